Source: an optimization exercise on an open RTL-to-GDS flow (aim: small area). Production flows keep margins and buffers that such runs may drop.
Only simulation tests tie the RTL to the original design; equivalence was not proved.
Runs are listed by start time; runs that overlapped did not see each other's results, and the first one shown may already differ from the original design.
Not every run is shown, and edits may drop behaviour that the tests do not exercise.
Power figures rest on the tool's default switching activity, not on a simulated workload.

### flow/config.mk
export PLATFORM = sky130hd
export DESIGN_NAME = spacekey
export DESIGN_NICKNAME = spacekey
export VERILOG_FILES = /design/flow/design.v
export SDC_FILE = /design/flow/constraint.sdc
export NUM_CORES = 4
export LEC_CHECK = 0
export ABC_AREA = 1
export CAP_MARGIN = 20
export CORE_MARGIN = 2
export CORE_UTILIZATION = 40
export PLACE_DENSITY = 0.6
export SLEW_MARGIN = 20
### flow/constraint.sdc
create_clock -name core_clock -period 12.0 [get_ports {clk}]
set_input_delay 2.4000 -clock core_clock [delete_from_list [all_inputs] [get_ports {clk}]]
set_output_delay 2.4000 -clock core_clock [all_outputs]
set_load 0.01 [all_outputs]
### flow/design.v
module spacekey
   (
    output logic [3:0]  VGA_RED,
    output logic [3:0]  VGA_BLUE,
    output logic [3:0]  VGA_GREEN,
    output logic [6:0]  hex0,
    input  logic [11:0] pix_x,
    input  logic [11:0] pix_y,
    input  logic        pix_v,
    input  logic        imgReturn,
    input  logic        jump, restart,
    input  logic        clk,
    input  logic        rst
    );
   logic [9:0] x;
   logic [8:0] y;
   assign x = pix_x[9:0];
   assign y = pix_y[8:0];
   logic press;
   assign press = !jump;
   logic [6:0] j1, j2;
   logic       t1, t2, jp1, jp2;
   always_ff @(posedge clk) begin
      if (!rst) begin
         j1 <= '0; t1 <= 1'b0; jp1 <= 1'b0;
         j2 <= '0; t2 <= 1'b0; jp2 <= 1'b0;
      end else begin
         if (press || j1 == 7'd0) jp1 <= press;
         if (j1 == 7'd69) t1 <= 1'b1; else if (j1 == 7'd0) t1 <= 1'b0;
         if (jp1 && imgReturn) j1 <= t1 ? ((j1 == 7'd0) ? 7'd0 : j1 - 7'd1) : j1 + 7'd1;
         if (press || j2 == 7'd0) jp2 <= press;
         if (j2 == 7'd79) t2 <= 1'b1; else if (j2 == 7'd0) t2 <= 1'b0;
         if (jp2 && imgReturn) j2 <= t2 ? ((j2 == 7'd0) ? 7'd0 : j2 - 7'd1) : j2 + 7'd1;
      end
   end
   logic [1:0] lvl, sub;
   logic [9:0] px;
   logic       onStart;
   logic       done, incS, hit, resetX;
   assign done = (sub == 2'd3);
   assign incS = sub[0] ? (px == 10'd1) : (px == 10'd620);
   always_ff @(posedge clk) begin
      if (!rst) begin
         lvl <= 2'd0; sub <= 2'd0;
      end else if (incS) begin
         if (sub == 2'd2) begin
            if (lvl == 2'd2) begin lvl <= 2'd0; sub <= 2'd3; end
            else begin lvl <= lvl + 2'd1; sub <= 2'd0; end
         end else
            sub <= sub + 2'd1;
      end
   end
   assign resetX = !rst || !restart || hit || done || (incS && sub == 2'd2);
   always_ff @(posedge clk) begin
      if (resetX) begin
         px <= '0; onStart <= 1'b0;
      end else begin
         onStart <= 1'b1;
         if (imgReturn) begin
            if (!sub[0]) px <= (px == 10'd639) ? 10'd0 : px + 10'd1;
            else         px <= (px == 10'd0) ? 10'd639 : px - 10'd1;
         end else if (!onStart && sub[0])
            px <= 10'd620;
      end
   end
   logic [10:0] dx;
   logic [9:0]  ty;
   logic        inX, inY, inP;
   assign dx  = {1'b0, x} - {1'b0, px};
   assign inX = (dx <= 11'd20);
   assign ty  = {1'b0, y} + {3'b0, (lvl == 2'd0) ? j1 : j2};
   always_comb begin
      case (sub)
         2'd0:    inY = (ty >= 10'd139) && (ty <= 10'd159);
         2'd1:    inY = (ty >= 10'd300) && (ty <= 10'd320);
         default: inY = (ty >= 10'd459) && (ty <= 10'd479);
      endcase
   end
   assign inP = pix_v && !done && inX && inY;
   function automatic logic r(input logic [9:0] xx, input logic [8:0] yy,
                              input logic [9:0] x0, input logic [9:0] x1,
                              input logic [8:0] y0, input logic [8:0] y1);
      r = (xx >= x0) && (xx <= x1) && (yy >= y0) && (yy <= y1);
   endfunction
   logic o1tb, o1m, o2tb, o2q, o2m, o3tb, o3m;
   assign o1tb = r(x,y,420,450,129,159) || r(x,y,120,140,321,361) || r(x,y,120,140,440,479)
              || r(x,y,300,320,321,381) || r(x,y,300,320,460,479);
   assign o1m  = r(x,y,400,425,295,320) || r(x,y,200,230,290,320);
   assign o2tb = r(x,y,100,170,139,159) || r(x,y,300,320,109,159) || r(x,y,100,125,321,361)
              || r(x,y,100,125,470,479);
   assign o2q  = r(x,y,300,325,321,361) || r(x,y,300,325,430,479);
   assign o2m  = r(x,y,500,525,295,320) || r(x,y,300,325,280,320) || r(x,y,100,125,270,320);
   assign o3tb = r(x,y,100,175,154,159) || r(x,y,400,475,154,159) || r(x,y,100,130,321,451)
              || r(x,y,300,330,450,479);
   assign o3m  = r(x,y,500,525,295,320) || r(x,y,350,375,295,320) || r(x,y,200,225,295,320);
   logic mid;
   assign mid = (y >= 9'd160) && (y <= 9'd320);
   logic [11:0] bg, pc;    
   logic        obst;
   always_comb begin
      case (lvl)
         2'd1: begin
            obst = o2tb || o2q || o2m;
            if (mid) bg = o2m ? 12'hF23 : 12'h69F;
            else     bg = o2tb ? 12'h69F : o2q ? 12'h699 : 12'h033;
            pc = sub[0] ? 12'h2F5 : 12'h66C;
         end
         2'd2: begin
            obst = o3tb || o3m;
            if (mid) bg = o3m ? 12'hEEE : 12'hF60;
            else     bg = o3tb ? 12'hE50 : 12'hEEE;
            pc = sub[0] ? 12'h02E : 12'h072;
         end
         default: begin
            obst = o1tb || o1m;
            if (mid) bg = o1m ? 12'h19F : 12'hDDD;
            else     bg = o1tb ? 12'hDDD : 12'h07C;
            pc = sub[0] ? 12'h4C2 : 12'hD61;
         end
      endcase
   end
   assign hit = inP && obst;
   logic [11:0] pa;
   assign pa = inP ? pc : 12'h000;
   assign VGA_RED   = pix_v ? bg[11:8] + pa[11:8] : 4'h0;
   assign VGA_GREEN = pix_v ? bg[7:4]  + pa[7:4]  : 4'h0;
   assign VGA_BLUE  = pix_v ? bg[3:0]  + pa[3:0]  : 4'h0;
   always_comb begin
      case (sub)
         2'd0: hex0 = 7'b1000000;
         2'd1: hex0 = 7'b1111001;
         2'd2: hex0 = 7'b0100100;
         2'd3: hex0 = 7'b0110000;
      endcase
   end
endmodule
### flow/run.sh
#!/bin/bash
# synth_recipe.tcl (not shown) runs the flow's synth.tcl, then flattens the netlist and writes it again
# the make line also repeats each setting of config.mk as NAME=value (left out here)
make -C /OpenROAD-flow-scripts/flow DESIGN_CONFIG=/design/flow/config.mk WORK_HOME=/design/flow/orfs CLKGATE_MAP_FILE= SYNTH_SCRIPT=/design/flow/synth_recipe.tcl finish
==> run summary, run 1 <==
The number of maximum-capacitance constraint violations came out at 0. More flip-flops sit in one register than any other, and that register is px. The placement row count came out at 42.

Traced cell by cell, the critical path runs through clkdlybuf4s50_1, ha_1, fa_1, nand3_1, nand3_1, nand2_1, nand2_1, nand2_1, nand3_1, nor2_1, nand2_1, nand2_1, nand3_2, nor2_4, inv_2, a211oi_1, ha_1, a21oi_1, o21ai_0, xnor2_1, nor2_1, nor2_1, clkdlybuf4s50_1. The routed length per instance came out at 13.75 um. The actual slew at the worst max-slew pin is 0.7312 ns.

The count of cell types in the netlist is 45. For this configuration, the core starts out at a cell density of 0.4100. The area growth from synthesis to layout is 12.40%. The via count came out at 6,314.

After the last flow step, the layout net total stands at 1,090. The share of synthesized flip-flops with an asynchronous set or reset is 0. The startpoint identified for the worst register-to-register timing path is lvl[0]. The number of endpoints failing setup at the final stage is 0.

The synthesized design spends more area on one cell type than any other, namely sky130_fd_sc_hd__nand2_1. TritonCTS built the clock tree. The area fraction in compound gates after synthesis is 0.1800.

The critical-path maximum fanout is 6. The number of nets in the synthesized netlist is 1,062. The final global-route overflow total is 0. In the post-synthesis netlist, the biggest area contributors are sky130_fd_sc_hd__nand2_1, sky130_fd_sc_hd__dfxtp_1, sky130_fd_sc_hd__inv_1. The xor and xnor fraction of the mapped netlist area is 0.02904.

The overall track demand over capacity in global routing is 0.2230. Static timing analysis puts the maximum clock frequency at 108.2 MHz. STA puts the critical path data arrival time at 6.85 ns.

The worst hold path begins at jp2. In this run the tightest slew margin relative to its limit is 0.5119. The x dimension of the die is 120.5 um. The critical path's slowest cell is sky130_fd_sc_hd__clkdlybuf4s50_1. Buffers added to address setup during post-CTS repair amount to 0. The simple-gate area share of the yosys netlist is 0.4328. The most used flip-flop cell after synthesis is sky130_fd_sc_hd__dfxtp_1.

For the final database, setup skew stands at 0.006111 ns. The endpoint identified for the worst register-to-register timing path is px[9]. The total count of hold-check failures in the final report was 0. The via count of the first global-routing pass came to 5,567. After layout, the minimum clock period comes to 9.246 ns. The first-pass GRT wire length is 26,490 um.

The fill cell total of the finished layout came out at 1,490. The fraction of the cycle the final worst path needs is 0.7705. In this design, the largest share of critical-path delay is due to simple AND/OR/NAND/NOR gates.

Of the total synthesized cell area, the portion taken by full adders, half adders and majority gates is 0.1069. The total wirelength of the detailed-routed design came out at 16,390 um. The count of warnings emitted by yosys is 1. The number of top-level pins is 49. Of the post-synthesis cell area, the dominant cell type holds 0.1805.

After legalization and detailed placement, the total HPWL measured 13,190 um. The initial DRC count came out at 412. The worst hold path cell count came out at 2.

The non-filler instance count after layout is 1,192. The final-report max-slew violation count is 0. The chip height came out at 120.5 um. The number of search-and-repair iterations in the first detailed-routing pass is 5. The root cell of the clock tree is sky130_fd_sc_hd__clkbuf_16. The part of the Yosys area used for sequential elements came out at 0.1217. In this run, placement finished with an instance count of 1,185. The count of clock tree sinks is 33. On the worst path, the slowest cell contributes a delay of 0.57 ns. TritonCTS created 5 clock buffers. The post-cts sizing count is 0. By area, the combinational part of the netlist is dominated by simple AND/OR/NAND/NOR gates. The required arrival time at the worst endpoint is 9.60 ns. The end-of-flow core utilization is 0.4608. After synthesis the netlist holds a flip-flop and latch count of 33.

The CTS clock-pin slew for the worst setup and hold paths is 0.05 ns. Of the post-synthesis cell area, the part taken by muxes is 0. Counting stages on the worst path, the most repeated cell is sky130_fd_sc_hd__nand2_1. By instance count, the leading cell after synthesis is sky130_fd_sc_hd__nand2_1. The initial antenna violation count was 0.

In the synthesized netlist, the cells that appear most often are sky130_fd_sc_hd__nand2_1, sky130_fd_sc_hd__inv_1, sky130_fd_sc_hd__nor2_1. In this run the number of H-tree levels came out at 2. The slack of the worst reg-to-reg path came out at 8.40 ns. In the final layout, the registers with the most flip-flops are px (10), j1 (7), j2 (7). The run finished with no timing, DRC or antenna violations.

The average instance area after synthesis came out at 5.495 um2. Setup repair after global routing left no endpoint under its margin. The summed instance area of the synthesized netlist is 5429 um2. The kind of critical path is in -> out.

The residual antenna-violating net count after detailed routing came out at 0. The clock passes through at most 2 buffers. The power per cell area came out at 63.35 nW/um2. The number of synthesized flops with an enable pin is 0. The number of port buffers came out at 42. After floorplanning, the core was sized to cover 13,240 um2.

The number of flip-flops in the largest register is 10. The clock insertion delay at the later pin of the skew report came out at 0.28 ns. VDD sags by at most 0.09594 mV. Adding up every negative setup slack in the final design gives 0 ns.

The path category of the worst min-delay check is reg -> reg. After layout, the design draws a total of 0.3866 mW. Summed over all cells, the static leakage comes to 2.936 nW. The worst hold path terminates at jp2. STA classifies the critical path endpoint as an output pin. The average vias per placed instance came out at 5.297.

Of the cells placed in the final design, the portion with a size suffix greater than 1 is 0.05020. The cell count after synthesis came out at 988. Hold repair after CTS inserted 0 buffers.

The area enclosed by the die boundary came out at 14,520 um2. The cell count of the worst reg-to-reg path came out at 19. The largest net degree at the start of global routing came out at 20. The weighted congestion at the end of routability-driven global placement came out at 0.9288. STA classifies the critical path startpoint as a primary input. After detailed routing, the number of remaining DRC violations is 0.

The critical path buffer and inverter count came out at 3. The number of antenna diodes in the final layout is 0.
worst max path at each step:
stage,from,to,slack (ns),cells after the start
after floorplan,pix_y[0],VGA_BLUE[3],4.43,21
after global placement,pix_y[0],VGA_BLUE[3],2.73,23
after detailed placement,pix_y[0],VGA_BLUE[3],2.71,23
after CTS,pix_y[0],VGA_BLUE[3],2.70,23
after global routing,pix_y[0],VGA_RED[3],2.46,27
final,pix_y[0],VGA_BLUE[3],2.75,23
area by class of cell:
cell class	count	area (um2)	share of cell area
inverter	157	589.3	0.09658
timing repair buffer	42	420.4	0.06889
tap	176	220.2	0.03609
multi-input combinational	777	4069	0.6668
sequential	33	660.6	0.1083
clock buffer	7	142.6	0.02338
metal layers:
| metal | global-route usage | part of all wire | wire length (um) | up-vias |
|---|---|---|---|---|
| li1 | - | - | - | 3284 |
| met1 | 0.3065 | 0.47 | 7708 | 2829 |
| met2 | 0.3701 | 0.46 | 7551 | 176 |
| met3 | 0.01745 | 0.047 | 778 | 25 |
| met4 | 0.07049 | 0.021 | 346 | 0 |
| met5 | 0 | 0 | 0 | - |
cells in the final DEF (no fill, tap or decap), types with 2 or more instances in the layout:
master,instances
sky130_fd_sc_hd__dfxtp_1,33
sky130_fd_sc_hd__nor4_1,5
sky130_fd_sc_hd__clkinv_1,5
sky130_fd_sc_hd__nand3_2,2
sky130_fd_sc_hd__clkbuf_16,5
sky130_fd_sc_hd__nand4_1,27
sky130_fd_sc_hd__o21ai_1,5
sky130_fd_sc_hd__xor2_1,15
sky130_fd_sc_hd__a21oi_1,62
sky130_fd_sc_hd__o211ai_1,6
sky130_fd_sc_hd__fa_1,4
sky130_fd_sc_hd__nand3_1,71
sky130_fd_sc_hd__ha_1,40
sky130_fd_sc_hd__inv_2,11
sky130_fd_sc_hd__xnor2_1,3
sky130_fd_sc_hd__nor2_1,115
sky130_fd_sc_hd__o31ai_1,2
sky130_fd_sc_hd__o21ai_0,67
sky130_fd_sc_hd__nand2_2,6
sky130_fd_sc_hd__a31oi_1,11
sky130_fd_sc_hd__o22ai_1,2
sky130_fd_sc_hd__nor2_4,3
sky130_fd_sc_hd__a211oi_1,5
sky130_fd_sc_hd__inv_1,141
sky130_fd_sc_hd__o21bai_1,4
sky130_fd_sc_hd__nand2_1,261
sky130_fd_sc_hd__o221ai_1,3
sky130_fd_sc_hd__a22oi_1,2
sky130_fd_sc_hd__nand3b_1,4
sky130_fd_sc_hd__nor2_2,18
sky130_fd_sc_hd__nor3_1,23
sky130_fd_sc_hd__clkdlybuf4s50_1,42
worst reg2reg max path, delay by kind of cell, from the launching register on:
kind                     cells  cell delay [ns]
AO/OA/AOI/OAI                2             0.31
AND/OR/NAND/NOR             13             1.58
adder cells (fa/ha/maj)      3             1.15
buffers and inverters        1             0.12
flip-flops                   1             0.32
per-stage QoR:
stage	hold slack, ns	instance area (um2)	worst slack [ns]
floorplan	0.4393	5429	4.429
global placement	0.4516	5959	2.727
detailed placement	0.4582	5959	2.714
CTS	0.4651	6102	2.704
global route	0.5161	6102	2.457
finish	0.4615	6102	2.754
power breakdown:
part	switching (mW)	internal (mW)	leakage [nW]
registers	0.00470	0.113	0.269
logic	0.0921	0.0508	2.60
clock network	0.0442	0.0813	0.0700
total	0.141	0.246	2.94
cells by family after synthesis:
group	Yosys count
flops	33
compound gates	175
simple gates	539
xor+xnor	18
other cells	1
buf+inv	178
fa+ha+maj	44
==> run 2, diff against run 1 <==
==> flow/design.v (replaced) <==
module spacekey
   (
    output logic [3:0]  VGA_RED,
    output logic [3:0]  VGA_BLUE,
    output logic [3:0]  VGA_GREEN,
    output logic [6:0]  hex0,
    input  logic [11:0] pix_x,
    input  logic [11:0] pix_y,
    input  logic        pix_v,
    input  logic        imgReturn,
    input  logic        jump, restart,
    input  logic        clk,
    input  logic        rst
    );
   logic [9:0] x;
   logic [8:0] y;
   assign x = pix_x[9:0];
   assign y = pix_y[8:0];
   logic press;
   assign press = !jump;
   logic [6:0] j1, j2;
   logic       t1, t2, jp1, jp2;
   logic       z1, z2, s1, s2;
   logic [6:0] g1, g2;    
   assign z1 = (j1 == 7'd0);
   assign z2 = (j2 == 7'd0);
   assign s1 = jp1 && imgReturn && !(t1 && z1);
   assign s2 = jp2 && imgReturn && !(t2 && z2);
   always_comb begin
      logic u1, d1, u2, d2;
      u1 = 1'b1; d1 = 1'b1; u2 = 1'b1; d2 = 1'b1;
      for (int i = 0; i < 7; i++) begin
         g1[i] = s1 && (t1 ? d1 : u1);
         g2[i] = s2 && (t2 ? d2 : u2);
         u1 = u1 && j1[i]; d1 = d1 && !j1[i];
         u2 = u2 && j2[i]; d2 = d2 && !j2[i];
      end
   end
   always_ff @(posedge clk) begin
      if (!rst) begin
         j1 <= '0; t1 <= 1'b0; jp1 <= 1'b0;
         j2 <= '0; t2 <= 1'b0; jp2 <= 1'b0;
      end else begin
         if (press || z1) jp1 <= press;
         if (j1 == 7'd69) t1 <= 1'b1; else if (z1) t1 <= 1'b0;
         j1 <= j1 ^ g1;
         if (press || z2) jp2 <= press;
         if (j2 == 7'd79) t2 <= 1'b1; else if (z2) t2 <= 1'b0;
         j2 <= j2 ^ g2;
      end
   end
   logic [1:0] lvl, sub;
   logic [9:0] px;
   logic       done, incS, hit, resetX, pz;
   assign done = (sub == 2'd3);
   assign pz   = (px == 10'd0);
   assign incS = sub[0] ? (px == 10'd1) : (px == 10'd620);
   always_ff @(posedge clk) begin
      if (!rst) begin
         lvl <= 2'd0; sub <= 2'd0;
      end else if (incS) begin
         if (sub == 2'd2) begin
            if (lvl == 2'd2) begin lvl <= 2'd0; sub <= 2'd3; end
            else begin lvl <= lvl + 2'd1; sub <= 2'd0; end
         end else
            sub <= sub + 2'd1;
      end
   end
   assign resetX = !rst || !restart || hit || done || (incS && sub == 2'd2);
   logic [9:0] gx;    
   always_comb begin
      logic u, d;
      u = 1'b1; d = 1'b1;
      for (int i = 0; i < 10; i++) begin
         gx[i] = sub[0] ? d : u;
         u = u && px[i]; d = d && !px[i];
      end
   end
   always_ff @(posedge clk) begin
      if (resetX)
         px <= '0;
      else if (imgReturn) begin
         if (!sub[0]) px <= (px == 10'd639) ? 10'd0 : px ^ gx;
         else         px <= pz ? 10'd639 : px ^ gx;
      end else if (pz && sub[0])
         px <= 10'd620;
   end
   logic [10:0] bx;
   logic [9:0]  dx;
   logic [9:0]  cy, ty;
   logic [6:0]  j;
   logic        inX, inY, inP;
   assign j = (lvl == 2'd0) ? j1 : j2;
   always_comb begin
      bx[0] = 1'b0;
      for (int i = 0; i < 10; i++) begin
         dx[i]   = x[i] ^ px[i] ^ bx[i];
         bx[i+1] = (!x[i] && px[i]) || (!(x[i] ^ px[i]) && bx[i]);
      end
      cy[0] = 1'b0;
      for (int i = 0; i < 9; i++) begin
         logic jb;
         jb = (i < 7) ? j[i] : 1'b0;
         ty[i]   = y[i] ^ jb ^ cy[i];
         cy[i+1] = (y[i] && jb) || ((y[i] ^ jb) && cy[i]);
      end
      ty[9] = cy[9];
   end
   assign inX = !bx[10] && (dx <= 10'd20);
   always_comb begin
      case (sub)
         2'd0:    inY = (ty >= 10'd139) && (ty <= 10'd159);
         2'd1:    inY = (ty >= 10'd300) && (ty <= 10'd320);
         default: inY = (ty >= 10'd459) && (ty <= 10'd479);
      endcase
   end
   assign inP = pix_v && !done && inX && inY;
   logic o1, o2, o2q, o3;
   wire xg100 = (x >= 10'd100);
   wire xg120 = (x >= 10'd120);
   wire xg126 = (x >= 10'd126);
   wire xg131 = (x >= 10'd131);
   wire xg141 = (x >= 10'd141);
   wire xg171 = (x >= 10'd171);
   wire xg176 = (x >= 10'd176);
   wire xg200 = (x >= 10'd200);
   wire xg226 = (x >= 10'd226);
   wire xg231 = (x >= 10'd231);
   wire xg300 = (x >= 10'd300);
   wire xg321 = (x >= 10'd321);
   wire xg326 = (x >= 10'd326);
   wire xg331 = (x >= 10'd331);
   wire xg350 = (x >= 10'd350);
   wire xg376 = (x >= 10'd376);
   wire xg400 = (x >= 10'd400);
   wire xg420 = (x >= 10'd420);
   wire xg426 = (x >= 10'd426);
   wire xg451 = (x >= 10'd451);
   wire xg476 = (x >= 10'd476);
   wire xg500 = (x >= 10'd500);
   wire xg526 = (x >= 10'd526);
   wire yg109 = (y >= 9'd109);
   wire yg129 = (y >= 9'd129);
   wire yg139 = (y >= 9'd139);
   wire yg154 = (y >= 9'd154);
   wire yg160 = (y >= 9'd160);
   wire yg270 = (y >= 9'd270);
   wire yg280 = (y >= 9'd280);
   wire yg290 = (y >= 9'd290);
   wire yg295 = (y >= 9'd295);
   wire yg321 = (y >= 9'd321);
   wire yg362 = (y >= 9'd362);
   wire yg382 = (y >= 9'd382);
   wire yg430 = (y >= 9'd430);
   wire yg440 = (y >= 9'd440);
   wire yg450 = (y >= 9'd450);
   wire yg452 = (y >= 9'd452);
   wire yg460 = (y >= 9'd460);
   wire yg470 = (y >= 9'd470);
   assign o1 = (xg420 && !xg451 && yg129 && !yg160)
        || (xg400 && !xg426 && yg295 && !yg321)
        || (xg200 && !xg231 && yg290 && !yg321)
        || (xg120 && !xg141 && yg321 && !yg362)
        || (xg120 && !xg141 && yg440)
        || (xg300 && !xg321 && yg321 && !yg382)
        || (xg300 && !xg321 && yg460);
   assign o2 = (xg100 && !xg171 && yg139 && !yg160)
        || (xg300 && !xg321 && yg109 && !yg160)
        || (xg500 && !xg526 && yg295 && !yg321)
        || (xg300 && !xg326 && yg280 && !yg321)
        || (xg100 && !xg126 && yg270 && !yg321)
        || (xg100 && !xg126 && yg321 && !yg362)
        || (xg100 && !xg126 && yg470);
   assign o2q = (xg300 && !xg326 && yg321 && !yg362)
        || (xg300 && !xg326 && yg430);
   assign o3 = (xg100 && !xg176 && yg154 && !yg160)
        || (xg400 && !xg476 && yg154 && !yg160)
        || (xg500 && !xg526 && yg295 && !yg321)
        || (xg350 && !xg376 && yg295 && !yg321)
        || (xg200 && !xg226 && yg295 && !yg321)
        || (xg100 && !xg131 && yg321 && !yg452)
        || (xg300 && !xg331 && yg450);
   logic mid;    
   assign mid = (y >= 9'd160) && (y <= 9'd320);
   logic on, oq;
   always_comb begin
      case (lvl)
         2'd1:    begin on = o2; oq = o2q; end
         2'd2:    begin on = o3; oq = 1'b0; end
         default: begin on = o1; oq = 1'b0; end
      endcase
   end
   assign hit = inP && (on || oq);
   logic [11:0] rgb;    
   always_comb begin
      case ({lvl, mid, oq, on, inP})
         6'b000000: rgb = 12'h07C;
         6'b000001: rgb = 12'hDDD;
         6'b000010: rgb = 12'hDDD;
         6'b000011: rgb = 12'hA3E;
         6'b001000: rgb = 12'hDDD;
         6'b001001: rgb = 12'h19F;
         6'b001010: rgb = 12'h19F;
         6'b001011: rgb = 12'h551;
         6'b010000: rgb = 12'h033;
         6'b010001: rgb = 12'h69F;
         6'b010010: rgb = 12'h69F;
         6'b010011: rgb = 12'hCFB;
         6'b010100: rgb = 12'h699;
         6'b010101: rgb = 12'hCF5;
         6'b011000: rgb = 12'h69F;
         6'b011001: rgb = 12'h884;
         6'b011010: rgb = 12'hF23;
         6'b011011: rgb = 12'h118;
         6'b100000: rgb = 12'hEEE;
         6'b100001: rgb = 12'hE50;
         6'b100010: rgb = 12'hE50;
         6'b100011: rgb = 12'hEC2;
         6'b101000: rgb = 12'hF60;
         6'b101001: rgb = 12'hF8E;
         6'b101010: rgb = 12'hEEE;
         6'b101011: rgb = 12'hE0C;
         default: rgb = 12'hxxx;
      endcase
   end
   assign VGA_RED   = pix_v ? rgb[11:8] : 4'h0;
   assign VGA_GREEN = pix_v ? rgb[7:4]  : 4'h0;
   assign VGA_BLUE  = pix_v ? rgb[3:0]  : 4'h0;
   always_comb begin
      case (sub)
         2'd0: hex0 = 7'b1000000;
         2'd1: hex0 = 7'b1111001;
         2'd2: hex0 = 7'b0100100;
         2'd3: hex0 = 7'b0110000;
      endcase
   end
endmodule
==> run summary, run 2 <==
The flow ran to the end and the layout has no timing, DRC or antenna violations. The root cell of the clock tree is sky130_fd_sc_hd__clkbuf_8. The growth of design area from synthesis to finish came out at 14.64%. The core region is 9864 um2. The weighted congestion at the end of routability-driven global placement came out at 0.9545.

Leaving out fill and tap cells, the most frequent cells in the layout are sky130_fd_sc_hd__nand2_1, sky130_fd_sc_hd__inv_1, sky130_fd_sc_hd__nor2_1. The count of inserted antenna diode cells came out at 0. The number of maximum-capacitance constraint violations came out at 0. The cell count after synthesis came out at 694.

The final global-route overflow total is 0. Dividing the detail-routed wire length by the instance count gives 13.32 um. The critical-path maximum fanout is 8. The most used flip-flop cell after synthesis is sky130_fd_sc_hd__dfxtp_1. The fraction of final layout cells with drive strength greater than 1 is 0.06173. After synthesis, the largest family of logic cells by area is simple AND/OR/NAND/NOR gates. CTS built an H-tree with a depth of 2. The first-pass GRT wire length is 19,510 um.

The placement row count came out at 36. Setup repair after global routing left no endpoint under its margin. The critical path is of the in -> out type.

TritonCTS built the clock tree. The initial DRC count came out at 258. TritonCTS created 5 clock buffers.

The residual antenna-violating net count after detailed routing is 0. The number of nets in the layout is 789. The end-of-flow core utilization came out at 0.4749. After synthesis, the most frequently instantiated cells are sky130_fd_sc_hd__nand2_1, sky130_fd_sc_hd__inv_1, sky130_fd_sc_hd__nor2_1. The count of clock tree sinks came out at 32. The commonest non-fill, non-tap cell in the layout is sky130_fd_sc_hd__nand2_1. The highest achievable clock rate came out at 89.56 MHz.

The kind of end point of the critical path is an output pin. The required arrival time at the worst endpoint came out at 9.60 ns. After layout, the minimum clock period comes to 11.17 ns. In the finished design, the share of the clock period the worst path needs comes to 0.9304.

Detailed placement ended at an HPWL of 9360 um. The initial antenna violation count was 0. The number of top-level pins came out at 49. The total nets after synthesis came out at 755. The multiplexer share of the synthesized area came out at 0. The starting density of the core came out at 0.4143.

The sum of negative setup slack came out at 0 ns. For this block, the via count after detailed routing is 4,497. The overall track demand over capacity in global routing came out at 0.2140.

The total count of hold-check failures in the final report is 0. The headroom to the max-slew limit is 0.5620. The CTS clock-pin slew for the worst setup and hold paths is 0.07 ns. The final-report max-slew violation count is 0. Sorting the synthesized cells by area gives the leading types as sky130_fd_sc_hd__dfxtp_1, sky130_fd_sc_hd__nand2_1, sky130_fd_sc_hd__inv_1.

The worst path meets setup with 0.8349 ns of slack. The post-synthesis sequential element count came out at 32. The area fraction of the dominant cell type after synthesis is 0.1568. The post-synthesis cell type with the largest combined area is sky130_fd_sc_hd__dfxtp_1. The number of hold-repair buffers added at the cts stage is 0. The number of endpoints failing setup at the final stage is 0.

The post-placement setup slack is 0.8564 ns. In the final layout, the registers with the most flip-flops are px (10), j1 (7), j2 (7). The startpoint type of the worst setup path is a primary input.

The number of search-and-repair iterations in the first detailed-routing pass came out at 5. The count of cell types in the netlist is 49. The cell leakage power is 2.061 nW. The number of DRC violations after detailed routing came out at 0. The count of warnings emitted by yosys came out at 1.

The post-CTS setup-driven buffer insertion count is 0. The number of synthesized flops with an enable pin came out at 0. The routed design has 11,480 um of wire.

The actual slew at the worst max-slew pin came out at 0.6550 ns. The maximum clock path buffer count came out at 2. The chip height is 105.1 um. The clock skew after layout came out at 0.005455 ns. The largest net degree at the start of global routing is 21. The register with the most flip-flops in the layout has 10 of them. In the synthesized netlist the async set-or-reset flop fraction comes to 0. The simple-gate area share of the yosys netlist came out at 0.3690. In this run the worst hold path is classified as reg -> reg.

The peak supply drop is 0.07489 mV. For the worst setup path, the data arrival time is 8.77 ns. Of the total synthesized cell area, the portion taken by XOR and XNOR cells is 0.02143. The area fraction in compound gates after synthesis is 0.2036.

The die covers 11,040 um2. The total chip power came out at 0.2856 mW. Of the total synthesized cell area, the portion taken by full adders, half adders and majority gates is 0.1225. Measured along the x axis, the die boundary spans 105.1 um. The via count of the first global-routing pass came out at 4,199. The power per cell area is 60.97 nW/um2.

The register containing the most flip-flops in the final layout is px. For this run, the register share of the synthesized area comes to 0.1568. The number of port buffers is 42. Dividing the detail-routed via count by the number of cells gives 5.217.

The post-cts sizing count is 0. sky130_fd_sc_hd__nand2_1 is the most common cell in the netlist. The clock insertion delay at the later pin of the skew report came out at 0.30 ns.

The average instance area after synthesis came out at 5.888 um2. Summing every instance area after synthesis gives 4086 um2.
run 2: cell types whose count changed after synthesis, sizes merged, moves of 15 or more:
| cell | delta |
|---|---|
| inv | -40 |
| nor2 | -42 |
| ha | -24 |
| nor3 | -15 |
| nand3 | -28 |
| nand2 | -99 |
run 2: final cells by class:
class / instances / area [um2]
Multi-Input combinational cell: 532 / 2932
Timing Repair Buffer: 42 / 420.4
Clock inverter: 1 / 7.507
Sequential cell: 32 / 640.6
Inverter: 115 / 431.7
Tap cell: 133 / 166.4
Clock buffer: 7 / 86.33
Fill cell: 1049 / 5180
run 2: metrics by stage:
stage,std cells,instance area [um2],hold slack (ns)
3_3_place_gp,854,4591,0.4533
4_1_cts,862,4684,0.4684
6_report,862,4684,0.4671
3_5_place_dp,854,4591,0.4578
2_1_floorplan,694,4086,0.4393
5_1_grt,862,4684,0.4879
run 2: worst paths after layout:
path | end | slack [ns] | cells past startpoint | start
hold reg to reg | jp2 | 0.47 | 2 | jp2
setup / recovery | VGA_RED[2] | 0.83 | 26 | pix_x[1]
hold / removal | jp2 | 0.47 | 2 | jp2
setup reg to reg | px[7] | 6.29 | 24 | lvl[1]
run 2: critical path, cell delays in order:
cell and delay [ns]:
sky130_fd_sc_hd__clkdlybuf4s50_1 0.52, sky130_fd_sc_hd__inv_1 0.18, sky130_fd_sc_hd__fa_1 0.19, sky130_fd_sc_hd__inv_1 0.05, sky130_fd_sc_hd__fa_1 0.37, sky130_fd_sc_hd__fa_1 0.39, sky130_fd_sc_hd__fa_1 0.39, sky130_fd_sc_hd__fa_1 0.36
sky130_fd_sc_hd__inv_1 0.07, sky130_fd_sc_hd__fa_1 0.15, sky130_fd_sc_hd__inv_1 0.05, sky130_fd_sc_hd__fa_1 0.37, sky130_fd_sc_hd__fa_1 0.41, sky130_fd_sc_hd__fa_1 0.43, sky130_fd_sc_hd__nor2_1 0.11, sky130_fd_sc_hd__nand3b_1 0.09
sky130_fd_sc_hd__nor4_2 0.25, sky130_fd_sc_hd__nand4_2 0.34, sky130_fd_sc_hd__inv_1 0.18, sky130_fd_sc_hd__ha_1 0.31, sky130_fd_sc_hd__nand2_1 0.18, sky130_fd_sc_hd__inv_1 0.06, sky130_fd_sc_hd__nor2_1 0.11, sky130_fd_sc_hd__a21oi_1 0.08
sky130_fd_sc_hd__a21oi_1 0.16, sky130_fd_sc_hd__clkdlybuf4s50_1 0.55
run 2: cells by family (layout without fill, tap and decap cells):
family	count (synthesis)	after routing
AOI/OAI and AO/OA	147	147
xor gates and xnor gates	10	10
adders and majority gates	31	31
buffers and inverters	130	165
DFF	32	32
other	1	1
and+or+nand+nor	343	343
run 2: power by group:
group,leakage (nW),switching (mW),internal (mW)
registers,0.259,0.00114,0.107
logic,1.76,0.0542,0.0328
clock network,0.0445,0.0436,0.0466
total,2.06,0.0990,0.187
run 2: layer usage:
layer | share of wire | up-vias | global-route usage
met5 | 0 | - | 0
met1 | 0.47 | 2032 | 0.2921
met3 | 0.046 | 17 | 0.02183
met4 | 0.020 | 0 | 0.06952
met2 | 0.46 | 127 | 0.3530
li1 | - | 2321 | -
==> run 3, diff against run 2 <==
==> flow/design.v (replaced) <==
module spacekey(VGA_RED, VGA_BLUE, VGA_GREEN, hex0, pix_x, pix_y, pix_v, imgReturn, jump, restart, clk, rst);
  output [3:0] VGA_RED;
  wire [3:0] VGA_RED;
  output [3:0] VGA_BLUE;
  wire [3:0] VGA_BLUE;
  output [3:0] VGA_GREEN;
  wire [3:0] VGA_GREEN;
  output [6:0] hex0;
  wire [6:0] hex0;
  input [11:0] pix_x;
  wire [11:0] pix_x;
  input [11:0] pix_y;
  wire [11:0] pix_y;
  input pix_v;
  wire pix_v;
  input imgReturn;
  wire imgReturn;
  input jump;
  wire jump;
  input restart;
  wire restart;
  input clk;
  wire clk;
  input rst;
  wire rst;
  wire _0000_;
  wire _0001_;
  wire _0002_;
  wire _0003_;
  wire _0004_;
  wire _0005_;
  wire _0006_;
  wire _0007_;
  wire _0008_;
  wire _0009_;
  wire _0010_;
  wire _0011_;
  wire _0012_;
  wire _0013_;
  wire _0014_;
  wire _0015_;
  wire _0016_;
  wire _0017_;
  wire _0018_;
  wire _0019_;
  wire _0020_;
  wire _0021_;
  wire _0022_;
  wire _0023_;
  wire _0024_;
  wire _0025_;
  wire _0026_;
  wire _0027_;
  wire _0028_;
  wire _0029_;
  wire _0030_;
  wire _0031_;
  wire _0032_;
  wire _0033_;
  wire _0034_;
  wire _0035_;
  wire _0036_;
  wire _0037_;
  wire _0038_;
  wire _0039_;
  wire _0040_;
  wire _0041_;
  wire _0042_;
  wire _0043_;
  wire _0044_;
  wire _0045_;
  wire _0046_;
  wire _0047_;
  wire _0048_;
  wire _0049_;
  wire _0050_;
  wire _0051_;
  wire _0052_;
  wire _0053_;
  wire _0054_;
  wire _0055_;
  wire _0056_;
  wire _0057_;
  wire _0058_;
  wire _0059_;
  wire _0060_;
  wire _0061_;
  wire _0062_;
  wire _0063_;
  wire _0064_;
  wire _0065_;
  wire _0066_;
  wire _0067_;
  wire _0068_;
  wire _0069_;
  wire _0070_;
  wire _0071_;
  wire _0072_;
  wire _0073_;
  wire _0074_;
  wire _0075_;
  wire _0076_;
  wire _0077_;
  wire _0078_;
  wire _0079_;
  wire _0080_;
  wire _0081_;
  wire _0082_;
  wire _0083_;
  wire _0084_;
  wire _0085_;
  wire _0086_;
  wire _0087_;
  wire _0088_;
  wire _0089_;
  wire _0090_;
  wire _0091_;
  wire _0092_;
  wire _0093_;
  wire _0094_;
  wire _0095_;
  wire _0096_;
  wire _0097_;
  wire _0098_;
  wire _0099_;
  wire _0100_;
  wire _0101_;
  wire _0102_;
  wire _0103_;
  wire _0104_;
  wire _0105_;
  wire _0106_;
  wire _0107_;
  wire _0108_;
  wire _0109_;
  wire _0110_;
  wire _0111_;
  wire _0112_;
  wire _0113_;
  wire _0114_;
  wire _0115_;
  wire _0116_;
  wire _0117_;
  wire _0118_;
  wire _0119_;
  wire _0120_;
  wire _0121_;
  wire _0122_;
  wire _0123_;
  wire _0124_;
  wire _0125_;
  wire _0126_;
  wire _0127_;
  wire _0128_;
  wire _0129_;
  wire _0130_;
  wire _0131_;
  wire _0132_;
  wire _0133_;
  wire _0134_;
  wire _0135_;
  wire _0136_;
  wire _0137_;
  wire _0138_;
  wire _0139_;
  wire _0140_;
  wire _0141_;
  wire _0142_;
  wire _0143_;
  wire _0144_;
  wire _0145_;
  wire _0146_;
  wire _0147_;
  wire _0148_;
  wire _0149_;
  wire _0150_;
  wire _0151_;
  wire _0152_;
  wire _0153_;
  wire _0154_;
  wire _0155_;
  wire _0156_;
  wire _0157_;
  wire _0158_;
  wire _0159_;
  wire _0160_;
  wire _0161_;
  wire _0162_;
  wire _0163_;
  wire _0164_;
  wire _0165_;
  wire _0166_;
  wire _0167_;
  wire _0168_;
  wire _0169_;
  wire _0170_;
  wire _0171_;
  wire _0172_;
  wire _0173_;
  wire _0174_;
  wire _0175_;
  wire _0176_;
  wire _0177_;
  wire _0178_;
  wire _0179_;
  wire _0180_;
  wire _0181_;
  wire _0182_;
  wire _0183_;
  wire _0184_;
  wire _0185_;
  wire _0186_;
  wire _0187_;
  wire _0188_;
  wire _0189_;
  wire _0190_;
  wire _0191_;
  wire _0192_;
  wire _0193_;
  wire _0194_;
  wire _0195_;
  wire _0196_;
  wire _0197_;
  wire _0198_;
  wire _0199_;
  wire _0200_;
  wire _0201_;
  wire _0202_;
  wire _0203_;
  wire _0204_;
  wire _0205_;
  wire _0206_;
  wire _0207_;
  wire _0208_;
  wire _0209_;
  wire _0210_;
  wire _0211_;
  wire _0212_;
  wire _0213_;
  wire _0214_;
  wire _0215_;
  wire _0216_;
  wire _0217_;
  wire _0218_;
  wire _0219_;
  wire _0220_;
  wire _0221_;
  wire _0222_;
  wire _0223_;
  wire _0224_;
  wire _0225_;
  wire _0226_;
  wire _0227_;
  wire _0228_;
  wire _0229_;
  wire _0230_;
  wire _0231_;
  wire _0232_;
  wire _0233_;
  wire _0234_;
  wire _0235_;
  wire _0236_;
  wire _0237_;
  wire _0238_;
  wire _0239_;
  wire _0240_;
  wire _0241_;
  wire _0242_;
  wire _0243_;
  wire _0244_;
  wire _0245_;
  wire _0246_;
  wire _0247_;
  wire _0248_;
  wire _0249_;
  wire _0250_;
  wire _0251_;
  wire _0252_;
  wire _0253_;
  wire _0254_;
  wire _0255_;
  wire _0256_;
  wire _0257_;
  wire _0258_;
  wire _0259_;
  wire _0260_;
  wire _0261_;
  wire _0262_;
  wire _0263_;
  wire _0264_;
  wire _0265_;
  wire _0266_;
  wire _0267_;
  wire _0268_;
  wire _0269_;
  wire _0270_;
  wire _0271_;
  wire _0272_;
  wire _0273_;
  wire _0274_;
  wire _0275_;
  wire _0276_;
  wire _0277_;
  wire _0278_;
  wire _0279_;
  wire _0280_;
  wire _0281_;
  wire _0282_;
  wire _0283_;
  wire _0284_;
  wire _0285_;
  wire _0286_;
  wire _0287_;
  wire _0288_;
  wire _0289_;
  wire _0290_;
  wire _0291_;
  wire _0292_;
  wire _0293_;
  wire _0294_;
  wire _0295_;
  wire _0296_;
  wire _0297_;
  wire _0298_;
  wire _0299_;
  wire _0300_;
  wire _0301_;
  wire _0302_;
  wire _0303_;
  wire _0304_;
  wire _0305_;
  wire _0306_;
  wire _0307_;
  wire _0308_;
  wire _0309_;
  wire _0310_;
  wire _0311_;
  wire _0312_;
  wire _0313_;
  wire _0314_;
  wire _0315_;
  wire _0316_;
  wire _0317_;
  wire _0318_;
  wire _0319_;
  wire _0320_;
  wire _0321_;
  wire _0322_;
  wire _0323_;
  wire _0324_;
  wire _0325_;
  wire _0326_;
  wire _0327_;
  wire _0328_;
  wire _0329_;
  wire _0330_;
  wire _0331_;
  wire _0332_;
  wire _0333_;
  wire _0334_;
  wire _0335_;
  wire _0336_;
  wire _0337_;
  wire _0338_;
  wire _0339_;
  wire _0340_;
  wire _0341_;
  wire _0342_;
  wire _0343_;
  wire _0344_;
  wire _0345_;
  wire _0346_;
  wire _0347_;
  wire _0348_;
  wire _0349_;
  wire _0350_;
  wire _0351_;
  wire _0352_;
  wire _0353_;
  wire _0354_;
  wire _0355_;
  wire _0356_;
  wire _0357_;
  wire _0358_;
  wire _0359_;
  wire _0360_;
  wire _0361_;
  wire _0362_;
  wire _0363_;
  wire _0364_;
  wire _0365_;
  wire _0366_;
  wire _0367_;
  wire _0368_;
  wire _0369_;
  wire _0370_;
  wire _0371_;
  wire _0372_;
  wire _0373_;
  wire _0374_;
  wire _0375_;
  wire _0376_;
  wire _0377_;
  wire _0378_;
  wire _0379_;
  wire _0380_;
  wire _0381_;
  wire _0382_;
  wire _0383_;
  wire _0384_;
  wire _0385_;
  wire _0386_;
  wire _0387_;
  wire _0388_;
  wire _0389_;
  wire _0390_;
  wire _0391_;
  wire _0392_;
  wire _0393_;
  wire _0394_;
  wire _0395_;
  wire _0396_;
  wire _0397_;
  wire _0398_;
  wire _0399_;
  wire _0400_;
  wire _0401_;
  wire _0402_;
  wire _0403_;
  wire _0404_;
  wire _0405_;
  wire _0406_;
  wire _0407_;
  wire _0408_;
  wire _0409_;
  wire _0410_;
  wire _0411_;
  wire _0412_;
  wire _0413_;
  wire _0414_;
  wire _0415_;
  wire _0416_;
  wire _0417_;
  wire _0418_;
  wire _0419_;
  wire _0420_;
  wire _0421_;
  wire _0422_;
  wire _0423_;
  wire _0424_;
  wire _0425_;
  wire _0426_;
  wire _0427_;
  wire _0428_;
  wire _0429_;
  wire _0430_;
  wire _0431_;
  wire _0432_;
  wire _0433_;
  wire _0434_;
  wire _0435_;
  wire _0436_;
  wire _0437_;
  wire _0438_;
  wire _0439_;
  wire _0440_;
  wire _0441_;
  wire _0442_;
  wire _0443_;
  wire _0444_;
  wire _0445_;
  wire _0446_;
  wire _0447_;
  wire _0448_;
  wire _0449_;
  wire _0450_;
  wire _0451_;
  wire _0452_;
  wire _0453_;
  wire _0454_;
  wire _0455_;
  wire _0456_;
  wire _0457_;
  wire _0458_;
  wire _0459_;
  wire _0460_;
  wire _0461_;
  wire _0462_;
  wire _0463_;
  wire _0464_;
  wire _0465_;
  wire _0466_;
  wire _0467_;
  wire _0468_;
  wire _0469_;
  wire _0470_;
  wire _0471_;
  wire _0472_;
  wire _0473_;
  wire _0474_;
  wire _0475_;
  wire _0476_;
  wire _0477_;
  wire _0478_;
  wire _0479_;
  wire _0480_;
  wire _0481_;
  wire _0482_;
  wire _0483_;
  wire _0484_;
  wire _0485_;
  wire _0486_;
  wire _0487_;
  wire _0488_;
  wire _0489_;
  wire _0490_;
  wire _0491_;
  wire _0492_;
  wire _0493_;
  wire _0494_;
  wire _0495_;
  wire _0496_;
  wire _0497_;
  wire _0498_;
  wire _0499_;
  wire _0500_;
  wire _0501_;
  wire _0502_;
  wire _0503_;
  wire _0504_;
  wire _0505_;
  wire _0506_;
  wire _0507_;
  wire _0508_;
  wire _0509_;
  wire _0510_;
  wire _0511_;
  wire _0512_;
  wire _0513_;
  wire _0514_;
  wire _0515_;
  wire _0516_;
  wire _0517_;
  wire _0518_;
  wire _0519_;
  wire _0520_;
  wire _0521_;
  wire _0522_;
  wire _0523_;
  wire _0524_;
  wire _0525_;
  wire _0526_;
  wire _0527_;
  wire _0528_;
  wire _0529_;
  wire _0530_;
  wire _0531_;
  wire _0532_;
  wire _0533_;
  wire _0534_;
  wire _0535_;
  wire _0536_;
  wire _0537_;
  wire _0538_;
  wire _0539_;
  wire _0540_;
  wire _0541_;
  wire _0542_;
  wire _0543_;
  wire _0544_;
  wire _0545_;
  wire _0546_;
  wire _0547_;
  wire _0548_;
  wire _0549_;
  wire _0550_;
  wire _0551_;
  wire _0552_;
  wire _0553_;
  wire _0554_;
  wire _0555_;
  wire _0556_;
  wire _0557_;
  wire _0558_;
  wire _0559_;
  wire _0560_;
  wire _0561_;
  wire _0562_;
  wire _0563_;
  wire _0564_;
  wire _0565_;
  wire _0566_;
  wire _0567_;
  wire _0568_;
  wire _0569_;
  wire _0570_;
  wire _0571_;
  wire _0572_;
  wire _0573_;
  wire _0574_;
  wire _0575_;
  wire _0576_;
  wire _0577_;
  wire _0578_;
  wire _0579_;
  wire _0580_;
  wire _0581_;
  wire _0582_;
  wire _0583_;
  wire _0584_;
  wire _0585_;
  wire _0586_;
  wire _0587_;
  wire _0588_;
  wire _0589_;
  wire _0590_;
  wire _0591_;
  wire _0592_;
  wire _0593_;
  wire _0594_;
  wire _0595_;
  wire _0596_;
  wire _0597_;
  wire _0598_;
  wire _0599_;
  wire _0600_;
  wire _0601_;
  wire _0602_;
  wire _0603_;
  wire _0604_;
  wire _0605_;
  wire _0606_;
  wire _0607_;
  wire _0608_;
  wire _0609_;
  wire _0610_;
  wire _0611_;
  wire _0612_;
  wire _0613_;
  wire _0614_;
  wire _0615_;
  wire _0616_;
  wire _0617_;
  wire _0618_;
  wire _0619_;
  wire _0620_;
  wire _0621_;
  wire _0622_;
  wire _0623_;
  wire _0624_;
  wire _0625_;
  wire _0626_;
  wire _0627_;
  wire _0628_;
  wire _0629_;
  wire _0630_;
  wire _0631_;
  wire _0632_;
  wire _0633_;
  wire _0634_;
  wire _0635_;
  wire _0636_;
  wire _0637_;
  wire _0638_;
  wire _0639_;
  wire _0640_;
  wire _0641_;
  wire _0642_;
  wire _0643_;
  wire _0644_;
  wire _0645_;
  wire _0646_;
  wire _0647_;
  wire _0648_;
  wire _0649_;
  wire _0650_;
  wire _0651_;
  wire _0652_;
  wire _0653_;
  wire _0654_;
  wire _0655_;
  wire _0656_;
  wire _0657_;
  wire _0658_;
  wire _0659_;
  wire _0660_;
  wire _0661_;
  wire _0662_;
  wire _0663_;
  wire _0664_;
  wire _0665_;
  wire _0666_;
  wire _0667_;
  wire _0668_;
  wire _0669_;
  wire _0670_;
  wire _0671_;
  wire _0672_;
  wire _0673_;
  wire _0674_;
  wire _0675_;
  wire _0676_;
  wire _0677_;
  wire _0678_;
  wire _0679_;
  wire _0680_;
  wire _0681_;
  wire _0682_;
  wire _0683_;
  wire _0684_;
  wire _0685_;
  wire _0686_;
  wire _0687_;
  wire _0688_;
  wire _0689_;
  wire _0690_;
  wire _0691_;
  wire _0692_;
  wire _0693_;
  wire _0694_;
  wire _0695_;
  wire _0696_;
  wire _0697_;
  wire _0698_;
  wire _0699_;
  wire _0700_;
  wire _0701_;
  wire _0702_;
  wire _0703_;
  wire _0704_;
  wire _0705_;
  wire _0706_;
  wire _0707_;
  wire _0708_;
  wire _0709_;
  wire _0710_;
  wire _0711_;
  wire _0712_;
  wire _0713_;
  wire _0714_;
  wire _0715_;
  wire _0716_;
  wire _0717_;
  wire _0718_;
  wire _0719_;
  wire _0720_;
  wire _0721_;
  wire _0722_;
  wire _0723_;
  wire _0724_;
  wire _0725_;
  wire _0726_;
  wire _0727_;
  wire _0728_;
  wire _0729_;
  wire _0730_;
  wire _0731_;
  wire _0732_;
  wire _0733_;
  wire _0734_;
  wire _0735_;
  wire _0736_;
  wire _0737_;
  wire _0738_;
  wire _0739_;
  wire _0740_;
  wire _0741_;
  wire _0742_;
  wire _0743_;
  wire _0744_;
  wire _0745_;
  wire _0746_;
  wire _0747_;
  wire _0748_;
  wire _0749_;
  wire _0750_;
  wire _0751_;
  wire _0752_;
  wire _0753_;
  wire _0754_;
  wire _0755_;
  wire _0756_;
  wire _0757_;
  wire _0758_;
  wire _0759_;
  wire _0760_;
  wire _0761_;
  wire _0762_;
  wire _0763_;
  wire _0764_;
  wire _0765_;
  wire _0766_;
  wire _0767_;
  wire _0768_;
  wire _0769_;
  wire _0770_;
  wire _0771_;
  wire _0772_;
  wire _0773_;
  wire _0774_;
  wire _0775_;
  wire _0776_;
  wire _0777_;
  wire _0778_;
  wire _0779_;
  wire _0780_;
  wire _0781_;
  wire _0782_;
  wire _0783_;
  wire _0784_;
  wire _0785_;
  wire _0786_;
  wire _0787_;
  wire _0788_;
  wire _0789_;
  wire _0790_;
  wire _0791_;
  wire _0792_;
  wire _0793_;
  wire _0794_;
  wire _0795_;
  wire _0796_;
  wire _0797_;
  wire _0798_;
  wire _0799_;
  wire _0800_;
  wire _0801_;
  wire _0802_;
  wire _0803_;
  wire _0804_;
  wire _0805_;
  wire _0806_;
  wire _0807_;
  wire _0808_;
  wire _0809_;
  wire _0810_;
  wire _0811_;
  wire _0812_;
  wire _0813_;
  wire _0814_;
  wire _0815_;
  wire _0816_;
  wire _0817_;
  wire _0818_;
  wire _0819_;
  wire _0820_;
  wire _0821_;
  wire _0822_;
  wire _0823_;
  wire _0824_;
  wire _0825_;
  wire _0826_;
  wire _0827_;
  wire _0828_;
  wire _0829_;
  wire _0830_;
  wire _0831_;
  wire _0832_;
  wire _0833_;
  wire _0834_;
  wire _0835_;
  wire _0836_;
  wire _0837_;
  wire _0838_;
  wire _0839_;
  wire _0840_;
  wire _0841_;
  wire _0842_;
  wire _0843_;
  wire _0844_;
  wire _0845_;
  wire _0846_;
  wire _0847_;
  wire _0848_;
  wire _0849_;
  wire _0850_;
  wire _0851_;
  wire _0852_;
  wire _0853_;
  wire _0854_;
  wire _0855_;
  wire _0856_;
  wire _0857_;
  wire _0858_;
  wire _0859_;
  wire _0860_;
  wire _0861_;
  wire _0862_;
  wire _0863_;
  wire _0864_;
  wire _0865_;
  wire _0866_;
  wire _0867_;
  wire _0868_;
  wire _0869_;
  wire _0870_;
  wire _0871_;
  wire _0872_;
  wire _0873_;
  wire _0874_;
  wire _0875_;
  wire _0876_;
  wire _0877_;
  wire _0878_;
  wire _0879_;
  wire _0880_;
  wire _0881_;
  wire _0882_;
  wire _0883_;
  wire _0884_;
  wire _0885_;
  wire _0886_;
  wire _0887_;
  wire _0888_;
  wire _0889_;
  wire _0890_;
  wire _0891_;
  wire _0892_;
  wire _0893_;
  wire _0894_;
  wire _0895_;
  wire _0896_;
  wire _0897_;
  wire _0898_;
  wire _0899_;
  wire _0900_;
  wire _0901_;
  wire _0902_;
  wire _0903_;
  wire _0904_;
  wire _0905_;
  wire _0906_;
  wire _0907_;
  wire _0908_;
  wire _0909_;
  wire _0910_;
  wire _0911_;
  wire _0912_;
  wire _0913_;
  wire _0914_;
  wire _0915_;
  wire _0916_;
  wire _0917_;
  wire _0918_;
  wire _0919_;
  wire _0920_;
  wire _0921_;
  wire _0922_;
  wire _0923_;
  wire _0924_;
  wire _0925_;
  wire _0926_;
  wire _0927_;
  wire _0928_;
  wire _0929_;
  wire _0930_;
  wire _0931_;
  wire _0932_;
  wire _0933_;
  wire _0934_;
  wire _0935_;
  wire _0936_;
  wire _0937_;
  wire _0938_;
  wire _0939_;
  wire _0940_;
  wire _0941_;
  wire _0942_;
  wire _0943_;
  wire _0944_;
  wire _0945_;
  wire _0946_;
  wire _0947_;
  wire _0948_;
  wire _0949_;
  wire _0950_;
  wire _0951_;
  wire _0952_;
  wire _0953_;
  wire _0954_;
  wire _0955_;
  wire _0956_;
  wire _0957_;
  wire _0958_;
  wire _0959_;
  wire _0960_;
  wire _0961_;
  wire _0962_;
  wire _0963_;
  wire _0964_;
  wire _0965_;
  wire _0966_;
  wire _0967_;
  wire _0968_;
  wire _0969_;
  wire _0970_;
  wire _0971_;
  wire _0972_;
  wire _0973_;
  wire _0974_;
  wire _0975_;
  wire _0976_;
  wire _0977_;
  wire _0978_;
  wire _0979_;
  wire _0980_;
  wire _0981_;
  wire _0982_;
  wire _0983_;
  wire _0984_;
  wire _0985_;
  wire _0986_;
  wire _0987_;
  wire _0988_;
  wire _0989_;
  wire _0990_;
  wire _0991_;
  wire _0992_;
  wire _0993_;
  wire _0994_;
  wire _0995_;
  wire _0996_;
  wire _0997_;
  wire _0998_;
  wire _0999_;
  wire _1000_;
  wire _1001_;
  wire _1002_;
  wire _1003_;
  wire _1004_;
  wire _1005_;
  wire _1006_;
  wire _1007_;
  wire _1008_;
  wire _1009_;
  wire _1010_;
  wire _1011_;
  wire _1012_;
  wire _1013_;
  wire _1014_;
  wire _1015_;
  wire _1016_;
  wire _1017_;
  wire _1018_;
  wire _1019_;
  wire _1020_;
  wire _1021_;
  wire _1022_;
  wire _1023_;
  wire _1024_;
  wire _1025_;
  wire _1026_;
  wire _1027_;
  wire _1028_;
  wire _1029_;
  wire _1030_;
  wire _1031_;
  wire _1032_;
  wire _1033_;
  wire _1034_;
  wire _1035_;
  wire _1036_;
  wire _1037_;
  wire _1038_;
  wire _1039_;
  wire _1040_;
  wire _1041_;
  wire _1042_;
  wire _1043_;
  wire _1044_;
  wire _1045_;
  wire _1046_;
  wire _1047_;
  wire _1048_;
  wire _1049_;
  wire _1050_;
  wire _1051_;
  wire _1052_;
  wire _1053_;
  wire _1054_;
  wire _1055_;
  wire _1056_;
  wire _1057_;
  wire _1058_;
  wire _1059_;
  wire _1060_;
  wire _1061_;
  wire _1062_;
  wire _1063_;
  wire _1064_;
  wire _1065_;
  wire _1066_;
  wire _1067_;
  wire _1068_;
  wire _1069_;
  wire _1070_;
  wire _1071_;
  wire _1072_;
  wire _1073_;
  wire _1074_;
  wire _1075_;
  wire _1076_;
  wire _1077_;
  wire _1078_;
  wire _1079_;
  wire _1080_;
  wire _1081_;
  wire _1082_;
  wire _1083_;
  wire _1084_;
  wire _1085_;
  wire _1086_;
  wire _1087_;
  wire _1088_;
  wire _1089_;
  wire _1090_;
  wire _1091_;
  wire _1092_;
  wire _1093_;
  wire _1094_;
  wire _1095_;
  wire _1096_;
  wire _1097_;
  wire _1098_;
  wire _1099_;
  wire _1100_;
  wire _1101_;
  wire _1102_;
  wire _1103_;
  wire _1104_;
  wire _1105_;
  wire _1106_;
  wire _1107_;
  wire _1108_;
  wire _1109_;
  wire _1110_;
  wire _1111_;
  wire _1112_;
  wire _1113_;
  wire _1114_;
  wire _1115_;
  wire _1116_;
  wire _1117_;
  wire _1118_;
  wire _1119_;
  wire _1120_;
  wire _1121_;
  wire _1122_;
  wire _1123_;
  wire _1124_;
  wire _1125_;
  wire _1126_;
  wire _1127_;
  wire _1128_;
  wire _1129_;
  wire _1130_;
  wire _1131_;
  wire _1132_;
  wire _1133_;
  wire _1134_;
  wire _1135_;
  wire _1136_;
  wire _1137_;
  wire _1138_;
  wire _1139_;
  wire _1140_;
  wire _1141_;
  wire _1142_;
  wire _1143_;
  wire _1144_;
  wire _1145_;
  wire _1146_;
  wire _1147_;
  wire _1148_;
  wire _1149_;
  wire _1150_;
  wire _1151_;
  wire _1152_;
  wire _1153_;
  wire _1154_;
  wire _1155_;
  wire _1156_;
  wire _1157_;
  wire _1158_;
  wire _1159_;
  wire _1160_;
  wire _1161_;
  wire _1162_;
  wire _1163_;
  wire _1164_;
  wire _1165_;
  wire _1166_;
  wire _1167_;
  wire _1168_;
  wire _1169_;
  wire _1170_;
  wire _1171_;
  wire _1172_;
  wire _1173_;
  wire _1174_;
  wire _1175_;
  wire _1176_;
  wire _1177_;
  wire _1178_;
  wire _1179_;
  wire _1180_;
  wire _1181_;
  wire _1182_;
  wire _1183_;
  wire _1184_;
  wire _1185_;
  wire _1186_;
  wire _1187_;
  wire _1188_;
  wire _1189_;
  wire _1190_;
  wire _1191_;
  wire _1192_;
  wire _1193_;
  wire _1194_;
  wire _1195_;
  wire _1196_;
  wire _1197_;
  wire _1198_;
  wire _1199_;
  wire _1200_;
  wire _1201_;
  wire _1202_;
  wire _1203_;
  wire _1204_;
  wire _1205_;
  wire _1206_;
  wire _1207_;
  wire _1208_;
  wire _1209_;
  wire _1210_;
  wire _1211_;
  wire _1212_;
  wire _1213_;
  wire _1214_;
  wire _1215_;
  wire _1216_;
  wire _1217_;
  wire _1218_;
  wire _1219_;
  wire _1220_;
  wire _1221_;
  reg [6:0] j1;
  reg [6:0] j2;
  reg jp1;
  reg jp2;
  reg [1:0] lvl;
  reg [9:0] px;
  wire [1:0] sub;
  reg t1;
  reg t2;
  assign hex0[6] = ~sub[1];
  assign hex0[0] = hex0[4] & hex0[6];
  assign _0108_ = ~pix_y[5];
  assign _0118_ = ~pix_y[4];
  assign _0127_ = _0118_ & _0108_;
  assign _0137_ = _0127_ & pix_y[7];
  assign _0148_ = ~_0137_;
  assign _0157_ = ~pix_y[0];
  assign _0168_ = ~pix_y[1];
  assign _0178_ = ~pix_y[3];
  assign _0188_ = _0178_ & _0108_;
  assign _0198_ = ~pix_y[2];
  assign _0208_ = _0198_ & _0118_;
  assign _0218_ = _0208_ & _0188_;
  assign _0229_ = _0218_ & _0168_;
  assign _0239_ = _0229_ & _0157_;
  assign _0248_ = _0239_ & _0148_;
  assign _0257_ = ~_0248_;
  assign _0267_ = _0168_ & _0198_;
  assign _0278_ = ~_0267_;
  assign _0288_ = _0278_ & pix_y[3];
  assign _0298_ = ~_0288_;
  assign _0308_ = _0298_ & _0118_;
  assign _0318_ = ~_0308_;
  assign _0328_ = ~pix_y[7];
  assign _0338_ = _0328_ & pix_y[5];
  assign _0348_ = _0338_ & _0318_;
  assign _0358_ = ~_0348_;
  assign _0369_ = ~pix_y[6];
  assign _0373_ = _0118_ & _0369_;
  assign _0374_ = pix_y[1] & pix_y[2];
  assign _0375_ = _0374_ & pix_y[3];
  assign _0376_ = ~_0375_;
  assign _0377_ = _0376_ & _0373_;
  assign _0378_ = ~_0377_;
  assign _0379_ = _0108_ & _0369_;
  assign _0380_ = ~_0379_;
  assign _0381_ = _0380_ & pix_y[8];
  assign _0382_ = _0381_ & _0378_;
  assign _0383_ = _0382_ & _0358_;
  assign _0384_ = _0383_ & _0257_;
  assign _0385_ = ~_0384_;
  assign _0386_ = _0348_ & pix_y[6];
  assign _0387_ = ~_0386_;
  assign _0388_ = _0387_ & _0328_;
  assign _0389_ = _0388_ & _0385_;
  assign _0390_ = _0389_ & pix_y[8];
  assign _0391_ = ~_0390_;
  assign _0392_ = ~pix_y[8];
  assign _0393_ = _0392_ & pix_y[7];
  assign _0394_ = _0393_ & _0380_;
  assign _0395_ = ~_0394_;
  assign _0396_ = _0395_ & _0391_;
  assign _0397_ = ~_0396_;
  assign _0398_ = ~lvl[1];
  assign _0399_ = ~lvl[0];
  assign _0400_ = _0399_ & _0398_;
  assign _0401_ = ~_0400_;
  assign _0402_ = _0401_ & j2[6];
  assign _0403_ = ~_0402_;
  assign _0404_ = _0400_ & j1[6];
  assign _0405_ = ~_0404_;
  assign _0406_ = _0405_ & _0403_;
  assign _0407_ = ~_0406_;
  assign _0408_ = _0407_ & pix_y[6];
  assign _0409_ = ~_0408_;
  assign _0410_ = _0406_ & _0369_;
  assign _0411_ = ~_0410_;
  assign _0412_ = _0401_ & j2[5];
  assign _0413_ = ~_0412_;
  assign _0414_ = _0400_ & j1[5];
  assign _0415_ = ~_0414_;
  assign _0416_ = _0415_ & _0413_;
  assign _0417_ = ~_0416_;
  assign _0418_ = _0417_ & pix_y[5];
  assign _0419_ = ~_0418_;
  assign _0420_ = _0401_ & j2[4];
  assign _0421_ = ~_0420_;
  assign _0422_ = _0400_ & j1[4];
  assign _0423_ = ~_0422_;
  assign _0424_ = _0423_ & _0421_;
  assign _0425_ = _0424_ & _0118_;
  assign _0426_ = ~_0425_;
  assign _0427_ = ~_0424_;
  assign _0428_ = _0427_ & pix_y[4];
  assign _0429_ = ~_0428_;
  assign _0430_ = _0429_ & _0426_;
  assign _0431_ = _0401_ & j2[3];
  assign _0432_ = ~_0431_;
  assign _0433_ = _0400_ & j1[3];
  assign _0434_ = ~_0433_;
  assign _0435_ = _0434_ & _0432_;
  assign _0436_ = ~_0435_;
  assign _0437_ = _0436_ & pix_y[3];
  assign _0438_ = ~_0437_;
  assign _0439_ = _0401_ & j2[2];
  assign _0440_ = ~_0439_;
  assign _0441_ = _0400_ & j1[2];
  assign _0442_ = ~_0441_;
  assign _0443_ = _0442_ & _0440_;
  assign _0444_ = _0443_ & _0198_;
  assign _0445_ = ~_0444_;
  assign _0446_ = _0401_ & j2[1];
  assign _0447_ = ~_0446_;
  assign _0448_ = _0400_ & j1[1];
  assign _0449_ = ~_0448_;
  assign _0450_ = _0449_ & _0447_;
  assign _0451_ = _0450_ & _0168_;
  assign _0452_ = ~_0451_;
  assign _0453_ = _0401_ & j2[0];
  assign _0454_ = ~_0453_;
  assign _0455_ = _0400_ & j1[0];
  assign _0456_ = ~_0455_;
  assign _0457_ = _0456_ & _0454_;
  assign _0458_ = ~_0457_;
  assign _0459_ = _0458_ & pix_y[0];
  assign _0460_ = ~_0459_;
  assign _0461_ = ~_0450_;
  assign _0462_ = _0461_ & pix_y[1];
  assign _0463_ = ~_0462_;
  assign _0464_ = _0463_ & _0452_;
  assign _0465_ = _0464_ & _0460_;
  assign _0466_ = ~_0465_;
  assign _0467_ = _0466_ & _0452_;
  assign _0468_ = ~_0467_;
  assign _0469_ = ~_0443_;
  assign _0470_ = _0469_ & pix_y[2];
  assign _0471_ = ~_0470_;
  assign _0472_ = _0471_ & _0445_;
  assign _0473_ = _0472_ & _0468_;
  assign _0474_ = ~_0473_;
  assign _0475_ = _0474_ & _0445_;
  assign _0476_ = _0435_ & _0178_;
  assign _0477_ = ~_0476_;
  assign _0478_ = _0477_ & _0438_;
  assign _0479_ = _0478_ & _0475_;
  assign _0480_ = ~_0479_;
  assign _0481_ = _0480_ & _0438_;
  assign _0482_ = _0481_ & _0430_;
  assign _0483_ = ~_0482_;
  assign _0484_ = _0483_ & _0426_;
  assign _0485_ = _0416_ & _0108_;
  assign _0486_ = ~_0485_;
  assign _0487_ = _0486_ & _0419_;
  assign _0488_ = _0487_ & _0484_;
  assign _0489_ = ~_0488_;
  assign _0490_ = _0489_ & _0419_;
  assign _0491_ = ~_0490_;
  assign _0492_ = _0491_ & _0411_;
  assign _0493_ = ~_0492_;
  assign _0494_ = _0493_ & _0409_;
  assign _0495_ = _0494_ & _0328_;
  assign _0496_ = ~_0495_;
  assign _0497_ = _0496_ & pix_y[8];
  assign _0498_ = ~_0497_;
  assign _0499_ = _0411_ & _0409_;
  assign _0500_ = _0499_ & _0490_;
  assign _0501_ = ~_0500_;
  assign _0502_ = ~_0499_;
  assign _0503_ = _0502_ & _0491_;
  assign _0504_ = ~_0503_;
  assign _0505_ = _0504_ & _0501_;
  assign _0506_ = ~_0505_;
  assign _0507_ = ~_0484_;
  assign _0508_ = ~_0487_;
  assign _0509_ = _0508_ & _0507_;
  assign _0510_ = ~_0509_;
  assign _0511_ = _0510_ & _0489_;
  assign _0512_ = ~_0511_;
  assign _0513_ = ~_0430_;
  assign _0514_ = ~_0481_;
  assign _0515_ = _0514_ & _0513_;
  assign _0516_ = ~_0515_;
  assign _0517_ = _0516_ & _0483_;
  assign _0518_ = ~_0475_;
  assign _0519_ = ~_0478_;
  assign _0520_ = _0519_ & _0518_;
  assign _0521_ = ~_0520_;
  assign _0522_ = _0521_ & _0480_;
  assign _0523_ = ~_0522_;
  assign _0524_ = ~_0472_;
  assign _0525_ = _0524_ & _0467_;
  assign _0526_ = ~_0525_;
  assign _0527_ = _0526_ & _0474_;
  assign _0528_ = ~_0464_;
  assign _0529_ = _0457_ & _0157_;
  assign _0530_ = ~_0529_;
  assign _0531_ = _0530_ & _0528_;
  assign _0532_ = ~_0531_;
  assign _0533_ = _0532_ & _0466_;
  assign _0534_ = _0533_ & _0527_;
  assign _0535_ = _0534_ & _0523_;
  assign _0536_ = _0535_ & _0517_;
  assign _0537_ = _0536_ & _0512_;
  assign _0538_ = ~_0537_;
  assign _0539_ = _0538_ & _0506_;
  assign _0540_ = ~_0539_;
  assign _0541_ = _0540_ & _0498_;
  assign _0542_ = ~_0541_;
  assign _0543_ = _0542_ & hex0[6];
  assign _0544_ = ~_0543_;
  assign _0545_ = ~hex0[0];
  assign _0546_ = ~_0527_;
  assign _0547_ = _0546_ & _0522_;
  assign _0548_ = ~_0547_;
  assign _0549_ = _0548_ & _0517_;
  assign _0550_ = _0530_ & _0465_;
  assign _0551_ = _0550_ & _0522_;
  assign _0552_ = ~_0551_;
  assign _0553_ = _0552_ & _0549_;
  assign _0554_ = ~_0553_;
  assign _0555_ = _0554_ & _0512_;
  assign _0556_ = _0555_ & _0496_;
  assign _0557_ = ~_0556_;
  assign _0558_ = _0557_ & _0545_;
  assign _0559_ = ~_0558_;
  assign _0560_ = ~_0494_;
  assign _0561_ = _0560_ & pix_y[7];
  assign _0562_ = ~_0561_;
  assign _0563_ = _0392_ & hex0[4];
  assign _0564_ = _0563_ & _0562_;
  assign _0565_ = ~_0564_;
  assign _0566_ = ~hex0[4];
  assign _0567_ = _0561_ & _0566_;
  assign _0568_ = ~_0567_;
  assign _0569_ = _0566_ & hex0[6];
  assign hex0[5] = ~_0569_;
  assign _0570_ = ~_0549_;
  assign _0571_ = _0570_ & _0511_;
  assign _0572_ = ~_0571_;
  assign _0573_ = _0572_ & hex0[5];
  assign _0574_ = _0573_ & _0505_;
  assign _0575_ = ~_0574_;
  assign _0576_ = ~px[1];
  assign _0577_ = pix_x[1] & _0576_;
  assign _0578_ = ~_0577_;
  assign _0579_ = ~pix_x[1];
  assign _0580_ = _0579_ & px[1];
  assign _0581_ = ~_0580_;
  assign _0582_ = ~px[0];
  assign _0583_ = pix_x[0] & _0582_;
  assign _0584_ = _0583_ & _0581_;
  assign _0585_ = ~_0584_;
  assign _0586_ = _0585_ & _0578_;
  assign _0587_ = ~pix_x[3];
  assign _0588_ = _0587_ & px[3];
  assign _0589_ = ~pix_x[2];
  assign _0590_ = _0589_ & px[2];
  assign _0591_ = _0590_ & _0588_;
  assign _0592_ = _0591_ & _0586_;
  assign _0593_ = ~_0592_;
  assign _0594_ = ~pix_x[0];
  assign _0595_ = _0594_ & px[0];
  assign _0596_ = _0595_ & _0578_;
  assign _0597_ = ~_0596_;
  assign _0598_ = ~_0588_;
  assign _0599_ = ~_0590_;
  assign _0600_ = _0599_ & _0598_;
  assign _0601_ = _0600_ & _0581_;
  assign _0602_ = _0601_ & _0597_;
  assign _0603_ = ~_0602_;
  assign _0604_ = ~px[4];
  assign _0605_ = pix_x[4] & _0604_;
  assign _0606_ = ~_0605_;
  assign _0607_ = ~pix_x[4];
  assign _0608_ = _0607_ & px[4];
  assign _0609_ = ~_0608_;
  assign _0610_ = _0609_ & _0606_;
  assign _0611_ = ~px[3];
  assign _0612_ = pix_x[3] & _0611_;
  assign _0613_ = ~_0612_;
  assign _0614_ = ~px[2];
  assign _0615_ = pix_x[2] & _0614_;
  assign _0616_ = ~_0615_;
  assign _0617_ = _0616_ & _0613_;
  assign _0618_ = ~_0617_;
  assign _0619_ = _0618_ & _0598_;
  assign _0620_ = ~_0619_;
  assign _0621_ = _0620_ & _0610_;
  assign _0622_ = _0621_ & _0603_;
  assign _0623_ = _0622_ & _0593_;
  assign _0624_ = ~_0623_;
  assign _0625_ = ~px[9];
  assign _0626_ = pix_x[9] & _0625_;
  assign _0627_ = ~pix_x[8];
  assign _0628_ = _0627_ & px[8];
  assign _0629_ = ~_0628_;
  assign _0630_ = _0629_ & _0626_;
  assign _0631_ = ~_0630_;
  assign _0632_ = ~_0626_;
  assign _0633_ = ~px[8];
  assign _0634_ = pix_x[8] & _0633_;
  assign _0635_ = ~_0634_;
  assign _0636_ = _0635_ & _0632_;
  assign _0637_ = ~_0636_;
  assign _0638_ = ~pix_x[7];
  assign _0639_ = _0638_ & px[7];
  assign _0640_ = _0639_ & _0637_;
  assign _0641_ = _0640_ & _0631_;
  assign _0642_ = ~_0641_;
  assign _0643_ = ~px[7];
  assign _0644_ = pix_x[7] & _0643_;
  assign _0645_ = ~_0644_;
  assign _0646_ = ~pix_x[6];
  assign _0647_ = _0646_ & px[6];
  assign _0648_ = _0647_ & _0645_;
  assign _0649_ = ~_0648_;
  assign _0650_ = _0636_ & _0629_;
  assign _0651_ = _0650_ & _0649_;
  assign _0652_ = ~_0651_;
  assign _0653_ = _0652_ & _0642_;
  assign _0654_ = ~_0653_;
  assign _0655_ = ~_0647_;
  assign _0656_ = ~px[6];
  assign _0657_ = pix_x[6] & _0656_;
  assign _0658_ = ~_0657_;
  assign _0659_ = _0658_ & _0655_;
  assign _0660_ = ~_0659_;
  assign _0661_ = ~pix_x[5];
  assign _0662_ = _0661_ & px[5];
  assign _0663_ = ~_0662_;
  assign _0664_ = _0663_ & _0660_;
  assign _0665_ = ~_0664_;
  assign _0666_ = _0662_ & _0646_;
  assign _0667_ = ~_0666_;
  assign _0668_ = ~_0639_;
  assign _0669_ = _0645_ & _0668_;
  assign _0670_ = ~_0669_;
  assign _0671_ = _0670_ & _0667_;
  assign _0672_ = ~_0671_;
  assign _0673_ = pix_y[8] & _0566_;
  assign _0674_ = ~_0673_;
  assign _0675_ = _0674_ & sub[1];
  assign _0676_ = ~_0675_;
  assign _0677_ = ~pix_x[9];
  assign _0678_ = _0677_ & px[9];
  assign _0679_ = ~_0678_;
  assign _0680_ = _0679_ & pix_v;
  assign _0681_ = _0680_ & _0676_;
  assign _0682_ = _0681_ & _0672_;
  assign _0683_ = _0682_ & _0665_;
  assign _0684_ = _0683_ & _0654_;
  assign _0685_ = ~px[5];
  assign _0686_ = pix_x[5] & _0685_;
  assign _0687_ = ~_0686_;
  assign _0688_ = _0687_ & _0659_;
  assign _0689_ = ~_0688_;
  assign _0690_ = _0609_ & _0598_;
  assign _0691_ = ~_0690_;
  assign _0692_ = _0691_ & _0606_;
  assign _0693_ = _0692_ & _0689_;
  assign _0694_ = ~_0693_;
  assign _0695_ = ~_0692_;
  assign _0696_ = _0687_ & _0663_;
  assign _0697_ = _0696_ & _0695_;
  assign _0698_ = ~_0697_;
  assign _0699_ = _0698_ & _0694_;
  assign _0700_ = ~_0699_;
  assign _0701_ = _0612_ & _0599_;
  assign _0702_ = ~_0701_;
  assign _0703_ = _0702_ & _0586_;
  assign _0704_ = ~_0703_;
  assign _0705_ = ~_0610_;
  assign _0706_ = _0619_ & _0705_;
  assign _0707_ = _0706_ & _0704_;
  assign _0708_ = ~_0707_;
  assign _0709_ = _0708_ & _0700_;
  assign _0710_ = _0709_ & _0684_;
  assign _0711_ = _0710_ & _0624_;
  assign _0712_ = _0711_ & _0575_;
  assign _0713_ = _0712_ & _0568_;
  assign _0714_ = _0713_ & _0565_;
  assign _0715_ = _0714_ & _0559_;
  assign _0716_ = _0715_ & _0544_;
  assign _0717_ = _0716_ & _0397_;
  assign _0718_ = ~_0717_;
  assign _0719_ = pix_v & lvl[0];
  assign _0720_ = _0719_ & _0718_;
  assign _0721_ = _0390_ & _0380_;
  assign _0722_ = _0373_ & _0178_;
  assign _0723_ = _0374_ & pix_y[0];
  assign _0724_ = ~_0723_;
  assign _0725_ = _0724_ & _0722_;
  assign _0726_ = ~_0725_;
  assign _0727_ = _0726_ & _0721_;
  assign _0728_ = _0587_ & _0589_;
  assign _0729_ = ~_0728_;
  assign _0730_ = _0729_ & pix_x[6];
  assign _0731_ = pix_x[4] & pix_x[5];
  assign _0732_ = pix_x[7] & _0677_;
  assign _0733_ = _0732_ & pix_x[8];
  assign _0734_ = _0733_ & _0731_;
  assign _0735_ = _0734_ & _0730_;
  assign _0736_ = ~_0735_;
  assign _0737_ = pix_x[3] & pix_x[2];
  assign _0738_ = _0737_ & pix_x[1];
  assign _0739_ = ~_0738_;
  assign _0740_ = _0607_ & _0661_;
  assign _0741_ = _0740_ & _0646_;
  assign _0742_ = pix_x[9] & _0627_;
  assign _0743_ = _0742_ & _0638_;
  assign _0744_ = _0743_ & _0741_;
  assign _0745_ = _0744_ & _0739_;
  assign _0746_ = ~_0745_;
  assign _0747_ = _0746_ & _0736_;
  assign _0748_ = ~_0747_;
  assign _0749_ = _0748_ & _0727_;
  assign _0750_ = ~_0749_;
  assign _0751_ = _0587_ & _0579_;
  assign _0752_ = ~_0751_;
  assign _0753_ = _0752_ & _0730_;
  assign _0754_ = ~_0753_;
  assign _0755_ = _0740_ & pix_x[6];
  assign _0756_ = ~_0755_;
  assign _0757_ = pix_x[5] & _0646_;
  assign _0758_ = ~_0737_;
  assign _0759_ = _0758_ & _0607_;
  assign _0760_ = ~_0759_;
  assign _0761_ = _0760_ & _0757_;
  assign _0762_ = ~_0761_;
  assign _0763_ = _0762_ & _0756_;
  assign _0764_ = ~_0763_;
  assign _0765_ = _0677_ & pix_x[8];
  assign _0766_ = _0765_ & _0638_;
  assign _0767_ = _0766_ & _0764_;
  assign _0768_ = _0767_ & _0754_;
  assign _0769_ = _0594_ & _0579_;
  assign _0770_ = _0769_ & _0589_;
  assign _0771_ = ~_0770_;
  assign _0772_ = _0771_ & _0661_;
  assign _0773_ = ~_0772_;
  assign _0774_ = _0393_ & _0379_;
  assign _0775_ = ~_0774_;
  assign _0776_ = _0157_ & _0168_;
  assign _0777_ = ~_0776_;
  assign _0778_ = _0777_ & pix_y[2];
  assign _0779_ = ~_0778_;
  assign _0780_ = _0779_ & _0118_;
  assign _0781_ = ~_0780_;
  assign _0782_ = _0781_ & _0392_;
  assign _0783_ = _0782_ & _0386_;
  assign _0784_ = ~_0783_;
  assign _0785_ = _0784_ & _0775_;
  assign _0786_ = ~_0785_;
  assign _0787_ = _0786_ & _0773_;
  assign _0788_ = ~_0787_;
  assign _0789_ = pix_y[3] & pix_y[4];
  assign _0790_ = ~_0789_;
  assign _0791_ = _0790_ & _0379_;
  assign _0792_ = ~_0791_;
  assign _0793_ = _0792_ & _0390_;
  assign _0794_ = ~_0793_;
  assign _0795_ = _0794_ & _0788_;
  assign _0796_ = ~_0795_;
  assign _0797_ = _0796_ & _0768_;
  assign _0798_ = ~_0797_;
  assign _0799_ = _0208_ & _0157_;
  assign _0800_ = ~_0799_;
  assign _0801_ = _0800_ & _0774_;
  assign _0802_ = _0801_ & _0318_;
  assign _0803_ = ~_0802_;
  assign _0804_ = _0377_ & _0108_;
  assign _0805_ = ~_0804_;
  assign _0806_ = ~_0374_;
  assign _0807_ = _0806_ & _0188_;
  assign _0808_ = ~_0807_;
  assign _0809_ = ~_0127_;
  assign _0810_ = _0809_ & pix_y[6];
  assign _0811_ = _0810_ & _0808_;
  assign _0812_ = ~_0811_;
  assign _0813_ = _0812_ & pix_y[7];
  assign _0814_ = ~_0813_;
  assign _0815_ = _0738_ & pix_x[4];
  assign _0816_ = ~_0815_;
  assign _0817_ = pix_x[6] & pix_y[8];
  assign _0818_ = _0817_ & _0816_;
  assign _0819_ = _0818_ & _0814_;
  assign _0820_ = _0819_ & _0805_;
  assign _0821_ = ~_0820_;
  assign _0822_ = _0821_ & _0803_;
  assign _0823_ = ~_0822_;
  assign _0824_ = pix_x[6] & _0638_;
  assign _0825_ = _0677_ & _0627_;
  assign _0826_ = _0825_ & _0824_;
  assign _0827_ = _0607_ & _0587_;
  assign _0828_ = _0827_ & _0589_;
  assign _0829_ = ~_0828_;
  assign _0830_ = _0829_ & pix_x[5];
  assign _0831_ = _0830_ & _0826_;
  assign _0832_ = ~_0831_;
  assign _0833_ = _0732_ & _0627_;
  assign _0834_ = ~_0731_;
  assign _0835_ = _0834_ & _0646_;
  assign _0836_ = _0835_ & _0833_;
  assign _0837_ = ~_0836_;
  assign _0838_ = _0837_ & _0832_;
  assign _0839_ = ~_0838_;
  assign _0840_ = pix_x[0] & pix_x[1];
  assign _0841_ = ~_0840_;
  assign _0842_ = _0841_ & _0589_;
  assign _0843_ = ~_0842_;
  assign _0844_ = _0843_ & pix_x[3];
  assign _0845_ = _0844_ & _0757_;
  assign _0846_ = ~_0845_;
  assign _0847_ = _0846_ & _0387_;
  assign _0848_ = _0847_ & _0839_;
  assign _0849_ = _0848_ & _0823_;
  assign _0850_ = ~_0849_;
  assign _0851_ = lvl[0] & _0398_;
  assign _0852_ = _0851_ & _0850_;
  assign _0853_ = _0852_ & _0798_;
  assign _0854_ = ~_0853_;
  assign _0855_ = _0579_ & _0589_;
  assign _0856_ = ~_0855_;
  assign _0857_ = _0856_ & pix_x[5];
  assign _0858_ = ~_0857_;
  assign _0859_ = _0827_ & pix_x[5];
  assign _0860_ = ~_0859_;
  assign _0861_ = ~_0827_;
  assign _0862_ = _0861_ & _0661_;
  assign _0863_ = ~_0862_;
  assign _0864_ = _0863_ & _0860_;
  assign _0865_ = ~_0864_;
  assign _0866_ = _0833_ & pix_x[6];
  assign _0867_ = _0866_ & _0865_;
  assign _0868_ = _0867_ & _0858_;
  assign _0869_ = ~_0868_;
  assign _0870_ = _0816_ & _0661_;
  assign _0871_ = ~_0870_;
  assign _0872_ = _0824_ & _0765_;
  assign _0873_ = _0872_ & _0871_;
  assign _0874_ = ~_0873_;
  assign _0875_ = _0874_ & _0869_;
  assign _0876_ = ~_0875_;
  assign _0877_ = _0731_ & pix_x[3];
  assign _0878_ = ~_0877_;
  assign _0879_ = _0878_ & _0876_;
  assign _0880_ = _0879_ & _0727_;
  assign _0881_ = ~_0880_;
  assign _0882_ = ~_0218_;
  assign _0883_ = _0844_ & _0661_;
  assign _0884_ = ~_0883_;
  assign _0885_ = pix_y[7] & pix_y[6];
  assign _0886_ = _0885_ & _0884_;
  assign _0887_ = _0886_ & _0882_;
  assign _0888_ = ~_0887_;
  assign _0889_ = _0833_ & _0741_;
  assign _0890_ = ~_0830_;
  assign _0891_ = _0864_ & _0842_;
  assign _0892_ = ~_0891_;
  assign _0893_ = _0892_ & _0890_;
  assign _0894_ = ~_0893_;
  assign _0895_ = _0894_ & _0889_;
  assign _0896_ = ~_0895_;
  assign _0897_ = _0896_ & _0832_;
  assign _0898_ = ~_0897_;
  assign _0899_ = _0898_ & _0888_;
  assign _0900_ = ~_0899_;
  assign _0901_ = ~_0229_;
  assign _0902_ = _0767_ & _0901_;
  assign _0903_ = _0902_ & _0886_;
  assign _0904_ = ~_0903_;
  assign _0905_ = _0904_ & _0900_;
  assign _0906_ = ~_0905_;
  assign _0907_ = ~_0389_;
  assign _0908_ = _0907_ & pix_y[8];
  assign _0909_ = _0908_ & _0906_;
  assign _0910_ = ~_0909_;
  assign _0911_ = ~_0741_;
  assign _0912_ = _0911_ & _0733_;
  assign _0913_ = _0737_ & pix_x[4];
  assign _0914_ = ~_0913_;
  assign _0915_ = _0914_ & _0661_;
  assign _0916_ = ~_0915_;
  assign _0917_ = _0916_ & pix_x[6];
  assign _0918_ = ~_0917_;
  assign _0919_ = _0918_ & _0912_;
  assign _0920_ = ~_0919_;
  assign _0921_ = _0920_ & _0838_;
  assign _0922_ = ~_0921_;
  assign _0923_ = _0288_ & pix_y[4];
  assign _0924_ = _0923_ & _0774_;
  assign _0925_ = _0924_ & _0922_;
  assign _0926_ = ~_0925_;
  assign _0927_ = _0399_ & lvl[1];
  assign _0928_ = _0927_ & _0926_;
  assign _0929_ = _0928_ & _0910_;
  assign _0930_ = _0929_ & _0881_;
  assign _0931_ = ~_0930_;
  assign _0932_ = _0931_ & _0854_;
  assign _0933_ = ~_0932_;
  assign _0934_ = _0933_ & _0750_;
  assign _0935_ = ~_0934_;
  assign _0936_ = _0857_ & pix_x[3];
  assign _0937_ = ~_0936_;
  assign _0938_ = _0912_ & _0835_;
  assign _0939_ = _0938_ & _0937_;
  assign _0940_ = _0939_ & _0727_;
  assign _0941_ = ~_0940_;
  assign _0942_ = _0722_ & _0267_;
  assign _0943_ = ~_0942_;
  assign _0944_ = pix_x[5] & pix_x[2];
  assign _0945_ = _0944_ & _0840_;
  assign _0946_ = ~_0945_;
  assign _0947_ = _0946_ & _0943_;
  assign _0948_ = _0947_ & _0867_;
  assign _0949_ = _0948_ & _0721_;
  assign _0950_ = ~_0949_;
  assign _0951_ = ~_0239_;
  assign _0952_ = pix_y[8] & pix_y[6];
  assign _0953_ = _0952_ & _0773_;
  assign _0954_ = pix_y[2] & pix_y[3];
  assign _0955_ = ~_0954_;
  assign _0956_ = _0955_ & _0137_;
  assign _0957_ = ~_0956_;
  assign _0958_ = _0338_ & pix_y[4];
  assign _0959_ = _0958_ & _0375_;
  assign _0960_ = ~_0959_;
  assign _0961_ = _0960_ & _0957_;
  assign _0962_ = _0961_ & _0953_;
  assign _0963_ = _0962_ & _0768_;
  assign _0964_ = ~_0963_;
  assign _0965_ = _0919_ & _0774_;
  assign _0966_ = _0965_ & _0894_;
  assign _0967_ = ~_0966_;
  assign _0968_ = _0967_ & _0964_;
  assign _0969_ = ~_0968_;
  assign _0970_ = _0969_ & _0951_;
  assign _0971_ = ~_0970_;
  assign _0972_ = _0790_ & _0369_;
  assign _0973_ = ~_0972_;
  assign _0974_ = ~_0769_;
  assign _0975_ = _0974_ & _0737_;
  assign _0976_ = ~_0975_;
  assign _0977_ = _0976_ & _0889_;
  assign _0978_ = ~_0977_;
  assign _0979_ = _0877_ & _0826_;
  assign _0980_ = ~_0979_;
  assign _0981_ = _0980_ & _0978_;
  assign _0982_ = ~_0981_;
  assign _0983_ = _0982_ & _0973_;
  assign _0984_ = _0983_ & _0384_;
  assign _0985_ = ~_0984_;
  assign _0986_ = ~_0851_;
  assign _0987_ = ~_0927_;
  assign _0988_ = _0987_ & _0986_;
  assign _0989_ = _0988_ & _0985_;
  assign _0990_ = _0989_ & _0971_;
  assign _0991_ = _0990_ & _0950_;
  assign _0992_ = _0991_ & _0941_;
  assign _0993_ = ~_0992_;
  assign _0994_ = _0993_ & _0935_;
  assign _0995_ = _0994_ & _0716_;
  assign _0996_ = ~_0995_;
  assign _0997_ = ~_0716_;
  assign _0998_ = ~_0994_;
  assign _0999_ = _0998_ & _0997_;
  assign _1000_ = ~_0999_;
  assign _1001_ = _1000_ & _0996_;
  assign _1002_ = ~_1001_;
  assign _1003_ = _1002_ & _0396_;
  assign _1004_ = ~_1003_;
  assign _1005_ = _0851_ & _0384_;
  assign _1006_ = _1005_ & _0768_;
  assign _1007_ = _1006_ & _1004_;
  assign _1008_ = ~_1007_;
  assign _1009_ = ~_1006_;
  assign _1010_ = _1009_ & _1003_;
  assign _1011_ = ~_1010_;
  assign _1012_ = _1011_ & _1008_;
  assign _1013_ = _1012_ & _0720_;
  assign _1014_ = ~_1013_;
  assign _1015_ = _0400_ & pix_v;
  assign _1016_ = _1015_ & _1004_;
  assign _1017_ = ~_1016_;
  assign _1018_ = _0720_ & _0398_;
  assign _1019_ = ~_1018_;
  assign _1020_ = _1019_ & _1017_;
  assign _1021_ = _1009_ & _0998_;
  assign _1022_ = ~_1021_;
  assign _1023_ = _1022_ & _0716_;
  assign _1024_ = _1023_ & _0396_;
  assign _1025_ = ~_1024_;
  assign _1026_ = pix_v & lvl[1];
  assign _1027_ = ~_1026_;
  assign _1028_ = _1027_ & _1025_;
  assign _1029_ = ~_1028_;
  assign _1030_ = _1029_ & _1020_;
  assign _1031_ = ~_1030_;
  assign _1032_ = _1031_ & _1014_;
  assign VGA_RED[1] = ~_1032_;
  assign VGA_BLUE[0] = ~_1020_;
  assign _1033_ = _1001_ & _0397_;
  assign _1034_ = ~_1033_;
  assign _1035_ = _1034_ & _0399_;
  assign _1036_ = ~_1035_;
  assign _1037_ = _1036_ & VGA_BLUE[0];
  assign _1038_ = ~_1037_;
  assign _1039_ = _1038_ & _1028_;
  assign _1040_ = _1039_ & _1015_;
  assign _1041_ = ~_1040_;
  assign _1042_ = _0718_ & _0401_;
  assign _1043_ = _1042_ & _1029_;
  assign _1044_ = ~_1043_;
  assign _1045_ = _1044_ & _1041_;
  assign VGA_GREEN[2] = ~_1045_;
  assign _1046_ = _0998_ & _0398_;
  assign _1047_ = ~_1046_;
  assign _1048_ = _0994_ & lvl[1];
  assign _1049_ = ~_1048_;
  assign _1050_ = _0397_ & pix_v;
  assign _1051_ = _1050_ & _1049_;
  assign _1052_ = _1051_ & _1047_;
  assign _1053_ = ~_1052_;
  assign _1054_ = _1053_ & _1017_;
  assign VGA_RED[0] = ~_1054_;
  assign _1055_ = _1033_ & _0401_;
  assign _1056_ = ~_1055_;
  assign _1057_ = _1002_ & lvl[1];
  assign _1058_ = ~_1057_;
  assign _1059_ = _1058_ & pix_v;
  assign VGA_GREEN[0] = _1059_ & _1056_;
  assign hex0[2] = _0566_ & sub[1];
  assign _1060_ = _1034_ & _1004_;
  assign _1061_ = ~_1060_;
  assign _1062_ = _1061_ & _0997_;
  assign _1063_ = ~_1062_;
  assign _1064_ = _0718_ & lvl[1];
  assign _1065_ = _1064_ & _1063_;
  assign _1066_ = ~_1065_;
  assign _1067_ = _1066_ & pix_v;
  assign _1068_ = _0851_ & _0397_;
  assign _1069_ = _1068_ & _0935_;
  assign _1070_ = ~_1069_;
  assign _1071_ = _1004_ & _0996_;
  assign _1072_ = ~_1071_;
  assign _1073_ = _1072_ & VGA_BLUE[0];
  assign _1074_ = ~_1073_;
  assign _1075_ = _1074_ & _1070_;
  assign VGA_BLUE[2] = _1075_ & _1067_;
  assign _1076_ = _0716_ & lvl[0];
  assign _1077_ = ~_1076_;
  assign _1078_ = _1077_ & _1032_;
  assign _1079_ = _1060_ & pix_v;
  assign _1080_ = ~_1079_;
  assign _1081_ = _1080_ & _1078_;
  assign _1082_ = ~_1081_;
  assign _1083_ = ~_1078_;
  assign _1084_ = ~_0720_;
  assign _1085_ = _1084_ & _0398_;
  assign _1086_ = _1085_ & _1083_;
  assign _1087_ = ~_1086_;
  assign VGA_RED[2] = _1087_ & _1082_;
  assign _1088_ = ~VGA_GREEN[0];
  assign _1089_ = _1088_ & _0718_;
  assign _1090_ = ~_1089_;
  assign _1091_ = _1090_ & _1012_;
  assign _1092_ = ~_1091_;
  assign _1093_ = ~_1067_;
  assign _1094_ = _1093_ & _1053_;
  assign _1095_ = ~_1094_;
  assign VGA_GREEN[1] = _1095_ & _1092_;
  assign _1096_ = _0996_ & _0399_;
  assign _1097_ = ~_1096_;
  assign _1098_ = _1097_ & _1078_;
  assign _1099_ = ~_1098_;
  assign _1100_ = ~_1068_;
  assign _1101_ = _1100_ & _1009_;
  assign _1102_ = ~_1101_;
  assign _1103_ = _1102_ & _1001_;
  assign _1104_ = ~_1103_;
  assign _1105_ = _1104_ & _1067_;
  assign VGA_BLUE[3] = _1105_ & _1099_;
  assign _1106_ = _1060_ & lvl[1];
  assign _1107_ = ~_1106_;
  assign _1108_ = _1003_ & _0400_;
  assign _1109_ = ~_1108_;
  assign _1110_ = _1070_ & pix_v;
  assign _1111_ = _1110_ & _1109_;
  assign _1112_ = _1111_ & _1107_;
  assign VGA_GREEN[3] = _1112_ & _1099_;
  assign _1113_ = VGA_GREEN[3] & _1035_;
  assign _1114_ = ~_1113_;
  assign _1115_ = _1033_ & _0719_;
  assign _1116_ = ~_1115_;
  assign _1117_ = _1116_ & _1028_;
  assign _1118_ = _1117_ & _1114_;
  assign VGA_RED[3] = ~_1118_;
  assign _1119_ = ~_1039_;
  assign _1120_ = _1107_ & _1009_;
  assign VGA_BLUE[1] = _1120_ & _1119_;
  assign _1121_ = ~j2[5];
  assign _1122_ = ~j2[4];
  assign _1123_ = ~j2[3];
  assign _1124_ = ~j2[0];
  assign _1125_ = _1124_ & _1123_;
  assign _1126_ = _1125_ & _1122_;
  assign _1127_ = _1126_ & _1121_;
  assign _1128_ = ~j2[6];
  assign _1129_ = ~j2[2];
  assign _1130_ = ~j2[1];
  assign _1131_ = _1130_ & _1129_;
  assign _1132_ = _1131_ & _1128_;
  assign _1133_ = _1132_ & _1127_;
  assign _1134_ = ~_1133_;
  assign _1135_ = _1134_ & t2;
  assign _1136_ = ~_1135_;
  assign _1137_ = _1136_ & j2[0];
  assign _1138_ = ~_1137_;
  assign _1139_ = _1138_ & j2[1];
  assign _1140_ = ~_1139_;
  assign _1141_ = imgReturn & jp2;
  assign _1142_ = _1135_ & _1124_;
  assign _1143_ = ~_1142_;
  assign _1144_ = _1143_ & _1130_;
  assign _1145_ = ~_1144_;
  assign _1146_ = _1145_ & _1141_;
  assign _1147_ = _1146_ & _1140_;
  assign _1148_ = _1147_ & j2[2];
  assign _1149_ = ~_1148_;
  assign _1150_ = ~_1147_;
  assign _1151_ = _1150_ & _1129_;
  assign _1152_ = ~_1151_;
  assign _1153_ = _1152_ & rst;
  assign _0005_ = _1153_ & _1149_;
  assign _1154_ = ~_1023_;
  assign _1155_ = hex0[4] & _0614_;
  assign _1156_ = _1155_ & _0611_;
  assign _1157_ = _1156_ & _0656_;
  assign _1158_ = ~_1157_;
  assign _1159_ = px[2] & px[3];
  assign _1160_ = px[5] & px[6];
  assign _1161_ = _1160_ & _1159_;
  assign _1162_ = ~_1161_;
  assign _1163_ = _1162_ & _1158_;
  assign _1164_ = ~_1163_;
  assign _1165_ = _0643_ & _0633_;
  assign _1166_ = _0576_ & _0604_;
  assign _1167_ = _1166_ & _1165_;
  assign _1168_ = px[5] & _0625_;
  assign _1169_ = ~_1168_;
  assign _1170_ = px[0] & px[9];
  assign _1171_ = ~_1170_;
  assign _1172_ = _1171_ & _1169_;
  assign _1173_ = _1172_ & _1167_;
  assign _1174_ = _1173_ & _1164_;
  assign _1175_ = ~_1174_;
  assign _1176_ = _1175_ & _0566_;
  assign _1177_ = ~_1176_;
  assign _1178_ = _1177_ & sub[1];
  assign _1179_ = ~_1178_;
  assign _1180_ = restart & rst;
  assign _1181_ = _1180_ & _1179_;
  assign _1182_ = _1181_ & _1154_;
  assign _1183_ = _0566_ & px[1];
  assign _1184_ = ~_1183_;
  assign _1185_ = _1184_ & px[0];
  assign _1186_ = ~_1185_;
  assign _1187_ = hex0[4] & _0576_;
  assign _1188_ = ~_1187_;
  assign _1189_ = _1188_ & _0582_;
  assign _1190_ = ~_1189_;
  assign _1191_ = _1190_ & imgReturn;
  assign _1192_ = _1191_ & _1186_;
  assign _1193_ = ~_1156_;
  assign _1194_ = _1193_ & _0604_;
  assign _1195_ = ~_1194_;
  assign _1196_ = _0566_ & px[2];
  assign _1197_ = _1196_ & px[3];
  assign _1198_ = ~_1197_;
  assign _1199_ = _1198_ & px[4];
  assign _1200_ = ~_1199_;
  assign _1201_ = _1200_ & _1195_;
  assign _1202_ = _1201_ & _1192_;
  assign _1203_ = _1202_ & _0685_;
  assign _1204_ = ~_1203_;
  assign _1205_ = ~_1202_;
  assign _1206_ = _1205_ & px[5];
  assign _1207_ = ~_1206_;
  assign _1208_ = _0582_ & _0625_;
  assign _1209_ = ~_1208_;
  assign _1210_ = _1209_ & _1171_;
  assign _1211_ = ~_1210_;
  assign _1212_ = _1211_ & _0633_;
  assign _1213_ = _1212_ & _1174_;
  assign _1214_ = ~_1213_;
  assign _1215_ = _1214_ & _1207_;
  assign _1216_ = _1215_ & _1204_;
  assign _1217_ = ~_1216_;
  assign _0006_ = _1217_ & _1182_;
  assign _1218_ = _0685_ & hex0[4];
  assign _1219_ = ~_1218_;
  assign _1220_ = px[5] & _0566_;
  assign _1221_ = ~_1220_;
  assign _0032_ = _1221_ & _1219_;
  assign _0033_ = ~_0032_;
  assign _0034_ = _0033_ & _1202_;
  assign _0035_ = _0034_ & _0656_;
  assign _0036_ = ~_0035_;
  assign _0037_ = ~_0034_;
  assign _0038_ = _0037_ & px[6];
  assign _0039_ = ~_0038_;
  assign _0040_ = _0039_ & _1214_;
  assign _0041_ = _0040_ & _0036_;
  assign _0042_ = ~_0041_;
  assign _0007_ = _0042_ & _1182_;
  assign _0043_ = ~j1[3];
  assign _0044_ = ~t1;
  assign _0045_ = j1[0] & _0044_;
  assign _0046_ = _0045_ & j1[1];
  assign _0047_ = _0046_ & j1[2];
  assign _0048_ = ~_0047_;
  assign _0049_ = ~j1[2];
  assign _0050_ = ~j1[0];
  assign _0051_ = _0050_ & _0049_;
  assign _0052_ = ~j1[1];
  assign _0053_ = _0052_ & t1;
  assign _0054_ = _0053_ & _0051_;
  assign _0055_ = ~_0054_;
  assign _0056_ = _0055_ & _0048_;
  assign _0057_ = ~_0056_;
  assign _0058_ = ~j1[6];
  assign _0059_ = ~j1[5];
  assign _0060_ = ~j1[4];
  assign _0061_ = _0043_ & _0060_;
  assign _0062_ = _0061_ & _0059_;
  assign _0063_ = _0062_ & _0054_;
  assign _0064_ = _0063_ & _0058_;
  assign _0065_ = ~_0064_;
  assign _0066_ = imgReturn & jp1;
  assign _0067_ = _0066_ & _0065_;
  assign _0068_ = _0067_ & _0057_;
  assign _0069_ = ~_0068_;
  assign _0070_ = _0069_ & _0043_;
  assign _0071_ = ~_0070_;
  assign _0072_ = _0068_ & j1[3];
  assign _0073_ = ~_0072_;
  assign _0074_ = _0073_ & rst;
  assign _0008_ = _0074_ & _0071_;
  assign _0075_ = ~_0045_;
  assign _0076_ = _0050_ & t1;
  assign _0077_ = ~_0076_;
  assign _0078_ = _0077_ & _0075_;
  assign _0079_ = ~_0078_;
  assign _0080_ = _0079_ & _0067_;
  assign _0081_ = ~_0080_;
  assign _0082_ = _0081_ & _0052_;
  assign _0083_ = ~_0082_;
  assign _0084_ = _0080_ & j1[1];
  assign _0085_ = ~_0084_;
  assign _0086_ = _0085_ & rst;
  assign _0009_ = _0086_ & _0083_;
  assign _0087_ = _1174_ & hex0[2];
  assign _0088_ = _0087_ & _0987_;
  assign _0089_ = ~_0088_;
  assign _0090_ = _0089_ & rst;
  assign _0091_ = _1174_ & px[0];
  assign _0092_ = ~_0091_;
  assign _0093_ = _0092_ & _1177_;
  assign _0010_ = _0093_ & _0090_;
  assign _0094_ = _1188_ & _1184_;
  assign _0095_ = imgReturn & _0582_;
  assign _0096_ = ~_0095_;
  assign _0097_ = ~imgReturn;
  assign _0098_ = _0097_ & _0566_;
  assign _0099_ = ~_0098_;
  assign _0100_ = _0099_ & _0096_;
  assign _0101_ = ~_0100_;
  assign _0102_ = _0101_ & _0094_;
  assign _0103_ = ~_0102_;
  assign _0104_ = ~_0094_;
  assign _0105_ = _0100_ & _0104_;
  assign _0106_ = ~_0105_;
  assign _0107_ = _0106_ & _0103_;
  assign _0011_ = _0107_ & _1182_;
  assign _0109_ = _1133_ & t2;
  assign _0110_ = ~_0109_;
  assign _0111_ = _0110_ & _1124_;
  assign _0112_ = ~_0111_;
  assign _0113_ = _0112_ & _1141_;
  assign _0114_ = ~_0113_;
  assign _0115_ = ~_1141_;
  assign _0116_ = _0115_ & _1124_;
  assign _0117_ = ~_0116_;
  assign _0119_ = _0117_ & rst;
  assign _0012_ = _0119_ & _0114_;
  assign _0120_ = _0097_ & px[0];
  assign _0121_ = ~_0120_;
  assign _0122_ = _0121_ & _0096_;
  assign _0123_ = ~_0122_;
  assign _0013_ = _0123_ & _1182_;
  assign _0124_ = _0087_ & _0401_;
  assign _0125_ = ~_0124_;
  assign _0126_ = ~_0087_;
  assign _0128_ = _0126_ & _0399_;
  assign _0129_ = ~_0128_;
  assign _0130_ = _0129_ & rst;
  assign _0014_ = _0130_ & _0125_;
  assign _0131_ = ~_1131_;
  assign _0132_ = j2[1] & j2[2];
  assign _0133_ = ~_0132_;
  assign _0134_ = _0133_ & _0131_;
  assign _0135_ = ~_0134_;
  assign _0136_ = _0135_ & _1147_;
  assign _0138_ = ~_1126_;
  assign _0139_ = j2[0] & j2[3];
  assign _0140_ = _0139_ & j2[4];
  assign _0141_ = ~_0140_;
  assign _0142_ = _0141_ & _0138_;
  assign _0143_ = ~_0142_;
  assign _0144_ = _0143_ & _0136_;
  assign _0145_ = ~_0144_;
  assign _0146_ = _0145_ & _1121_;
  assign _0147_ = ~_0146_;
  assign _0149_ = _0144_ & j2[5];
  assign _0150_ = ~_0149_;
  assign _0151_ = _0150_ & rst;
  assign _0015_ = _0151_ & _0147_;
  assign _0152_ = _0087_ & _0986_;
  assign _0153_ = ~_0152_;
  assign _0154_ = _0126_ & _0398_;
  assign _0155_ = ~_0154_;
  assign _0156_ = _0155_ & rst;
  assign _0016_ = _0156_ & _0153_;
  assign _0158_ = ~_0061_;
  assign _0159_ = j1[3] & j1[4];
  assign _0160_ = ~_0159_;
  assign _0161_ = _0160_ & _0158_;
  assign _0162_ = ~_0161_;
  assign _0163_ = _0055_ & _0043_;
  assign _0164_ = ~_0163_;
  assign _0165_ = _0048_ & j1[3];
  assign _0166_ = ~_0165_;
  assign _0167_ = _0166_ & _0164_;
  assign _0169_ = _0167_ & _0067_;
  assign _0170_ = _0169_ & _0162_;
  assign _0171_ = ~_0170_;
  assign _0172_ = _0171_ & _0059_;
  assign _0173_ = ~_0172_;
  assign _0174_ = _0170_ & j1[5];
  assign _0175_ = ~_0174_;
  assign _0176_ = _0175_ & rst;
  assign _0017_ = _0176_ & _0173_;
  assign _0177_ = _0092_ & sub[1];
  assign _0179_ = ~_0177_;
  assign _0180_ = _0091_ & hex0[6];
  assign _0181_ = ~_0180_;
  assign _0182_ = _0181_ & _0179_;
  assign _0183_ = ~_0182_;
  assign _0018_ = _0183_ & _0090_;
  assign _0184_ = ~_0063_;
  assign _0185_ = _0159_ & j1[5];
  assign _0186_ = _0185_ & _0047_;
  assign _0187_ = ~_0186_;
  assign _0189_ = _0187_ & _0184_;
  assign _0190_ = ~_0189_;
  assign _0191_ = _0190_ & _0067_;
  assign _0192_ = ~_0191_;
  assign _0193_ = _0192_ & _0058_;
  assign _0194_ = ~_0193_;
  assign _0195_ = _0191_ & j1[6];
  assign _0196_ = ~_0195_;
  assign _0197_ = _0196_ & rst;
  assign _0019_ = _0197_ & _0194_;
  assign _0199_ = _0169_ & j1[4];
  assign _0200_ = ~_0199_;
  assign _0201_ = ~_0169_;
  assign _0202_ = _0201_ & _0060_;
  assign _0203_ = ~_0202_;
  assign _0204_ = _0203_ & rst;
  assign _0020_ = _0204_ & _0200_;
  assign _0205_ = ~_1127_;
  assign _0206_ = _0140_ & j2[5];
  assign _0207_ = ~_0206_;
  assign _0209_ = _0207_ & _0205_;
  assign _0210_ = ~_0209_;
  assign _0211_ = _0210_ & _0136_;
  assign _0212_ = ~_0211_;
  assign _0213_ = _0212_ & _1128_;
  assign _0214_ = ~_0213_;
  assign _0215_ = _0211_ & j2[6];
  assign _0216_ = ~_0215_;
  assign _0217_ = _0216_ & rst;
  assign _0021_ = _0217_ & _0214_;
  assign _0219_ = _0062_ & _0052_;
  assign _0220_ = _0051_ & _0058_;
  assign _0221_ = _0220_ & _0219_;
  assign _0222_ = ~_0221_;
  assign _0223_ = _0222_ & t1;
  assign _0224_ = ~_0223_;
  assign _0225_ = j1[2] & j1[6];
  assign _0226_ = _0225_ & j1[0];
  assign _0227_ = _0226_ & _0219_;
  assign _0228_ = ~_0227_;
  assign _0230_ = _0228_ & _0224_;
  assign _0231_ = ~_0230_;
  assign _0022_ = _0231_ & rst;
  assign _0232_ = j2[3] & _1122_;
  assign _0233_ = _0232_ & j2[0];
  assign _0234_ = _1121_ & j2[6];
  assign _0235_ = _0234_ & _0132_;
  assign _0236_ = _0235_ & _0233_;
  assign _0237_ = ~_0236_;
  assign _0238_ = _0237_ & _1136_;
  assign _0240_ = ~_0238_;
  assign _0023_ = _0240_ & rst;
  assign _0241_ = _0222_ & jp1;
  assign _0242_ = ~_0241_;
  assign _0243_ = _0242_ & jump;
  assign _0244_ = ~_0243_;
  assign _0024_ = _0244_ & rst;
  assign _0245_ = _1134_ & jp2;
  assign _0246_ = ~_0245_;
  assign _0247_ = _0246_ & jump;
  assign _0249_ = ~_0247_;
  assign _0025_ = _0249_ & rst;
  assign _0250_ = _0136_ & j2[3];
  assign _0251_ = ~_0250_;
  assign _0252_ = ~_0136_;
  assign _0253_ = _0252_ & _1123_;
  assign _0254_ = ~_0253_;
  assign _0255_ = _0254_ & rst;
  assign _0026_ = _0255_ & _0251_;
  assign _0256_ = _1143_ & _1138_;
  assign _0258_ = ~_0256_;
  assign _0259_ = _0258_ & _1141_;
  assign _0260_ = ~_0259_;
  assign _0261_ = _0260_ & _1130_;
  assign _0262_ = ~_0261_;
  assign _0263_ = _0259_ & j2[1];
  assign _0264_ = ~_0263_;
  assign _0265_ = _0264_ & rst;
  assign _0027_ = _0265_ & _0262_;
  assign _0266_ = ~_0046_;
  assign _0268_ = ~_0053_;
  assign _0269_ = _0268_ & _0266_;
  assign _0270_ = ~_0269_;
  assign _0271_ = _0270_ & _0080_;
  assign _0272_ = ~_0271_;
  assign _0273_ = _0272_ & _0049_;
  assign _0274_ = ~_0273_;
  assign _0275_ = _0271_ & j1[2];
  assign _0276_ = ~_0275_;
  assign _0277_ = _0276_ & rst;
  assign _0028_ = _0277_ & _0274_;
  assign _0279_ = _1198_ & _1193_;
  assign _0280_ = ~_0279_;
  assign _0281_ = _0280_ & _1192_;
  assign _0282_ = ~_0281_;
  assign _0283_ = _0282_ & px[4];
  assign _0284_ = ~_0283_;
  assign _0285_ = _0281_ & _0604_;
  assign _0286_ = ~_0285_;
  assign _0287_ = _0286_ & _0284_;
  assign _0289_ = ~_0287_;
  assign _0029_ = _0289_ & _1182_;
  assign _0290_ = ~_1125_;
  assign _0291_ = ~_0139_;
  assign _0292_ = _0291_ & _0290_;
  assign _0293_ = ~_0292_;
  assign _0294_ = _0293_ & _0136_;
  assign _0295_ = ~_0294_;
  assign _0296_ = _0295_ & _1122_;
  assign _0297_ = ~_0296_;
  assign _0299_ = _0294_ & j2[4];
  assign _0300_ = ~_0299_;
  assign _0301_ = _0300_ & rst;
  assign _0030_ = _0301_ & _0297_;
  assign _0302_ = _0067_ & j1[0];
  assign _0303_ = ~_0302_;
  assign _0304_ = ~_0067_;
  assign _0305_ = _0304_ & _0050_;
  assign _0306_ = ~_0305_;
  assign _0307_ = _0306_ & rst;
  assign _0031_ = _0307_ & _0303_;
  assign _0309_ = ~_1212_;
  assign _0310_ = _0034_ & _1164_;
  assign _0311_ = _0310_ & _0309_;
  assign _0312_ = ~_0311_;
  assign _0313_ = _0312_ & _0643_;
  assign _0314_ = ~_0313_;
  assign _0315_ = _0310_ & px[7];
  assign _0316_ = ~_0315_;
  assign _0317_ = _0316_ & _0314_;
  assign _0000_ = _0317_ & _1182_;
  assign _0319_ = _0582_ & _0643_;
  assign _0320_ = ~_0319_;
  assign _0321_ = px[0] & px[7];
  assign _0322_ = ~_0321_;
  assign _0323_ = _0322_ & _0320_;
  assign _0324_ = ~_0323_;
  assign _0325_ = _0324_ & _0310_;
  assign _0326_ = ~_0325_;
  assign _0327_ = _0326_ & _0633_;
  assign _0329_ = ~_0327_;
  assign _0330_ = _0325_ & px[8];
  assign _0331_ = ~_0330_;
  assign _0332_ = _0331_ & _1214_;
  assign _0333_ = _0332_ & _0329_;
  assign _0001_ = _0333_ & _1182_;
  assign _0334_ = _1192_ & px[2];
  assign _0335_ = ~_0334_;
  assign _0336_ = ~_1192_;
  assign _0337_ = _0336_ & _0614_;
  assign _0339_ = _0337_ & _1214_;
  assign _0340_ = ~_0339_;
  assign _0341_ = _0340_ & _0335_;
  assign _0002_ = _0341_ & _1182_;
  assign _0342_ = ~_1155_;
  assign _0343_ = ~_1196_;
  assign _0344_ = _0343_ & _0342_;
  assign _0345_ = ~_0344_;
  assign _0346_ = _0345_ & _1192_;
  assign _0347_ = _0346_ & _0611_;
  assign _0349_ = ~_0347_;
  assign _0350_ = ~_0346_;
  assign _0351_ = _0350_ & px[3];
  assign _0352_ = ~_0351_;
  assign _0353_ = _0352_ & _1214_;
  assign _0354_ = _0353_ & _0349_;
  assign _0355_ = ~_0354_;
  assign _0003_ = _0355_ & _1182_;
  assign _0356_ = px[7] & _0625_;
  assign _0357_ = _0356_ & _0330_;
  assign _0359_ = ~_0357_;
  assign _0360_ = _0322_ & px[8];
  assign _0361_ = ~_0360_;
  assign _0362_ = px[7] & _0633_;
  assign _0363_ = ~_0362_;
  assign _0364_ = _0363_ & _0361_;
  assign _0365_ = _0364_ & _0310_;
  assign _0366_ = ~_0365_;
  assign _0367_ = _0366_ & px[9];
  assign _0368_ = ~_0367_;
  assign _0370_ = _0368_ & _1214_;
  assign _0371_ = _0370_ & _0359_;
  assign _0372_ = ~_0371_;
  assign _0004_ = _0372_ & _1182_;
  always @(posedge clk)
    px[0] <= _0013_;
  always @(posedge clk)
    px[1] <= _0011_;
  always @(posedge clk)
    px[2] <= _0002_;
  always @(posedge clk)
    px[3] <= _0003_;
  always @(posedge clk)
    px[4] <= _0029_;
  always @(posedge clk)
    px[5] <= _0006_;
  always @(posedge clk)
    px[6] <= _0007_;
  always @(posedge clk)
    px[7] <= _0000_;
  always @(posedge clk)
    px[8] <= _0001_;
  always @(posedge clk)
    px[9] <= _0004_;
  always @(posedge clk)
    lvl[0] <= _0014_;
  always @(posedge clk)
    lvl[1] <= _0016_;
  reg \hex0_reg[4] ;
  always @(posedge clk)
    \hex0_reg[4]  <= _0010_;
  assign hex0[4] = \hex0_reg[4] ;
  reg \sub_reg[1] ;
  always @(posedge clk)
    \sub_reg[1]  <= _0018_;
  assign sub[1] = \sub_reg[1] ;
  always @(posedge clk)
    j1[0] <= _0031_;
  always @(posedge clk)
    j1[1] <= _0009_;
  always @(posedge clk)
    j1[2] <= _0028_;
  always @(posedge clk)
    j1[3] <= _0008_;
  always @(posedge clk)
    j1[4] <= _0020_;
  always @(posedge clk)
    j1[5] <= _0017_;
  always @(posedge clk)
    j1[6] <= _0019_;
  always @(posedge clk)
    j2[0] <= _0012_;
  always @(posedge clk)
    j2[1] <= _0027_;
  always @(posedge clk)
    j2[2] <= _0005_;
  always @(posedge clk)
    j2[3] <= _0026_;
  always @(posedge clk)
    j2[4] <= _0030_;
  always @(posedge clk)
    j2[5] <= _0015_;
  always @(posedge clk)
    j2[6] <= _0021_;
  always @(posedge clk)
    t1 <= _0022_;
  always @(posedge clk)
    t2 <= _0023_;
  always @(posedge clk)
    jp1 <= _0024_;
  always @(posedge clk)
    jp2 <= _0025_;
  assign sub[0] = hex0[4];
  assign { hex0[3], hex0[1] } = { hex0[0], 1'h0 };
endmodule
==> run summary, run 3 <==
The flow ran to the end and the layout has no timing, DRC or antenna violations. Clock skew on the completed layout was measured at 0.002930 ns. The actual slew at the worst max-slew pin is 0.6547 ns. The top cell types in the final layout, fill and taps aside, are sky130_fd_sc_hd__nand2_1, sky130_fd_sc_hd__inv_1, sky130_fd_sc_hd__nor2_1. For this run, the slowest stage of the critical path takes 0.62 ns. The finished cells cover 4153 um2. The first-pass GRT wire length is 17,060 um.

The summed instance area of the synthesized netlist is 3577 um2. Across the run, the number of max-cap violations was 0. The register containing the most flip-flops in the final layout is px. The area of the core is 8678 um2. Dividing total power by cell area gives a power density of 63.17 nW/um2. The starting density of the core came out at 0.4122. The die is 98.57 um wide.

The final layout contains routed wiring with a total length of 9701 um. The cell leakage power came out at 1.853 nW. The growth of design area from synthesis to finish is 16.09%. The total count of hold-check failures in the final report is 0.

The clock insertion delay at the later pin of the skew report came out at 0.28 ns. The area fraction of the dominant cell type after synthesis came out at 0.1791. Timing analysis after detailed placement gives a worst setup slack of 1.509 ns. The largest net degree at the start of global routing is 21. The worst pin sits at a relative slew slack of 0.5621.

Leaving out fill and tap cells, the most frequent cell in the layout is sky130_fd_sc_hd__nand2_1. The peak supply drop came out at 0.07520 mV. The path category of the worst min-delay check is reg -> reg. Data on the critical path is required at its endpoint by 9.60 ns. Data arrives at the worst endpoint at 8.11 ns.

The overall track demand over capacity in global routing came out at 0.2087. The total chip power came out at 0.2623 mW. Counting the fill cells in the layout gives 934. The startpoint type of the worst setup path is a primary input. The routed length per instance is 13.57 um. The cell count after synthesis came out at 569. The weighted congestion at the end of routability-driven global placement came out at 0.9603. The number of nets in the layout came out at 670. The final global-route overflow total came out at 0.

The most used flip-flop cell after synthesis is sky130_fd_sc_hd__dfxtp_1. In this design, the critical path's most frequently occurring cell is sky130_fd_sc_hd__fa_1. Of the cells placed in the final design, the portion with a size suffix greater than 1 is 0.07743. The residual antenna-violating net count after detailed routing came out at 0. The root cell of the clock tree is sky130_fd_sc_hd__clkbuf_8. The number of top-level pins is 49.

The via count is 3,821. The count of cell types in the netlist is 51. The initial DRC count came out at 183.

The critical path buffer and inverter count is 8. The number of DRC violations after detailed routing came out at 0. The post-synthesis sequential element count came out at 32. The first detailed-routing pass took 4 iterations. The net switching power figure came out at 0.07844 mW. Buffers inserted during clock tree synthesis total 5. The post-cts sizing count is 0.

The final-report max-slew violation count came to 0. Ranked by instance count, the synthesized netlist is headed by sky130_fd_sc_hd__nand2_1, sky130_fd_sc_hd__inv_1, sky130_fd_sc_hd__nor2_1. The part of the total power dissipated in sequential elements is 0.415. The number of synthesized flops with an enable pin came out at 0. The count of inserted antenna diode cells is 0. The slowest stage of the critical path belongs to the cell sky130_fd_sc_hd__clkdlybuf4s50_1. The average vias per placed instance came out at 5.344. Setup repair after global routing left no endpoint under its margin. The initial antenna violation count is 0. Summing all placed instances gives a cell area of 4056 um2. The share of synthesized flip-flops with an asynchronous set or reset came out at 0.

The critical-path maximum fanout came out at 7. The number of endpoints failing setup at the final stage is 0. Internal power comes to 0.1839 mW.

Averaged over all synthesized cells, the footprint is 6.287 um2. Of the total power, the share spent switching nets is 0.2991. The floorplan step defined a die boundary enclosing 9715 um2. The number of flip-flops in the largest register came out at 10. The power share of the combinational group came out at 0.245.

sky130_fd_sc_hd__dfxtp_1 takes more of the synthesized area than any other cell. The H-tree depth is 2. The sum of negative setup slack is 0 ns. Ranked by total cell area, the synthesized netlist is headed by sky130_fd_sc_hd__dfxtp_1, sky130_fd_sc_hd__nand2_1, sky130_fd_sc_hd__ha_1. Counting every net in the synthesized netlist gives 632.

The number of hold-repair buffers added at the cts stage is 0. The count of clock tree sinks came out at 32. The post-CTS setup-driven buffer insertion count came out at 0. After layout, the minimum clock period comes to 10.51 ns. Once routing completed, OpenROAD measured the worst setup slack at 1.495 ns. The chip height came out at 98.57 um. Static timing analysis puts the maximum clock frequency at 95.19 MHz. For this run, the number of Yosys warnings is 1. Among all cell types in the netlist, the one instantiated most often is sky130_fd_sc_hd__nand2_1. The CTS clock-pin slew for the worst setup and hold paths came out at 0.06 ns. The placement row count came out at 34. The half-perimeter wire length after detailed placement came out at 7997 um. The count of buffers added on input and output ports is 42.

The fraction of the cycle the final worst path needs came out at 0.8754. The critical path is of the in -> out type. TritonCTS built the clock tree. The maximum clock path buffer count is 2. In the final layout, the registers with the most flip-flops are px (10), j1 (7), j2 (7). STA classifies the critical path endpoint as an output pin. The part of the Yosys area used for sequential elements is 0.1791.

The relative contribution of the clock network to total power is 0.340. The via count of the first global-routing pass is 3,712. The kind of cell with the highest combined delay on the critical path is adder cells.
[run 3: cell count changes after synthesis, sizes merged, moves of 9 or more]
| cell | before | now |
|---|---|---|
| inv | 112 | 83 |
| a21oi | 52 | 43 |
| ha | 16 | 28 |
| nand2 | 169 | 127 |
| nor2 | 94 | 63 |
| fa | 15 | 5 |
[run 3: metal layers]
| layer | track usage | share of wire |
|---|---|---|
| met5 | 0 | 0 |
| met4 | 0.05585 | 0.019 |
| met1 | 0.2945 | 0.49 |
| met3 | 0.02270 | 0.055 |
| met2 | 0.3407 | 0.44 |
[run 3: through the flow]
step / std cells / util / hold slack, ns
after global routing: 715 / 0.4785 / 0.5006
after detailed placement: 708 / 0.4674 / 0.4592
after floorplan: 569 / - / 0.4404
final: 715 / 0.4785 / 0.4683
after global placement: 708 / 0.4674 / 0.4549
after CTS: 715 / 0.4785 / 0.4688
[run 3: worst register-to-register path: stages, from the launching register on]
cell	delay (ns)
sky130_fd_sc_hd__dfxtp_1	0.39
sky130_fd_sc_hd__inv_1	0.19
sky130_fd_sc_hd__ha_1	0.57
sky130_fd_sc_hd__o21ai_0	0.27
sky130_fd_sc_hd__ha_1	0.36
sky130_fd_sc_hd__a21oi_1	0.18
sky130_fd_sc_hd__fa_1	0.20
sky130_fd_sc_hd__fa_1	0.16
sky130_fd_sc_hd__inv_1	0.05
sky130_fd_sc_hd__fa_1	0.40
sky130_fd_sc_hd__fa_1	0.40
sky130_fd_sc_hd__fa_1	0.41
sky130_fd_sc_hd__or2_0	0.25
sky130_fd_sc_hd__o21ai_0	0.08
sky130_fd_sc_hd__o21ai_1	0.08
sky130_fd_sc_hd__nand2_1	0.08
sky130_fd_sc_hd__nor3_2	0.04
sky130_fd_sc_hd__nand3b_1	0.09
sky130_fd_sc_hd__nor2_2	0.05
sky130_fd_sc_hd__nand3_1	0.09
sky130_fd_sc_hd__clkinv_2	0.12
sky130_fd_sc_hd__nand2_2	0.13
sky130_fd_sc_hd__o2111ai_4	0.23
sky130_fd_sc_hd__a211oi_2	0.22
[run 3: final cells by class]
cell class	instances	area (um2)	area share
flip-flops and latches	32	640.6	0.1543
repair buffers	42	420.4	0.1012
clock buffers	7	96.34	0.02320
multi-input cells	439	2530	0.6092
inverters	87	330.3	0.07954
well taps	108	135.1	0.03254
[run 3: final timing paths]
path	from	cells after the start	endpoint	slack (ns)
max reg2reg	lvl[1]	23	px[7]	6.90
min	jp2	2	jp2	0.47
min reg2reg	jp2	2	jp2	0.47
max	pix_y[1]	30	VGA_GREEN[2]	1.49
[run 3: cells by family (layout without fill, tap and decap cells)]
logic type / Yosys count / after routing / share of synthesized area
AND/OR/NAND/NOR: 271 / 271 / 0.3578
AO/OA/AOI/OAI: 127 / 127 / 0.2053
other: 1 / 1 / 0.001048
adder cells (fa/ha/maj): 33 / 33 / 0.1259
flip-flops: 32 / 32 / 0.1791
XOR/XNOR: 7 / 7 / 0.01714
buffers and inverters: 98 / 136 / 0.1137
[run 3: power groups by stage]
stage / clock, mW / sequential (mW) / combinational [mW]
finish: 0.0891 / 0.109 / 0.0644
global placement: 0 / 0.111 / 0.0632
floorplan: 0 / 0.111 / 0.0394
CTS: 0.0919 / 0.109 / 0.0641
global route: 0.0976 / 0.109 / 0.0725
detailed placement: 0 / 0.111 / 0.0638
==> run 4, diff against run 3 <==
--- a/flow/config.mk
+++ b/flow/config.mk
@@ -10,4 +10,6 @@
 export CORE_MARGIN = 2
 export CORE_UTILIZATION = 40
+export CTS_BUF_LIST = sky130_fd_sc_hd__clkbuf_4
+export CTS_CLUSTER_SIZE = 20
 export PLACE_DENSITY = 0.6
 export SLEW_MARGIN = 20
==> run summary, run 4 <==
The flow ran to the end and the layout has no timing, DRC or antenna violations. The relative contribution of the clock network to total power is 0.242. Measured against its own limit, the worst slew margin works out to 0.5680. The number of DRC violations after detailed routing is 0. TritonCTS built the clock tree.

The critical path's slowest cell is sky130_fd_sc_hd__clkdlybuf4s50_1. Setup slack on the critical path of the routed design comes to 1.496 ns. The total count of hold-check failures in the final report is 0. The floorplan step defined a die boundary enclosing 9715 um2. The fraction of final layout cells with drive strength greater than 1 came out at 0.07414. The share of synthesized flip-flops with an asynchronous set or reset is 0. The largest net degree at the start of global routing is 21. The starting density of the core came out at 0.4122. The number of port buffers is 42.

The part of the total power dissipated in sequential elements is 0.476. The half-perimeter wire length after detailed placement came out at 7997 um. At the later pin of the worst-skew pair, clock insertion delay measures 0.32 ns.

In the global route stage, met3 resource usage came out at 0.02057. The most used flip-flop cell after synthesis is sky130_fd_sc_hd__dfxtp_1. The standard cell area after detailed placement is 4056 um2.

For this run, the number of Yosys warnings is 1. The hold path startpoint is jp2. The number of top-level pins is 49. The cell count after synthesis is 569.

The share of synthesized area in the top cell type comes to 0.1791. The largest stage delay on the critical path is 0.62 ns. The startpoint type of the worst setup path is a primary input.

The initialized floorplan defines 34 standard-cell rows. Including well taps, the total number of placed cells is 708. Tracing the worst setup path back leads to its startpoint at pix_y[1]. In this run the cell area of the synthesized design comes to 3577 um2. In this run the worst path has a maximum fanout of 7. The path category of the worst min-delay check is reg -> reg. The part of the Yosys area used for sequential elements came out at 0.1791. The post-synthesis sequential element count came out at 32. In this run the critical register-to-register path is launched from lvl[1].

In the final layout, the registers with the most flip-flops are px (10), j1 (7), j2 (7). The peak supply drop is 0.06729 mV. The met1 layer usage reported by global route came out at 0.2932. The total nets after synthesis is 632.

The post-synthesis cell type with the largest combined area is sky130_fd_sc_hd__dfxtp_1. The final global-route overflow total is 0. For this design the static power due to leakage is 1.829 nW. The actual slew at the worst max-slew pin came out at 0.6459 ns.

The overall track demand over capacity in global routing is 0.2084. The power per cell area came out at 55.68 nW/um2. Of the total power, the share spent switching nets is 0.3292. The power share of the combinational group came out at 0.282. The clock skew after layout is 0.005370 ns. Timing analysis after detailed placement gives a worst setup slack of 1.509 ns.

The initial antenna violation count came to 0. The most common cell in the synthesized netlist is sky130_fd_sc_hd__nand2_1. The analysis attributes to net switching a power of 0.07517 mW. The first-pass GRT wire length is 17,070 um. The number of nets in the layout is 670. The root cell of the clock tree is sky130_fd_sc_hd__clkbuf_4.

The average instance area after synthesis is 6.287 um2. In this run, post-CTS repair resized a total of 0 instances. The total chip power came out at 0.2283 mW. The area of the core came out at 8678 um2.

The design internal power came out at 0.1532 mW. The number of search-and-repair iterations in the first detailed-routing pass is 4. The clock buffer count from CTS is 5.

The kind of critical path is in -> out. The final instance area came out at 4101 um2. met2 is the most crowded layer. The final-report max-slew violation count came out at 0. Leaving out fill and tap cells, the most frequent cells in the layout are sky130_fd_sc_hd__nand2_1, sky130_fd_sc_hd__inv_1, sky130_fd_sc_hd__nor2_1. The routed length per instance came out at 13.57 um.

The number of flip-flops in the largest register is 10. The non-filler instance count after layout is 715. The weighted congestion at the end of routability-driven global placement came out at 0.9603. Setup repair after global routing left no endpoint under its margin. In this run the deepest clock path goes through 2 buffers.

The via count came out at 3,803. Buffers added to address setup during post-CTS repair amount to 0. Counting flops per register, the top entry is px. The tool flagged a number of max-cap violations equal to 0. The sum of negative setup slack came out at 0 ns. The fraction of the cycle the final worst path needs is 0.8754.

Measured on the finished design, the core utilization comes to 0.4726. The growth of design area from synthesis to finish is 14.66%. The number of endpoints failing setup at the final stage came out at 0. The H-tree was split into 2 levels.

The first routing iteration left 159 violations. After clock tree synthesis, the clock-pin slew on the worst setup and hold paths is 0.10 ns. STA classifies the critical path endpoint as an output pin. For this design, the CTS-stage hold fixing added 0 buffers. Data on the critical path is required at its endpoint by 9.60 ns. The count of inserted antenna diode cells is 0. The cell count of the worst reg-to-reg path came out at 23.

Ranked by total cell area, the synthesized netlist is headed by sky130_fd_sc_hd__dfxtp_1, sky130_fd_sc_hd__nand2_1, sky130_fd_sc_hd__ha_1. The x dimension of the die is 98.57 um. The library cell used most frequently in the layout, excluding fill and tap cells, is sky130_fd_sc_hd__nand2_1. Sorting the synthesized cells by how often they occur yields sky130_fd_sc_hd__nand2_1, sky130_fd_sc_hd__inv_1, sky130_fd_sc_hd__nor2_1.

The chip height came out at 98.57 um. The worst hold margin came out at 0.4746 ns. The total wirelength of the detailed-routed design came out at 9702 um. The residual antenna-violating net count after detailed routing came out at 0. The library cell appearing most often on the critical path is sky130_fd_sc_hd__fa_1. In this run, synthesis inferred 0 flip-flops with an integrated enable. The average vias per placed instance is 5.319. The global routing usage on met2 came out at 0.3412. The via count of the first global-routing pass is 3,725.

The worst hold path passes through 2 cells. Data arrives at the worst endpoint at 8.10 ns. The clock net in this run drives a total of 32 sinks. The post-route minimum period came out at 10.50 ns. The highest achievable clock rate came out at 95.20 MHz. The netlist uses 51 different library cells.
## run 4: kinds of logic after synthesis
family | count (synthesis) | synth area share
and+or+nand+nor | 271 | 0.3578
AOI/OAI and AO/OA | 127 | 0.2053
buffers and inverters | 98 | 0.1137
adders and majority gates | 33 | 0.1259
DFF | 32 | 0.1791
xor gates and xnor gates | 7 | 0.01714
other | 1 | 0.001048
## run 4: power groups by stage
stage | logic (mW) | registers [mW] | clock network (mW)
floorplan | 0.0394 | 0.111 | 0
global placement | 0.0632 | 0.111 | 0
detailed placement | 0.0638 | 0.111 | 0
CTS | 0.0641 | 0.109 | 0.0586
global route | 0.0725 | 0.109 | 0.0629
finish | 0.0643 | 0.109 | 0.0553
## run 4: final cells by class
| type | instances | area (um2) |
|---|---|---|
| Tap cell | 108 | 135.1 |
| Inverter | 87 | 330.3 |
| Clock buffer | 5 | 37.54 |
| Timing Repair Buffer | 42 | 420.4 |
| Fill cell | 947 | 4577 |
| Clock inverter | 2 | 7.507 |
| Sequential cell | 32 | 640.6 |
| Multi-Input combinational cell | 439 | 2530 |
## run 4: per-layer routing
layer | wire [um] | share of wire | vias up
met2 | 4311 | 0.44 | 91
li1 | - | - | 1979
met4 | 165 | 0.017 | 0
met1 | 4827 | 0.50 | 1721
met5 | 0 | 0 | -
met3 | 398 | 0.041 | 12
## run 4: critical path, delay by kind of cell
family | cells | cell delay [ns]
AO/OA/AOI/OAI | 3 | 0.39
adder cells (fa/ha/maj) | 8 | 2.40
buffers and inverters | 8 | 1.72
AND/OR/NAND/NOR | 11 | 1.18
## run 4: worst paths after layout
check / end / slack, ns
worst min register to register: jp2 / 0.47
worst max-delay path: VGA_GREEN[2] / 1.50
worst max register to register: px[7] / 6.88
worst min-delay path: jp2 / 0.47
==> run 5, diff against run 4 <==
==> flow/flow/run.sh (new file) <==
#!/bin/bash
# Standard layout, except that the port buffers are the smallest buffer cell.
set -e
echo 'export BUFFER_PORTS_ARGS = -buffer_cell sky130_fd_sc_hd__buf_1' >> config.mk
bash standard.sh > standard.log 2>&1
==> flow/standard.sh (new file) <==
#!/bin/bash
# synth_recipe.tcl (not shown) runs the flow's synth.tcl, then flattens the netlist and writes it again
# the make line also repeats each setting of config.mk as NAME=value (left out here)
make -C /OpenROAD-flow-scripts/flow DESIGN_CONFIG=/design/flow/config.mk WORK_HOME=/design/flow/orfs CLKGATE_MAP_FILE= SYNTH_SCRIPT=/design/flow/synth_recipe.tcl "${@:-finish}"
--- a/flow/config.mk
+++ b/flow/config.mk
@@ -11,5 +11,5 @@
 export CORE_UTILIZATION = 40
 export CTS_BUF_LIST = sky130_fd_sc_hd__clkbuf_4
-export CTS_CLUSTER_SIZE = 20
 export PLACE_DENSITY = 0.6
 export SLEW_MARGIN = 20
+export BUFFER_PORTS_ARGS = -buffer_cell sky130_fd_sc_hd__buf_1
removed: flow/run.sh
==> run summary, run 5 <==
The global routing usage on met2 came out at 0.3208. The placed instances occupy a cell area of 3794 um2. The design internal power came out at 0.1451 mW. The area fraction of the dominant cell type after synthesis came out at 0.1791.

The design draws 0.2194 mW. The final instance area came out at 3839 um2. The fill cell total of the finished layout came out at 976. The share of the Yosys chip area taken by registers is 0.1791.

Setup repair after global routing left no endpoint under its margin. By count the netlist is led by sky130_fd_sc_hd__nand2_1, sky130_fd_sc_hd__inv_1, sky130_fd_sc_hd__nor2_1. The worst setup path is launched from a primary input.

The total wirelength of the detailed-routed design came out at 9233 um. The number of DRC violations after detailed routing came out at 0. The cell leakage power is 1.719 nW. In the layout the commonest cells are sky130_fd_sc_hd__nand2_1, sky130_fd_sc_hd__inv_1, sky130_fd_sc_hd__nor2_1. Sorting the synthesized cells by area gives the leading types as sky130_fd_sc_hd__dfxtp_1, sky130_fd_sc_hd__nand2_1, sky130_fd_sc_hd__ha_1. The cell area that synthesis handed to floorplanning was 3577 um2. The root cell of the clock tree is sky130_fd_sc_hd__clkbuf_4. The chip height came out at 98.57 um. The non-filler instance count after layout is 715.

Setup violations remaining at the end of the flow were counted as 0. Of the total power, combinational logic draws 0.252. The initial DRC count came out at 127.

STA classifies the critical path endpoint as an output pin. The largest individual stage delay along the critical path comes from the cell sky130_fd_sc_hd__fa_1. The multi-input combinational cells in the finished layout cover a total of 2530 um2. The register with the most flip-flops in the layout has 10 of them. The final-report max-slew violation count came out at 0. The count of warnings emitted by yosys came out at 1.

The startpoint identified for the worst hold timing path is jp2. The first-pass GRT wire length is 15,620 um. The first element of the critical path is pix_y[1]. The kind of cell with the highest combined delay on the critical path is adder cells. The total count of hold-check failures in the final report came out at 0. TritonCTS built the clock tree. Buffers inserted to repair hold after CTS numbered 0. More flip-flops sit in one register than any other, and that register is px. The via count came out at 3,794. The number of nets in the layout is 670. Following the worst setup path forward leads to its endpoint at VGA_GREEN[2]. The worst register-to-register path ends at px[9].

The flow ran to the end and the layout has no timing, DRC or antenna violations. Summed over all instances, the cell type with the most area after synthesis is sky130_fd_sc_hd__dfxtp_1. The largest stage delay on the critical path is 0.40 ns. The post-CTS setup-driven buffer insertion count is 0. The total placed cells including tap cells came out at 708. The peak supply drop is 0.06123 mV. For this run, the total global-route usage over all layers was measured as 0.1925. Synthesis produced 569 cells. Each instance of the synthesized netlist takes up on average 6.287 um2. The number of synthesized flops with an enable pin is 0. In the final layout, the registers with the most flip-flops are px (10), j1 (7), j2 (7).

The share of synthesized flip-flops with an asynchronous set or reset came out at 0. In the final routed layout, each cell accounts on average for 12.91 um. For this configuration, the core starts out at a cell density of 0.4122. The post-route minimum period is 9.681 ns. In this run the critical register-to-register path is launched from lvl[1]. In this run the core area contains 34 standard-cell rows.

The growth of design area from synthesis to finish came out at 7.310%. In this run, synthesis produced a sequential element count of 32. The fraction of final layout cells with drive strength greater than 1 came out at 0.07414. In the final timing run, aggregate negative setup slack is 0 ns.

The number of top-level pins is 49. The switching share of total power came out at 0.3385. The met1 layer usage reported by global route is 0.2637.

The final global-route overflow total is 0. The via count of the first global-routing pass is 3,392. The clock insertion delay at the later pin of the skew report is 0.33 ns. The critical-path maximum fanout came out at 7. The die is 98.57 um wide.

The initial antenna violation count came out at 0. Data on the critical path arrives at its endpoint at 7.28 ns. Synthesis produced a netlist with a net count of 632. The number of clock buffers added by TritonCTS is 5. The CTS clock-pin slew for the worst setup and hold paths is 0.08 ns. Summed over all nets, the switching power comes to 0.07425 mW. In the routed layout, each cell is associated on average with a via count of 5.306. The floorplan step defined a die boundary enclosing 9715 um2. Across all register-to-register paths, the minimum setup slack is 6.86 ns. Gates resized during post-CTS repair numbered 0. Counting both buffers and inverters, the worst setup path holds a total of 8. The number of maximum-capacitance constraint violations is 0. The residual antenna-violating net count after detailed routing came out at 0. In this run the worst hold path is classified as reg -> reg. The clock skew after layout is 0.01020 ns. The cell count of the worst reg-to-reg path is 23.

For this run, the detailed router's first-pass iteration total came to 5. The relative contribution of the clock network to total power came out at 0.252. The critical path is of the in -> out type.

The highest achievable clock rate is 103.3 MHz. The half-perimeter wire length after detailed placement is 7645 um. The fraction of the cycle the final worst path needs is 0.8068.

The weighted congestion at the end of routability-driven global placement is 1.016. The headroom to the max-slew limit is 0.4838. The most used flip-flop cell after synthesis is sky130_fd_sc_hd__dfxtp_1. The clock passes through at most 2 buffers.

Data on the critical path is required at its endpoint by 9.60 ns. The total area inside the core boundary comes to 8678 um2. In this run the most used layer during global routing was met2. The largest net degree at the start of global routing came out at 21.

The count of cell types in the netlist came out at 51. The H-tree was split into 2 levels. The share of total power dissipated in sequential elements is 0.496.

The met3 demand-to-capacity share in global routing came out at 0.02553. The sequential cell area in the final layout came out at 640.6 um2. The number of port buffers is 42.

The worst hold margin came out at 0.4682 ns. The library cell appearing most often on the critical path is sky130_fd_sc_hd__fa_1. The actual slew at the worst max-slew pin is 0.7743 ns. The total number of cells along the worst setup path came out at 31.

The count of inserted antenna diode cells came out at 0. In the post-synthesis netlist, the cell with the most instances is sky130_fd_sc_hd__nand2_1. The commonest non-fill, non-tap cell in the layout is sky130_fd_sc_hd__nand2_1. The power per cell area is 57.15 nW/um2. CTS saw 32 sinks.
[run 5: changes by cell type in the layout (fill, tap and decap cells not counted), sizes merged]
cell,before,now
buf,0,42
clkdlybuf4s50,42,0
[run 5: layer usage]
metal | wire length [um] | vias to the layer above | part of all wire
met3 | 340 | 11 | 0.037
li1 | - | 1978 | -
met2 | 4268 | 84 | 0.46
met1 | 4495 | 1721 | 0.49
met4 | 127 | 0 | 0.014
met5 | 0 | - | 0
[run 5: layout make-up]
cell class,instances,share of cell area
clock inverter,2,0.001956
tap,108,0.03520
clock buffer,5,0.009778
multi-input combinational,439,0.6591
sequential,32,0.1669
timing repair buffer,42,0.04107
inverter,87,0.08605
[run 5: through the flow]
step / worst slack, ns / util
after detailed placement: 2.280 / 0.4371
after global placement: 2.316 / 0.4371
after floorplan: 3.095 / -
after global routing: 1.841 / 0.4423
after CTS: 2.272 / 0.4423
final: 2.319 / 0.4423
[run 5: kinds of logic (layout without fill, tap and decap cells)]
group                    Yosys count  after routing  share of synthesized area
adder cells (fa/ha/maj)           33             33                     0.1259
other                              1              1                   0.001048
buffers and inverters             98            136                     0.1137
AND/OR/NAND/NOR                  271            271                     0.3578
XOR/XNOR                           7              7                    0.01714
flip-flops                        32             32                     0.1791
AO/OA/AOI/OAI                    127            127                     0.2053
[run 5: worst min-delay path by stage]
stage	endpoint	slack (ns)	depth (start not counted)
final	jp2	0.47	2
after CTS	jp2	0.47	2
after global placement	jp2	0.46	2
after global routing	jp2	0.51	2
after floorplan	jp2	0.44	2
after detailed placement	jp2	0.46	2
[run 5: tightest hold or removal path, stage by stage, from the launching register on]
cell and delay (ns):
sky130_fd_sc_hd__dfxtp_1 0.32, sky130_fd_sc_hd__nand2_1 0.06, sky130_fd_sc_hd__a21oi_1 0.05
[run 5: power by group through the flow]
stage | Combinational (mW) | Sequential, mW | Clock [mW]
floorplan | 0.0394 | 0.111 | 0
global placement | 0.0547 | 0.111 | 0
detailed placement | 0.0549 | 0.111 | 0
CTS | 0.0552 | 0.109 | 0.0597
global route | 0.0633 | 0.109 | 0.0634
finish | 0.0553 | 0.109 | 0.0554
## Run 6: large edit since run 5, in outline
flow/design.v: 2565 -> 3917 lines; modules unchanged: 0
  spacekey: edited, 2565 -> 3917 lines, shown in part
==> module spacekey as of run 6, first 107 of 3917 lines <==
module spacekey(VGA_RED, VGA_BLUE, VGA_GREEN, hex0, pix_x, pix_y, pix_v, imgReturn, jump, restart, clk, rst);
  output [3:0] VGA_RED;
  wire [3:0] VGA_RED;
  output [3:0] VGA_BLUE;
  wire [3:0] VGA_BLUE;
  output [3:0] VGA_GREEN;
  wire [3:0] VGA_GREEN;
  output [6:0] hex0;
  wire [6:0] hex0;
  input [11:0] pix_x;
  wire [11:0] pix_x;
  input [11:0] pix_y;
  wire [11:0] pix_y;
  input pix_v;
  wire pix_v;
  input imgReturn;
  wire imgReturn;
  input jump;
  wire jump;
  input restart;
  wire restart;
  input clk;
  wire clk;
  input rst;
  wire rst;
  wire _0000_;
  wire _0001_;
  wire _0002_;
  wire _0003_;
  wire _0004_;
  wire _0005_;
  wire _0006_;
  wire _0007_;
  wire _0008_;
  wire _0009_;
  wire _0010_;
  wire _0011_;
  wire _0012_;
  wire _0013_;
  wire _0014_;
  wire _0015_;
  wire _0016_;
  wire _0017_;
  wire _0018_;
  wire _0019_;
  wire _0020_;
  wire _0021_;
  wire _0022_;
  wire _0023_;
  wire _0024_;
  wire _0025_;
  wire _0026_;
  wire _0027_;
  wire _0028_;
  wire _0029_;
  wire _0030_;
  wire _0031_;
  wire _0032_;
  wire _0033_;
  wire _0034_;
  wire _0035_;
  wire _0036_;
  wire _0037_;
  wire _0038_;
  wire _0039_;
  wire _0040_;
  wire _0041_;
  wire _0042_;
  wire _0043_;
  wire _0044_;
  wire _0045_;
  wire _0046_;
  wire _0047_;
  wire _0048_;
  wire _0049_;
  wire _0050_;
  wire _0051_;
  wire _0052_;
  wire _0053_;
  wire _0054_;
  wire _0055_;
  wire _0056_;
  wire _0057_;
  wire _0058_;
  wire _0059_;
  wire _0060_;
  wire _0061_;
  wire _0062_;
  wire _0063_;
  wire _0064_;
  wire _0065_;
  wire _0066_;
  wire _0067_;
  wire _0068_;
  wire _0069_;
  wire _0070_;
  wire _0071_;
  wire _0072_;
  wire _0073_;
  wire _0074_;
  wire _0075_;
  wire _0076_;
  wire _0077_;
  wire _0078_;
  wire _0079_;
  wire _0080_;
  wire _0081_;
==> run summary, run 6 <==
The average vias per placed instance is 5.400. By area, the combinational part of the netlist is dominated by simple AND/OR/NAND/NOR gates. The signal arrival time at the worst endpoint came out at 7.25 ns.

The end-of-flow core utilization came out at 0.4445. The number of DRC violations after detailed routing is 0. The peak supply drop is 0.07864 mV. For this run, asynchronously set or reset flops after synthesis account for 0. The part of the Yosys area used for sequential elements came out at 0.1796. The weighted congestion at the end of routability-driven global placement came out at 0.9022. On the critical path, the stage with the largest delay is an instance of sky130_fd_sc_hd__fa_1. The number of nets in the layout is 698.

The first-pass GRT wire length is 17,080 um. The part of the total power dissipated in sequential elements came out at 0.459. Setup repair after global routing left no endpoint under its margin. The fraction of final layout cells with drive strength greater than 1 is 0.08075. The worst register-to-register path begins at lvl[1]. The library cell used most frequently in the layout, excluding fill and tap cells, is sky130_fd_sc_hd__nand2_1. The area of the core is 8678 um2. The maximum clock path buffer count came out at 2.

The simple-gate area share of the yosys netlist is 0.3849. In the global route stage, overall resource usage came out at 0.2134. In this run the tool buffered the top-level ports with 42 buffer cells. Of all cell types, the one taking the most synthesized area is sky130_fd_sc_hd__dfxtp_1. The clock skew after layout came out at 0.01504 ns. The kind of critical path is in -> out.

The later pin in the worst-skew pair is clocked with a latency of 0.34 ns. The actual slew at the worst max-slew pin came out at 0.7284 ns. The most used flip-flop cell after synthesis is sky130_fd_sc_hd__dfxtp_1. The via count is 4,061. The post-route minimum period came out at 9.653 ns. The post-placement setup slack came out at 2.374 ns. The worst hold path cell count came out at 1.

The final instance area came out at 3857 um2. The chip height is 98.42 um. The root cell of the clock tree is sky130_fd_sc_hd__clkbuf_4. The CTS clock-pin slew for the worst setup and hold paths came out at 0.10 ns. The standard cell area after detailed placement came out at 3807 um2. Yosys instantiated no cell more often than sky130_fd_sc_hd__nand2_1. In the synthesized netlist, the number of instances is 603.

The multiplexer share of the synthesized area came out at 0. The starting density of the core is 0.4109. The total count of hold-check failures in the final report came out at 0.

The initial DRC count came out at 174. After floorplanning, the core was divided into 34 placement rows. The x dimension of the die is 98.42 um. Of the post-synthesis cell area, the dominant cell type holds 0.1796. TritonCTS built the clock tree. The headroom to the max-slew limit came out at 0.5144. The final global-route overflow total came out at 0. The average instance area after synthesis is 5.914 um2.

The xor and xnor fraction of the mapped netlist area is 0.02175. Entering global routing, the biggest net connects 19 pins. Dividing the final minimum period by the clock period gives 0.8044. The design internal power is 0.1647 mW. The relative contribution of the clock network to total power came out at 0.226. The total wirelength of the detailed-routed design is 10,230 um. The worst hold path begins at j2[2].

The die covers 9687 um2. After synthesis, the most frequently instantiated cells are sky130_fd_sc_hd__nand2_1, sky130_fd_sc_hd__inv_1, sky130_fd_sc_hd__nor2_1. The slack of the worst reg-to-reg path came out at 6.92 ns. The required arrival time at the worst endpoint is 9.60 ns. The path with the worst hold slack has its endpoint at j2[2]. The total nets after synthesis is 657. The count of cell types in the netlist came out at 49.

The switching share of total power came out at 0.3831. Pin placement for this block handled 49 I/O pins. The post-cts sizing count is 0.

The routed length per instance is 13.60 um. The adder and majority gate portion of the synthesized area came out at 0.09053. The power share of the combinational group came out at 0.315. In the post-route analysis, the smallest setup slack over all paths is 2.347 ns. The area fraction in compound gates after synthesis came out at 0.1972.

For this run, the number of Yosys warnings is 1. The power per cell area came out at 69.21 nW/um2. In this run the worst path has a maximum fanout of 4. The number of hold-repair buffers added at the cts stage came out at 0. The H-tree was split into 2 levels. The growth of design area from synthesis to finish is 8.175%. The net switching power figure is 0.1023 mW.

The library cells used most frequently in the layout, excluding fill and tap cells, are sky130_fd_sc_hd__nand2_1, sky130_fd_sc_hd__inv_1, sky130_fd_sc_hd__nor2_1. The clock net in this run drives a total of 32 sinks. The final-report max-slew violation count is 0.

The half-perimeter wire length after detailed placement came out at 8285 um. The post-synthesis sequential element count came out at 32. The cell count of the worst reg-to-reg path came out at 27. Summed over all failing endpoints, the final setup total negative slack is 0 ns. The run finished with no timing, DRC or antenna violations. The highest achievable clock rate is 103.6 MHz.

The count of nets left with antenna violations once routing finished came out at 0. The count of inserted antenna diode cells came out at 0. The via count of the first global-routing pass is 3,741. The number of synthesized flops with an enable pin is 0. The cell leakage power came out at 1.792 nW. The worst hold path belongs to the class reg -> reg. The clock buffer count from CTS came out at 5. The post-CTS setup-driven buffer insertion count is 0. The startpoint type of the worst setup path is a primary input. The register with the most flip-flops in the layout has 10 of them. The summed instance area of the synthesized netlist is 3566 um2.

The initial antenna violation count is 0. The largest registers in the layout are px (10), j1 (7), j2 (7). The number of search-and-repair iterations in the first detailed-routing pass came out at 5.

The number of maximum-capacitance constraint violations is 0. Counting the fill cells in the layout gives 1,004. Setup violations remaining at the end of the flow were counted as 0.

The register with the most flip-flops in the final layout is px. The endpoint of the most critical register-to-register path is px[3]. The worst setup path is captured at an output pin.

Sorting the synthesized cells by area gives the leading types as sky130_fd_sc_hd__dfxtp_1, sky130_fd_sc_hd__nand2_1, sky130_fd_sc_hd__inv_1. The largest stage delay on the critical path came out at 0.43 ns.
[run 6: cell count changes in the layout (fill, tap and decap cells not counted), sizes merged, moves of 4 or more]
cell	before	now
a21oi	43	50
nor2	63	82
nand4	17	12
nand3	37	44
clkinv	6	2
o21ai	54	44
inv	83	104
nand2	127	137
ha	28	21
[run 6: power by group through the flow]
stage	Combinational [mW]	Sequential [mW]	Clock (mW)
finish	0.0842	0.123	0.0603
global route	0.0965	0.124	0.0667
CTS	0.0838	0.122	0.0631
detailed placement	0.0833	0.125	0
global placement	0.0826	0.125	0
floorplan	0.0619	0.123	0
[run 6: cell families (layout without fill, tap and decap cells)]
logic type / Yosys count / after routing
buffers and inverters: 113 / 154
AND/OR/NAND/NOR: 306 / 306
flip-flops: 32 / 32
other: 1 / 1
AO/OA/AOI/OAI: 119 / 119
adder cells (fa/ha/maj): 24 / 24
XOR/XNOR: 8 / 8
[run 6: critical path, delay by kind of cell]
kind                     cells  cell delay, ns
adder cells (fa/ha/maj)      7            2.08
buffers and inverters        7            0.79
AO/OA/AOI/OAI                8            1.09
AND/OR/NAND/NOR              6            0.91
[run 6: how the worst max path moves through the flow]
stage	from	end	slack [ns]	cells past startpoint
3_5_place_dp	pix_y[1]	VGA_GREEN[3]	2.37	28
2_1_floorplan	pix_y[1]	VGA_GREEN[3]	3.19	26
5_1_grt	pix_y[1]	VGA_GREEN[3]	1.96	28
4_1_cts	pix_y[1]	VGA_GREEN[3]	2.34	28
3_3_place_gp	pix_y[1]	VGA_GREEN[3]	2.44	28
6_report	pix_y[1]	VGA_GREEN[3]	2.35	28
[run 6: cell type report]
type / count / area (um2) / share of cell area
inverter: 105 / 394.1 / 0.1022
timing repair buffer: 42 / 157.7 / 0.04087
clock inverter: 1 / 5.005 / 0.001297
clock buffer: 6 / 45.04 / 0.01168
sequential: 32 / 640.6 / 0.1661
multi-input combinational: 458 / 2480 / 0.6429
tap: 108 / 135.1 / 0.03503
[run 6: per-stage QoR]
step	instances	total power, mW	hold slack [ns]
after global routing	752	0.2871	0.5100
after global placement	745	0.2075	0.4648
after floorplan	603	0.1844	0.4434
final	752	0.2670	0.4749
after detailed placement	745	0.2081	0.4611
after CTS	752	0.2693	0.4793
[run 6: routing by layer]
metal / global-route usage / share of wire / routed length, um / up-vias
met5: 0 / 0 / 0 / -
met4: 0.09062 / 0.030 / 308 / 0
met3: 0.02695 / 0.055 / 566 / 25
met2: 0.3579 / 0.46 / 4708 / 131
met1: 0.2767 / 0.45 / 4644 / 1846
li1: - / - / - / 2059
==> run 7, diff against run 6 <==
==> flow/flow/run.sh (replaced) <==
#!/bin/bash
# Standard layout, except that
#  - after the standard synthesis, the logic between the registers is re-mapped
#    for area (flow/resynth.tcl); the registers are kept as they are;
#  - the port buffers are the smallest buffer cell.
set -euo pipefail
HERE=$(pwd)
R=$HERE/orfs/results/$FLOW_PLATFORM/spacekey/base
echo 'export BUFFER_PORTS_ARGS = -buffer_cell sky130_fd_sc_hd__buf_1' >> config.mk

bash standard.sh synth > synth.log 2>&1

cp $R/1_2_yosys.v $HERE/std_synth.v
YOSYS=$(command -v yosys || echo $FLOW_HOME/../tools/install/yosys/bin/yosys)
LIB=$FLOW_HOME/platforms/$FLOW_PLATFORM/lib/sky130_fd_sc_hd__tt_025C_1v80.lib \
IN_NET=$HERE/std_synth.v OUT_NET=$HERE/resynth.v TOP=$FLOW_TOP \
STAT_BEFORE=$HERE/resynth_before.txt STAT_AFTER=$HERE/resynth_after.txt \
DONT_USE="$(cat $HERE/flow/dont_use.txt)" ABC_SCRIPT=$HERE/flow/abc_area.scr \
  $YOSYS -c $HERE/flow/resynth.tcl > resynth.log 2>&1

cp $HERE/resynth.v $R/1_2_yosys.v
rm -f $R/1_synth.odb $R/1_synth.sdc
bash standard.sh finish > finish.log 2>&1
==> flow/flow/abc_area.scr (new file) <==
strash
dch -f
amap
topo
==> flow/flow/dont_use.txt (new file) <==
sky130_fd_sc_hd__probe_p_8 sky130_fd_sc_hd__probec_p_8 sky130_fd_sc_hd__lpflow_bleeder_1 sky130_fd_sc_hd__lpflow_clkbufkapwr_1 sky130_fd_sc_hd__lpflow_clkbufkapwr_16 sky130_fd_sc_hd__lpflow_clkbufkapwr_2 sky130_fd_sc_hd__lpflow_clkbufkapwr_4 sky130_fd_sc_hd__lpflow_clkbufkapwr_8 sky130_fd_sc_hd__lpflow_clkinvkapwr_1 sky130_fd_sc_hd__lpflow_clkinvkapwr_16 sky130_fd_sc_hd__lpflow_clkinvkapwr_2 sky130_fd_sc_hd__lpflow_clkinvkapwr_4 sky130_fd_sc_hd__lpflow_clkinvkapwr_8 sky130_fd_sc_hd__lpflow_decapkapwr_12 sky130_fd_sc_hd__lpflow_decapkapwr_3 sky130_fd_sc_hd__lpflow_decapkapwr_4 sky130_fd_sc_hd__lpflow_decapkapwr_6 sky130_fd_sc_hd__lpflow_decapkapwr_8 sky130_fd_sc_hd__lpflow_inputiso0n_1 sky130_fd_sc_hd__lpflow_inputiso0p_1 sky130_fd_sc_hd__lpflow_inputiso1n_1 sky130_fd_sc_hd__lpflow_inputiso1p_1 sky130_fd_sc_hd__lpflow_inputisolatch_1 sky130_fd_sc_hd__lpflow_isobufsrc_1 sky130_fd_sc_hd__lpflow_isobufsrc_16 sky130_fd_sc_hd__lpflow_isobufsrc_2 sky130_fd_sc_hd__lpflow_isobufsrc_4 sky130_fd_sc_hd__lpflow_isobufsrc_8 sky130_fd_sc_hd__lpflow_isobufsrckapwr_16 sky130_fd_sc_hd__lpflow_lsbuf_lh_hl_isowell_tap_1 sky130_fd_sc_hd__lpflow_lsbuf_lh_hl_isowell_tap_2 sky130_fd_sc_hd__lpflow_lsbuf_lh_hl_isowell_tap_4 sky130_fd_sc_hd__lpflow_lsbuf_lh_isowell_4 sky130_fd_sc_hd__lpflow_lsbuf_lh_isowell_tap_1 sky130_fd_sc_hd__lpflow_lsbuf_lh_isowell_tap_2 sky130_fd_sc_hd__lpflow_lsbuf_lh_isowell_tap_4
==> flow/flow/resynth.tcl (new file) <==
# Re-map the combinational logic of the standard synthesis for area: every
# register stays the same cell under the same name; the logic between them is
# re-mapped by ABC's area mapper (amap).
set lib $::env(LIB)
yosys read_liberty -ignore_miss_func $lib
yosys read_verilog $::env(IN_NET)
yosys hierarchy -top $::env(TOP)
yosys setattr -mod -set keep_hierarchy 1 sky130_fd_sc_hd__dfxtp_1
yosys flatten
yosys opt_clean -purge
yosys tee -o $::env(STAT_BEFORE) stat -liberty $lib
set du {}
foreach c $::env(DONT_USE) { lappend du -dont_use $c }
yosys abc -script $::env(ABC_SCRIPT) -liberty $lib {*}$du
yosys opt_clean -purge
yosys hilomap -singleton -hicell sky130_fd_sc_hd__conb_1 HI -locell sky130_fd_sc_hd__conb_1 LO
yosys tee -o $::env(STAT_AFTER) stat -liberty $lib
yosys select $::env(TOP)
yosys write_verilog -selected -noattr -noexpr -nohex -nodec $::env(OUT_NET)
==> run summary, run 7 <==
The flow ran to the end and the layout has no timing, DRC or antenna violations. Among the stages of the critical path, the cell type that occurs most often is sky130_fd_sc_hd__nor2_1. The signal arrival time at the worst endpoint is 7.81 ns. Setup violations remaining at the end of the flow were counted as 0.

The fraction of the cycle the final worst path needs is 0.8510. In the final layout, the registers with the most flip-flops are px (10), j1 (7), j2 (7). The average instance area after synthesis is 5.936 um2.

The count of clock tree sinks came out at 32. The total chip power is 0.2356 mW. The worst setup path is launched from a primary input.

The beginning of the worst register-to-register path is lvl[1]. For the finished layout, the period the worst path requires is 10.21 ns. The number of search-and-repair iterations in the first detailed-routing pass is 5. The routed length per instance came out at 14.48 um. Counting instances, the worst hold path has a depth of 2. On the critical path, the stage with the largest delay is an instance of sky130_fd_sc_hd__nor3_1. The number of DRC violations after detailed routing came out at 0. TritonCTS built the clock tree. The worst hold path begins at jp2. The wire-length estimate of the detail-placed layout is 7634 um.

The post-CTS setup-driven buffer insertion count is 0. The placement row count is 31. The total nets after synthesis came out at 530.

The H-tree was split into 2 levels. The CTS clock-pin slew for the worst setup and hold paths is 0.10 ns. The area enclosed by the die boundary came out at 8124 um2. Setup repair after global routing left no endpoint under its margin.

The path category of the worst min-delay check is reg -> reg. The headroom to the max-slew limit came out at 0.4823. The growth of design area from synthesis to finish is 11.00%. The number of port buffers came out at 42. Detailed routing inserted a total of 3,794 vias. The final-report max-slew violation count came out at 0. The clock skew after layout is 0.008708 ns.

Using the TritonRoute via totals, the vias-per-cell ratio works out to 5.855. The total wirelength of the detailed-routed design is 9385 um. Across the run, the number of max-cap violations was 0. The register with the most flip-flops in the layout has 10 of them. The kind of critical path is in -> out. The initial utilization of the core area, before any placement, comes to 0.4114. The required arrival time at the worst endpoint is 9.60 ns. The initial antenna violation count is 0.

The overall track demand over capacity in global routing came out at 0.2296. The slack of the worst reg-to-reg path came out at 5.62 ns. The via count of the first global-routing pass is 3,365.

49 I/O pins were placed. The area of the core is 7214 um2. The largest net degree at the start of global routing came out at 20. The fill cell total of the finished layout came out at 797. The actual slew at the worst max-slew pin is 0.7758 ns. For this run, the slowest stage of the critical path takes 0.50 ns.

The root buffer cell chosen for the clock tree is sky130_fd_sc_hd__clkbuf_4. The first-pass GRT wire length came out at 15,590 um. The number of nets in the layout came out at 579. The count of warnings emitted by yosys came out at 1. The fraction of final layout cells with drive strength greater than 1 is 0.009107. In this run the power density over the cells is 71.52 nW/um2. For hold timing, the worst endpoint is jp2. For this design, the CTS-stage hold fixing added 0 buffers. The maximum clock path buffer count came out at 2. The congestion estimate from routability-driven global placement came to 0.9830. The clock insertion delay at the later pin of the skew report is 0.34 ns. The final global-route overflow total came out at 0. In this run the critical register-to-register path is captured at px[8]. Measured in cells, the most critical reg-to-reg path has a length of 32. The total count of hold-check failures in the final report is 0. The post-cts sizing count is 0.

The first element of the critical path is pix_y[0]. The library cell used most frequently in the layout, excluding fill and tap cells, is sky130_fd_sc_hd__nor2_1. In the layout the commonest cells are sky130_fd_sc_hd__nor2_1, sky130_fd_sc_hd__clkinv_1, sky130_fd_sc_hd__nand2_1.

The peak supply drop is 0.07476 mV. The cell leakage power came out at 1.021 nW. The x dimension of the die came out at 90.14 um.

The residual antenna-violating net count after detailed routing is 0. The clock buffer count from CTS came out at 5. The number of antenna diodes in the final layout is 0. The cell count after synthesis is 500. The sum of negative setup slack came out at 0 ns. The highest achievable clock rate came out at 97.92 MHz.

The chip height is 90.14 um. Along the worst path, the maximum fanout reaches 5. The initial DRC count is 256. The worst setup path is captured at an output pin. The summed instance area of the synthesized netlist came out at 2968 um2. px holds more flip-flops than any other register.
## run 7: metrics by stage
stage / cell area [um2] / hold slack, ns / setup slack (ns) / std cells / util
floorplan: 2968 / 0.4487 / 2.993 / 500 / -
global placement: 3249 / 0.4660 / 2.101 / 641 / 0.4504
detailed placement: 3249 / 0.4668 / 1.939 / 641 / 0.4504
CTS: 3294 / 0.4806 / 1.896 / 648 / 0.4566
global route: 3294 / 0.5173 / 1.030 / 648 / 0.4566
finish: 3294 / 0.4776 / 1.787 / 648 / 0.4566
## run 7: power breakdown
group | switching (mW) | leakage, nW | internal, mW
Clock | 0.0360 | 0.0261 | 0.0204
Sequential | 0.00448 | 0.259 | 0.110
Combinational | 0.0439 | 0.735 | 0.0205
Total | 0.0844 | 1.02 | 0.151
## run 7: critical path, delay by kind of cell
kind | cells | cell delay (ns)
AND/OR/NAND/NOR | 18 | 2.65
AO/OA/AOI/OAI | 10 | 1.90
buffers and inverters | 6 | 0.85
## run 7: worst max-delay path by stage
stage | cells after the start | end | slack, ns
3_5_place_dp | 34 | VGA_BLUE[3] | 1.94
3_3_place_gp | 34 | VGA_BLUE[3] | 2.10
4_1_cts | 34 | VGA_BLUE[3] | 1.90
2_1_floorplan | 33 | VGA_BLUE[3] | 2.99
5_1_grt | 34 | VGA_BLUE[3] | 1.03
6_report | 34 | VGA_BLUE[3] | 1.79
## run 7: metal layers
metal | part of all wire | track usage
met1 | 0.47 | 0.3222
met2 | 0.43 | 0.3452
met3 | 0.058 | 0.02766
met4 | 0.040 | 0.1167
met5 | 0 | 0
## run 7: layout make-up
class / count / area, um2 / share of cell area
sequential: 32 / 640.6 / 0.1945
timing repair buffer: 42 / 157.7 / 0.04785
clock buffer: 5 / 37.54 / 0.01139
clock inverter: 2 / 7.507 / 0.002279
inverter: 77 / 289.0 / 0.08773
multi-input combinational: 391 / 2038 / 0.6187
tap: 99 / 123.9 / 0.03760
==> run 8, diff against run 7 <==
--- a/flow/config.mk
+++ b/flow/config.mk
@@ -10,5 +10,7 @@
 export CORE_MARGIN = 2
 export CORE_UTILIZATION = 40
-export CTS_BUF_LIST = sky130_fd_sc_hd__clkbuf_4
+export CTS_BUF_LIST = sky130_fd_sc_hd__clkbuf_8
+export CTS_CLUSTER_DIAMETER = 200
+export CTS_CLUSTER_SIZE = 32
 export PLACE_DENSITY = 0.6
 export SLEW_MARGIN = 20
==> run summary, run 8 <==
The total wirelength of the detailed-routed design is 9311 um. The count of inserted antenna diode cells is 0. The via count came out at 3,770.

The clock tree from TritonCTS is yes. The detail route stage leaves a number of antenna-violating nets equal to 0. For this configuration, the core starts out at a cell density of 0.4114. Counting along the longest clock path gives a buffer depth of 2. The peak supply drop came out at 0.05334 mV. The placement row count came out at 31. Broken down by cell family, the worst path's largest delay share belongs to simple AND/OR/NAND/NOR gates. The number of cells on the worst reg-to-reg path is 32. Hold timing on the final database bottoms out at a slack of 0.4729 ns. The count of clock tree sinks is 32.

Counting flops per register, the top entry is px. By startpoint and endpoint, the worst setup path is classified as in -> out. The area of the core came out at 7214 um2. Data on the critical path is required at its endpoint by 9.60 ns.

The critical-path maximum fanout is 5. The fill cell total of the finished layout came out at 786. The total nets after synthesis is 530.

The initial DRC count is 285. The highest achievable clock rate is 97.82 MHz. The number of nets in the layout is 579.

The initial antenna violation count came to 0. Data on the critical path arrives at its endpoint at 7.82 ns. The largest registers in the layout are px (10), j1 (7), j2 (7). The average vias per placed instance is 5.818. The worst setup path endpoint is VGA_BLUE[3]. The fraction of final layout cells with drive strength greater than 1 is 0.01275. In this run the cell area of the synthesized design comes to 2968 um2. The H-tree generated during clock tree synthesis spans 2 levels.

In this run the horizontal extent of the chip is 90.14 um. The half-perimeter wire length after detailed placement is 7634 um. In the layout the commonest cells are sky130_fd_sc_hd__nor2_1, sky130_fd_sc_hd__clkinv_1, sky130_fd_sc_hd__nand2_1. The largest net degree at the start of global routing is 20.

The total count of hold-check failures in the final report is 0. Setup repair after global routing left no endpoint under its margin. The critical path's slowest cell is sky130_fd_sc_hd__nor3_1. For this design the static power due to leakage is 1.045 nW. Dividing the detail-routed wire length by the instance count gives 14.37 um. The cell count after synthesis came out at 500. The library cell appearing most often on the critical path is sky130_fd_sc_hd__nor2_1. Before antenna repair, the detailed router went through 7 iterations. The run finished with no timing, DRC or antenna violations. The number of endpoints failing setup at the final stage is 0. The worst setup path is captured at an output pin. The slack of the worst reg-to-reg path is 5.62 ns. The die is 90.14 um tall. The total number of cells along the worst setup path came out at 34. The number of hold-repair buffers added at the cts stage came out at 0. The final global-route overflow total came out at 0.

The power per cell area came out at 80.32 nW/um2. The via count of the first global-routing pass is 3,373. The post-placement setup slack came out at 1.939 ns. The count of buffers added on input and output ports is 42. Across all setup checks in the final design, the least slack found is 1.777 ns. Of the available clock period, the critical path in the final layout requires 0.8519. The register with the most flip-flops in the layout has 10 of them. Leaving out fill and tap cells, the most frequent cell in the layout is sky130_fd_sc_hd__nor2_1. For this run, the slowest stage of the critical path takes 0.48 ns. The critical path contains buffers and inverters numbering 6 combined. The number of top-level pins is 49. The first element of the critical path is pix_y[0].

Subtracting the final worst setup slack from the clock period gives 10.22 ns. The path category of the worst min-delay check is reg -> reg. The number of DRC violations after detailed routing came out at 0. In this run, CTS created clock tree buffers numbering 5.

The first-pass GRT wire length is 15,550 um. The weighted congestion at the end of routability-driven global placement came out at 0.9830. The startpoint type of the worst setup path is a primary input. The post-cts sizing count came out at 0.

The final-report max-slew violation count came to 0. The growth of design area from synthesis to finish came out at 12.73%. The count of warnings emitted by yosys came out at 1. In this run the critical register-to-register path is launched from lvl[1]. In this run the critical register-to-register path is captured at px[8]. The clock reaches the later pin of the worst-skew pair after 0.28 ns. The overall track demand over capacity in global routing is 0.2276.

The number of maximum-capacitance constraint violations came out at 0. The CTS clock-pin slew for the worst setup and hold paths is 0.06 ns. The area enclosed by the die boundary came out at 8124 um2. The average instance area after synthesis came out at 5.936 um2. The root cell of the clock tree is sky130_fd_sc_hd__clkbuf_8. Setup total negative slack on the finished layout was measured at 0 ns. The post-CTS setup-driven buffer insertion count came out at 0.

The clock skew after layout is 0.002968 ns. The actual slew at the worst max-slew pin is 0.7851 ns. Measured against its own limit, the worst slew margin works out to 0.4761.
-- run 8: worst min-delay path by stage --
stage / from / slack, ns / endpoint / cells after the start
floorplan: jp2 / 0.45 / jp2 / 2
global placement: jp2 / 0.47 / jp2 / 2
detailed placement: jp2 / 0.47 / jp2 / 2
CTS: jp2 / 0.48 / jp2 / 2
global route: jp2 / 0.51 / jp2 / 2
finish: jp2 / 0.47 / jp2 / 2
-- run 8: area by class of cell --
cell class / instances / area [um2] / area share
Multi-Input combinational cell: 391 / 2038 / 0.6092
Sequential cell: 32 / 640.6 / 0.1915
Inverter: 77 / 289.0 / 0.08639
Timing Repair Buffer: 42 / 157.7 / 0.04712
Tap cell: 99 / 123.9 / 0.03702
Clock buffer: 7 / 96.34 / 0.02880
-- run 8: worst min-delay path: cells and delay by family (launching register included) --
family / cells / cell delay, ns
AOI/OAI and AO/OA: 1 / 0.07
DFF: 1 / 0.30
buffers and inverters: 1 / 0.06
-- run 8: report_power, final --
group	switching (mW)	total [mW]	internal (mW)
sequential	0.00443	0.115	0.110
combinational	0.0439	0.0644	0.0205
clock	0.0384	0.0894	0.0510
total	0.0867	0.269	0.182
-- run 8: per-stage QoR --
stage / util / std cells / instance area, um2 / power [mW]
floorplan: - / 500 / 2968 / 0.1597
global placement: 0.4504 / 641 / 3249 / 0.1808
detailed placement: 0.4504 / 641 / 3249 / 0.1802
CTS: 0.4638 / 648 / 3346 / 0.2685
global route: 0.4638 / 648 / 3346 / 0.2838
finish: 0.4638 / 648 / 3346 / 0.2687
-- run 8: per-layer routing --
layer  track usage  wire [um]  up-vias
met5             0          0        -
met4        0.1064        362        0
met3       0.03018        575       35
met2        0.3434       4022      153
met1        0.3207       4350     1672
li1              -          -     1910
==> run 9, diff against run 8 <==
==> flow/flow/abc_area.scr (replaced) <==
strash
dch -f
amap
strash
dch -f
amap -m
topo
--- a/flow/config.mk
+++ b/flow/config.mk
@@ -10,7 +10,5 @@
 export CORE_MARGIN = 2
 export CORE_UTILIZATION = 40
-export CTS_BUF_LIST = sky130_fd_sc_hd__clkbuf_8
-export CTS_CLUSTER_DIAMETER = 200
-export CTS_CLUSTER_SIZE = 32
+export CTS_BUF_LIST = sky130_fd_sc_hd__clkbuf_4
 export PLACE_DENSITY = 0.6
 export SLEW_MARGIN = 20
==> run summary, run 9 <==
The power per cell area is 78.84 nW/um2. The routed length per instance came out at 14.41 um. The via count came out at 3,732. The number of top-level pins is 49. For this design, the slowest cell found on the critical path is sky130_fd_sc_hd__nor3_1. The initial antenna violation count is 0. The weighted congestion at the end of routability-driven global placement is 0.9736. The design internal power is 0.1738 mW. The actual slew at the worst max-slew pin is 0.7661 ns. Hold is met by 0.4868 ns. The relative contribution of the clock network to total power came out at 0.310. The first-pass GRT wire length came out at 15,260 um.

Measured along the y axis, the die boundary spans 89.68 um. For this run, global-route usage on met2 was measured as 0.3636. The via count of the first global-routing pass was 3,228. Fill cells in the final layout number 790. For this run, the total global-route usage over all layers was measured as 0.2392. Setup repair after global routing left no endpoint under its margin.

At the worst endpoint, the arrival time is 7.54 ns. The detail route stage leaves a number of antenna-violating nets equal to 0. After the last flow step, the layout net total stands at 567. The average instance area after synthesis is 6.018 um2. Clock tree synthesis inserted a total of 5 buffers. The peak supply drop is 0.08475 mV. The final-report max-slew violation count is 0. The path category of the worst min-delay check is reg -> reg. The wire-length estimate of the detail-placed layout is 7432 um. The register containing the most flip-flops in the final layout is px. The routing layer with the top usage in global route is met2.

The run finished with no timing, DRC or antenna violations. In this design, the largest share of critical-path delay is due to compound AO/OA/AOI/OAI gates. The fraction of the cycle the final worst path needs came out at 0.8282. The critical-path maximum fanout is 6. The net switching power figure came out at 0.08585 mW. The number of antenna diodes in the final layout is 0. The routed design has 9181 um of wire. The core region is 7176 um2. The headroom to the max-slew limit is 0.4887. The number of endpoints failing setup at the final stage came out at 0. The worst setup path is launched from a primary input. The end-of-flow core utilization is 0.4589. The total count of hold-check failures in the final report was 0. The post-route minimum period came out at 9.938 ns. The largest stage delay on the critical path is 0.49 ns. The number of port buffers came out at 42. The number of nets in the synthesized netlist is 518. The count of clock tree sinks came out at 32.

The worst setup path is captured at an output pin. The average vias per placed instance is 5.859. The clock skew after layout came out at 0.02181 ns. The switching share of total power came out at 0.3307. The largest registers in the layout are px (10), j1 (7), j2 (7). The CTS clock-pin slew for the worst setup and hold paths is 0.08 ns. Once the clock tree was built, the setup fixing pass inserted 0 buffers.

Of the cells placed in the final design, the portion with a size suffix greater than 1 is 0.01115. The cell count after synthesis is 488. The count of warnings emitted by yosys came out at 1. The maximum clock path buffer count came out at 2. The top cell types in the final layout, fill and taps aside, are sky130_fd_sc_hd__nor2_1, sky130_fd_sc_hd__clkinv_1, sky130_fd_sc_hd__buf_1.

The clock tree from TritonCTS is yes. The clock insertion delay at the later pin of the skew report is 0.34 ns. The first detailed-routing pass ran for 5 iterations. STA puts the critical path data required time at 9.60 ns. The number of flip-flops in the largest register is 10. The x dimension of the die is 89.68 um. The largest net degree at the start of global routing came out at 23. The post-cts sizing count is 0. The number of maximum-capacitance constraint violations came out at 0. The tree is rooted in a sky130_fd_sc_hd__clkbuf_4.

The number of hold-repair buffers added at the cts stage came out at 0. The library cell appearing most often on the critical path is sky130_fd_sc_hd__nor2_1. The number of DRC violations after detailed routing came out at 0. The die covers 8043 um2. The part of the total power dissipated in sequential elements came out at 0.442. The H-tree depth is 2. For this run, global-route usage on met1 was measured as 0.3376. Compared with the post-synthesis result, the final layout area differs by 12.14%. The placement row count is 31. In this run, the number of DRC markers left after iteration 0 of detailed routing was 247. The library cell used most frequently in the layout, excluding fill and tap cells, is sky130_fd_sc_hd__nor2_1.

The met3 demand-to-capacity share in global routing came out at 0.03291. The critical path buffer and inverter count is 4. The final global-route overflow total is 0. The share of total power dissipated in combinational logic is 0.248.

The summed instance area of the synthesized netlist is 2937 um2. The starting density of the core came out at 0.4092. The cell leakage power is 0.9994 nW.

The sum of negative setup slack is 0 ns. The highest achievable clock rate is 100.6 MHz. By startpoint and endpoint, the worst setup path is classified as in -> out.
-- run 9: cell type report --
| class | count | area [um2] | area share |
|---|---|---|---|
| Clock buffer | 5 | 37.54 | 0.01140 |
| Clock inverter | 3 | 37.54 | 0.01140 |
| Inverter | 77 | 289.0 | 0.08777 |
| Multi-Input combinational cell | 379 | 2007 | 0.6094 |
| Sequential cell | 32 | 640.6 | 0.1945 |
| Tap cell | 99 | 123.9 | 0.03761 |
| Timing Repair Buffer | 42 | 157.7 | 0.04787 |
-- run 9: final timing paths --
path	from	end	slack, ns	cells past startpoint
max reg2reg	lvl[1]	px[8]	6.01	29
min	jp2	jp2	0.49	2
min reg2reg	jp2	jp2	0.49	2
max	pix_y[1]	VGA_BLUE[3]	2.06	30
-- run 9: power groups by stage --
stage                     clock [mW]  sequential [mW]  combinational (mW)
after floorplan                    0            0.116              0.0445
after global placement             0            0.117              0.0634
after detailed placement           0            0.117              0.0631
after CTS                     0.0825            0.115              0.0634
after global routing          0.0874            0.115              0.0737
final                         0.0806            0.115              0.0644
-- run 9: worst register-to-register path: cells and delay by family (launching register included) --
family,cells,cell delay [ns]
AOI/OAI and AO/OA,14,2.38
and+or+nand+nor,12,2.34
buffers and inverters,3,0.77
DFF,1,0.37
-- run 9: per-stage QoR --
stage / std cells / instance area (um2) / setup slack, ns / power [mW]
floorplan: 488 / 2937 / 3.127 / 0.1603
global placement: 629 / 3218 / 2.271 / 0.1804
detailed placement: 629 / 3218 / 2.133 / 0.1801
CTS: 637 / 3293 / 2.109 / 0.2605
global route: 637 / 3293 / 1.153 / 0.2762
finish: 637 / 3293 / 2.062 / 0.2596
-- run 9: routing by layer --
layer,wire length [um],up-vias
li1,-,1900
met1,4318,1671
met2,4067,131
met3,493,30
met4,302,0
met5,0,-
==> run 10, diff against run 9 <==
--- a/flow/flow/run.sh
+++ b/flow/flow/run.sh
@@ -7,4 +7,5 @@
 HERE=$(pwd)
 R=$HERE/orfs/results/$FLOW_PLATFORM/spacekey/base
+echo 'export CTS_ARGS = -sink_clustering_enable -repair_clock_nets -buf_list sky130_fd_sc_hd__clkbuf_8 -sink_clustering_size 32 -sink_clustering_max_diameter 500 -dont_use_dummy_load' >> config.mk
 echo 'export BUFFER_PORTS_ARGS = -buffer_cell sky130_fd_sc_hd__buf_1' >> config.mk
 
--- a/flow/config.mk
+++ b/flow/config.mk
@@ -13,3 +13,4 @@
 export PLACE_DENSITY = 0.6
 export SLEW_MARGIN = 20
+export CTS_ARGS = -sink_clustering_enable -repair_clock_nets -buf_list sky130_fd_sc_hd__clkbuf_8 -sink_clustering_size 32 -sink_clustering_max_diameter 500 -dont_use_dummy_load
 export BUFFER_PORTS_ARGS = -buffer_cell sky130_fd_sc_hd__buf_1
==> run summary, run 10 <==
The critical-path maximum fanout is 6. The worst path needs 9.958 ns of the cycle, external delays included. The register containing the most flip-flops in the final layout is px. The number of DRC violations after detailed routing came out at 0.

The summed instance area of the synthesized netlist came out at 2937 um2. The power per cell area came out at 76.88 nW/um2. The clock tree from TritonCTS is yes. The count of clock tree sinks came out at 32. Setup repair after global routing left no endpoint under its margin. Grouping stages by cell kind, the critical path spends the most delay in compound AO/OA/AOI/OAI gates. The top cell types in the final layout, fill and taps aside, are sky130_fd_sc_hd__nor2_1, sky130_fd_sc_hd__clkinv_1, sky130_fd_sc_hd__buf_1.

The number of maximum-capacitance constraint violations is 0. OpenSTA, run right after detailed placement, puts the worst setup slack at 2.133 ns. STA classifies the critical path endpoint as an output pin. Of the cells placed in the final design, the portion with a size suffix greater than 1 is 0.009346. The count of warnings emitted by yosys is 1. CTS built an H-tree with a depth of 2. The weighted congestion at the end of routability-driven global placement is 0.9736. The final-report max-slew violation count is 0. The initial antenna violation count came out at 0. The startpoint type of the worst setup path is a primary input.

The worst path meets setup with 2.042 ns of slack. The peak supply drop came out at 0.08394 mV. The number of port buffers is 42. The first global-routing pass estimated 15,280 um of wire. The sum of negative setup slack came out at 0 ns. The half-perimeter wire length after detailed placement came out at 7432 um. The total count of hold-check failures in the final report was 0.

The cell that appears most often on the critical path is sky130_fd_sc_hd__nor2_1. The via count of the first global-routing pass came to 3,230. Compared with the post-synthesis result, the final layout area differs by 11.93%.

The required arrival time at the worst endpoint came out at 9.60 ns. Setup violations remaining at the end of the flow were counted as 0. The cell leakage power came out at 0.9951 nW. The number of nets handed over by synthesis was 518. The x dimension of the die is 89.68 um. Including well taps, the total number of placed cells is 629. The signal arrival time at the worst endpoint came out at 7.56 ns. Of the available clock period, the critical path in the final layout requires 0.8298.

On the final layout, the worst clock skew is 0.02316 ns. 0 antenna diodes ended up in the layout. The number of nets in the layout came out at 567. The largest net degree at the start of global routing is 23. The critical path buffer and inverter count came out at 4.

In this design, the stage delay of the slowest critical-path cell is 0.51 ns. The number of top-level pins came out at 49. The actual slew at the worst max-slew pin came out at 0.7870 ns.

The highest achievable clock rate is 100.4 MHz. The routed layout has 3,739 vias. The chip height came out at 89.68 um.

After detailed routing, the average wire length per cell comes to 14.59 um. The worst hold path belongs to the class reg -> reg. The cell count after synthesis came out at 488. The headroom to the max-slew limit came out at 0.4748. Leaving out fill and tap cells, the most frequent cell in the layout is sky130_fd_sc_hd__nor2_1. The average instance area after synthesis came out at 6.018 um2. The root cell of the clock tree is sky130_fd_sc_hd__clkbuf_8.

The post-CTS setup-driven buffer insertion count came out at 0. The post-cts sizing count is 0. After the first detailed-routing iteration, the DRC count stood at 243. The overall track demand over capacity in global routing is 0.2388. The register with the most flip-flops in the layout has 10 of them. The CTS clock-pin slew for the worst setup and hold paths came out at 0.05 ns. The maximum clock path buffer count is 2. The largest registers in the layout are px (10), j1 (7), j2 (7). The starting density of the core came out at 0.4092. The first detailed-routing pass ran for 4 iterations. The clock insertion delay at the later pin of the skew report is 0.28 ns. The placement row count is 31. The non-filler instance count after layout is 634. The number of hold-repair buffers added at the cts stage came out at 0. The slowest stage of the critical path is the sky130_fd_sc_hd__nor3_1 cell. The run finished with no timing, DRC or antenna violations. The critical path is of the in -> out type. The total wirelength of the detailed-routed design came out at 9253 um. The die covers 8043 um2.

The clock buffer count from CTS came out at 5. Using the TritonRoute via totals, the vias-per-cell ratio works out to 5.897. The floorplan step defined a core boundary enclosing 7176 um2. The residual antenna-violating net count after detailed routing is 0. The final global-route overflow total came out at 0.
==> run 10: worst min-delay path, stage by stage (launching register included) <==
cell and delay [ns]:
sky130_fd_sc_hd__dfxtp_1 0.30, sky130_fd_sc_hd__clkinv_1 0.06, sky130_fd_sc_hd__o22ai_1 0.07
==> run 10: path summary, 6_finish.rpt <==
path            start     endpoint  slack, ns  cells after the start
min reg2reg       jp2          jp2       0.48                      2
max reg2reg    lvl[1]        px[8]       5.97                     29
min               jp2          jp2       0.48                      2
max          pix_y[1]  VGA_BLUE[3]       2.04                     30
==> run 10: metrics by stage <==
step | hold WS, ns | utilization | power [mW] | area, um2
3_3_place_gp | 0.4705 | 0.4485 | 0.1804 | 3218
4_1_cts | 0.4882 | 0.4581 | 0.2534 | 3287
2_1_floorplan | 0.4494 | - | 0.1603 | 2937
3_5_place_dp | 0.4778 | 0.4485 | 0.1801 | 3218
6_report | 0.4815 | 0.4581 | 0.2527 | 3287
5_1_grt | 0.5163 | 0.4581 | 0.2687 | 3287
==> run 10: power by group <==
part | internal (mW) | switching (mW) | leakage (nW)
registers | 0.111 | 0.00423 | 0.259
logic | 0.0208 | 0.0438 | 0.700
clock network | 0.0372 | 0.0361 | 0.0359
total | 0.169 | 0.0841 | 0.995
==> run 10: layout make-up <==
class                      count  area [um2]
fill                         790        3889
multi-input combinational    379        2007
sequential                    32       640.6
inverter                      77       289.0
timing repair buffer          42       157.7
tap                           99       123.9
clock buffer                   5       68.82
==> run 10: metal layers <==
layer,share of wire,track usage,up-vias
met1,0.48,0.3370,1688
met5,0,0,-
li1,-,-,1891
met4,0.033,0.1085,0
met3,0.049,0.02742,28
met2,0.44,0.3636,132
==> run 11, diff against run 10 <==
--- a/flow/flow/run.sh
+++ b/flow/flow/run.sh
@@ -7,5 +7,5 @@
 HERE=$(pwd)
 R=$HERE/orfs/results/$FLOW_PLATFORM/spacekey/base
-echo 'export CTS_ARGS = -sink_clustering_enable -repair_clock_nets -buf_list sky130_fd_sc_hd__clkbuf_8 -sink_clustering_size 32 -sink_clustering_max_diameter 500 -dont_use_dummy_load' >> config.mk
+echo 'export CTS_ARGS = -sink_clustering_enable -repair_clock_nets -buf_list sky130_fd_sc_hd__clkbuf_4 -dont_use_dummy_load' >> config.mk
 echo 'export BUFFER_PORTS_ARGS = -buffer_cell sky130_fd_sc_hd__buf_1' >> config.mk
 
--- a/flow/config.mk
+++ b/flow/config.mk
@@ -13,4 +13,4 @@
 export PLACE_DENSITY = 0.6
 export SLEW_MARGIN = 20
-export CTS_ARGS = -sink_clustering_enable -repair_clock_nets -buf_list sky130_fd_sc_hd__clkbuf_8 -sink_clustering_size 32 -sink_clustering_max_diameter 500 -dont_use_dummy_load
+export CTS_ARGS = -sink_clustering_enable -repair_clock_nets -buf_list sky130_fd_sc_hd__clkbuf_4 -dont_use_dummy_load
 export BUFFER_PORTS_ARGS = -buffer_cell sky130_fd_sc_hd__buf_1
==> run summary, run 11 <==
The critical path's slowest cell is sky130_fd_sc_hd__nor3_1. The summed instance area of the synthesized netlist came out at 2937 um2. The placement row count is 31.

The total count of hold-check failures in the final report came to 0. The routed length per instance came out at 14.55 um. The post-CTS setup-driven buffer insertion count came out at 0.

The clock tree from TritonCTS is yes. The clock insertion delay at the later pin of the skew report is 0.34 ns. The fraction of the cycle the final worst path needs came out at 0.8290. In the final layout, the share of cells above drive strength 1 is 0.009346.

The cell count of the worst reg-to-reg path came out at 29. The chip height is 89.68 um. The weighted congestion at the end of routability-driven global placement came out at 0.9736. The area taken by multi-input logic gates is 2007 um2.

The number of search-and-repair iterations in the first detailed-routing pass is 5. The half-perimeter wire length after detailed placement came out at 7432 um. The overall track demand over capacity in global routing came out at 0.2394. Counting the fill cells in the layout gives 793.

The total chip power is 0.2322 mW. Wires add up to 9222 um. The worst-case IR drop observed on VDD is 0.07550 mV. Setup repair after global routing left no endpoint under its margin. Max-cap violations in this run came to 0. The initial utilization of the core area, before any placement, comes to 0.4092. Leaving out fill and tap cells, the most frequent cell in the layout is sky130_fd_sc_hd__nor2_1.

Measured along the x axis, the die boundary spans 89.68 um. The number of nets in the layout came out at 567. The final global-route overflow total came out at 0. The share of total power dissipated in combinational logic is 0.278.

Between clock sinks in the finished design, the worst skew comes to 0.03665 ns. In this run the static leakage power is 0.9821 nW. The number of flip-flops in the largest register came out at 10. The critical-path maximum fanout came out at 6. The net switching power figure is 0.08143 mW.

The initial antenna violation count is 0. The count of inserted antenna diode cells came out at 0. The highest achievable clock rate came out at 100.5 MHz. The final instance area came out at 3256 um2. The maximum clock path buffer count came out at 2. The endpoint of the most critical register-to-register path is px[8]. The number of DRC violations after detailed routing came out at 0. The first global-routing pass estimated 15,260 um of wire. For the worst setup path, the data arrival time is 7.55 ns.

The via count is 3,731. The number of top-level pins came out at 49. The slack of the worst reg-to-reg path is 5.99 ns. For the final routed database, the setup TNS stands at 0 ns.

The relative contribution of the clock network to total power came out at 0.228. In this run the critical register-to-register path is launched from lvl[1]. Once layout is complete, the utilization of the core stands at 0.4537. The residual antenna-violating net count after detailed routing came out at 0. The run finished with no timing, DRC or antenna violations. The top cell types in the final layout, fill and taps aside, are sky130_fd_sc_hd__nor2_1, sky130_fd_sc_hd__clkinv_1, sky130_fd_sc_hd__buf_1. The post-placement setup slack is 2.133 ns. Of the total power, registers draw 0.494. The root cell of the clock tree is sky130_fd_sc_hd__clkbuf_4. The growth of design area from synthesis to finish came out at 10.86%. The final-report max-slew violation count came out at 0.

The count of clock tree sinks is 32. For this block, the initial DRC count from the detailed router was 263. The area of the core is 7176 um2. The number of nets handed over by synthesis was 518. The critical path is of the in -> out type. The first element of the critical path is pix_y[1].

Synthesis produced 488 cells. The actual slew at the worst max-slew pin is 0.7746 ns. The average vias per placed instance came out at 5.885.

The placed instances occupy a cell area of 3218 um2. Setup violations remaining at the end of the flow were counted as 0. The sequential cell area in the final layout came out at 640.6 um2. The path category of the worst min-delay check is reg -> reg. The design internal power came out at 0.1508 mW. The number of port buffers is 42. The headroom to the max-slew limit came out at 0.4831. The area enclosed by the die boundary came out at 8043 um2.

In this run the power density over the cells is 71.33 nW/um2. Averaged over all synthesized cells, the footprint is 6.018 um2. Counting the buffers created by CTS gives 5.

The largest net degree at the start of global routing came out at 23. The number of hold-repair buffers added at the cts stage came out at 0. By instance count, the cell type seen most on the critical path is sky130_fd_sc_hd__nor2_1.

The switching share of total power came out at 0.3507. The critical path ends at VGA_BLUE[3]. The via count of the first global-routing pass is 3,221. The worst setup path is launched from a primary input. The setup slack after layout came out at 2.052 ns. The largest registers in the layout are px (10), j1 (7), j2 (7). The post-cts sizing count came out at 0. STA classifies the critical path endpoint as an output pin. The H-tree depth came out at 2. px holds more flip-flops than any other register. The count of warnings emitted by yosys came out at 1. The largest stage delay on the critical path is 0.50 ns. The post-route minimum period is 9.948 ns. For the worst setup path, the data required time is 9.60 ns. The CTS clock-pin slew for the worst setup and hold paths is 0.06 ns. The hold path startpoint is jp2.
[run 11: worst min-delay path by stage]
stage | end | slack [ns] | cells past startpoint
floorplan | jp2 | 0.45 | 2
global placement | t2 | 0.47 | 2
detailed placement | jp1 | 0.48 | 2
CTS | jp2 | 0.49 | 2
global route | jp2 | 0.52 | 2
finish | jp2 | 0.48 | 2
[run 11: worst max-delay path, delay by kind of cell]
| kind | cells | cell delay (ns) |
|---|---|---|
| AND/OR/NAND/NOR | 11 | 1.64 |
| buffers and inverters | 4 | 0.62 |
| AO/OA/AOI/OAI | 15 | 2.89 |
[run 11: metrics by stage]
step	std cells	hold WS, ns
after global placement	629	0.4705
after floorplan	488	0.4494
final	634	0.4841
after global routing	634	0.5200
after CTS	634	0.4910
after detailed placement	629	0.4778
[run 11: layout make-up]
cell class | instances | share of cell area
clock buffer | 5 | 0.01153
timing repair buffer | 42 | 0.04842
inverter | 77 | 0.08878
sequential | 32 | 0.1968
multi-input combinational | 379 | 0.6164
tap | 99 | 0.03805
[run 11: power groups by stage]
stage,clock (mW),sequential (mW),combinational [mW]
6_report,0.0530,0.115,0.0646
5_1_grt,0.0606,0.115,0.0737
2_1_floorplan,0,0.116,0.0445
3_3_place_gp,0,0.117,0.0634
4_1_cts,0.0554,0.115,0.0635
3_5_place_dp,0,0.117,0.0631
[run 11: layer usage]
layer | track usage | vias up | share of wire
li1 | - | 1894 | -
met1 | 0.3365 | 1680 | 0.48
met2 | 0.3623 | 133 | 0.44
met3 | 0.03291 | 24 | 0.051
met4 | 0.1085 | 0 | 0.031
met5 | 0 | - | 0
==> run 12, diff against run 11 <==
--- a/flow/flow/run.sh
+++ b/flow/flow/run.sh
@@ -7,5 +7,5 @@
 HERE=$(pwd)
 R=$HERE/orfs/results/$FLOW_PLATFORM/spacekey/base
-echo 'export CTS_ARGS = -sink_clustering_enable -repair_clock_nets -buf_list sky130_fd_sc_hd__clkbuf_4 -dont_use_dummy_load' >> config.mk
+echo 'export CTS_ARGS = -repair_clock_nets -buf_list sky130_fd_sc_hd__clkbuf_8 -root_buf sky130_fd_sc_hd__clkbuf_8 -distance_between_buffers 1000 -dont_use_dummy_load' >> config.mk
 echo 'export BUFFER_PORTS_ARGS = -buffer_cell sky130_fd_sc_hd__buf_1' >> config.mk
 
--- a/flow/config.mk
+++ b/flow/config.mk
@@ -13,4 +13,4 @@
 export PLACE_DENSITY = 0.6
 export SLEW_MARGIN = 20
-export CTS_ARGS = -sink_clustering_enable -repair_clock_nets -buf_list sky130_fd_sc_hd__clkbuf_4 -dont_use_dummy_load
+export CTS_ARGS = -repair_clock_nets -buf_list sky130_fd_sc_hd__clkbuf_8 -root_buf sky130_fd_sc_hd__clkbuf_8 -distance_between_buffers 1000 -dont_use_dummy_load
 export BUFFER_PORTS_ARGS = -buffer_cell sky130_fd_sc_hd__buf_1
==> run summary, run 12 <==
The total count of hold-check failures in the final report was 0. The min-delay analysis places its worst path in the category reg -> reg. In the routed design, unresolved DRC markers number 0. The peak supply drop is 0.08394 mV. The number of antenna diodes in the final layout is 0. The count of warnings emitted by yosys came out at 1.

The summed instance area of the synthesized netlist is 2937 um2. Setup repair after global routing left no endpoint under its margin. The final-report max-slew violation count is 0. The number of port buffers is 42. Including well taps, the total number of placed cells is 629.

The starting density of the core came out at 0.4092. Leaving out fill and tap cells, the most frequent cell in the layout is sky130_fd_sc_hd__nor2_1. The routing layer with the top usage in global route is met2. The clock skew after layout is 0.02316 ns. The number of flip-flops in the largest register came out at 10. The via count of the first global-routing pass is 3,230. The signal arrival time at the worst endpoint is 7.56 ns.

Once detailed placement completed, the half-perimeter wirelength came to 7432 um. The critical path's slowest cell is sky130_fd_sc_hd__nor3_1. The overall track demand over capacity in global routing is 0.2388.

Derived from the worst setup path, the maximum achievable clock frequency is 100.4 MHz. The H-tree was split into 2 levels. TritonCTS built the clock tree. For the pin with the worst max-slew slack, the measured transition is 0.7870 ns.

The growth of design area from synthesis to finish came out at 11.93%. The placement row count is 31. The initial antenna violation count came to 0. STA classifies the critical path startpoint as a primary input. The power per cell area came out at 76.88 nW/um2. Once the clock tree was built, the setup fixing pass inserted 0 buffers. In this design, the stage delay of the slowest critical-path cell is 0.51 ns. The clock buffer count from CTS is 5.

The post-cts sizing count is 0. The global routing usage on met2 came out at 0.3636. For this block, the initial DRC count from the detailed router was 243. The number of search-and-repair iterations in the first detailed-routing pass is 4. At the worst endpoint, the required time is 9.60 ns. In this run the clock root is driven by a sky130_fd_sc_hd__clkbuf_8.

The number of endpoints failing setup at the final stage is 0. The cell count of the worst reg-to-reg path is 29. Once layout is complete, the cells apart from fillers number 634. The largest net degree at the start of global routing came out at 23. The run finished with no timing, DRC or antenna violations. Of the cells placed in the final design, the portion with a size suffix greater than 1 is 0.009346. The largest registers in the layout are px (10), j1 (7), j2 (7).

The cell that appears most often on the critical path is sky130_fd_sc_hd__nor2_1. The CTS clock-pin slew for the worst setup and hold paths is 0.05 ns. 49 I/O pins were placed. The weighted congestion at the end of routability-driven global placement is 0.9736. The final instance area came out at 3287 um2. The maximum clock path buffer count came out at 2. The sum of negative setup slack came out at 0 ns.

The cell count after synthesis came out at 488. The final global-route overflow total is 0. The number of hold-repair buffers added at the cts stage came out at 0.

For this run, the post-layout net count is 567. Summed over all cells, the static leakage comes to 0.9951 nW. The worst setup path is captured at an output pin. The post-route minimum period is 9.958 ns. The area enclosed by the die boundary came out at 8043 um2. In this run the cell area measured after placement is 3218 um2. The x dimension of the die is 89.68 um. The residual antenna-violating net count after detailed routing came out at 0. The number of maximum-capacitance constraint violations is 0.

The average vias per placed instance is 5.897. In the global route stage, met3 resource usage came out at 0.02742. The total nets after synthesis is 518. Ranked by flip-flop count, first place goes to px. The routed length per instance came out at 14.59 um.

The worst hold path cell count came out at 2. The average instance area after synthesis came out at 6.018 um2. The floorplan step defined a core boundary enclosing 7176 um2. The first global-routing pass estimated 15,280 um of wire. The top cell types in the final layout, fill and taps aside, are sky130_fd_sc_hd__nor2_1, sky130_fd_sc_hd__clkinv_1, sky130_fd_sc_hd__buf_1.

The fraction of the cycle the final worst path needs is 0.8298. Across all hold checks on the routed design, the worst slack comes to 0.4815 ns. The via count is 3,739. The headroom to the max-slew limit is 0.4748.

The clock insertion delay at the later pin of the skew report came out at 0.28 ns. The met1 layer usage reported by global route came out at 0.3370. The total wirelength of the detailed-routed design came out at 9253 um. The chip height is 89.68 um. Along the worst path, the maximum fanout reaches 6. The count of clock tree sinks came out at 32.

The worst setup path is of the in -> out kind.
## run 12: cell types whose count changed in the layout (fill, tap and decap cells not counted)
cell | previous run | this run
sky130_fd_sc_hd__clkbuf_8 | 0 | 5
sky130_fd_sc_hd__clkbuf_4 | 5 | 0
## run 12: worst paths after layout
check        slack [ns]           to  startpoint
min reg2reg        0.48          jp2         jp2
max                2.04  VGA_BLUE[3]    pix_y[1]
min                0.48          jp2         jp2
max reg2reg        5.97        px[8]      lvl[1]
## run 12: final cells by class
| type | instances | area [um2] |
|---|---|---|
| Timing Repair Buffer | 42 | 157.7 |
| Tap cell | 99 | 123.9 |
| Inverter | 77 | 289.0 |
| Sequential cell | 32 | 640.6 |
| Clock buffer | 5 | 68.82 |
| Fill cell | 790 | 3889 |
| Multi-Input combinational cell | 379 | 2007 |
## run 12: worst max-delay path: cells and delay by family
family                 cells  cell delay (ns)
buffers and inverters      4             0.62
AND/OR/NAND/NOR           11             1.65
AO/OA/AOI/OAI             15             2.89
## run 12: report_power, final
| group | leakage, nW | switching [mW] | internal (mW) | total, mW |
|---|---|---|---|---|
| sequential | 0.259 | 0.00423 | 0.111 | 0.115 |
| clock | 0.0359 | 0.0361 | 0.0372 | 0.0733 |
| combinational | 0.700 | 0.0438 | 0.0208 | 0.0646 |
## run 12: stage by stage
step	worst slack [ns]	util	total power, mW
6_report	2.042	0.4581	0.2527
5_1_grt	1.153	0.4581	0.2687
4_1_cts	2.109	0.4581	0.2534
3_5_place_dp	2.133	0.4485	0.1801
3_3_place_gp	2.271	0.4485	0.1804
2_1_floorplan	3.127	-	0.1603
## run 12: metal layers
| layer | wire [um] | share of wire |
|---|---|---|
| met5 | 0 | 0 |
| met4 | 304 | 0.033 |
| met3 | 457 | 0.049 |
| met2 | 4090 | 0.44 |
| met1 | 4400 | 0.48 |
==> run 13, diff against run 12 <==
--- a/flow/flow/run.sh
+++ b/flow/flow/run.sh
@@ -7,5 +7,5 @@
 HERE=$(pwd)
 R=$HERE/orfs/results/$FLOW_PLATFORM/spacekey/base
-echo 'export CTS_ARGS = -repair_clock_nets -buf_list sky130_fd_sc_hd__clkbuf_8 -root_buf sky130_fd_sc_hd__clkbuf_8 -distance_between_buffers 1000 -dont_use_dummy_load' >> config.mk
+echo 'export CTS_ARGS = -sink_clustering_enable -repair_clock_nets -buf_list sky130_fd_sc_hd__clkbuf_8 -sink_clustering_size 32 -sink_clustering_max_diameter 1000 -sink_clustering_levels 1 -dont_use_dummy_load' >> config.mk
 echo 'export BUFFER_PORTS_ARGS = -buffer_cell sky130_fd_sc_hd__buf_1' >> config.mk
 
--- a/flow/config.mk
+++ b/flow/config.mk
@@ -13,4 +13,4 @@
 export PLACE_DENSITY = 0.6
 export SLEW_MARGIN = 20
-export CTS_ARGS = -repair_clock_nets -buf_list sky130_fd_sc_hd__clkbuf_8 -root_buf sky130_fd_sc_hd__clkbuf_8 -distance_between_buffers 1000 -dont_use_dummy_load
+export CTS_ARGS = -sink_clustering_enable -repair_clock_nets -buf_list sky130_fd_sc_hd__clkbuf_8 -sink_clustering_size 32 -sink_clustering_max_diameter 1000 -sink_clustering_levels 1 -dont_use_dummy_load
 export BUFFER_PORTS_ARGS = -buffer_cell sky130_fd_sc_hd__buf_1
==> run summary, run 13 <==
The routed design could run at a clock period as short as 9.958 ns. The initial DRC count is 243. The top cell types in the final layout, fill and taps aside, are sky130_fd_sc_hd__nor2_1, sky130_fd_sc_hd__clkinv_1, sky130_fd_sc_hd__buf_1. The post-placement setup slack is 2.133 ns. In this design, the critical path's most frequently occurring cell is sky130_fd_sc_hd__nor2_1.

The total count of hold-check failures in the final report is 0. The chip height is 89.68 um. The via count of the first global-routing pass is 3,230. The summed instance area of the synthesized netlist is 2937 um2.

The final global-route overflow total is 0. The placement row count is 31. The highest achievable clock rate is 100.4 MHz. The area enclosed by the die boundary came out at 8043 um2. The total chip power came out at 0.2527 mW.

The flow ran to the end and the layout has no timing, DRC or antenna violations. The standard cell area after detailed placement came out at 3218 um2. The setup slack after layout is 2.042 ns. The root cell of the clock tree is sky130_fd_sc_hd__clkbuf_8. The starting density of the core came out at 0.4092. The H-tree depth is 2. The x dimension of the die is 89.68 um. The slowest stage of the critical path belongs to the cell sky130_fd_sc_hd__nor3_1. The post-CTS setup-driven buffer insertion count came out at 0.

The initial antenna violation count is 0. For the worst setup path, the data arrival time is 7.56 ns. VDD sags by at most 0.08394 mV. The number of search-and-repair iterations in the first detailed-routing pass came out at 4. The final-report max-slew violation count came to 0. The average instance area after synthesis is 6.018 um2. After clock tree synthesis, the flow added hold-fix buffers numbering 0. Buffers placed on the I/O ports in this run total 42. Setup repair after global routing left no endpoint under its margin. The power per cell area came out at 76.88 nW/um2.

Of the available clock period, the critical path in the final layout requires 0.8298. Synthesis produced a netlist whose cell count is 488. The count of nets left with antenna violations once routing finished came out at 0. The largest net degree at the start of global routing came out at 23. Setup violations remaining at the end of the flow were counted as 0. The total placed cells including tap cells is 629.

The fraction of final layout cells with drive strength greater than 1 is 0.009346. The startpoint type of the worst setup path is a primary input. The clock buffer count from CTS is 5. The number of top-level pins came out at 49. The worst hold path belongs to the class reg -> reg.

For this run, the total global-route usage over all layers was measured as 0.2388. The required arrival time at the worst endpoint is 9.60 ns. The maximum clock path buffer count is 2. The total nets after synthesis came out at 518. The commonest non-fill, non-tap cell in the layout is sky130_fd_sc_hd__nor2_1. The worst setup path is captured at an output pin. The headroom to the max-slew limit is 0.4748. The CTS clock-pin slew for the worst setup and hold paths came out at 0.05 ns. For this run, the share of the core covered by cells in the final layout is 0.4581. The critical path is of the in -> out type. The largest single stage delay on the critical path is 0.51 ns.

The largest registers in the layout are px (10), j1 (7), j2 (7). The total wirelength of the detailed-routed design came out at 9253 um. At the pin with the least slew margin, the transition time is 0.7870 ns. After detailed routing, the number of remaining DRC violations is 0. The average vias per placed instance came out at 5.897. The tool flagged a number of max-cap violations equal to 0. The clock insertion delay at the later pin of the skew report is 0.28 ns. The wire-length estimate of the detail-placed layout is 7432 um. The detailed router placed 3,739 vias in this run. The number of antenna diodes in the final layout is 0.

The region available for standard cell placement spans 7176 um2. Summed over all cells, the static leakage comes to 0.9951 nW. The register containing the most flip-flops in the final layout is px. The growth of design area from synthesis to finish is 11.93%. TritonCTS built the clock tree. After detailed routing, the average wire length per cell comes to 14.59 um. After clock tree synthesis, the repair step resized 0 gates. The register with the most flip-flops in the layout has 10 of them. The final instance area is 3287 um2. The first-pass GRT wire length is 15,280 um. The sum of negative setup slack is 0 ns. The critical-path maximum fanout is 6.

The non-filler instance count after layout is 634. The weighted congestion at the end of routability-driven global placement is 0.9736. The count of clock tree sinks came out at 32.

The count of warnings emitted by yosys is 1. The number of nets in the layout is 567. The worst hold margin is 0.4815 ns. Across the routed clock network, the largest skew measured is 0.02316 ns.
[run 13: cell counts in the layout (fill, tap and decap cells not counted)]
Identical to the previous run, type by type.
[run 13: worst paths after layout]
check / end / startpoint / slack (ns) / cells after the start
worst max-delay path: VGA_BLUE[3] / pix_y[1] / 2.04 / 30
worst min-delay path: jp2 / jp2 / 0.48 / 2
worst max register to register: px[8] / lvl[1] / 5.97 / 29
worst min register to register: jp2 / jp2 / 0.48 / 2
[run 13: where the power goes]
| part | switching (mW) | internal, mW | leakage (nW) |
|---|---|---|---|
| registers | 0.00423 | 0.111 | 0.259 |
| logic | 0.0438 | 0.0208 | 0.700 |
| clock network | 0.0361 | 0.0372 | 0.0359 |
| total | 0.0841 | 0.169 | 0.995 |
[run 13: per-layer routing]
layer,wire (um),global-route usage,up-vias
met2,4090,0.3636,132
met3,457,0.02742,28
met4,304,0.1085,0
li1,-,-,1891
met5,0,0,-
met1,4400,0.3370,1688
[run 13: cell type report]
cell class	instances	area, um2
timing repair buffer	42	157.7
multi-input combinational	379	2007
fill	790	3889
sequential	32	640.6
inverter	77	289.0
tap	99	123.9
clock buffer	5	68.82
[run 13: worst max-delay path, delay by kind of cell]
family / cells / cell delay (ns)
AOI/OAI and AO/OA: 15 / 2.89
and+or+nand+nor: 11 / 1.65
buffers and inverters: 4 / 0.62
==> run 14, diff against run 13 <==
--- a/flow/flow/run.sh
+++ b/flow/flow/run.sh
@@ -3,9 +3,10 @@
 #  - after the standard synthesis, the logic between the registers is re-mapped
 #    for area (flow/resynth.tcl); the registers are kept as they are;
-#  - the port buffers are the smallest buffer cell.
+#  - the port buffers are the smallest buffer cell;
+#  - the clock tree is built of clkbuf_4 cells, without dummy loads.
 set -euo pipefail
 HERE=$(pwd)
 R=$HERE/orfs/results/$FLOW_PLATFORM/spacekey/base
-echo 'export CTS_ARGS = -sink_clustering_enable -repair_clock_nets -buf_list sky130_fd_sc_hd__clkbuf_8 -sink_clustering_size 32 -sink_clustering_max_diameter 1000 -sink_clustering_levels 1 -dont_use_dummy_load' >> config.mk
+echo 'export CTS_ARGS = -sink_clustering_enable -repair_clock_nets -buf_list sky130_fd_sc_hd__clkbuf_4 -dont_use_dummy_load' >> config.mk
 echo 'export BUFFER_PORTS_ARGS = -buffer_cell sky130_fd_sc_hd__buf_1' >> config.mk
 
--- a/flow/config.mk
+++ b/flow/config.mk
@@ -13,4 +13,4 @@
 export PLACE_DENSITY = 0.6
 export SLEW_MARGIN = 20
-export CTS_ARGS = -sink_clustering_enable -repair_clock_nets -buf_list sky130_fd_sc_hd__clkbuf_8 -sink_clustering_size 32 -sink_clustering_max_diameter 1000 -sink_clustering_levels 1 -dont_use_dummy_load
+export CTS_ARGS = -sink_clustering_enable -repair_clock_nets -buf_list sky130_fd_sc_hd__clkbuf_4 -dont_use_dummy_load
 export BUFFER_PORTS_ARGS = -buffer_cell sky130_fd_sc_hd__buf_1
==> run summary, run 14 <==
The headroom to the max-slew limit is 0.4831. The congestion estimate from routability-driven global placement came to 0.9736. The floorplan step set the die height to 89.68 um. For flop-to-flop paths, the worst setup slack is 5.99 ns. The flow ran to the end and the layout has no timing, DRC or antenna violations. The setup slack after layout came out at 2.052 ns. The initial antenna violation count is 0. The x dimension of the die came out at 89.68 um. Leaving out fill and tap cells, the most frequent cells in the layout are sky130_fd_sc_hd__nor2_1, sky130_fd_sc_hd__clkinv_1, sky130_fd_sc_hd__buf_1. Setup repair after global routing left no endpoint under its margin. The largest net degree at the start of global routing is 23. Static timing analysis puts the maximum clock frequency at 100.5 MHz. The CTS clock-pin slew for the worst setup and hold paths is 0.06 ns. The post-cts sizing count is 0. The worst hold path cell count came out at 2. The root buffer cell chosen for the clock tree is sky130_fd_sc_hd__clkbuf_4. The worst hold path belongs to the class reg -> reg. The number of DRC violations after detailed routing is 0.

The library cell appearing most often on the critical path is sky130_fd_sc_hd__nor2_1. After detailed placement, the design holds a cell count of 629. Summed over all cells, the static leakage comes to 0.9821 nW.

The area growth from synthesis to layout is 10.86%. Summing all flip-flop and latch instances after layout gives 640.6 um2. At the later pin of the worst-skew pair, clock insertion delay measures 0.34 ns. The largest stage delay on the critical path came out at 0.50 ns. The half-perimeter wire length after detailed placement came out at 7432 um.

When the netlist entered floorplanning its net count stood at 518. The fill cell total of the finished layout came out at 793. The cell count after synthesis came out at 488.

TritonCTS built the clock tree. The placement row count is 31. The smallest clock period supported by the final layout is computed as 9.948 ns. Of the available clock period, the critical path in the final layout requires 0.8290.

The number of port buffers is 42. Buffers inserted during clock tree synthesis total 5. The initial DRC count came out at 263. The endpoint identified for the worst register-to-register timing path is px[8]. The area taken by multi-input logic gates came out at 2007 um2. Post-CTS timing repair inserted 0 buffers for setup. STA classifies the critical path endpoint as an output pin. For this run, the total global-route usage over all layers was measured as 0.2394.

The total wirelength of the detailed-routed design came out at 9222 um. The area enclosed by the die boundary is 8043 um2. The fraction of final layout cells with drive strength greater than 1 is 0.009346. At the pin with the least slew margin, the transition time is 0.7746 ns. The average instance area after synthesis is 6.018 um2. The routed length per instance is 14.55 um. The final instance area came out at 3256 um2. Hold repair after CTS inserted 0 buffers.

Leaving out fill and tap cells, the most frequent cell in the layout is sky130_fd_sc_hd__nor2_1. The total chip power is 0.2322 mW. The post-placement setup slack came out at 2.133 ns. The final-report max-slew violation count is 0. Setup violations remaining at the end of the flow were counted as 0. The final global-route overflow total came out at 0. The startpoint identified for the worst hold timing path is jp2. The clock skew after layout came out at 0.03665 ns. The peak supply drop is 0.07550 mV.

The total area inside the core boundary comes to 7176 um2. The beginning of the worst register-to-register path is lvl[1]. The via count is 3,731. The signal arrival time at the worst endpoint is 7.55 ns.

The summed instance area of the synthesized netlist is 2937 um2. The H-tree was split into 2 levels. The sum of negative setup slack is 0 ns. The end-of-flow core utilization is 0.4537.

The worst hold margin came out at 0.4841 ns. The critical path is of the in -> out type. Across the run, the number of max-cap violations was 0. Of all nets on the critical path, the largest fanout is 6. The worst setup path is launched from a primary input. The standard cell area after detailed placement is 3218 um2. The slowest stage of the critical path is the sky130_fd_sc_hd__nor3_1 cell. The residual antenna-violating net count after detailed routing came out at 0. Pin placement for this block handled 49 I/O pins. The via count of the first global-routing pass came out at 3,221. The number of nets in the layout is 567. The starting density of the core came out at 0.4092.

The power per cell area is 71.33 nW/um2. The total count of hold-check failures in the final report came to 0. The required arrival time at the worst endpoint is 9.60 ns. The number of search-and-repair iterations in the first detailed-routing pass came out at 5. The count of warnings emitted by yosys came out at 1. The register with the most flip-flops in the layout has 10 of them. The maximum clock path buffer count is 2. The count of clock tree sinks came out at 32. For hold timing, the worst endpoint is jp2. The cell count of the worst reg-to-reg path is 29. The first global-routing pass estimated 15,260 um of wire.

The largest registers in the layout are px (10), j1 (7), j2 (7). The average vias per placed instance came out at 5.885. The count of inserted antenna diode cells came out at 0. The non-filler instance count after layout is 634.

px holds more flip-flops than any other register.
==> run 14: area by class of cell <==
class / count / area share
Clock buffer: 5 / 0.01153
Inverter: 77 / 0.08878
Multi-Input combinational cell: 379 / 0.6164
Sequential cell: 32 / 0.1968
Tap cell: 99 / 0.03805
Timing Repair Buffer: 42 / 0.04842
==> run 14: critical path, delay by kind of cell <==
kind            cells  cell delay, ns
compound gates     15            2.89
buf+inv             4            0.62
simple gates       11            1.64
==> run 14: report_power, final <==
part           internal [mW]  switching [mW]
Sequential             0.110         0.00423
Clock                 0.0196          0.0334
Combinational         0.0208          0.0438
Total                  0.151          0.0814
==> run 14: how the worst max path moves through the flow <==
stage / endpoint / slack [ns] / start
after global routing: VGA_BLUE[3] / 1.15 / pix_y[1]
final: VGA_BLUE[3] / 2.05 / pix_y[1]
after CTS: VGA_BLUE[3] / 2.11 / pix_y[1]
after floorplan: VGA_BLUE[3] / 3.13 / pix_y[1]
after global placement: VGA_BLUE[3] / 2.27 / pix_y[1]
after detailed placement: VGA_BLUE[3] / 2.13 / pix_y[1]
==> run 14: layer usage <==
layer	track usage	vias to the layer above	wire, um
met4	0.1085	0	289
met5	0	-	0
met1	0.3365	1680	4381
met2	0.3623	133	4077
li1	-	1894	-
met3	0.03291	24	474
==> run 15, diff against run 14 <==
--- a/flow/flow/run.sh
+++ b/flow/flow/run.sh
@@ -8,5 +8,5 @@
 HERE=$(pwd)
 R=$HERE/orfs/results/$FLOW_PLATFORM/spacekey/base
-echo 'export CTS_ARGS = -sink_clustering_enable -repair_clock_nets -buf_list sky130_fd_sc_hd__clkbuf_4 -dont_use_dummy_load' >> config.mk
+echo 'export CTS_ARGS = -sink_clustering_enable -repair_clock_nets -buf_list sky130_fd_sc_hd__clkbuf_1 -root_buf sky130_fd_sc_hd__clkbuf_4 -dont_use_dummy_load' >> config.mk
 echo 'export BUFFER_PORTS_ARGS = -buffer_cell sky130_fd_sc_hd__buf_1' >> config.mk
 
--- a/flow/config.mk
+++ b/flow/config.mk
@@ -13,4 +13,4 @@
 export PLACE_DENSITY = 0.6
 export SLEW_MARGIN = 20
-export CTS_ARGS = -sink_clustering_enable -repair_clock_nets -buf_list sky130_fd_sc_hd__clkbuf_4 -dont_use_dummy_load
+export CTS_ARGS = -sink_clustering_enable -repair_clock_nets -buf_list sky130_fd_sc_hd__clkbuf_1 -root_buf sky130_fd_sc_hd__clkbuf_4 -dont_use_dummy_load
 export BUFFER_PORTS_ARGS = -buffer_cell sky130_fd_sc_hd__buf_1
==> run summary, run 15 <==
The sum of negative setup slack came out at 0 ns. In this run the static leakage power is 0.9821 nW. The required arrival time at the worst endpoint is 9.60 ns. The largest registers in the layout are px (10), j1 (7), j2 (7). The number of port buffers is 42. The total wirelength of the detailed-routed design came out at 9222 um. The first element of the critical path is pix_y[1]. The overall track demand over capacity in global routing came out at 0.2394. For this run, the share of the core covered by cells in the final layout is 0.4537. Leaving out fill and tap cells, the most frequent cells in the layout are sky130_fd_sc_hd__nor2_1, sky130_fd_sc_hd__clkinv_1, sky130_fd_sc_hd__buf_1. Buffers inserted to repair hold after CTS numbered 0. The root cell of the clock tree is sky130_fd_sc_hd__clkbuf_4. The placement row count is 31. Synthesis handed over a netlist of 488 instances.

The endpoint of the most critical register-to-register path is px[8]. The first-pass GRT wire length is 15,260 um. The number of nets in the layout is 567. In this run the worst setup path terminates at VGA_BLUE[3]. The critical-path maximum fanout is 6. The number of flip-flops in the largest register is 10.

The worst setup path is captured at an output pin. The weighted congestion at the end of routability-driven global placement came out at 0.9736. The total placed cells including tap cells came out at 629. The largest stage delay on the critical path came out at 0.50 ns. The initial DRC count is 263. The clock skew after layout came out at 0.03665 ns.

Setup repair after global routing left no endpoint under its margin. The standard cell area after detailed placement is 3218 um2. The average vias per placed instance is 5.885. The growth of design area from synthesis to finish came out at 10.86%.

The post-cts sizing count came out at 0. For this configuration, the core starts out at a cell density of 0.4092. The count of inserted antenna diode cells is 0. Counting along the longest clock path gives a buffer depth of 2.

The summed instance area of the synthesized netlist came out at 2937 um2. The count of warnings emitted by yosys is 1. The non-filler instance count after layout is 634. The final instance area is 3256 um2. The power per cell area is 71.33 nW/um2. The half-perimeter wire length after detailed placement came out at 7432 um. The path category of the worst min-delay check is reg -> reg.

TritonCTS created 5 clock buffers. The signal arrival time at the worst endpoint came out at 7.55 ns. The most numerous cell type found on the critical path is sky130_fd_sc_hd__nor2_1. The routed length per instance came out at 14.55 um. The highest achievable clock rate is 100.5 MHz.

The die is 89.68 um wide. During I/O placement, the number of pins put on the boundary was 49. The slowest stage of the critical path is the sky130_fd_sc_hd__nor3_1 cell.

The flow ran to the end and the layout has no timing, DRC or antenna violations. The number of maximum-capacitance constraint violations came out at 0. The headroom to the max-slew limit is 0.4831.

The floorplan step defined a core boundary enclosing 7176 um2. The fraction of the cycle the final worst path needs is 0.8290. The number of search-and-repair iterations in the first detailed-routing pass is 5. The initial antenna violation count is 0. The total count of hold-check failures in the final report is 0. TritonCTS built the clock tree.

The area enclosed by the die boundary is 8043 um2. The fraction of final layout cells with drive strength greater than 1 is 0.009346. In this run the most critical hold path is launched from jp2. The cell count of the worst reg-to-reg path came out at 29. The number of setup buffers added after CTS is 0.

Leaving out fill and tap cells, the most frequent cell in the layout is sky130_fd_sc_hd__nor2_1. The H-tree depth is 2. The residual antenna-violating net count after detailed routing is 0. The average instance area after synthesis is 6.018 um2. The actual slew at the worst max-slew pin is 0.7746 ns. The kind of critical path is in -> out. The clock insertion delay at the later pin of the skew report came out at 0.34 ns. The worst setup path is launched from a primary input. Global routing finished with a remaining overflow of 0. The final-report max-slew violation count is 0. For this run, design rule violations remaining after detail routing come to 0. In this run the critical register-to-register path is launched from lvl[1]. The slack of the worst reg-to-reg path came out at 5.99 ns. For this design, the sink count on the clock tree is 32. In this run the vertical extent of the chip is 89.68 um. The via count of the first global-routing pass is 3,221. The peak supply drop came out at 0.07550 mV. The register with the most flip-flops in the final layout is px. The post-route minimum period is 9.948 ns. The CTS clock-pin slew for the worst setup and hold paths came out at 0.06 ns. The largest net degree at the start of global routing is 23. The via count came out at 3,731.

Final hold analysis gives a worst-case slack of 0.4841 ns. The total nets after synthesis is 518. The number of endpoints failing setup at the final stage is 0.
==> run 15: worst max-delay path: cells and delay by family <==
kind	cells	cell delay (ns)
AOI/OAI and AO/OA	15	2.89
and+or+nand+nor	11	1.64
buffers and inverters	4	0.62
==> run 15: worst min path at each step <==
stage,endpoint,depth (start not counted)
floorplan,jp2,2
global placement,t2,2
detailed placement,jp1,2
CTS,jp2,2
global route,jp2,2
finish,jp2,2
==> run 15: where the power goes <==
| part | switching, mW | total (mW) | internal (mW) |
|---|---|---|---|
| clock | 0.0334 | 0.0530 | 0.0196 |
| sequential | 0.00423 | 0.115 | 0.110 |
| combinational | 0.0438 | 0.0646 | 0.0208 |
==> run 15: area by class of cell <==
| type | count | area (um2) |
|---|---|---|
| well taps | 99 | 123.9 |
| repair buffers | 42 | 157.7 |
| fillers | 793 | 3920 |
| flip-flops and latches | 32 | 640.6 |
| inverters | 77 | 289.0 |
| multi-input cells | 379 | 2007 |
| clock buffers | 5 | 37.54 |
==> run 15: routing by layer <==
metal | routed length [um] | global-route usage | vias to the layer above
li1 | - | - | 1894
met1 | 4381 | 0.3365 | 1680
met2 | 4077 | 0.3623 | 133
met3 | 474 | 0.03291 | 24
met4 | 289 | 0.1085 | 0
met5 | 0 | 0 | -
==> run 15: through the flow <==
| stage | total power, mW | setup slack (ns) |
|---|---|---|
| final | 0.2322 | 2.052 |
| after global routing | 0.2494 | 1.153 |
| after detailed placement | 0.1801 | 2.133 |
| after floorplan | 0.1603 | 3.127 |
| after CTS | 0.2335 | 2.109 |
| after global placement | 0.1804 | 2.271 |
==> run 16, diff against run 15 <==
--- a/flow/flow/run.sh
+++ b/flow/flow/run.sh
@@ -8,5 +8,5 @@
 HERE=$(pwd)
 R=$HERE/orfs/results/$FLOW_PLATFORM/spacekey/base
-echo 'export CTS_ARGS = -sink_clustering_enable -repair_clock_nets -buf_list sky130_fd_sc_hd__clkbuf_1 -root_buf sky130_fd_sc_hd__clkbuf_4 -dont_use_dummy_load' >> config.mk
+echo 'export CTS_ARGS = -sink_clustering_enable -repair_clock_nets -buf_list sky130_fd_sc_hd__clkbuf_2 -root_buf sky130_fd_sc_hd__clkbuf_4 -dont_use_dummy_load' >> config.mk
 echo 'export BUFFER_PORTS_ARGS = -buffer_cell sky130_fd_sc_hd__buf_1' >> config.mk
 
--- a/flow/config.mk
+++ b/flow/config.mk
@@ -13,4 +13,4 @@
 export PLACE_DENSITY = 0.6
 export SLEW_MARGIN = 20
-export CTS_ARGS = -sink_clustering_enable -repair_clock_nets -buf_list sky130_fd_sc_hd__clkbuf_1 -root_buf sky130_fd_sc_hd__clkbuf_4 -dont_use_dummy_load
+export CTS_ARGS = -sink_clustering_enable -repair_clock_nets -buf_list sky130_fd_sc_hd__clkbuf_2 -root_buf sky130_fd_sc_hd__clkbuf_4 -dont_use_dummy_load
 export BUFFER_PORTS_ARGS = -buffer_cell sky130_fd_sc_hd__buf_1
==> run summary, run 16 <==
The growth of design area from synthesis to finish came out at 10.86%. The via count of the first global-routing pass is 3,221. The floorplan has 31 rows. The headroom to the max-slew limit is 0.4831.

IR analysis of the VDD net gives a maximum drop of 0.07550 mV. The share of total power dissipated in combinational logic is 0.278. Setup repair after global routing left no endpoint under its margin.

The clock passes through at most 2 buffers. The area of the core came out at 7176 um2. The number of port buffers came out at 42. Setup violations remaining at the end of the flow were counted as 0. Routability-driven placement finished with a final weighted congestion of 0.9736. The final-report max-slew violation count is 0. The worst setup path is launched from a primary input. For this run, design rule violations remaining after detail routing come to 0. After clock tree synthesis, the clock-pin slew on the worst setup and hold paths is 0.06 ns. The first element of the critical path is pix_y[1]. STA classifies the critical path endpoint as an output pin.

The post-route minimum period came out at 9.948 ns. Including well taps, the total number of placed cells is 629. The count of clock tree sinks is 32. The first-pass GRT wire length is 15,260 um. In the layout the commonest cells are sky130_fd_sc_hd__nor2_1, sky130_fd_sc_hd__clkinv_1, sky130_fd_sc_hd__buf_1. The largest net degree at the start of global routing is 23. The path category of the worst min-delay check is reg -> reg. Of the total power, the share spent switching nets is 0.3507. The power per cell area is 71.33 nW/um2. TritonCTS built the clock tree.

The clock skew after layout came out at 0.03665 ns. px holds more flip-flops than any other register. In this run the power spent charging and discharging nets is 0.08143 mW. The beginning of the worst register-to-register path is lvl[1]. The H-tree depth came out at 2. The area enclosed by the die boundary is 8043 um2.

The average vias per placed instance came out at 5.885. Buffers added to address setup during post-CTS repair amount to 0. Among all stages on the critical path, the largest delay is contributed by sky130_fd_sc_hd__nor3_1. The design internal power came out at 0.1508 mW. In this run the vertical extent of the chip is 89.68 um. For this run, the number of Yosys warnings is 1. Clock tree synthesis selected as its root buffer the cell sky130_fd_sc_hd__clkbuf_4.

The initial antenna violation count is 0. The critical path is of the in -> out type. The number of top-level pins came out at 49.

Across all layers, the routed design uses 3,731 vias. The x dimension of the die is 89.68 um. The number of hold-repair buffers added at the cts stage is 0.

In this run the worst path has a maximum fanout of 6. The clock buffer count from CTS came out at 5. The signal arrival time at the worst endpoint came out at 7.55 ns. Across every metal layer, demand over resource in global routing totals 0.2394. The number of flip-flops in the largest register is 10. The cell leakage power came out at 0.9821 nW. The number of maximum-capacitance constraint violations came out at 0. The count of inserted antenna diode cells came out at 0. Summed over all nets, the half-perimeter wirelength after detailed placement is 7432 um. The post-cts sizing count came out at 0. The average instance area after synthesis is 6.018 um2. The total count of hold-check failures in the final report came to 0. The cell count after synthesis is 488. After global routing the overflow that remains totals 0.

Before antenna repair, the detailed router went through 5 iterations. The largest registers in the layout are px (10), j1 (7), j2 (7). The clock insertion delay at the later pin of the skew report is 0.34 ns. The part of the total power dissipated in sequential elements came out at 0.494. The largest stage delay on the critical path is 0.50 ns. The required arrival time at the worst endpoint is 9.60 ns. The mapped netlist covers 2937 um2. The fraction of final layout cells with drive strength greater than 1 is 0.009346. Once detail routing completed, the nets flagged for antenna violations numbered 0. The startpoint identified for the worst hold timing path is jp2.

The finished layout holds 634 standard cells, fillers aside. Setup total negative slack on the finished layout was measured at 0 ns. The library cell appearing most often on the critical path is sky130_fd_sc_hd__nor2_1.

The fraction of the cycle the final worst path needs came out at 0.8290. The number of nets in the layout came out at 567. The total nets after synthesis is 518. The total wirelength of the detailed-routed design is 9222 um. After the first detailed-routing iteration, the DRC count stood at 263. The library cell used most frequently in the layout, excluding fill and tap cells, is sky130_fd_sc_hd__nor2_1. In the final routed layout, each cell accounts on average for 14.55 um.

The relative contribution of the clock network to total power came out at 0.228. The starting density of the core is 0.4092. The actual slew at the worst max-slew pin is 0.7746 ns. Based on the critical path, the design can be clocked at up to 100.5 MHz. The run finished with no timing, DRC or antenna violations.
-- run 16: path summary, 6_finish.rpt --
check,depth (start not counted),to,slack [ns]
worst max-delay path,30,VGA_BLUE[3],2.05
worst min-delay path,2,jp2,0.48
worst max register to register,29,px[8],5.99
worst min register to register,2,jp2,0.48
-- run 16: area by class of cell --
cell class                 count  area [um2]
fill                         793        3920
inverter                      77       289.0
tap                           99       123.9
multi-input combinational    379        2007
clock buffer                   5       37.54
timing repair buffer          42       157.7
sequential                    32       640.6
-- run 16: power groups by stage --
stage	Combinational, mW	Clock [mW]	Sequential (mW)
floorplan	0.0445	0	0.116
global placement	0.0634	0	0.117
detailed placement	0.0631	0	0.117
CTS	0.0635	0.0554	0.115
global route	0.0737	0.0606	0.115
finish	0.0646	0.0530	0.115
-- run 16: critical path: cells and delay by family --
| kind | cells | cell delay (ns) |
|---|---|---|
| simple gates | 11 | 1.64 |
| buf+inv | 4 | 0.62 |
| compound gates | 15 | 2.89 |
-- run 16: metrics by stage --
stage	total power, mW	hold slack [ns]	instance area (um2)	setup slack, ns	util
after floorplan	0.1603	0.4494	2937	3.127	-
after global placement	0.1804	0.4705	3218	2.271	0.4485
after detailed placement	0.1801	0.4778	3218	2.133	0.4485
after CTS	0.2335	0.4910	3256	2.109	0.4537
after global routing	0.2494	0.5200	3256	1.153	0.4537
final	0.2322	0.4841	3256	2.052	0.4537
-- run 16: per-layer routing --
layer / vias to the layer above / wire [um] / track usage
li1: 1894 / - / -
met1: 1680 / 4381 / 0.3365
met2: 133 / 4077 / 0.3623
met3: 24 / 474 / 0.03291
met4: 0 / 289 / 0.1085
met5: - / 0 / 0
==> run 17, diff against run 16 <==
==> flow/run.sh (new file) <==
#!/bin/bash
# synth_recipe.tcl (not shown) runs the flow's synth.tcl, then flattens the netlist and writes it again
# the make line also repeats each setting of config.mk as NAME=value (left out here)
make -C /OpenROAD-flow-scripts/flow DESIGN_CONFIG=/design/flow/config.mk WORK_HOME=/design/flow/orfs CLKGATE_MAP_FILE= SYNTH_SCRIPT=/design/flow/synth_recipe.tcl finish
--- a/flow/config.mk
+++ b/flow/config.mk
@@ -13,4 +13,2 @@
 export PLACE_DENSITY = 0.6
 export SLEW_MARGIN = 20
-export CTS_ARGS = -sink_clustering_enable -repair_clock_nets -buf_list sky130_fd_sc_hd__clkbuf_2 -root_buf sky130_fd_sc_hd__clkbuf_4 -dont_use_dummy_load
-export BUFFER_PORTS_ARGS = -buffer_cell sky130_fd_sc_hd__buf_1
removed: flow/flow/run.sh
removed: flow/flow/abc_area.scr
removed: flow/flow/dont_use.txt
removed: flow/flow/resynth.tcl
removed: flow/standard.sh
==> run summary, run 17 <==
The flow ran to the end and the layout has no timing, DRC or antenna violations. The startpoint type of the worst setup path is a primary input. The x dimension of the die came out at 98.42 um. The path with the worst hold slack has its endpoint at jp2. Before antenna repair, the detailed router went through 5 iterations. The maximum clock path buffer count came out at 2.

The count of clock tree sinks came out at 32. STA puts the critical path data arrival time at 7.98 ns. Setup repair after global routing left no endpoint under its margin.

The area of the core came out at 8678 um2. The half-perimeter wire length after detailed placement is 8411 um. The path category of the worst min-delay check is reg -> reg.

Of the total synthesized cell area, the portion taken by full adders, half adders and majority gates is 0.09053. The via count is 3,902. In the final routed layout, each cell accounts on average for 13.47 um. The post-CTS setup-driven buffer insertion count came out at 0.

The xor and xnor fraction of the mapped netlist area came out at 0.02175. The cell leakage power is 1.896 nW. The worst hold path cell count is 2. The post-synthesis sequential element count came out at 32. The average vias per placed instance is 5.189. The post-cts sizing count came out at 0. The end-of-flow core utilization is 0.4742.

Across every metal layer, demand over resource in global routing totals 0.2124. In this run the worst path has a maximum fanout of 4. Global routing finished with a remaining overflow of 0. The multiplexer share of the synthesized area came out at 0. The headroom to the max-slew limit is 0.5904. The residual antenna-violating net count after detailed routing is 0. The worst register-to-register path has a setup slack of 6.89 ns. The highest achievable clock rate is 96.35 MHz.

The final-report max-slew violation count is 0. The number of top-level pins is 49. The kind of end point of the critical path is an output pin. The standard cell area after detailed placement came out at 4070 um2. The simple-gate area share of the yosys netlist came out at 0.3849. The via count of the first global-routing pass came out at 3,568.

The clock skew after layout is 0.007597 ns. The part of the Yosys area used for sequential elements is 0.1796. The number of endpoints failing setup at the final stage is 0. STA puts the critical path data required time at 9.60 ns. TritonCTS created 5 clock buffers. The count of cell types in the netlist is 49.

The commonest cells after synthesis are sky130_fd_sc_hd__nand2_1, sky130_fd_sc_hd__inv_1, sky130_fd_sc_hd__nor2_1. The most used flip-flop cell after synthesis is sky130_fd_sc_hd__dfxtp_1. Yosys attributes the largest share of cell area to sky130_fd_sc_hd__dfxtp_1, sky130_fd_sc_hd__nand2_1, sky130_fd_sc_hd__inv_1. The initial antenna violation count came out at 0. The number of hold-repair buffers added at the cts stage came out at 0.

Leaving out fill and tap cells, the most frequent cells in the layout are sky130_fd_sc_hd__nand2_1, sky130_fd_sc_hd__inv_1, sky130_fd_sc_hd__nor2_1. Compared with the post-synthesis result, the final layout area differs by 15.40%. The area fraction of the dominant cell type after synthesis came out at 0.1796. By startpoint and endpoint, the worst setup path is classified as in -> out.

The count of inserted antenna diode cells came out at 0. The number of synthesized flops with an enable pin is 0. The number of port buffers came out at 42. The actual slew at the worst max-slew pin is 0.6125 ns. For this run, the number of Yosys warnings is 1. Dividing the final minimum period by the clock period gives 0.8649. The worst hold margin came out at 0.4857 ns. Counting every instance in the synthesized netlist gives 603. For this design the ratio of total power to cell area is 65.37 nW/um2. The first-pass GRT wire length came out at 16,990 um.

The tree is rooted in a sky130_fd_sc_hd__clkbuf_4. The peak supply drop is 0.06444 mV. The commonest non-fill, non-tap cell in the layout is sky130_fd_sc_hd__nand2_1. The number of nets in the synthesized netlist is 657.

The weighted congestion at the end of routability-driven global placement came out at 0.9225. The initialized floorplan defines 34 standard-cell rows. The worst register-to-register path ends at px[6]. The register containing the most flip-flops in the final layout is px. The biggest area contributor in the post-synthesis netlist is sky130_fd_sc_hd__dfxtp_1. The sum of negative setup slack is 0 ns.

The dominant combinational cell family by area after synthesis is simple AND/OR/NAND/NOR gates. The largest registers in the layout are px (10), j1 (7), j2 (7). The most common cell in the synthesized netlist is sky130_fd_sc_hd__nand2_1. The chip height is 98.42 um.

The CTS clock-pin slew for the worst setup and hold paths is 0.09 ns. The number of nets in the layout came out at 698. The initial DRC count came out at 182. The startpoint identified for the worst hold timing path is jp2. The post-route minimum period is 10.38 ns. The number of flip-flops in the largest register is 10. A synthesized cell averages 5.914 um2. The cell count of the worst reg-to-reg path is 27. The floorplan step defined a die boundary enclosing 9687 um2. After detailed routing, the total wire length is 10,130 um.

The number of maximum-capacitance constraint violations is 0. The clock tree from TritonCTS is yes. The starting density of the core is 0.4109.

The largest net degree at the start of global routing came out at 19. The final instance area is 4115 um2. Clock latency on the worst-skew pair, taken at its later pin, is 0.32 ns.

The number of DRC violations after detailed routing is 0. The share of synthesized flip-flops with an asynchronous set or reset came out at 0. The total count of hold-check failures in the final report came out at 0. The H-tree generated during clock tree synthesis spans 2 levels. The area fraction in compound gates after synthesis came to 0.1972. The fraction of final layout cells with drive strength greater than 1 came out at 0.07764. The worst register-to-register path begins at lvl[1]. Summing every instance area after synthesis gives 3566 um2.
run 17: cell count changes in the layout (fill, tap and decap cells not counted), moves of 17 or more:
cell / before / now
sky130_fd_sc_hd__a211oi_1: 18 / 1
sky130_fd_sc_hd__clkdlybuf4s50_1: 0 / 42
sky130_fd_sc_hd__nor3_1: 35 / 18
sky130_fd_sc_hd__clkinv_1: 77 / 3
sky130_fd_sc_hd__inv_1: 0 / 95
sky130_fd_sc_hd__nand2_1: 41 / 126
sky130_fd_sc_hd__ha_1: 0 / 21
sky130_fd_sc_hd__nand3_1: 7 / 38
sky130_fd_sc_hd__a21oi_1: 28 / 46
sky130_fd_sc_hd__buf_1: 42 / 0
sky130_fd_sc_hd__nor2_1: 110 / 79
run 17: report_power, final:
| group | total, mW | internal (mW) | switching, mW |
|---|---|---|---|
| logic | 0.0917 | 0.0350 | 0.0567 |
| registers | 0.123 | 0.114 | 0.00917 |
| clock network | 0.0544 | 0.0204 | 0.0340 |
| total | 0.269 | 0.169 | 0.0999 |
run 17: through the flow:
stage	cells	setup slack [ns]	power (mW)
after floorplan	603	3.190	0.1844
after global placement	745	1.731	0.2161
after detailed placement	745	1.648	0.2166
after CTS	752	1.626	0.2727
after global routing	752	1.238	0.2915
final	752	1.621	0.2690
run 17: area by class of cell:
class / count / area [um2]
fill: 962 / 4563
multi-input combinational: 458 / 2480
sequential: 32 / 640.6
timing repair buffer: 42 / 420.4
inverter: 105 / 394.1
tap: 108 / 135.1
clock buffer: 5 / 37.54
clock inverter: 2 / 7.507
run 17: routing by layer:
layer | global-route usage | wire [um]
met2 | 0.3522 | 4568
met5 | 0 | 0
met3 | 0.01986 | 536
met1 | 0.2935 | 4819
met4 | 0.06533 | 207
run 17: kinds of logic after synthesis:
group,after synthesis
other,1
AOI/OAI and AO/OA,119
and+or+nand+nor,306
DFF,32
xor gates and xnor gates,8
buffers and inverters,113
adders and majority gates,24
run 17: how the worst max path moves through the flow:
stage               slack (ns)           end     start  cells past startpoint
detailed placement        1.65  VGA_GREEN[3]  pix_y[1]                     28
global placement          1.73  VGA_GREEN[3]  pix_y[1]                     28
global route              1.24  VGA_GREEN[3]  pix_y[1]                     28
CTS                       1.63  VGA_GREEN[3]  pix_y[1]                     28
finish                    1.62  VGA_GREEN[3]  pix_y[1]                     28
floorplan                 3.19  VGA_GREEN[3]  pix_y[1]                     26
run 17: worst max-delay path: stages:
cell,delay (ns)
sky130_fd_sc_hd__clkdlybuf4s50_1,0.53
sky130_fd_sc_hd__inv_1,0.09
sky130_fd_sc_hd__ha_1,0.31
sky130_fd_sc_hd__nand2_1,0.10
sky130_fd_sc_hd__clkinv_1,0.08
sky130_fd_sc_hd__nor2_1,0.15
sky130_fd_sc_hd__fa_1,0.20
sky130_fd_sc_hd__inv_1,0.05
sky130_fd_sc_hd__fa_1,0.43
sky130_fd_sc_hd__inv_1,0.09
sky130_fd_sc_hd__a21oi_1,0.09
sky130_fd_sc_hd__fa_1,0.39
sky130_fd_sc_hd__nor2_1,0.15
sky130_fd_sc_hd__a21oi_1,0.09
sky130_fd_sc_hd__ha_1,0.29
sky130_fd_sc_hd__a21oi_1,0.07
sky130_fd_sc_hd__nor3_1,0.20
sky130_fd_sc_hd__nand4_1,0.18
sky130_fd_sc_hd__a21oi_4,0.20
sky130_fd_sc_hd__nand2_2,0.11
sky130_fd_sc_hd__ha_1,0.20
sky130_fd_sc_hd__inv_1,0.10
sky130_fd_sc_hd__ha_1,0.25
sky130_fd_sc_hd__a21oi_1,0.15
sky130_fd_sc_hd__o21ai_0,0.14
sky130_fd_sc_hd__o21bai_2,0.22
sky130_fd_sc_hd__a22oi_1,0.15
sky130_fd_sc_hd__clkdlybuf4s50_1,0.56

port drivers added, routing unchanged:
The flow's constraints put no driver on any port. The routed layouts listed below were extracted and timed again, unchanged, in two steps. Step 1, drivers: a clkbuf_16 drives clk and a buf_2 each remaining input, both assumed. Step 2, shift: input delay + t, output delay - t, t = (earliest + latest rising clock arrival at the registers) / 2. This alone moves slack from input paths to output paths. a / b / c = ideal ports / drivers / drivers and shift; a / b = the first two.
| run | shift t [ns] | setup WS [ns] | hold WS [ns] | pins driven straight from the clock port |
|---|---|---|---|---|
| run 1 | 0.311 | 2.754 / 2.731 / 2.731 | 0.462 / 0.462 / 0.462 | 1 |
| run 2 | 0.325 | 0.835 / 0.814 / 0.814 | 0.467 / 0.467 / 0.467 | 1 |
| run 3 | 0.308 | 1.495 / 1.466 / 1.466 | 0.468 / 0.468 / 0.468 | 1 |
| run 4 | 0.343 | 1.496 / 1.467 / 1.467 | 0.475 / 0.475 / 0.475 | 1 |
| run 5 | 0.352 | 2.319 / 2.294 / 2.294 | 0.468 / 0.468 / 0.468 | 1 |
| run 6 | 0.358 | 2.347 / 2.316 / 2.316 | 0.475 / 0.475 / 0.475 | 1 |
| run 7 | 0.363 | 1.787 / 1.758 / 1.758 | 0.478 / 0.478 / 0.478 | 1 |
| run 8 | 0.307 | 1.777 / 1.747 / 1.747 | 0.473 / 0.473 / 0.473 | 1 |
| run 9 | 0.356 | 2.062 / 2.038 / 2.038 | 0.487 / 0.487 / 0.487 | 1 |
| run 10 | 0.298 | 2.042 / 2.018 / 2.018 | 0.482 / 0.482 / 0.482 | 1 |
| run 11 | 0.344 | 2.052 / 2.028 / 2.028 | 0.484 / 0.484 / 0.484 | 1 |
| run 12 | 0.298 | 2.042 / 2.018 / 2.018 | 0.482 / 0.482 / 0.482 | 1 |
| run 13 | 0.298 | 2.042 / 2.018 / 2.018 | 0.482 / 0.482 / 0.482 | 1 |
| run 14 | 0.344 | 2.052 / 2.028 / 2.028 | 0.484 / 0.484 / 0.484 | 1 |
| run 15 | 0.344 | 2.052 / 2.028 / 2.028 | 0.484 / 0.484 / 0.484 | 1 |
| run 16 | 0.344 | 2.052 / 2.028 / 2.028 | 0.484 / 0.484 / 0.484 | 1 |
| run 17 | 0.346 | 1.621 / 1.578 / 1.578 | 0.486 / 0.486 / 0.486 | 1 |
After both steps every run listed still meets setup and hold. The setup slack of run 17, which loses most, moves by -0.043 ns with the drivers and by -0.043 ns with both steps.
